Background: an optimization exercise with open tools, aiming at small area. Do not read the settings as production practice. RTL that was checked went through simulation tests only; none was proved equivalent to the original. Runs are listed by start time; runs that overlapped did not see each other's results, and the first one shown may already differ from the original design. Some runs may be left out. An edit can pass the tests and still lose a function that they never use. Function not checked in runs 1 to 3, 6 to 8, 12 and 13: the RTL went through the layout flow alone. In runs 10 and 12 to 18 the design's own scripts or RTL, not TritonCTS, make the clock network. No driver is modelled on the clock port, so clock power and skew are understated where the tree is cut down; a real chip needs a root buffer or a tree. No activity file was given, so power comes from the tool's default toggle rates.

--- flow/run.sh ---
#!/bin/bash
# synth_recipe.tcl (not shown) runs the flow's synth.tcl, then flattens the netlist and writes it again
# the make line also repeats each setting of config.mk as NAME=value (left out here)
make -C /OpenROAD-flow-scripts/flow DESIGN_CONFIG=/design/flow/config.mk WORK_HOME=/design/flow/orfs CLKGATE_MAP_FILE= SYNTH_SCRIPT=/design/flow/synth_recipe.tcl finish
--- flow/config.mk ---
export PLATFORM = sky130hd
export DESIGN_NAME = top_module
export DESIGN_NICKNAME = top_module
export VERILOG_FILES = /design/flow/design.v
export SDC_FILE = /design/flow/constraint.sdc
export NUM_CORES = 4
export LEC_CHECK = 0
export CAP_MARGIN = 20
export CORE_MARGIN = 2
export CORE_UTILIZATION = 40
export SLEW_MARGIN = 20
--- flow/constraint.sdc ---
create_clock -name core_clock -period 10.0 [get_ports {clk}]
set_input_delay 2.0000 -clock core_clock [delete_from_list [all_inputs] [get_ports {clk}]]
set_output_delay 2.0000 -clock core_clock [all_outputs]
set_load 0.01 [all_outputs]
--- flow/design.v ---
module top_module(
    input wire clk,
    input wire rst,                
    input wire speed_up_switch,
    input wire pause_button,
    input wire hour_inc_button,    
    input wire hour_dec_button,    
    input wire min_inc_button,     
    input wire min_dec_button,     
    input wire reset_switch,
    input wire [5:0] second_switches,
    output wire [6:0] segments,
    output wire [3:0] anodes,
    output wire [5:0] leds
);
    wire speed_up;
    wire enable;
    wire hour_inc, hour_dec, min_inc, min_dec;
    wire reset_up;
    test_debouncer td(
        .clk(clk),
        .rst(rst),
        .switch(speed_up_switch),
        .speed_up(speed_up)
    );
    enable_toggle_debouncer enable_debouncer(
        .clk(clk),
        .rst(rst),
        .button(pause_button),
        .enable(enable)
    );
    debouncer hour_inc_debouncer(
        .clk(clk),
        .rst(rst),
        .PB(hour_inc_button),
        .PB_state(),
        .PB_down(),
        .PB_up(hour_inc)
    );
    debouncer hour_dec_debouncer(
        .clk(clk),
        .rst(rst),
        .PB(hour_dec_button),
        .PB_state(),
        .PB_down(),
        .PB_up(hour_dec)
    );
    debouncer min_inc_debouncer(
        .clk(clk),
        .rst(rst),
        .PB(min_inc_button),
        .PB_state(),
        .PB_down(),
        .PB_up(min_inc)
    );
    debouncer min_dec_debouncer(
        .clk(clk),
        .rst(rst),
        .PB(min_dec_button),
        .PB_state(),
        .PB_down(),
        .PB_up(min_dec)
    );
    display display_inst (
        .clk(clk),
        .rst(rst),
        .speed_up(speed_up),
        .enable(enable),
        .hour_inc(hour_inc),
        .hour_dec(hour_dec),
        .min_inc(min_inc),
        .min_dec(min_dec),
	.reset_switch(reset_switch),
        .second_switches(second_switches),
        .segments(segments),
        .anodes(anodes),
        .leds(leds)
    );
endmodule
module display(
    input wire clk,
    input wire rst,
    input wire speed_up,
    input wire enable,
    input wire hour_inc,
    input wire hour_dec,
    input wire min_inc,
    input wire min_dec,
    input wire reset_switch,	
    input wire [5:0] second_switches,
    output reg [6:0] segments,
    output reg [3:0] anodes,
    output reg [5:0] leds
);
    reg [7:0] hours;
    reg [7:0] minutes;
    reg [7:0] seconds;
    reg [1:0] digit_select;
    reg [9:0] refresh_counter;  
    reg [3:0] current_digit;
    wire one_second_pulse;
    reg prev_hour_inc;
    reg prev_hour_dec;
    reg prev_min_inc;
    reg prev_min_dec;
    reg prev_reset_switch;
    clock_divider clk_div(
        .clk(clk),
        .rst(rst),
        .speed_up(speed_up),
        .enable(enable),
        .one_second_pulse(one_second_pulse)
    );
    wire [6:0] seg;
    seven_segment_decoder decoder (
        .binary_input(current_digit),
        .segments(seg)
    );
    always @(posedge clk) begin
      if (rst) begin
        hours <= 0;
        minutes <= 0;
        seconds <= 0;
        prev_hour_inc <= 0;
        prev_hour_dec <= 0;
        prev_min_inc <= 0;
        prev_min_dec <= 0;
        prev_reset_switch <= 0;
      end else begin
	if(prev_reset_switch && reset_switch) begin
	    hours <= 0;
	    minutes <= 0;
	    seconds <= 0;
	end
        if (enable) begin
            if (one_second_pulse) begin
                if (seconds == 59) begin
                    seconds <= 0;
                    if (minutes == 59) begin
                        minutes <= 0;
                        if (hours == 23) begin
                            hours <= 0;
                        end else begin
                            hours <= hours + 1;
                        end
                    end else begin
                        minutes <= minutes + 1;
                    end
                end else begin
                    seconds <= seconds + 1;
                end
            end
        end else begin
            if (prev_hour_inc && !hour_inc) begin
                if (hours == 23)
                    hours <= 0;
                else
                    hours <= hours + 1;
            end else if (prev_hour_dec && !hour_dec) begin
                if (hours == 0)
                    hours <= 23;
                else
                    hours <= hours - 1;
            end
            if (prev_min_inc && !min_inc) begin
                if (minutes == 59)
                    minutes <= 0;
                else
                    minutes <= minutes + 1;
            end else if (prev_min_dec && !min_dec) begin
                if (minutes == 0)
                    minutes <= 59;
                else
                    minutes <= minutes - 1;
            end
            seconds <= second_switches;
        end
        prev_hour_inc <= hour_inc;
        prev_hour_dec <= hour_dec;
        prev_min_inc <= min_inc;
        prev_min_dec <= min_dec;
	prev_reset_switch <= reset_switch;
      end
    end
    always @(posedge clk) begin
        if (rst) begin
            refresh_counter <= 0;
            digit_select <= 0;
        end else if (refresh_counter == 999) begin  
            refresh_counter <= 0;
            digit_select <= digit_select + 1;
        end else begin
            refresh_counter <= refresh_counter + 1;
        end
    end
always @(*) begin
    case (digit_select)
        2'b00: begin
            anodes = 4'b0111;  
            current_digit = hours / 10;  
        end
        2'b01: begin
            anodes = 4'b1011;  
            current_digit = hours % 10;  
        end
        2'b10: begin
            anodes = 4'b1101;  
            current_digit = minutes / 10;  
        end
        2'b11: begin
            anodes = 4'b1110;  
            current_digit = minutes % 10;  
        end
    endcase
    segments = seg;
    leds = seconds[5:0];  
end
endmodule
module clock_divider(
    input wire clk,
    input wire rst,
    input wire speed_up,
    input wire enable,   
    output reg one_second_pulse
);
    reg [15:0] counter;
    reg [15:0] count_limit;
    reg prev_speed_up;
    always @(posedge clk) begin
      if (rst) begin
        counter <= 0;
        count_limit <= 0;
        prev_speed_up <= 0;
        one_second_pulse <= 0;
      end else begin
        if (speed_up)
            count_limit <= 1000;      
        else
            count_limit <= 60000;     
        if (prev_speed_up && !speed_up) begin
            if (counter >= count_limit) begin
                counter <= count_limit - 2;  
            end
        end
        if (enable) begin
            if (counter == count_limit - 1) begin
                counter <= 0;
                one_second_pulse <= 1;
            end else begin
                counter <= counter + 1;
                one_second_pulse <= 0;
            end
        end else begin
            one_second_pulse <= 0;  
        end
        prev_speed_up <= speed_up;
      end
    end
endmodule
module debouncer #(parameter N = 10)(
    input clk,
    input rst,
    input PB,   
    output reg PB_state,   
    output PB_down,   
    output PB_up    
);
    reg PB_sync_0;  
    always @(posedge clk) PB_sync_0 <= rst ? 1'b0 : ~PB;   
    reg PB_sync_1;  
    always @(posedge clk) PB_sync_1 <= rst ? 1'b0 : PB_sync_0;
    reg [N-1:0] PB_cnt;
    wire PB_idle = (PB_state == PB_sync_1);
    wire PB_cnt_max = &PB_cnt;   
    always @(posedge clk) begin
        if (rst) begin
            PB_cnt <= 0;
            PB_state <= 0;
        end else if (PB_idle)
            PB_cnt <= 0;   
        else begin
            PB_cnt <= PB_cnt + 1;   
            if (PB_cnt_max) PB_state <= ~PB_state;   
        end
    end
    assign PB_down = ~PB_idle & PB_cnt_max & ~PB_state;
    assign PB_up   = ~PB_idle & PB_cnt_max &  PB_state;
endmodule
module enable_toggle_debouncer(
    input wire clk,
    input wire rst,
    input wire button,
    output reg enable
);
    wire debounced_button_up;
    debouncer db(
        .clk(clk),
        .rst(rst),
        .PB(button),
        .PB_state(),
        .PB_down(),
        .PB_up(debounced_button_up)
    );
    reg prev_debounced_button_up;
    always @(posedge clk) begin
      if (rst) begin
        enable <= 1;  
        prev_debounced_button_up <= 0;
      end else begin
        prev_debounced_button_up <= debounced_button_up;
        if(prev_debounced_button_up && !debounced_button_up) begin
            enable <= ~enable;    
        end
      end
    end
endmodule
module seven_segment_decoder(
    input wire [3:0] binary_input,
    output reg [6:0] segments
);
    always @(*) begin
        case (binary_input)
            4'b0000: segments = 7'b1000000;  
            4'b0001: segments = 7'b1111001;  
            4'b0010: segments = 7'b0100100;  
            4'b0011: segments = 7'b0110000;  
            4'b0100: segments = 7'b0011001;  
            4'b0101: segments = 7'b0010010;  
            4'b0110: segments = 7'b0000010;  
            4'b0111: segments = 7'b1111000;  
            4'b1000: segments = 7'b0000000;  
            4'b1001: segments = 7'b0010000;  
            default: segments = 7'b1111111;  
        endcase
    end
endmodule
module test_debouncer(
    input wire clk,
    input wire rst,
    input wire switch,
    output reg speed_up
);
    reg prev_switch_state;
    always @(posedge clk) begin
      if (rst) begin
        prev_switch_state <= 0;
        speed_up <= 0;
      end else begin
        prev_switch_state <= switch;
        if (!prev_switch_state && switch) begin
            speed_up <= 1;   
        end
        else if (prev_switch_state && !switch) begin
            speed_up <= 0;   
        end
      end
    end
endmodule
==> impl_summary.log, run 1 <==
INFO  metric crit_path_start_kind = flip-flop
INFO  metric tightest_pin_transition = 976 ps
INFO  metric cts_tree = built
INFO  metric hold_violations = 0
INFO  metric synthToLayoutAreaGrowth = 12.6%
INFO  metric placementRows = 53
INFO  metric synth.cells.most_frequent = 161 x nor2_1, 130 x dfxtp_1, 92 x nand2_1
INFO  metric clock_transition_time_at_the_flip_flop_clock_pins_of_the_worst_setup_and_hold_paths = 50 ps
INFO  metric finalSetupTns = 0 ps
INFO  metric max_cap_viol_count = 0
INFO  metric die_w = 150 um
INFO  metric nFillCells = 2,117
INFO  metric multi_input_gate_area = 5440 um2
INFO  metric synth-edff-count = 0
INFO  metric port_buffers = 31
INFO  metric route.detailed.wl_per_inst = 14.3 um
INFO  metric synth-seq-cells = 130
INFO  metric synth_sequential_area_ratio = 30.7%
INFO  metric period_needed = 7210 ps
INFO  metric setup_repair_after_global_routing_missed_its_margin = false
INFO  metric post-dp-hpwl = 13,500 um
INFO  metric synth.most_common_cell = nor2_1
INFO  metric cts-buffers-inserted = 17
INFO  metric yosys.area.top_type_share = 30.7%
INFO  metric timing.hold.worst.class = flip-flop to flip-flop
INFO  metric globalRouteTotalUtil = 18.1%
INFO  metric num-nets-final = 1,140
INFO  metric post_synthesis_async_set_or_reset_flop_share = 0%
INFO  metric antenna_viol_nets_final = 0
INFO  metric mappedNetlistArea = 8480 um2
INFO  metric insertedDiodeCount = 0
INFO  metric mappedNetlistNets = 1,140
INFO  metric dr.pass1.iters = 5
INFO  metric finalMaxSlewViolations = 0
INFO  metric post_synth_inst_count = 1,081
INFO  metric slew-limit-headroom = 34.4%
INFO  metric clock_latency = 420 ps
INFO  metric fraction_of_layout_instances_using_a_drive_strength_above_1 = 6.58%
INFO  metric placeable_area = 20,900 um2
INFO  metric cts-resized-gates = 0
INFO  metric vdd_drop_max = 0.121 mV
INFO  metric synth_cell_types = 79
INFO  metric grt.overflow.total = 0
INFO  metric yosys_warnings = 6
INFO  metric skew_final = 15.5 ps
INFO  metric p_leak = 3.52 nW
INFO  metric clock-sinks = 130
INFO  metric final-seq-area = 2600 um2
INFO  metric post_drt_via_cell_ratio = 5.53
INFO  metric fin_crit_sh = 72.1%
INFO  metric design.portCount = 32
INFO  metric route.vias.total = 7,568
INFO  metric post-cts-setup-buffers = 0
INFO  metric run_status = timing/DRC/antenna clean
INFO  metric critPathCaptureType = output pin
INFO  metric drc_markers = 0
INFO  metric final_setup_violation_count = 0
INFO  metric synth.largest_area_cell = dfxtp_1
INFO  metric cts.root.buffer_cell = clkbuf_16
INFO  metric cts_max_path_buffers = 2
INFO  metric place_congestion = 0.889
INFO  metric drt-total-wl = 19,500 um
INFO  metric die_h = 150 um
INFO  metric design.die.area = 22,400 um2
INFO  metric power-per-cell-area = 131 nW/um2
INFO  metric crit_arrival = 5210 ps
INFO  metric max_clock_freq = 139 MHz
INFO  metric grt_pass1_wl = 33,400 um
INFO  metric worst-endpoint-required = 8000 ps
INFO  metric detail_route.iter0.violations = 423
INFO  metric first_global_vias = 6,878
INFO  metric worst-setup-path-type = flip-flop to output pin
INFO  metric total_power = 1.25 mW
INFO  metric crit_fanout = 27
INFO  metric ctsHoldBuffers = 0
INFO  metric grt_max_degree = 52
INFO  metric antenna_found_initial = 0
INFO  metric cts.htree.levels = 4
INFO  metric dominantRegCellSynth = dfxtp_1
INFO  metric initial_util = 40.6%
INFO  metric synth.area.top_cells = dfxtp_1 31%, nor2_1 7.1%, ha_1 6.5%, nand2_1 4.1%, nand3_1 3.8%
INFO  metric mean_instance_size_in_the_synthesized_netlist = 7.84 um2
## final timing paths
| path | cells after the start | endpoint | slack [ps] | startpoint |
|---|---|---|---|---|
| hold / removal | 1 | display_inst.refresh_counter[0] | 440 | display_inst.refresh_counter[0] |
| hold reg to reg | 1 | display_inst.refresh_counter[0] | 440 | display_inst.refresh_counter[0] |
| setup / recovery | 19 | segments[5] | 2790 | display_inst.digit_select[0] |
| setup reg to reg | 12 | display_inst.clk_div.counter[7] | 6920 | display_inst.clk_div.count_limit[8] |
## critical path, cell delays in order (launching register included)
cell             delay [ps]
dfxtp_1                 410
ha_1                    170
buf_4                   310
mux2i_4                 430
inv_4                   120
ha_1                    440
and4b_1                 230
a211oi_1                220
o211ai_1                180
a22o_1                  270
a31oi_4                 200
o211ai_2                160
nor2_1                  120
o32a_1                  260
clkinv_1                190
ha_1                    260
inv_1                    50
mux2i_1                  60
a21oi_1                 150
clkdlybuf4s50_1         550
## stage by stage
stage	instances	cell area (um2)	hold WS (ps)	util (%)	setup slack [ps]
after detailed placement	1337	8890	427	42.6	3240
final	1369	9550	438	45.7	2790
after global routing	1369	9550	456	45.7	2380
after CTS	1369	9550	440	45.7	2790
after floorplan	1081	8480	413	-	4170
after global placement	1337	8890	422	42.6	3360
## kinds of logic after synthesis
group                      synth area share [%]
xor gates and xnor gates                   7.34
and+or+nand+nor                            25.7
adders and majority gates                  6.73
DFF                                        30.7
buffers and inverters                      5.08
AOI/OAI and AO/OA                          19.1
muxes                                      5.34
## cells in the final DEF (no fill, tap or decap), types with 8 or more instances in the layout
master / netlist / final
nor3_1: 18 / 18
nand4_1: 16 / 16
o211ai_1: 16 / 16
nand2_1: 92 / 92
clkbuf_16: 0 / 17
nand3_1: 64 / 64
mux2_2: 8 / 8
xnor2_1: 35 / 35
xor2_1: 36 / 36
ha_1: 44 / 44
dfxtp_1: 130 / 129
nor2b_1: 15 / 15
o21ai_0: 61 / 61
a31oi_1: 16 / 16
a21oi_1: 60 / 60
a211oi_1: 15 / 15
and3_1: 26 / 26
mux2i_1: 25 / 25
nor2_1: 161 / 161
or3_1: 21 / 21
clkdlybuf4s50_1: 0 / 30
nor4_1: 8 / 8
inv_1: 35 / 35
## registers in the layout, indices dropped and copies added, names as in the netlist, 2 cells and up
| register | flops |
|---|---|
| display_inst.clk_div.counter | 16 |
| display_inst.refresh_counter | 10 |
| enable_debouncer.db.PB_cnt | 10 |
| hour_dec_debouncer.PB_cnt | 10 |
| hour_inc_debouncer.PB_cnt | 10 |
| min_dec_debouncer.PB_cnt | 10 |
| min_inc_debouncer.PB_cnt | 10 |
| display_inst.hours | 8 |
| display_inst.minutes | 8 |
| display_inst.seconds | 8 |
| display_inst.clk_div.count_limit | 3 |
| display_inst.digit_select | 2 |
## report_power, final
group | total, mW | switching, mW | internal [mW]
Clock | 0.677 | 0.233 | 0.445
Sequential | 0.530 | 0.00545 | 0.525
Combinational | 0.0458 | 0.0262 | 0.0195
Total | 1.25 | 0.264 | 0.989
## area by class of cell
type | count | share of cell area (%)
clock buffers | 21 | 5.03
multi-input cells | 857 | 57.0
clock inverters | 11 | 1.82
inverters | 38 | 1.57
repair buffers | 37 | 3.67
well taps | 275 | 3.60
flip-flops and latches | 130 | 27.3
## metal layers
metal / vias to the layer above / share of wire, % / GRT usage [%]
met5: - / 0 / 0
li1: 3869 / - / -
met1: 3506 / 49 / 25.2
met3: 31 / 4.1 / 3.17
met4: 0 / 1.7 / 5.38
met2: 162 / 45 / 28.6
==> run 2, diff against run 1 <==
==> flow/design.v (replaced) <==
module top_module(
    input wire clk,
    input wire rst,                
    input wire speed_up_switch,
    input wire pause_button,
    input wire hour_inc_button,
    input wire hour_dec_button,
    input wire min_inc_button,
    input wire min_dec_button,
    input wire reset_switch,
    input wire [5:0] second_switches,
    output wire [6:0] segments,
    output wire [3:0] anodes,
    output wire [5:0] leds
);
    wire speed_up;
    wire enable;
    wire hour_inc, hour_dec, min_inc, min_dec;
    test_debouncer td(.clk(clk), .rst(rst), .switch(speed_up_switch), .speed_up(speed_up));
    enable_toggle_debouncer enable_debouncer(.clk(clk), .rst(rst), .button(pause_button), .enable(enable));
    debouncer hour_inc_debouncer(.clk(clk), .rst(rst), .PB(hour_inc_button), .PB_up(hour_inc));
    debouncer hour_dec_debouncer(.clk(clk), .rst(rst), .PB(hour_dec_button), .PB_up(hour_dec));
    debouncer min_inc_debouncer(.clk(clk), .rst(rst), .PB(min_inc_button), .PB_up(min_inc));
    debouncer min_dec_debouncer(.clk(clk), .rst(rst), .PB(min_dec_button), .PB_up(min_dec));
    display display_inst (
        .clk(clk), .rst(rst), .speed_up(speed_up), .enable(enable),
        .hour_inc(hour_inc), .hour_dec(hour_dec), .min_inc(min_inc), .min_dec(min_dec),
        .reset_switch(reset_switch), .second_switches(second_switches),
        .segments(segments), .anodes(anodes), .leds(leds)
    );
endmodule
module display(
    input wire clk,
    input wire rst,
    input wire speed_up,
    input wire enable,
    input wire hour_inc,
    input wire hour_dec,
    input wire min_inc,
    input wire min_dec,
    input wire reset_switch,
    input wire [5:0] second_switches,
    output reg [6:0] segments,
    output reg [3:0] anodes,
    output reg [5:0] leds
);
    localparam [9:0] R999 = 10'b1111010110;
    reg [1:0] hours_t;     
    reg [3:0] hours_u;     
    reg [2:0] minutes_t;   
    reg [3:0] minutes_u;   
    reg [7:0] seconds;
    reg [1:0] digit_select;
    reg [9:0] refresh_counter;
    reg [3:0] current_digit;
    wire one_second_pulse;
    reg prev_hour_inc, prev_hour_dec, prev_min_inc, prev_min_dec;
    reg prev_reset_switch;
    clock_divider clk_div(
        .clk(clk), .rst(rst), .speed_up(speed_up), .enable(enable),
        .one_second_pulse(one_second_pulse)
    );
    wire [6:0] seg;
    seven_segment_decoder decoder(.binary_input(current_digit), .segments(seg));
    wire hours_top = (hours_t == 2'd2) & (hours_u == 4'd3);
    wire hours_zero = (hours_t == 2'd0) & (hours_u == 4'd0);
    wire min_top = (minutes_t == 3'd5) & (minutes_u == 4'd9);
    wire min_zero = (minutes_t == 3'd0) & (minutes_u == 4'd0);
    wire [1:0] hinc_t = hours_top ? 2'd0 : (hours_u == 4'd9) ? hours_t + 2'd1 : hours_t;
    wire [3:0] hinc_u = (hours_top | hours_u == 4'd9) ? 4'd0 : hours_u + 4'd1;
    wire [1:0] hdec_t = hours_zero ? 2'd2 : (hours_u == 4'd0) ? hours_t - 2'd1 : hours_t;
    wire [3:0] hdec_u = hours_zero ? 4'd3 : (hours_u == 4'd0) ? 4'd9 : hours_u - 4'd1;
    wire [2:0] minc_t = min_top ? 3'd0 : (minutes_u == 4'd9) ? minutes_t + 3'd1 : minutes_t;
    wire [3:0] minc_u = (minutes_u == 4'd9) ? 4'd0 : minutes_u + 4'd1;
    wire [2:0] mdec_t = min_zero ? 3'd5 : (minutes_u == 4'd0) ? minutes_t - 3'd1 : minutes_t;
    wire [3:0] mdec_u = (minutes_u == 4'd0) ? 4'd9 : minutes_u - 4'd1;
    always @(posedge clk) begin
      if (rst) begin
        hours_t <= 0;
        hours_u <= 0;
        minutes_t <= 0;
        minutes_u <= 0;
        seconds <= 0;
        prev_hour_inc <= 0;
        prev_hour_dec <= 0;
        prev_min_inc <= 0;
        prev_min_dec <= 0;
        prev_reset_switch <= 0;
      end else begin
        if (prev_reset_switch && reset_switch) begin
            hours_t <= 0;
            hours_u <= 0;
            minutes_t <= 0;
            minutes_u <= 0;
            seconds <= 0;
        end
        if (enable) begin
            if (one_second_pulse) begin
                if (seconds == 59) begin
                    seconds <= 0;
                    minutes_t <= minc_t;
                    minutes_u <= minc_u;
                    if (min_top) begin
                        hours_t <= hinc_t;
                        hours_u <= hinc_u;
                    end
                end else
                    seconds <= seconds + 8'd1;
            end
        end else begin
            if (prev_hour_inc) begin
                hours_t <= hinc_t;
                hours_u <= hinc_u;
            end else if (prev_hour_dec) begin
                hours_t <= hdec_t;
                hours_u <= hdec_u;
            end
            if (prev_min_inc) begin
                minutes_t <= minc_t;
                minutes_u <= minc_u;
            end else if (prev_min_dec) begin
                minutes_t <= mdec_t;
                minutes_u <= mdec_u;
            end
            seconds <= {2'b00, second_switches};
        end
        prev_hour_inc <= hour_inc;
        prev_hour_dec <= hour_dec;
        prev_min_inc <= min_inc;
        prev_min_dec <= min_dec;
        prev_reset_switch <= reset_switch;
      end
    end
    wire refresh_wrap = (refresh_counter == R999);
    always @(posedge clk) begin
        if (rst | refresh_wrap)
            refresh_counter <= 10'd1;
        else
            refresh_counter <= {refresh_counter[8:0], refresh_counter[9] ^ refresh_counter[6]};
        if (rst)
            digit_select <= 0;
        else if (refresh_wrap)
            digit_select <= digit_select + 2'd1;
    end
    always @(*) begin
        case (digit_select)
            2'b00: begin anodes = 4'b0111; current_digit = {2'b00, hours_t}; end
            2'b01: begin anodes = 4'b1011; current_digit = hours_u; end
            2'b10: begin anodes = 4'b1101; current_digit = {1'b0, minutes_t}; end
            2'b11: begin anodes = 4'b1110; current_digit = minutes_u; end
        endcase
        segments = seg;
        leds = seconds[5:0];
    end
endmodule
module clock_divider(
    input wire clk,
    input wire rst,
    input wire speed_up,
    input wire enable,
    output reg one_second_pulse
);
    localparam [15:0] E998   = 16'b0101010101101100;
    localparam [15:0] E999   = 16'b1010101011011001;
    localparam [15:0] E59999 = 16'b0111110110011110;
    reg [15:0] counter;
    reg speed_up_d;
    reg ge1000;
    wire low_zero = ~|counter[14:0];
    wire fb = counter[15] ^ counter[14] ^ counter[12] ^ counter[3] ^ low_zero;
    wire at_999 = (counter == E999);
    wire at_limit = speed_up_d ? at_999 : (counter == E59999);
    wire at_65535 = counter[15] & low_zero;
    wire adjust = speed_up_d & ~speed_up & ge1000;
    always @(posedge clk) begin
        speed_up_d <= ~rst & speed_up;
        one_second_pulse <= ~rst & enable & at_limit;
        if (rst) begin
            counter <= 16'd0;
            ge1000 <= 1'b0;
        end else if (enable) begin
            if (at_limit) begin
                counter <= 16'd0;
                ge1000 <= 1'b0;
            end else begin
                counter <= {counter[14:0], fb};
                if (at_65535)
                    ge1000 <= 1'b0;
                else if (at_999)
                    ge1000 <= 1'b1;
            end
        end else if (adjust) begin
            counter <= E998;
            ge1000 <= 1'b0;
        end
    end
endmodule
module debouncer(
    input clk,
    input rst,
    input PB,
    output PB_up
);
    reg PB_sync_0, PB_sync_1, PB_state;
    reg [9:0] PB_cnt;
    wire PB_idle = (PB_state == PB_sync_1);
    wire low_zero = ~|PB_cnt[8:0];
    wire PB_cnt_max = PB_cnt[9] & low_zero;
    wire fb = PB_cnt[9] ^ PB_cnt[6] ^ low_zero;
    always @(posedge clk) begin
        PB_sync_0 <= ~(rst | PB);
        PB_sync_1 <= ~rst & PB_sync_0;
        if (rst | PB_idle)
            PB_cnt <= 10'd0;
        else
            PB_cnt <= {PB_cnt[8:0], fb};
        if (rst)
            PB_state <= 1'b0;
        else if (PB_cnt_max)
            PB_state <= PB_sync_1;
    end
    assign PB_up = PB_cnt_max & PB_state & ~PB_sync_1;
endmodule
module enable_toggle_debouncer(
    input wire clk,
    input wire rst,
    input wire button,
    output reg enable
);
    wire up;
    reg up_d;
    debouncer db(.clk(clk), .rst(rst), .PB(button), .PB_up(up));
    always @(posedge clk) begin
        up_d <= ~rst & up;
        enable <= rst | (enable ^ up_d);
    end
endmodule
module seven_segment_decoder(
    input wire [3:0] binary_input,
    output reg [6:0] segments
);
    always @(*) begin
        case (binary_input)
            4'b0000: segments = 7'b1000000;  
            4'b0001: segments = 7'b1111001;  
            4'b0010: segments = 7'b0100100;  
            4'b0011: segments = 7'b0110000;  
            4'b0100: segments = 7'b0011001;  
            4'b0101: segments = 7'b0010010;  
            4'b0110: segments = 7'b0000010;  
            4'b0111: segments = 7'b1111000;  
            4'b1000: segments = 7'b0000000;  
            4'b1001: segments = 7'b0010000;  
            default: segments = 7'b1111111;
        endcase
    end
endmodule
module test_debouncer(
    input wire clk,
    input wire rst,
    input wire switch,
    output reg speed_up
);
    always @(posedge clk) speed_up <= ~rst & switch;
endmodule
--- a/flow/config.mk
+++ b/flow/config.mk
@@ -10,2 +10,5 @@
 export CORE_UTILIZATION = 40
+export CTS_BUF_LIST = sky130_fd_sc_hd__clkbuf_4
+export CTS_CLUSTER_DIAMETER = 100
+export CTS_CLUSTER_SIZE = 30
 export SLEW_MARGIN = 20
==> impl_summary.log, run 2 <==
INFO  metric cp.buffers_inverters = 3
INFO  metric finalMaxSlewViolations = 0
INFO  metric post_synthesis_async_set_or_reset_flop_share = 0%
INFO  metric grt_max_degree = 65
INFO  metric setup_repair_after_global_routing_missed_its_margin = false
INFO  metric synth.most_common_cell = dfxtp_1
INFO  metric fraction_of_layout_instances_using_a_drive_strength_above_1 = 7.65%
INFO  metric route.vias.total = 4,658
INFO  metric cts_max_path_buffers = 2
INFO  metric skew_final = 15.1 ps
INFO  metric design.portCount = 32
INFO  metric clock-sinks = 125
INFO  metric power-per-cell-area = 131 nW/um2
INFO  metric placementRows = 43
INFO  metric layout.cells.most_common = dfxtp_1
INFO  metric worst-setup-path-type = flip-flop to output pin
INFO  metric clock_latency = 530 ps
INFO  metric worst-endpoint-required = 8000 ps
INFO  metric tightest_pin_transition = 919 ps
INFO  metric dominantRegCellSynth = dfxtp_1
INFO  metric dp.cells = 817
INFO  metric initial_util = 41.2%
INFO  metric design.die.area = 15,400 um2
INFO  metric stdcell_count = 847
INFO  metric placement.cell_area = 6140 um2
INFO  metric cpMaxStageDelayCell = a222oi_1
INFO  metric finalSetupTns = 0 ps
INFO  metric critPathCaptureType = output pin
INFO  metric cts_tree = built
INFO  metric period_needed = 5300 ps
INFO  metric flip_flop_count_of_the_largest_register_after_layout = 16
INFO  metric die_h = 124 um
INFO  metric total_power = 0.834 mW
INFO  metric post_synth_inst_count = 638
INFO  metric post-dp-hpwl = 8050 um
INFO  metric globalRouteTotalUtil = 16.6%
INFO  metric hold_violations = 0
INFO  metric vdd_drop_max = 0.0630 mV
INFO  metric detail_route.iter0.violations = 299
INFO  metric crit_arrival = 3300 ps
INFO  metric max_clock_freq = 189 MHz
INFO  metric synth_cell_types = 67
INFO  metric route.detailed.wl_per_inst = 14.1 um
INFO  metric crit_path_start_kind = flip-flop
INFO  metric place_congestion = 0.823
INFO  metric antenna_viol_nets_final = 0
INFO  metric critical_path.top_delay_family = buffers and inverters
INFO  metric drt-total-wl = 11,900 um
INFO  metric die_w = 124 um
INFO  metric max_cap_viol_count = 0
INFO  metric first_global_vias = 4,334
INFO  metric cts.root.buffer_cell = clkbuf_4
INFO  metric p_leak = 2.41 nW
INFO  metric port_buffers = 31
INFO  metric cts-resized-gates = 0
INFO  metric mean_instance_size_in_the_synthesized_netlist = 9.03 um2
INFO  metric antenna_found_initial = 0
INFO  metric mappedNetlistArea = 5760 um2
INFO  metric final_setup_violation_count = 0
INFO  metric fin_area = 6360 um2
INFO  metric synth.largest_area_cell = dfxtp_1
INFO  metric post_drt_via_cell_ratio = 5.50
INFO  metric yosys.area.top_type_share = 43.4%
INFO  metric clock_transition_time_at_the_flip_flop_clock_pins_of_the_worst_setup_and_hold_paths = 90 ps
INFO  metric dr.pass1.iters = 5
INFO  metric placeable_area = 14,000 um2
INFO  metric layout.cells.most_common_list = 125 x dfxtp_1, 63 x nor2_1, 51 x and2_1, 42 x nand2_1
INFO  metric cts-buffers-inserted = 17
INFO  metric insertedDiodeCount = 0
INFO  metric timing.hold.worst.class = flip-flop to flip-flop
INFO  metric fin_crit_sh = 53.0%
INFO  metric ctsHoldBuffers = 0
INFO  metric synthToLayoutAreaGrowth = 10.5%
INFO  metric synth-edff-count = 0
INFO  metric run_status = timing/DRC/antenna clean
INFO  metric grt.overflow.total = 0
INFO  metric slew-limit-headroom = 38.7%
INFO  metric max_flop_register = display_inst.clk_div.counter
INFO  metric synth.cells.most_frequent = 125 x dfxtp_1, 63 x nor2_1, 51 x and2_1
INFO  metric timing.critical_path.slowest_cell_delay = 520 ps
INFO  metric cts.htree.levels = 4
INFO  metric synth.area.top_cells = dfxtp_1 43%, and2_1 5.5%, ha_1 4.1%, nor2_1 4.1%, xnor2_1 3.0%
INFO  metric final.hold.worst_slack = 447 ps
INFO  metric crit_fanout = 6
INFO  metric synth_sequential_area_ratio = 43.4%
INFO  metric yosys_warnings = 6
INFO  metric mappedNetlistNets = 672
INFO  metric crit_chain = inv_1 > ha_1 > a222oi_1 > mux2_2 > inv_1 > ha_1 > nor3_1 > a31oi_1 > nor2_1 > a21oi_1 > clkdlybuf4s50_1
INFO  metric synth-seq-cells = 125
INFO  metric drc_markers = 0
INFO  metric num-nets-final = 690
INFO  metric post-cts-setup-buffers = 0
INFO  metric grt_pass1_wl = 20,200 um
## run 2: cell types whose count changed after synthesis, sizes merged, moves of 33 or more
cell   before  now
and2        6   52
nand2      92   42
nand3      65   26
nor2      161   63
o21ai      63   20
xor2       36    3
## run 2: kinds of logic after synthesis
| group | synth area share [%] |
|---|---|
| AOI/OAI and AO/OA | 16.4 |
| adders and majority gates | 4.13 |
| muxes | 2.56 |
| xor gates and xnor gates | 3.50 |
| buffers and inverters | 4.34 |
| and+or+nand+nor | 25.6 |
| DFF | 43.4 |
## run 2: final cells by class
type / count / area, um2
fill: 1382 / 7620
multi-input combinational: 457 / 3010
sequential: 125 / 2500
timing repair buffer: 33 / 320
tap: 180 / 225
clock buffer: 20 / 150
inverter: 22 / 82.6
clock inverter: 10 / 76.3
## run 2: path summary, 6_finish.rpt
kind	to	slack (ps)	startpoint	depth (start not counted)
setup / recovery	segments[6]	4700	display_inst.digit_select[1]	11
hold / removal	min_dec_debouncer.PB_sync_1	450	min_dec_debouncer.PB_sync_0	1
setup reg to reg	display_inst.hours_u[0]	7480	display_inst.seconds[0]	6
hold reg to reg	min_dec_debouncer.PB_sync_1	450	min_dec_debouncer.PB_sync_0	1
## run 2: where the power goes
group          leakage, nW  internal (mW)  switching, mW  total (mW)
logic                 1.27         0.0124         0.0152      0.0276
clock network        0.128          0.124          0.174       0.299
registers             1.01          0.503        0.00409       0.507
## run 2: metrics by stage
stage	utilization, %	setup WS, ps
finish	45.5	4700
global route	45.5	4460
detailed placement	43.9	5310
CTS	45.5	4690
floorplan	-	5990
global placement	43.9	5370
## run 2: layer usage
metal	share of wire (%)	GRT usage (%)	up-vias
met5	0	0	-
met4	1.6	6.81	0
met3	4.2	3.85	15
met2	45	26.5	106
met1	49	21.7	2215
li1	-	-	2322
==> run 3, diff against run 2 <==
--- a/flow/config.mk
+++ b/flow/config.mk
@@ -10,5 +10,2 @@
 export CORE_UTILIZATION = 40
-export CTS_BUF_LIST = sky130_fd_sc_hd__clkbuf_4
-export CTS_CLUSTER_DIAMETER = 100
-export CTS_CLUSTER_SIZE = 30
 export SLEW_MARGIN = 20
==> impl_summary.log, run 3 <==
INFO  metric regToRegEndpoint = display_inst.hours_u[0]
INFO  metric max_cap_viol_count = 0
INFO  metric hold_violations = 0
INFO  metric use_met1 = 21.9%
INFO  metric max_clock_freq = 194 MHz
INFO  metric setup_repair_after_global_routing_missed_its_margin = false
INFO  metric synthToLayoutAreaGrowth = 16.2%
INFO  metric finalSetupTns = 0 ps
INFO  metric worstHoldStart = enable_debouncer.db.PB_sync_0
INFO  metric synth-edff-count = 0
INFO  metric placeable_area = 14,000 um2
INFO  metric cts_max_path_buffers = 2
INFO  metric r2r-start = display_inst.seconds[0]
INFO  metric critPathCaptureType = output pin
INFO  metric tightest_pin_transition = 924 ps
INFO  metric mappedNetlistArea = 5760 um2
INFO  metric port_buffers = 31
INFO  metric total_power = 1.10 mW
INFO  metric worst-endpoint-required = 8000 ps
INFO  metric fraction_of_layout_instances_using_a_drive_strength_above_1 = 7.80%
INFO  metric design.die.area = 15,400 um2
INFO  metric clock_latency = 400 ps
INFO  metric synth.largest_area_cell = dfxtp_1
INFO  metric worst-setup-path-type = flip-flop to output pin
INFO  metric yosys_warnings = 6
INFO  metric clock_transition_time_at_the_flip_flop_clock_pins_of_the_worst_setup_and_hold_paths = 50 ps
INFO  metric ctsHoldBuffers = 0
INFO  metric layout.cells.most_common = dfxtp_1
INFO  metric final_setup_violation_count = 0
INFO  metric yosys.area.top_type_share = 43.4%
INFO  metric run_status = timing/DRC/antenna clean
INFO  metric place_congestion = 0.823
INFO  metric synth.most_common_cell = dfxtp_1
INFO  metric grt_max_degree = 65
INFO  metric groute.layer.met3.usage = 3.71%
INFO  metric p_leak = 2.55 nW
INFO  metric post_synthesis_async_set_or_reset_flop_share = 0%
INFO  metric post-dp-hpwl = 8050 um
INFO  metric die_h = 124 um
INFO  metric crit_path_end = segments[5]
INFO  metric finalMaxSlewViolations = 0
INFO  metric crit_path_start_kind = flip-flop
INFO  metric synth-seq-cells = 125
INFO  metric multi_input_gate_area = 3010 um2
INFO  metric cts-buffers-inserted = 17
INFO  metric globalRouteTotalUtil = 16.8%
INFO  metric detail_route.iter0.violations = 306
INFO  metric crit_fanout = 6
INFO  metric cts-resized-gates = 0
INFO  metric dominantRegCellSynth = dfxtp_1
INFO  metric critPathLaunch = display_inst.digit_select[1]
INFO  metric cts_tree = built
INFO  metric vdd_drop_max = 0.128 mV
INFO  metric max_flop_register = display_inst.clk_div.counter
INFO  metric dr.pass1.iters = 5
INFO  metric die_w = 124 um
INFO  metric global_route.peak_usage_layer = met2
INFO  metric fin_crit_sh = 51.5%
INFO  metric cts.root.buffer_cell = clkbuf_16
INFO  metric post-cts-setup-buffers = 0
INFO  metric first_global_vias = 4,382
INFO  metric initial_util = 41.2%
INFO  metric drt-total-wl = 12,100 um
INFO  metric post_synth_inst_count = 638
INFO  metric insertedDiodeCount = 0
INFO  metric timing.hold.worst.class = flip-flop to flip-flop
INFO  metric synth.area.top_cells = dfxtp_1 43%, and2_1 5.5%, ha_1 4.1%, nor2_1 4.1%, xnor2_1 3.0%
INFO  metric design.portCount = 32
INFO  metric power-per-cell-area = 165 nW/um2
INFO  metric worst_r2r_path_depth = 6
INFO  metric clock-sinks = 125
INFO  metric route.detailed.wl_per_inst = 14.3 um
INFO  metric num-nets-final = 690
INFO  metric grt.overflow.total = 0
INFO  metric synth_cell_types = 67
INFO  metric post_drt_via_cell_ratio = 5.48
INFO  metric period_needed = 5150 ps
INFO  metric synth.cells.most_frequent = 125 x dfxtp_1, 63 x nor2_1, 51 x and2_1
INFO  metric layout.cells.most_common_list = 125 x dfxtp_1, 63 x nor2_1, 51 x and2_1, 42 x nand2_1
INFO  metric final-seq-area = 2500 um2
INFO  metric route.vias.total = 4,639
INFO  metric antenna_found_initial = 0
INFO  metric final_util = 47.8%
INFO  metric grt_pass1_wl = 20,500 um
INFO  metric cts.htree.levels = 4
INFO  metric flip_flop_count_of_the_largest_register_after_layout = 16
INFO  metric placementRows = 43
INFO  metric skew_final = 7.03 ps
INFO  metric synth_sequential_area_ratio = 43.4%
INFO  metric mean_instance_size_in_the_synthesized_netlist = 9.03 um2
INFO  metric r2r_slack = 7490 ps
INFO  metric antenna_viol_nets_final = 0
INFO  metric drc_markers = 0
INFO  metric slew-limit-headroom = 37.6%
INFO  metric crit_arrival = 3150 ps
INFO  metric nFillCells = 1,350
INFO  metric grt_util_met2 = 27.1%
INFO  metric mappedNetlistNets = 672
-- run 3: report_power, final --
| part | switching [mW] | total (mW) | internal (mW) | leakage (nW) |
|---|---|---|---|---|
| sequential | 0.00417 | 0.509 | 0.504 | 1.01 |
| combinational | 0.0151 | 0.0275 | 0.0124 | 1.27 |
| clock | 0.204 | 0.568 | 0.364 | 0.272 |
-- run 3: how the worst min path moves through the flow --
stage / to / cells past startpoint
after detailed placement: enable_debouncer.db.PB_sync_1 / 1
after floorplan: enable_debouncer.db.PB_sync_1 / 1
after CTS: enable_debouncer.db.PB_sync_1 / 1
after global placement: min_dec_debouncer.PB_sync_1 / 1
final: enable_debouncer.db.PB_sync_1 / 1
after global routing: min_inc_debouncer.PB_sync_1 / 1
-- run 3: layout make-up --
cell class / instances / share of cell area [%]
Sequential cell: 125 / 37.4
Inverter: 22 / 1.23
Clock inverter: 6 / 0.916
Clock buffer: 24 / 7.35
Tap cell: 180 / 3.37
Multi-Input combinational cell: 457 / 45.0
Timing Repair Buffer: 33 / 4.79
-- run 3: logic make-up (layout without fill, tap and decap cells) --
family	Yosys count	in the layout	synth area share (%)
simple gates	269	269	25.6
buf+inv	56	85	4.34
fa+ha+maj	19	19	4.13
flops	125	125	43.4
xor+xnor	23	23	3.50
mux	14	14	2.56
compound gates	132	132	16.4
-- run 3: per-layer routing --
metal | up-vias | share of wire (%)
li1 | 2319 | -
met1 | 2194 | 47
met2 | 118 | 47
met3 | 8 | 4.5
met4 | 0 | 1.0
met5 | - | 0
-- run 3: per-stage QoR --
stage | instance area, um2 | hold WS [ps] | setup slack, ps | std cells
finish | 6690 | 437 | 4850 | 847
global route | 6690 | 464 | 4620 | 847
CTS | 6690 | 440 | 4840 | 847
detailed placement | 6140 | 427 | 5310 | 817
global placement | 6140 | 422 | 5370 | 817
floorplan | 5760 | 414 | 5990 | 638
-- run 3: critical path, cell delays in order (launching register included) --
cell and delay (ps):
dfxtp_1 370, inv_1 80, ha_1 240, a222oi_1 510, mux2_2 310, inv_1 110, ha_1 200, nor3_1 170
a31oi_1 60, nor2_1 160, nor2_1 70, clkdlybuf4s50_1 470
==> run 4, diff against run 3 <==
--- a/flow/design.v
+++ b/flow/design.v
@@ -64,70 +64,71 @@
     seven_segment_decoder decoder(.binary_input(current_digit), .segments(seg));
-    wire hours_top = (hours_t == 2'd2) & (hours_u == 4'd3);
-    wire hours_zero = (hours_t == 2'd0) & (hours_u == 4'd0);
-    wire min_top = (minutes_t == 3'd5) & (minutes_u == 4'd9);
-    wire min_zero = (minutes_t == 3'd0) & (minutes_u == 4'd0);
-    wire [1:0] hinc_t = hours_top ? 2'd0 : (hours_u == 4'd9) ? hours_t + 2'd1 : hours_t;
-    wire [3:0] hinc_u = (hours_top | hours_u == 4'd9) ? 4'd0 : hours_u + 4'd1;
-    wire [1:0] hdec_t = hours_zero ? 2'd2 : (hours_u == 4'd0) ? hours_t - 2'd1 : hours_t;
-    wire [3:0] hdec_u = hours_zero ? 4'd3 : (hours_u == 4'd0) ? 4'd9 : hours_u - 4'd1;
-    wire [2:0] minc_t = min_top ? 3'd0 : (minutes_u == 4'd9) ? minutes_t + 3'd1 : minutes_t;
-    wire [3:0] minc_u = (minutes_u == 4'd9) ? 4'd0 : minutes_u + 4'd1;
-    wire [2:0] mdec_t = min_zero ? 3'd5 : (minutes_u == 4'd0) ? minutes_t - 3'd1 : minutes_t;
-    wire [3:0] mdec_u = (minutes_u == 4'd0) ? 4'd9 : minutes_u - 4'd1;
-    always @(posedge clk) begin
-      if (rst) begin
-        hours_t <= 0;
-        hours_u <= 0;
-        minutes_t <= 0;
-        minutes_u <= 0;
-        seconds <= 0;
-        prev_hour_inc <= 0;
-        prev_hour_dec <= 0;
-        prev_min_inc <= 0;
-        prev_min_dec <= 0;
-        prev_reset_switch <= 0;
-      end else begin
-        if (prev_reset_switch && reset_switch) begin
+    wire clear = prev_reset_switch & reset_switch;
+    wire sec_top = (seconds == 8'd59);
+    wire mu9 = minutes_u[3] & minutes_u[0];
+    wire mu0 = ~|minutes_u;
+    wire mt5 = minutes_t[2] & minutes_t[0];
+    wire mt0 = ~|minutes_t;
+    wire hu9 = hours_u[3] & hours_u[0];
+    wire hu0 = ~|hours_u;
+    wire h23 = hours_t[1] & hours_u[1] & hours_u[0];
+    wire h0 = ~|hours_t & hu0;
+    wire roll = enable & one_second_pulse & sec_top;
+    wire min_up = enable ? roll : prev_min_inc;
+    wire min_dn = ~enable & ~prev_min_inc & prev_min_dec;
+    wire hour_up = enable ? roll & mu9 & mt5 : prev_hour_inc;
+    wire hour_dn = ~enable & ~prev_hour_inc & prev_hour_dec;
+    always @(posedge clk) begin
+        if (rst) begin
+            minutes_u <= 0;
+            minutes_t <= 0;
+        end else if (min_up) begin
+            minutes_u <= mu9 ? 4'd0 : minutes_u + 4'd1;
+            if (mu9) minutes_t <= mt5 ? 3'd0 : minutes_t + 3'd1;
+        end else if (min_dn) begin
+            minutes_u <= mu0 ? 4'd9 : minutes_u - 4'd1;
+            if (mu0) minutes_t <= mt0 ? 3'd5 : minutes_t - 3'd1;
+        end else if (clear) begin
+            minutes_u <= 0;
+            minutes_t <= 0;
+        end
+    end
+    always @(posedge clk) begin
+        if (rst) begin
+            hours_u <= 0;
             hours_t <= 0;
+        end else if (hour_up) begin
+            hours_u <= (h23 | hu9) ? 4'd0 : hours_u + 4'd1;
+            hours_t <= h23 ? 2'd0 : hu9 ? hours_t + 2'd1 : hours_t;
+        end else if (hour_dn) begin
+            hours_u <= h0 ? 4'd3 : hu0 ? 4'd9 : hours_u - 4'd1;
+            hours_t <= h0 ? 2'd2 : hu0 ? hours_t - 2'd1 : hours_t;
+        end else if (clear) begin
             hours_u <= 0;
-            minutes_t <= 0;
-            minutes_u <= 0;
+            hours_t <= 0;
+        end
+    end
+    always @(posedge clk) begin
+        if (rst)
             seconds <= 0;
-        end
-        if (enable) begin
-            if (one_second_pulse) begin
-                if (seconds == 59) begin
-                    seconds <= 0;
-                    minutes_t <= minc_t;
-                    minutes_u <= minc_u;
-                    if (min_top) begin
-                        hours_t <= hinc_t;
-                        hours_u <= hinc_u;
-                    end
-                end else
-                    seconds <= seconds + 8'd1;
-            end
+        else if (~enable)
+            seconds <= {2'b00, second_switches};
+        else if (one_second_pulse)
+            seconds <= sec_top ? 8'd0 : seconds + 8'd1;
+        else if (clear)
+            seconds <= 0;
+    end
+    always @(posedge clk) begin
+        if (rst) begin
+            prev_hour_inc <= 0;
+            prev_hour_dec <= 0;
+            prev_min_inc <= 0;
+            prev_min_dec <= 0;
+            prev_reset_switch <= 0;
         end else begin
-            if (prev_hour_inc) begin
-                hours_t <= hinc_t;
-                hours_u <= hinc_u;
-            end else if (prev_hour_dec) begin
-                hours_t <= hdec_t;
-                hours_u <= hdec_u;
-            end
-            if (prev_min_inc) begin
-                minutes_t <= minc_t;
-                minutes_u <= minc_u;
-            end else if (prev_min_dec) begin
-                minutes_t <= mdec_t;
-                minutes_u <= mdec_u;
-            end
-            seconds <= {2'b00, second_switches};
-        end
-        prev_hour_inc <= hour_inc;
-        prev_hour_dec <= hour_dec;
-        prev_min_inc <= min_inc;
-        prev_min_dec <= min_dec;
-        prev_reset_switch <= reset_switch;
-      end
+            prev_hour_inc <= hour_inc;
+            prev_hour_dec <= hour_dec;
+            prev_min_inc <= min_inc;
+            prev_min_dec <= min_dec;
+            prev_reset_switch <= reset_switch;
+        end
     end
@@ -239,19 +240,13 @@
     input wire [3:0] binary_input,
-    output reg [6:0] segments
-);
-    always @(*) begin
-        case (binary_input)
-            4'b0000: segments = 7'b1000000;  
-            4'b0001: segments = 7'b1111001;  
-            4'b0010: segments = 7'b0100100;  
-            4'b0011: segments = 7'b0110000;  
-            4'b0100: segments = 7'b0011001;  
-            4'b0101: segments = 7'b0010010;  
-            4'b0110: segments = 7'b0000010;  
-            4'b0111: segments = 7'b1111000;  
-            4'b1000: segments = 7'b0000000;  
-            4'b1001: segments = 7'b0010000;  
-            default: segments = 7'b1111111;
-        endcase
-    end
+    output wire [6:0] segments
+);
+    wire A = binary_input[3], B = binary_input[2], C = binary_input[1], D = binary_input[0];
+    wire a = A | C | (B & D) | (~B & ~D);
+    wire b = ~B | (~C & ~D) | (C & D);
+    wire c = B | ~C | D;
+    wire d = A | (~B & ~D) | (~B & C) | (C & ~D) | (B & ~C & D);
+    wire e = (~B & ~D) | (C & ~D);
+    wire f = A | (~C & ~D) | (B & ~C) | (B & ~D);
+    wire g = A | (~B & C) | (B & ~C) | (C & ~D);
+    assign segments = ~{g, f, e, d, c, b, a};
 endmodule
--- a/flow/config.mk
+++ b/flow/config.mk
@@ -10,2 +10,5 @@
 export CORE_UTILIZATION = 40
+export CTS_BUF_LIST = sky130_fd_sc_hd__clkbuf_4
+export CTS_CLUSTER_DIAMETER = 100
+export CTS_CLUSTER_SIZE = 30
 export SLEW_MARGIN = 20
==> impl_summary.log, run 4 <==
INFO  metric crit_arrival = 2940 ps
INFO  metric setup_repair_after_global_routing_missed_its_margin = false
INFO  metric final_setup_violation_count = 0
INFO  metric dominantRegCellSynth = dfxtp_1
INFO  metric stdcell_count = 786
INFO  metric mean_instance_size_in_the_synthesized_netlist = 9.12 um2
INFO  metric antenna_viol_nets_final = 0
INFO  metric route.detailed.wl_per_inst = 13.2 um
INFO  metric port_buffers = 31
INFO  metric slew-limit-headroom = 35.9%
INFO  metric timing.hold.worst.class = flip-flop to flip-flop
INFO  metric nFillCells = 1,245
INFO  metric yosys_warnings = 5
INFO  metric die_w = 119 um
INFO  metric cts-resized-gates = 0
INFO  metric max_cap_viol_count = 0
INFO  metric clock-sinks = 125
INFO  metric period_needed = 4940 ps
INFO  metric synth_sequential_area_ratio = 47.5%
INFO  metric design.portCount = 32
INFO  metric grt_pass1_wl = 18,200 um
INFO  metric tightest_pin_transition = 954 ps
INFO  metric worstHoldStart = hour_inc_debouncer.PB_sync_0
INFO  metric final_util = 47.0%
INFO  metric cts_tree = built
INFO  metric initial_util = 41.4%
INFO  metric total_power = 0.927 mW
INFO  metric synth.area.top_cells = dfxtp_1 48%, and2_1 6.3%, nor2_1 4.2%, xnor2_1 3.8%, ha_1 3.6%
INFO  metric die_h = 119 um
INFO  metric run_status = timing/DRC/antenna clean
INFO  metric mappedNetlistNets = 607
INFO  metric grt.overflow.total = 0
INFO  metric max_flop_register = display_inst.clk_div.counter
INFO  metric detail_route.iter0.violations = 274
INFO  metric post_synth_inst_count = 577
INFO  metric place_congestion = 0.908
INFO  metric max_clock_freq = 202 MHz
INFO  metric design.die.area = 14,100 um2
INFO  metric crit_fanout = 5
INFO  metric fraction_of_layout_instances_using_a_drive_strength_above_1 = 6.51%
INFO  metric worst-endpoint-required = 8000 ps
INFO  metric synth.largest_area_cell = dfxtp_1
INFO  metric post-dp-hpwl = 7110 um
INFO  metric hold_violations = 0
INFO  metric cts_max_path_buffers = 2
INFO  metric crit_path_start_kind = flip-flop
INFO  metric first_global_vias = 3,908
INFO  metric dr.pass1.iters = 5
INFO  metric dp.cells = 754
INFO  metric synth.most_common_cell = dfxtp_1
INFO  metric r2r_slack = 7020 ps
INFO  metric vdd_drop_max = 0.109 mV
INFO  metric finalMaxSlewViolations = 0
INFO  metric antenna_found_initial = 0
INFO  metric num-nets-final = 631
INFO  metric power-per-cell-area = 155 nW/um2
INFO  metric grt_max_degree = 67
INFO  metric regToRegEndpoint = display_inst.minutes_u[2]
INFO  metric fin_crit_sh = 49.4%
INFO  metric critPathCaptureType = output pin
INFO  metric insertedDiodeCount = 0
INFO  metric route.vias.total = 4,104
INFO  metric cts-buffers-inserted = 17
INFO  metric synth.cells.most_frequent = 125 x dfxtp_1, 59 x nor2_1, 53 x and2_1
INFO  metric globalRouteTotalUtil = 15.8%
INFO  metric drt-total-wl = 10,300 um
INFO  metric cts.root.buffer_cell = clkbuf_4
INFO  metric synthToLayoutAreaGrowth = 13.6%
INFO  metric yosys.area.top_type_share = 47.5%
INFO  metric synth-edff-count = 0
INFO  metric mappedNetlistArea = 5270 um2
INFO  metric placementRows = 41
INFO  metric worstHoldEndpoint = hour_inc_debouncer.PB_sync_1
INFO  metric drc_markers = 0
INFO  metric flip_flop_count_of_the_largest_register_after_layout = 16
INFO  metric cts.htree.levels = 4
INFO  metric finalSetupTns = 0 ps
INFO  metric layout.cells.most_common_list = 125 x dfxtp_1, 59 x nor2_1, 53 x and2_1, 35 x nor3_1, 30 x clkdlybuf4s50_1
INFO  metric clock_latency = 520 ps
INFO  metric synth-seq-cells = 125
INFO  metric p_leak = 2.22 nW
INFO  metric worst-setup-path-type = flip-flop to output pin
INFO  metric synth_cell_types = 61
INFO  metric post_drt_via_cell_ratio = 5.22
INFO  metric r2r-start = enable_debouncer.enable
INFO  metric clock_transition_time_at_the_flip_flop_clock_pins_of_the_worst_setup_and_hold_paths = 110 ps
INFO  metric placeable_area = 12,700 um2
INFO  metric worst_r2r_path_depth = 5
INFO  metric skew_final = 17.5 ps
INFO  metric layout.cells.most_common = dfxtp_1
INFO  metric post_synthesis_async_set_or_reset_flop_share = 0%
INFO  metric post-cts-setup-buffers = 0
INFO  metric ctsHoldBuffers = 0
INFO  metric hold_depth = 1
-- run 4: changes by cell type after synthesis, sizes merged, moves of 5 or more --
cell,delta
nand2,-18
nor3,+18
nand3,-10
nor2b,-5
nor3b,+5
-- run 4: critical path, stage by stage, from the launching register on --
cell and delay [ps]:
dfxtp_1 400, inv_1 80, ha_1 240, a22oi_1 210
o211ai_1 200, nor3_1 410, xnor2_1 120, nor3_1 190
clkdlybuf4s50_1 570
-- run 4: report_power, final --
group	switching (mW)	internal [mW]	total, mW	leakage (nW)
Sequential	0.00455	0.504	0.508	1.01
Clock	0.190	0.198	0.388	0.168
Combinational	0.0161	0.0141	0.0303	1.04
-- run 4: final cells by class --
cell class	instances	area (um2)	share of cell area, %
clock buffers	17	128	2.13
repair buffers	32	313	5.23
multi-input cells	404	2550	42.7
clock inverters	15	193	3.22
well taps	172	215	3.60
flip-flops and latches	125	2500	41.8
inverters	21	78.8	1.32
-- run 4: routing by layer --
layer / up-vias / track usage, % / part of all wire [%]
li1: 2102 / - / -
met1: 1907 / 20.7 / 49
met2: 87 / 23.6 / 45
met3: 8 / 5.21 / 5.1
met4: 0 / 6.77 / 0.94
met5: - / 0 / 0
-- run 4: stage by stage --
step	instance area [um2]	hold WS [ps]	worst slack, ps
after global routing	5980	471	4740
after global placement	5660	422	5800
after detailed placement	5660	430	5660
after floorplan	5270	414	6230
final	5980	452	5060
after CTS	5980	456	5040
-- run 4: cell families after synthesis --
family	synth area share (%)
buffers and inverters	4.02
AND/OR/NAND/NOR	25.9
multiplexers	1.73
XOR/XNOR	3.99
flip-flops	47.5
adder cells (fa/ha/maj)	3.56
AO/OA/AOI/OAI	13.3
-- run 4: worst max-delay path by stage --
| stage | cells after the start | endpoint | slack, ps | startpoint |
|---|---|---|---|---|
| floorplan | 8 | segments[3] | 6230 | display_inst.digit_select[0] |
| global placement | 7 | segments[3] | 5800 | display_inst.digit_select[1] |
| detailed placement | 7 | segments[3] | 5660 | display_inst.digit_select[1] |
| CTS | 7 | segments[3] | 5040 | display_inst.digit_select[1] |
| global route | 8 | segments[3] | 4740 | display_inst.digit_select[1] |
| finish | 8 | segments[3] | 5060 | display_inst.digit_select[1] |
==> run 5, diff against run 4 <==
==> flow/flow/run.sh (new file) <==
#!/bin/bash
# Own layout flow: the standard ORFS flow with
#  - the standard synthesis script (synth_recipe.tcl) run unchanged, except that the
#    combinational logic is mapped with an area-oriented ABC script (flow/abc_area.script)
#    and adders are left to ABC (no separate half/full-adder extraction);
#  - ports buffered with the smallest buffer (buf_1);
#  - clock tree built from clkbuf_4 without dummy loads.
# Each tool's output goes to make.log / write_def.log here, and ORFS's per-step logs
# to orfs/logs/.
set -euo pipefail
W=$(pwd)
export BUFFER_PORTS_ARGS="-buffer_cell sky130_fd_sc_hd__buf_1"
export CTS_ARGS="-sink_clustering_enable -repair_clock_nets -buf_list sky130_fd_sc_hd__clkbuf_4 -sink_clustering_size 30 -sink_clustering_max_diameter 100 -dont_use_dummy_load"
KNOBS=()
while IFS= read -r line; do
  k=${line#export }; k=${k%% =*}; v=${line#*= }
  KNOBS+=("$k=$v")
done < <(grep -E '^export (CORE_UTILIZATION|CORE_MARGIN|CAP_MARGIN|SLEW_MARGIN|PLACE_DENSITY|DIE_AREA|CORE_AREA|CORE_ASPECT_RATIO|CTS_BUF_LIST|CTS_CLUSTER_SIZE|CTS_CLUSTER_DIAMETER) ' config.mk || true)
make -C "$FLOW_HOME" DESIGN_CONFIG="$W/config.mk" WORK_HOME="$W/orfs" CLKGATE_MAP_FILE= \
  ADDER_MAP_FILE= SYNTH_SCRIPT="$W/flow/synth.tcl" "${KNOBS[@]}" finish > "$W/make.log" 2>&1
R="$W/orfs/results/${FLOW_PLATFORM}/top_module/base"
: # left out here: write the final layout as DEF
==> flow/flow/abc_area.script (new file) <==
strash
dc2
&get -n
&dch -f
&nf -R 1000
&put
strash
dc2
&get -n
&dch -f
&nf -R 1000
&put
topo
==> flow/flow/synth.tcl (new file) <==
# The standard synthesis script, with ABC's mapping script replaced by an area one.
set own_abc_script [file join [file dirname [info script]] abc_area.script]
proc abc {args} {
  global own_abc_script
  set i [lsearch -exact $args -script]
  if {$i >= 0} { set args [lreplace $args $i [expr {$i + 1}] -script $own_abc_script] }
  yosys abc {*}$args
}
source [file join [file dirname [info script]] .. synth_recipe.tcl]
==> flow/standard.sh (new file) <==
#!/bin/bash
# synth_recipe.tcl (not shown) runs the flow's synth.tcl, then flattens the netlist and writes it again
# the make line also repeats each setting of config.mk as NAME=value (left out here)
make -C /OpenROAD-flow-scripts/flow DESIGN_CONFIG=/design/flow/config.mk WORK_HOME=/design/flow/orfs CLKGATE_MAP_FILE= SYNTH_SCRIPT=/design/flow/synth_recipe.tcl "${@:-finish}"
--- a/flow/config.mk
+++ b/flow/config.mk
@@ -10,5 +10,2 @@
 export CORE_UTILIZATION = 40
-export CTS_BUF_LIST = sky130_fd_sc_hd__clkbuf_4
-export CTS_CLUSTER_DIAMETER = 100
-export CTS_CLUSTER_SIZE = 30
 export SLEW_MARGIN = 20
removed: flow/run.sh
==> impl_summary.log, run 5 <==
INFO  metric grt_max_degree = 66
INFO  metric critPathLaunch = display_inst.digit_select[0]
INFO  metric post-dp-hpwl = 6330 um
INFO  metric power-per-cell-area = 149 nW/um2
INFO  metric tightest_pin_transition = 1080 ps
INFO  metric run_status = timing/DRC/antenna clean
INFO  metric synth.most_common_cell = dfxtp_1
INFO  metric layout.cells.most_common_list = 125 x dfxtp_1, 82 x nor2_1, 58 x and2_0, 41 x nand2_1, 41 x nor3_1
INFO  metric met2_wire_length = 4000 um
INFO  metric r2r_slack = 7430 ps
INFO  metric mappedNetlistArea = 4740 um2
INFO  metric detail_route.iter0.violations = 216
INFO  metric yosys_warnings = 5
INFO  metric design.die.area = 12,700 um2
INFO  metric worst_r2r_path_depth = 6
INFO  metric clock_transition_time_at_the_flip_flop_clock_pins_of_the_worst_setup_and_hold_paths = 100 ps
INFO  metric cts-buffers-inserted = 17
INFO  metric drt-total-wl = 9310 um
INFO  metric synth_cell_types = 41
INFO  metric placementRows = 39
INFO  metric finalMaxSlewViolations = 0
INFO  metric synth_sequential_area_ratio = 52.8%
INFO  metric placeable_area = 11,500 um2
INFO  metric fin_crit_sh = 44.2%
INFO  metric antenna_found_initial = 0
INFO  metric synth.cells.most_frequent = 125 x dfxtp_1, 82 x nor2_1, 58 x and2_0
INFO  metric clock_latency = 510 ps
INFO  metric max_flop_register = display_inst.clk_div.counter
INFO  metric hold_violations = 0
INFO  metric mappedNetlistNets = 546
INFO  metric post-cts-setup-buffers = 0
INFO  metric max_clock_freq = 226 MHz
INFO  metric initial_util = 41.3%
INFO  metric worst-setup-path-type = flip-flop to output pin
INFO  metric synth.largest_area_cell = dfxtp_1
INFO  metric timing.hold.worst.class = flip-flop to flip-flop
INFO  metric skew_final = 27.6 ps
INFO  metric port_buffers = 31
INFO  metric detailroute.wirelength.met3 = 409 um
INFO  metric first_global_vias = 3,594
INFO  metric flip_flop_count_of_the_largest_register_after_layout = 16
INFO  metric globalRouteTotalUtil = 16.0%
INFO  metric cts.htree.levels = 4
INFO  metric die_w = 113 um
INFO  metric crit_arrival = 2420 ps
INFO  metric ctsHoldBuffers = 0
INFO  metric synth-seq-cells = 125
INFO  metric nFillCells = 1,141
INFO  metric period_needed = 4420 ps
INFO  metric synth-edff-count = 0
INFO  metric crit_fanout = 7
INFO  metric top_signal_layer_used = met4
INFO  metric vdd_drop_max = 0.0765 mV
INFO  metric crit_path_end = segments[5]
INFO  metric synth.area.top_cells = dfxtp_1 53%, and2_0 7.7%, nor2_1 6.5%, nor3_1 4.3%, a21oi_1 4.1%
INFO  metric drc_markers = 0
INFO  metric mean_instance_size_in_the_synthesized_netlist = 8.93 um2
INFO  metric dominantRegCellSynth = dfxtp_1
INFO  metric met1_length = 4730 um
INFO  metric post_drt_via_cell_ratio = 5.20
INFO  metric r2r-start = enable_debouncer.enable
INFO  metric post_synth_inst_count = 531
INFO  metric finalSetupTns = 0 ps
INFO  metric grt_pass1_wl = 16,300 um
INFO  metric die_h = 113 um
INFO  metric fraction_of_layout_instances_using_a_drive_strength_above_1 = 3.31%
INFO  metric place_congestion = 0.849
INFO  metric cts_tree = built
INFO  metric route.detailed.wl_per_inst = 13.0 um
INFO  metric final_setup_violation_count = 0
INFO  metric yosys.area.top_type_share = 52.8%
INFO  metric dr.pass1.iters = 5
INFO  metric p_leak = 1.88 nW
INFO  metric post_synthesis_async_set_or_reset_flop_share = 0%
INFO  metric grt.overflow.total = 0
INFO  metric antenna_viol_nets_final = 0
INFO  metric clock-sinks = 125
INFO  metric layout.cells.most_common = dfxtp_1
INFO  metric cts.root.buffer_cell = clkbuf_4
INFO  metric route.vias.total = 3,731
INFO  metric total_power = 0.765 mW
INFO  metric max_cap_viol_count = 0
INFO  metric regToRegEndpoint = display_inst.minutes_t[0]
INFO  metric synthToLayoutAreaGrowth = 8.16%
INFO  metric slew-limit-headroom = 27.1%
INFO  metric insertedDiodeCount = 0
INFO  metric critPathCaptureType = output pin
INFO  metric design.portCount = 32
INFO  metric setup_repair_after_global_routing_missed_its_margin = false
INFO  metric cts-resized-gates = 0
INFO  metric num-nets-final = 591
INFO  metric crit_path_start_kind = flip-flop
INFO  metric cts_max_path_buffers = 2
INFO  metric worst-endpoint-required = 8000 ps
[run 5: changes by cell type in the layout (fill, tap and decap cells not counted), sizes merged, moves of 13 or more]
cell           previous run  this run
nand2                    24        41
nor2                     59        82
ha                       15         0
buf                       2        31
inv                      24         0
xnor2                    23        10
clkdlybuf4s50            30         0
[run 5: how the worst min path moves through the flow]
stage                                   from                       endpoint  cells past startpoint
3_3_place_gp   enable_debouncer.db.PB_sync_0  enable_debouncer.db.PB_sync_1                      1
4_1_cts          min_inc_debouncer.PB_sync_0    min_inc_debouncer.PB_sync_1                      1
6_report         min_inc_debouncer.PB_sync_0    min_inc_debouncer.PB_sync_1                      1
2_1_floorplan          enable_debouncer.up_d        enable_debouncer.enable                      1
3_5_place_dp   enable_debouncer.db.PB_sync_0  enable_debouncer.db.PB_sync_1                      1
5_1_grt          min_inc_debouncer.PB_sync_0    min_inc_debouncer.PB_sync_1                      1
[run 5: critical path: stages (launching register included)]
cell,delay (ps)
dfxtp_1,380
clkinv_1,180
and3_1,190
a221oi_1,490
nor2_1,160
nor2_1,190
and3b_1,180
buf_1,150
[run 5: power by group]
group	internal (mW)	switching, mW
clock network	0.0776	0.147
logic	0.0124	0.0177
registers	0.504	0.00602
[run 5: cells by family after synthesis]
logic type | count (synthesis) | synth area share [%]
compound gates | 98 | 12.8
simple gates | 280 | 29.9
xor+xnor | 16 | 2.96
mux | 1 | 0.238
buf+inv | 11 | 1.35
flops | 125 | 52.8
[run 5: layout make-up]
type | instances | area, um2 | share of cell area [%]
Clock buffer | 17 | 128 | 2.49
Multi-Input combinational cell | 395 | 2170 | 42.4
Inverter | 5 | 18.8 | 0.366
Timing Repair Buffer | 32 | 125 | 2.44
Tap cell | 143 | 179 | 3.49
Sequential cell | 125 | 2500 | 48.8
[run 5: per-stage QoR]
stage               cell area, um2  std cells  hold WS [ps]  setup WS [ps]  util [%]
floorplan                     4740        531           412           6390         -
global placement              5000        700           419           6270      43.6
detailed placement            5000        700           431           6110      43.6
CTS                           5130        717           433           5520      44.7
global route                  5130        717           439           5270      44.7
finish                        5130        717           431           5580      44.7
[run 5: per-layer routing]
layer | vias up | track usage, %
met3 | 12 | 5.03
met1 | 1691 | 20.4
met2 | 76 | 24.8
li1 | 1952 | -
met4 | 0 | 7.40
met5 | - | 0
==> run 6, diff against run 5 <==
--- a/flow/design.v
+++ b/flow/design.v
@@ -46,7 +46,7 @@
 );
-    localparam [9:0] R999 = 10'b1111010110;
-    reg [1:0] hours_t;     
-    reg [3:0] hours_u;     
-    reg [2:0] minutes_t;   
-    reg [3:0] minutes_u;   
+    localparam [9:0] R999 = 10'b1001101110;
+    reg [1:0] hours_t;
+    reg [4:0] hours_u;
+    reg [2:0] minutes_t;
+    reg [4:0] minutes_u;
     reg [7:0] seconds;
@@ -54,3 +54,3 @@
     reg [9:0] refresh_counter;
-    reg [3:0] current_digit;
+    reg [4:0] current_digit;
     wire one_second_pulse;
@@ -66,10 +66,9 @@
     wire sec_top = (seconds == 8'd59);
-    wire mu9 = minutes_u[3] & minutes_u[0];
-    wire mu0 = ~|minutes_u;
-    wire mt5 = minutes_t[2] & minutes_t[0];
-    wire mt0 = ~|minutes_t;
-    wire hu9 = hours_u[3] & hours_u[0];
-    wire hu0 = ~|hours_u;
-    wire h23 = hours_t[1] & hours_u[1] & hours_u[0];
-    wire h0 = ~|hours_t & hu0;
+    wire mu9 = minutes_u[4] & ~minutes_u[3];
+    wire mu0 = ~minutes_u[4] & ~minutes_u[0];
+    wire mt5 = minutes_t[2] & ~minutes_t[1];
+    wire hu9 = hours_u[4] & ~hours_u[3];
+    wire hu0 = ~hours_u[4] & ~hours_u[0];
+    wire h23 = hours_t[1] & hours_u[2];             
+    wire h0 = ~hours_t[0] & hu0;
     wire roll = enable & one_second_pulse & sec_top;
@@ -84,7 +83,7 @@
         end else if (min_up) begin
-            minutes_u <= mu9 ? 4'd0 : minutes_u + 4'd1;
-            if (mu9) minutes_t <= mt5 ? 3'd0 : minutes_t + 3'd1;
+            minutes_u <= {minutes_u[3:0], ~minutes_u[4]};
+            if (mu9) minutes_t <= {minutes_t[1:0], ~minutes_t[2]};
         end else if (min_dn) begin
-            minutes_u <= mu0 ? 4'd9 : minutes_u - 4'd1;
-            if (mu0) minutes_t <= mt0 ? 3'd5 : minutes_t - 3'd1;
+            minutes_u <= {~minutes_u[0], minutes_u[4:1]};
+            if (mu0) minutes_t <= {~minutes_t[0], minutes_t[2:1]};
         end else if (clear) begin
@@ -99,7 +98,17 @@
         end else if (hour_up) begin
-            hours_u <= (h23 | hu9) ? 4'd0 : hours_u + 4'd1;
-            hours_t <= h23 ? 2'd0 : hu9 ? hours_t + 2'd1 : hours_t;
+            if (h23) begin
+                hours_u <= 0;
+                hours_t <= 0;
+            end else begin
+                hours_u <= {hours_u[3:0], ~hours_u[4]};
+                if (hu9) hours_t <= {hours_t[0], 1'b1};
+            end
         end else if (hour_dn) begin
-            hours_u <= h0 ? 4'd3 : hu0 ? 4'd9 : hours_u - 4'd1;
-            hours_t <= h0 ? 2'd2 : hu0 ? hours_t - 2'd1 : hours_t;
+            if (h0) begin
+                hours_u <= 5'b00111;
+                hours_t <= 2'b11;
+            end else begin
+                hours_u <= {~hours_u[0], hours_u[4:1]};
+                if (hu0) hours_t <= {1'b0, hours_t[1]};
+            end
         end else if (clear) begin
@@ -135,7 +144,5 @@
     wire refresh_wrap = (refresh_counter == R999);
-    always @(posedge clk) begin
-        if (rst | refresh_wrap)
-            refresh_counter <= 10'd1;
-        else
-            refresh_counter <= {refresh_counter[8:0], refresh_counter[9] ^ refresh_counter[6]};
+    wire refresh_clr = rst | refresh_wrap;
+    always @(posedge clk) begin
+        refresh_counter <= ~({refresh_counter[8:0], refresh_counter[9] ^ refresh_counter[6]} | {10{refresh_clr}});
         if (rst)
@@ -145,7 +152,9 @@
     end
+    wire [4:0] mt_code = {minutes_t[2] & ~minutes_t[1], minutes_t[2] & ~minutes_t[0], minutes_t[2],
+                          minutes_t[1] | minutes_t[2], minutes_t[0] | minutes_t[2]};
     always @(*) begin
         case (digit_select)
-            2'b00: begin anodes = 4'b0111; current_digit = {2'b00, hours_t}; end
+            2'b00: begin anodes = 4'b0111; current_digit = {3'b000, hours_t}; end
             2'b01: begin anodes = 4'b1011; current_digit = hours_u; end
-            2'b10: begin anodes = 4'b1101; current_digit = {1'b0, minutes_t}; end
+            2'b10: begin anodes = 4'b1101; current_digit = mt_code; end
             2'b11: begin anodes = 4'b1110; current_digit = minutes_u; end
@@ -239,14 +248,17 @@
 module seven_segment_decoder(
-    input wire [3:0] binary_input,
+    input wire [4:0] binary_input,
     output wire [6:0] segments
 );
-    wire A = binary_input[3], B = binary_input[2], C = binary_input[1], D = binary_input[0];
-    wire a = A | C | (B & D) | (~B & ~D);
-    wire b = ~B | (~C & ~D) | (C & D);
-    wire c = B | ~C | D;
-    wire d = A | (~B & ~D) | (~B & C) | (C & ~D) | (B & ~C & D);
-    wire e = (~B & ~D) | (C & ~D);
-    wire f = A | (~C & ~D) | (B & ~C) | (B & ~D);
-    wire g = A | (~B & C) | (B & ~C) | (C & ~D);
-    assign segments = ~{g, f, e, d, c, b, a};
+    wire [4:0] q = binary_input;
+    wire d1 = q[0] & ~q[1];
+    wire d4 = q[3] & ~q[4];
+    wire d7 = q[2] & ~q[1];
+    wire a = d1 | d4;                                   
+    wire b = q[4] & q[1];                               
+    wire c = q[1] & ~q[2];                              
+    wire d = d1 | d4 | d7;                              
+    wire e = d1 | (q[2] & q[0]) | d7 | (q[4] & ~q[3]);  
+    wire f = (q[0] & ~q[3]) | d7;                       
+    wire g = ~q[1] & (~q[4] | q[2]);                    
+    assign segments = {g, f, e, d, c, b, a};
 endmodule
--- a/flow/flow/run.sh
+++ b/flow/flow/run.sh
@@ -6,3 +6,3 @@
 #  - ports buffered with the smallest buffer (buf_1);
-#  - clock tree built from clkbuf_4 without dummy loads.
+#  - clock tree built without dummy loads, from the buffers in CTS_BUF_LIST.
 # Each tool's output goes to make.log / write_def.log here, and ORFS's per-step logs
@@ -12,3 +12,2 @@
 export BUFFER_PORTS_ARGS="-buffer_cell sky130_fd_sc_hd__buf_1"
-export CTS_ARGS="-sink_clustering_enable -repair_clock_nets -buf_list sky130_fd_sc_hd__clkbuf_4 -sink_clustering_size 30 -sink_clustering_max_diameter 100 -dont_use_dummy_load"
 KNOBS=()
@@ -18,2 +17,7 @@
 done < <(grep -E '^export (CORE_UTILIZATION|CORE_MARGIN|CAP_MARGIN|SLEW_MARGIN|PLACE_DENSITY|DIE_AREA|CORE_AREA|CORE_ASPECT_RATIO|CTS_BUF_LIST|CTS_CLUSTER_SIZE|CTS_CLUSTER_DIAMETER) ' config.mk || true)
+cfg() { grep -E "^export $1 = " config.mk | head -n 1 | sed -e "s/^export $1 = //"; }
+CTS_BUFS=$(cfg CTS_BUF_LIST); CTS_BUFS=${CTS_BUFS:-sky130_fd_sc_hd__clkbuf_4}
+CTS_SIZE=$(cfg CTS_CLUSTER_SIZE); CTS_SIZE=${CTS_SIZE:-30}
+CTS_DIAM=$(cfg CTS_CLUSTER_DIAMETER); CTS_DIAM=${CTS_DIAM:-100}
+export CTS_ARGS="-sink_clustering_enable -repair_clock_nets -buf_list {$CTS_BUFS} -sink_clustering_size $CTS_SIZE -sink_clustering_max_diameter $CTS_DIAM -dont_use_dummy_load"
 make -C "$FLOW_HOME" DESIGN_CONFIG="$W/config.mk" WORK_HOME="$W/orfs" CLKGATE_MAP_FILE= \
--- a/flow/config.mk
+++ b/flow/config.mk
@@ -10,2 +10,5 @@
 export CORE_UTILIZATION = 40
+export CTS_BUF_LIST = sky130_fd_sc_hd__clkbuf_16
+export CTS_CLUSTER_DIAMETER = 200
+export CTS_CLUSTER_SIZE = 70
 export SLEW_MARGIN = 20
==> impl_summary.log, run 6 <==
INFO  metric die_h = 112 um
INFO  metric yosys.area.top_type_share = 54.3%
INFO  metric power-per-cell-area = 192 nW/um2
INFO  metric clock_power_share = 46.1%
INFO  metric skew_final = 15.8 ps
INFO  metric synth_sequential_area_ratio = 54.3%
INFO  metric max_clock_freq = 239 MHz
INFO  metric layout.cells.most_common = dfxtp_1
INFO  metric power_frac_seq = 51.2%
INFO  metric placeable_area = 11,400 um2
INFO  metric fin_crit_sh = 41.9%
INFO  metric clock_transition_time_at_the_flip_flop_clock_pins_of_the_worst_setup_and_hold_paths = 50 ps
INFO  metric post-cts-setup-buffers = 0
INFO  metric max_cap_viol_count = 0
INFO  metric port_buffers = 31
INFO  metric post-dp-hpwl = 6090 um
INFO  metric drt-total-wl = 9020 um
INFO  metric layout.cells.most_common_list = 127 x dfxtp_1, 80 x nor2_1, 51 x and2_0, 39 x nand2_1, 38 x a21oi_1
INFO  metric place_congestion = 0.820
INFO  metric stdcell_count = 700
INFO  metric timing.hold.worst.class = flip-flop to flip-flop
INFO  metric post_synth_inst_count = 521
INFO  metric nFillCells = 1,100
INFO  metric die_w = 112 um
INFO  metric dp.cells = 683
INFO  metric crit_fanout = 10
INFO  metric vdd_drop_max = 0.116 mV
INFO  metric finalSetupTns = 0 ps
INFO  metric dr.pass1.iters = 4
INFO  metric antenna_viol_nets_final = 0
INFO  metric cts_tree = built
INFO  metric met2_wire_length = 4030 um
INFO  metric worst-endpoint-required = 8000 ps
INFO  metric fraction_of_layout_instances_using_a_drive_strength_above_1 = 3.41%
INFO  metric hold_depth = 1
INFO  metric critPathCaptureType = output pin
INFO  metric grt_pass1_wl = 15,800 um
INFO  metric route.detailed.wl_per_inst = 12.9 um
INFO  metric insertedDiodeCount = 0
INFO  metric drc_markers = 0
INFO  metric synth.most_common_cell = dfxtp_1
INFO  metric dominantRegCellSynth = dfxtp_1
INFO  metric hold_violations = 0
INFO  metric crit_path_start_kind = flip-flop
INFO  metric p_int = 0.820 mW
INFO  metric total_power = 1.02 mW
INFO  metric slew-limit-headroom = 45.1%
INFO  metric synth.largest_area_cell = dfxtp_1
INFO  metric num-nets-final = 574
INFO  metric cts.htree.levels = 4
INFO  metric synth-seq-cells = 127
INFO  metric synth.area.top_cells = dfxtp_1 54%, and2_0 6.8%, nor2_1 6.4%, a21oi_1 4.1%, nor3_1 3.6%
INFO  metric synthToLayoutAreaGrowth = 13.5%
INFO  metric mean_instance_size_in_the_synthesized_netlist = 8.99 um2
INFO  metric netSwitchingPower = 0.202 mW
INFO  metric placement.setup.worst_slack = 6250 ps
INFO  metric worst_r2r_path_depth = 6
INFO  metric power.switching_fraction = 19.8%
INFO  metric mappedNetlistNets = 536
INFO  metric tightest_pin_transition = 815 ps
INFO  metric antenna_found_initial = 0
INFO  metric placement.cell_area = 4890 um2
INFO  metric first_global_vias = 3,457
INFO  metric p_leak = 1.98 nW
INFO  metric post_synthesis_async_set_or_reset_flop_share = 0%
INFO  metric max_flop_register = display_inst.clk_div.counter
INFO  metric route.vias.total = 3,650
INFO  metric synth-edff-count = 0
INFO  metric final_setup_violation_count = 0
INFO  metric globalRouteTotalUtil = 15.4%
INFO  metric met1_length = 4540 um
INFO  metric clock-sinks = 127
INFO  metric flip_flop_count_of_the_largest_register_after_layout = 16
INFO  metric synth.cells.most_frequent = 127 x dfxtp_1, 80 x nor2_1, 51 x and2_0
INFO  metric grt_max_degree = 67
INFO  metric top_signal_layer_used = met4
INFO  metric initial_util = 41.0%
INFO  metric detailroute.wirelength.met3 = 366 um
INFO  metric placementRows = 39
INFO  metric mappedNetlistArea = 4690 um2
INFO  metric post_drt_via_cell_ratio = 5.21
INFO  metric synth_cell_types = 37
INFO  metric yosys_warnings = 5
INFO  metric grt.overflow.total = 0
INFO  metric final.setup.worst_slack = 5810 ps
INFO  metric run_status = timing/DRC/antenna clean
INFO  metric worst-setup-path-type = flip-flop to output pin
INFO  metric finalMaxSlewViolations = 0
INFO  metric setup_repair_after_global_routing_missed_its_margin = false
INFO  metric share_comb_of_total_power = 2.8%
INFO  metric design.die.area = 12,600 um2
INFO  metric detail_route.iter0.violations = 258
INFO  metric design.portCount = 32
INFO  metric crit_arrival = 2190 ps
INFO  metric cts-resized-gates = 0
INFO  metric clock_latency = 400 ps
INFO  metric cts_max_path_buffers = 2
INFO  metric cts-buffers-inserted = 17
INFO  metric period_needed = 4190 ps
INFO  metric ctsHoldBuffers = 0
INFO  metric cts.root.buffer_cell = clkbuf_16
INFO  metric fin_area = 5320 um2
-- run 6: cell types whose count changed in the layout (fill, tap and decap cells not counted), moves of 5 or more --
cell	change
xor2_1	-5
clkbuf_4	-17
and2_0	-7
clkinv_1	+6
clkbuf_16	+17
nor3_1	-7
-- run 6: final timing paths --
check | to | startpoint | slack (ps)
worst max-delay path | segments[3] | display_inst.digit_select[0] | 5810
worst min-delay path | display_inst.refresh_counter[9] | display_inst.refresh_counter[8] | 420
worst max register to register | display_inst.minutes_t[2] | enable_debouncer.enable | 7060
worst min register to register | display_inst.refresh_counter[9] | display_inst.refresh_counter[8] | 420
-- run 6: logic make-up after synthesis --
logic type             share of synthesized area [%]
flip-flops                                      54.3
AND/OR/NAND/NOR                                 27.6
AO/OA/AOI/OAI                                   13.7
XOR/XNOR                                        1.50
buffers and inverters                           2.96
-- run 6: critical path, stage by stage, from the launching register on --
cell	delay [ps]
dfxtp_1	370
and2_0	280
a221oi_1	530
nor2_1	130
o22ai_1	190
nand2b_1	140
buf_1	150
-- run 6: stage by stage --
| stage | utilization (%) | hold WS (ps) |
|---|---|---|
| final | 46.6 | 415 |
| after global routing | 46.6 | 428 |
| after CTS | 46.6 | 416 |
| after detailed placement | 42.8 | 399 |
| after global placement | 42.8 | 396 |
| after floorplan | - | 385 |
-- run 6: layout make-up --
class                      instances  area (um2)  area share (%)
clock buffer                      17         425            8.00
sequential                       127        2540            47.8
inverter                          11        41.3           0.776
tap                              143         179            3.36
multi-input combinational        370        2000            37.7
timing repair buffer              32         125            2.35
-- run 6: metal layers --
metal	track usage, %	up-vias
met5	0	-
met2	23.0	69
met3	5.56	11
met4	6.34	0
li1	-	1885
met1	20.2	1685
-- run 6: power by group through the flow --
stage,sequential [mW],clock (mW),combinational [mW]
floorplan,0.531,0,0.0183
global placement,0.533,0,0.0278
detailed placement,0.533,0,0.0285
CTS,0.523,0.484,0.0286
global route,0.524,0.507,0.0321
finish,0.523,0.471,0.0281
==> run 7, diff against run 6 <==
--- a/flow/config.mk
+++ b/flow/config.mk
@@ -10,5 +10,5 @@
 export CORE_UTILIZATION = 40
-export CTS_BUF_LIST = sky130_fd_sc_hd__clkbuf_16
-export CTS_CLUSTER_DIAMETER = 200
-export CTS_CLUSTER_SIZE = 70
+export CTS_BUF_LIST = sky130_fd_sc_hd__clkbuf_8
+export CTS_CLUSTER_DIAMETER = 100
+export CTS_CLUSTER_SIZE = 30
 export SLEW_MARGIN = 20
==> impl_summary.log, run 7 <==
INFO  metric worst-path-stages = 6
INFO  metric dr.pass1.iters = 6
INFO  metric crit_path_end = segments[3]
INFO  metric port_buffers = 31
INFO  metric die_w = 112 um
INFO  metric initial_util = 41.0%
INFO  metric synth.largest_area_cell = dfxtp_1
INFO  metric tightest_pin_transition = 839 ps
INFO  metric global_route.peak_usage_layer = met2
INFO  metric synth_sequential_area_ratio = 54.3%
INFO  metric p_leak = 1.90 nW
INFO  metric cpMaxStageDelayCell = a221oi_1
INFO  metric clock_latency = 430 ps
INFO  metric design.die.area = 12,600 um2
INFO  metric critPathLaunch = display_inst.digit_select[0]
INFO  metric placement.setup.worst_slack = 6250 ps
INFO  metric crit_path_start_kind = flip-flop
INFO  metric post-cts-setup-buffers = 0
INFO  metric groute.layer.met3.usage = 4.91%
INFO  metric grt.overflow.total = 0
INFO  metric setup_repair_after_global_routing_missed_its_margin = false
INFO  metric vdd_drop_max = 0.0720 mV
INFO  metric drt-total-wl = 8990 um
INFO  metric timing.critical_path.slowest_cell_delay = 530 ps
INFO  metric synthToLayoutAreaGrowth = 9.40%
INFO  metric period_needed = 4210 ps
INFO  metric skew_final = 23.2 ps
INFO  metric final.hold.worst_slack = 410 ps
INFO  metric power-per-cell-area = 167 nW/um2
INFO  metric cts.htree.levels = 4
INFO  metric insertedDiodeCount = 0
INFO  metric layout.cells.most_common_list = 127 x dfxtp_1, 80 x nor2_1, 51 x and2_0, 39 x nand2_1, 38 x a21oi_1
INFO  metric run_status = timing/DRC/antenna clean
INFO  metric globalRouteTotalUtil = 15.3%
INFO  metric ctsHoldBuffers = 0
INFO  metric grt_util_met2 = 23.2%
INFO  metric placement.cell_area = 4890 um2
INFO  metric mappedNetlistNets = 536
INFO  metric crit_chain = and2_0 > a221oi_1 > nor2_1 > o22ai_1 > nand2b_1 > buf_1
INFO  metric route.vias.total = 3,643
INFO  metric finalSetupTns = 0 ps
INFO  metric fraction_of_layout_instances_using_a_drive_strength_above_1 = 3.41%
INFO  metric drc_markers = 0
INFO  metric dp.cells = 683
INFO  metric post_synthesis_async_set_or_reset_flop_share = 0%
INFO  metric synth_cell_types = 37
INFO  metric die_h = 112 um
INFO  metric timing.hold.worst.class = flip-flop to flip-flop
INFO  metric cts-buffers-inserted = 17
INFO  metric post_drt_via_cell_ratio = 5.20
INFO  metric mean_instance_size_in_the_synthesized_netlist = 8.99 um2
INFO  metric use_met1 = 20.1%
INFO  metric stdcell_count = 700
INFO  metric clock_transition_time_at_the_flip_flop_clock_pins_of_the_worst_setup_and_hold_paths = 70 ps
INFO  metric fin_area = 5130 um2
INFO  metric grt_pass1_wl = 15,700 um
INFO  metric route.detailed.wl_per_inst = 12.8 um
INFO  metric placementRows = 39
INFO  metric num-nets-final = 574
INFO  metric placeable_area = 11,400 um2
INFO  metric post_synth_inst_count = 521
INFO  metric worst-setup-path-type = flip-flop to output pin
INFO  metric mappedNetlistArea = 4690 um2
INFO  metric grt_max_degree = 67
INFO  metric cts_tree = built
INFO  metric detail_route.iter0.violations = 238
INFO  metric worst-endpoint-required = 8000 ps
INFO  metric crit_arrival = 2210 ps
INFO  metric regToRegEndpoint = display_inst.minutes_t[2]
INFO  metric antenna_found_initial = 0
INFO  metric worst_r2r_path_depth = 6
INFO  metric place_congestion = 0.820
INFO  metric cts.root.buffer_cell = clkbuf_8
INFO  metric r2r-start = enable_debouncer.enable
INFO  metric final_setup_violation_count = 0
INFO  metric crit_fanout = 10
INFO  metric r2r_slack = 7070 ps
INFO  metric synth.cells.most_frequent = 127 x dfxtp_1, 80 x nor2_1, 51 x and2_0
INFO  metric design.portCount = 32
INFO  metric critPathCaptureType = output pin
INFO  metric finalMaxSlewViolations = 0
INFO  metric max_clock_freq = 238 MHz
INFO  metric cts_max_path_buffers = 2
INFO  metric yosys_warnings = 5
INFO  metric flip_flop_count_of_the_largest_register_after_layout = 16
INFO  metric max_cap_viol_count = 0
INFO  metric cts-resized-gates = 0
INFO  metric post-dp-hpwl = 6090 um
INFO  metric critical_path.top_delay_family = compound AO/OA/AOI/OAI gates
INFO  metric slew-limit-headroom = 43.5%
INFO  metric antenna_viol_nets_final = 0
INFO  metric layout.cells.most_common = dfxtp_1
INFO  metric hold_violations = 0
INFO  metric synth-seq-cells = 127
INFO  metric nFillCells = 1,124
INFO  metric dominantRegCellSynth = dfxtp_1
INFO  metric fin_crit_sh = 42.1%
INFO  metric synth-edff-count = 0
INFO  metric max_flop_register = display_inst.clk_div.counter
INFO  metric clock-sinks = 127
INFO  metric final.setup.worst_slack = 5790 ps
INFO  metric cp.buffers_inverters = 1
INFO  metric first_global_vias = 3,444
INFO  metric yosys.area.top_type_share = 54.3%
INFO  metric synth.area.top_cells = dfxtp_1 54%, and2_0 6.8%, nor2_1 6.4%, a21oi_1 4.1%, nor3_1 3.6%
INFO  metric synth.most_common_cell = dfxtp_1
[run 7: cell type report]
cell class / instances / area (um2) / area share (%)
sequential: 127 / 2540 / 49.6
tap: 143 / 179 / 3.49
multi-input combinational: 370 / 2000 / 39.1
clock buffer: 17 / 234 / 4.56
timing repair buffer: 32 / 125 / 2.44
inverter: 11 / 41.3 / 0.805
[run 7: per-layer routing]
layer,vias to the layer above,share of wire [%]
met5,-,0
met4,0,1.4
met3,10,3.7
met2,66,44
met1,1687,50
li1,1880,-
[run 7: worst min path at each step]
stage	from	to	slack [ps]	depth (start not counted)
4_1_cts	display_inst.refresh_counter[7]	display_inst.refresh_counter[8]	410	1
3_3_place_gp	display_inst.refresh_counter[5]	display_inst.refresh_counter[6]	400	1
5_1_grt	display_inst.refresh_counter[7]	display_inst.refresh_counter[8]	420	1
6_report	display_inst.refresh_counter[7]	display_inst.refresh_counter[8]	410	1
2_1_floorplan	display_inst.refresh_counter[3]	display_inst.refresh_counter[4]	380	1
3_5_place_dp	display_inst.refresh_counter[5]	display_inst.refresh_counter[6]	400	1
[run 7: worst reg2reg max path, delay by kind of cell, from the launching register on]
kind                   cells  cell delay (ps)
AO/OA/AOI/OAI              3              930
buffers and inverters      1              550
flip-flops                 1              630
AND/OR/NAND/NOR            2              680
[run 7: report_power, final]
part / total (mW) / internal, mW / switching [mW] / leakage [nW]
logic: 0.0282 / 0.0111 / 0.0171 / 0.742
clock network: 0.307 / 0.149 / 0.158 / 0.122
registers: 0.522 / 0.515 / 0.00669 / 1.03
[run 7: kinds of logic after synthesis]
group / after synthesis / synth area share (%)
AO/OA/AOI/OAI: 103 / 13.7
XOR/XNOR: 8 / 1.50
buffers and inverters: 24 / 2.96
flip-flops: 127 / 54.3
AND/OR/NAND/NOR: 259 / 27.6
[run 7: metrics by stage]
| step | power, mW | util [%] |
|---|---|---|
| 3_3_place_gp | 0.560 | 42.8 |
| 2_1_floorplan | 0.549 | - |
| 5_1_grt | 0.895 | 44.9 |
| 6_report | 0.857 | 44.9 |
| 3_5_place_dp | 0.561 | 42.8 |
| 4_1_cts | 0.870 | 44.9 |
==> run 8, diff against run 7 <==
--- a/flow/design.v
+++ b/flow/design.v
@@ -172,14 +172,16 @@
 );
-    localparam [15:0] E998   = 16'b0101010101101100;
-    localparam [15:0] E999   = 16'b1010101011011001;
-    localparam [15:0] E59999 = 16'b0111110110011110;
-    reg [15:0] counter;
+    localparam [6:0] A0 = 7'b0100001;
+    localparam [9:0] B0 = 10'b0000000001;
+    localparam [9:0] E998 = 10'b1111101011;
+    reg [6:0] a;
+    reg [9:0] b;
     reg speed_up_d;
-    reg ge1000;
-    wire low_zero = ~|counter[14:0];
-    wire fb = counter[15] ^ counter[14] ^ counter[12] ^ counter[3] ^ low_zero;
-    wire at_999 = (counter == E999);
-    wire at_limit = speed_up_d ? at_999 : (counter == E59999);
-    wire at_65535 = counter[15] & low_zero;
-    wire adjust = speed_up_d & ~speed_up & ge1000;
+    wire a_zero = ~a[1] & ~a[2] & ~a[3] & ~a[4];            
+    wire a_59 = ~a[0] & ~a[2] & ~a[4] & ~a[6];
+    wire a_65 = a[1] & a[2] & a[3] & a[4] & a[5];
+    wire b_999 = ~b[0] & b[1] & b[2] & ~b[3] & b[4] & ~b[5] & b[6] & b[7] & b[8] & b[9];
+    wire b_535 = b[0] & b[1] & b[2] & b[3] & ~b[4] & ~b[5] & b[6] & b[7] & b[8] & ~b[9];
+    wire at_limit = b_999 & (speed_up_d ? a_zero : a_59);   
+    wire at_65535 = a_65 & b_535;
+    wire adjust = speed_up_d & ~speed_up & ~a_zero;         
     always @(posedge clk) begin
@@ -188,18 +190,17 @@
         if (rst) begin
-            counter <= 16'd0;
-            ge1000 <= 1'b0;
+            a <= A0;
+            b <= B0;
         end else if (enable) begin
-            if (at_limit) begin
-                counter <= 16'd0;
-                ge1000 <= 1'b0;
+            if (at_limit | at_65535) begin
+                a <= A0;
+                b <= B0;
+            end else if (b_999) begin
+                a <= {a[5:0], a[6] ^ a[5]};
+                b <= B0;
             end else begin
-                counter <= {counter[14:0], fb};
-                if (at_65535)
-                    ge1000 <= 1'b0;
-                else if (at_999)
-                    ge1000 <= 1'b1;
+                b <= {b[8:0], b[9] ^ b[6]};
             end
         end else if (adjust) begin
-            counter <= E998;
-            ge1000 <= 1'b0;
+            a <= A0;
+            b <= E998;
         end
--- a/flow/flow/run.sh
+++ b/flow/flow/run.sh
@@ -17,3 +17,3 @@
 done < <(grep -E '^export (CORE_UTILIZATION|CORE_MARGIN|CAP_MARGIN|SLEW_MARGIN|PLACE_DENSITY|DIE_AREA|CORE_AREA|CORE_ASPECT_RATIO|CTS_BUF_LIST|CTS_CLUSTER_SIZE|CTS_CLUSTER_DIAMETER) ' config.mk || true)
-cfg() { grep -E "^export $1 = " config.mk | head -n 1 | sed -e "s/^export $1 = //"; }
+cfg() { grep -E "^export $1 = " config.mk | head -n 1 | sed -e "s/^export $1 = //" || true; }
 CTS_BUFS=$(cfg CTS_BUF_LIST); CTS_BUFS=${CTS_BUFS:-sky130_fd_sc_hd__clkbuf_4}
@@ -21,3 +21,5 @@
 CTS_DIAM=$(cfg CTS_CLUSTER_DIAMETER); CTS_DIAM=${CTS_DIAM:-100}
-export CTS_ARGS="-sink_clustering_enable -repair_clock_nets -buf_list {$CTS_BUFS} -sink_clustering_size $CTS_SIZE -sink_clustering_max_diameter $CTS_DIAM -dont_use_dummy_load"
+CTS_ROOT=""
+ROOT_ARG=""; [ -n "$CTS_ROOT" ] && ROOT_ARG="-root_buf $CTS_ROOT"
+export CTS_ARGS="$ROOT_ARG -sink_clustering_enable -repair_clock_nets -buf_list {$CTS_BUFS} -sink_clustering_size $CTS_SIZE -sink_clustering_max_diameter $CTS_DIAM -dont_use_dummy_load"
 make -C "$FLOW_HOME" DESIGN_CONFIG="$W/config.mk" WORK_HOME="$W/orfs" CLKGATE_MAP_FILE= \
--- a/flow/config.mk
+++ b/flow/config.mk
@@ -10,5 +10,5 @@
 export CORE_UTILIZATION = 40
-export CTS_BUF_LIST = sky130_fd_sc_hd__clkbuf_8
+export CTS_BUF_LIST = sky130_fd_sc_hd__clkbuf_4
 export CTS_CLUSTER_DIAMETER = 100
-export CTS_CLUSTER_SIZE = 30
+export CTS_CLUSTER_SIZE = 60
 export SLEW_MARGIN = 20
==> impl_summary.log, run 8 <==
INFO  metric run_status = timing/DRC/antenna clean
INFO  metric worst-endpoint-required = 8000 ps
INFO  metric antenna_viol_nets_final = 0
INFO  metric post-dp-hpwl = 5950 um
INFO  metric synthToLayoutAreaGrowth = 7.14%
INFO  metric antenna_found_initial = 0
INFO  metric grt.overflow.total = 0
INFO  metric post-cts-setup-buffers = 0
INFO  metric critPathCaptureType = output pin
INFO  metric yosys.area.top_type_share = 54.4%
INFO  metric design.portCount = 32
INFO  metric cts-resized-gates = 0
INFO  metric cts_tree = built
INFO  metric slew-limit-headroom = 33.0%
INFO  metric grt_max_degree = 62
INFO  metric num-nets-final = 562
INFO  metric fraction_of_layout_instances_using_a_drive_strength_above_1 = 3.49%
INFO  metric synth.most_common_cell = dfxtp_1
INFO  metric cts.root.buffer_cell = clkbuf_4
INFO  metric crit_path_start_kind = flip-flop
INFO  metric use_met1 = 19.8%
INFO  metric placementRows = 39
INFO  metric grt_util_met2 = 22.0%
INFO  metric clock-sinks = 127
INFO  metric synth.largest_area_cell = dfxtp_1
INFO  metric globalRouteTotalUtil = 14.8%
INFO  metric timing.critical_path.mode_cell = nor2b_1
INFO  metric max_clock_freq = 234 MHz
INFO  metric cpMaxStageDelayCell = dfxtp_1
INFO  metric synth.cells.most_frequent = 127 x dfxtp_1, 70 x nor2_1, 52 x and2_0
INFO  metric fin_crit_sh = 42.7%
INFO  metric route.detailed.wl_per_inst = 12.6 um
INFO  metric synth.area.top_cells = dfxtp_1 54%, and2_0 7.0%, nor2_1 5.6%, nor3_1 4.4%, a21oi_1 3.6%
INFO  metric global_route.peak_usage_layer = met2
INFO  metric setup_repair_after_global_routing_missed_its_margin = false
INFO  metric mappedNetlistNets = 524
INFO  metric clock_latency = 510 ps
INFO  metric timing.hold.worst.class = flip-flop to flip-flop
INFO  metric multi_input_gate_area = 1990 um2
INFO  metric p_leak = 1.79 nW
INFO  metric groute.layer.met3.usage = 5.45%
INFO  metric drc_markers = 0
INFO  metric finalMaxSlewViolations = 0
INFO  metric crit_fanout = 8
INFO  metric initial_util = 41.0%
INFO  metric hold_violations = 0
INFO  metric placeable_area = 11,400 um2
INFO  metric placement.setup.worst_slack = 6180 ps
INFO  metric place_congestion = 0.854
INFO  metric detail_route.iter0.violations = 290
INFO  metric first_global_vias = 3,358
INFO  metric final_setup_violation_count = 0
INFO  metric final-seq-area = 2540 um2
INFO  metric crit_arrival = 2270 ps
INFO  metric port_buffers = 31
INFO  metric post_drt_via_cell_ratio = 5.18
INFO  metric timing.critical_path.slowest_cell_delay = 440 ps
INFO  metric post_synth_inst_count = 509
INFO  metric ctsHoldBuffers = 0
INFO  metric max_cap_viol_count = 0
INFO  metric clock_transition_time_at_the_flip_flop_clock_pins_of_the_worst_setup_and_hold_paths = 110 ps
INFO  metric synth_sequential_area_ratio = 54.4%
INFO  metric crit_chain = nor2b_1 > clkinv_1 > nor2_1 > o22ai_1 > o21a_1 > nor2b_1 > o211ai_1 > buf_1
INFO  metric final.setup.worst_slack = 5730 ps
INFO  metric layout.cells.most_common = dfxtp_1
INFO  metric mappedNetlistArea = 4680 um2
INFO  metric mean_instance_size_in_the_synthesized_netlist = 9.19 um2
INFO  metric finalSetupTns = 0 ps
INFO  metric cts.htree.levels = 4
INFO  metric drt-total-wl = 8650 um
INFO  metric worst-setup-path-type = flip-flop to output pin
INFO  metric power-per-cell-area = 154 nW/um2
INFO  metric synth_cell_types = 41
INFO  metric synth-edff-count = 0
INFO  metric period_needed = 4270 ps
INFO  metric die_h = 112 um
INFO  metric nFillCells = 1,153
INFO  metric critPathLaunch = display_inst.digit_select[0]
INFO  metric tightest_pin_transition = 995 ps
INFO  metric worstHoldStart = display_inst.refresh_counter[0]
INFO  metric post_synthesis_async_set_or_reset_flop_share = 0%
INFO  metric die_w = 112 um
INFO  metric synth-seq-cells = 127
INFO  metric grt_pass1_wl = 15,400 um
INFO  metric dr.pass1.iters = 5
INFO  metric r2r-start = enable_debouncer.enable
INFO  metric design.die.area = 12,600 um2
INFO  metric skew_final = 30.0 ps
INFO  metric insertedDiodeCount = 0
INFO  metric cts_max_path_buffers = 2
INFO  metric route.vias.total = 3,563
INFO  metric vdd_drop_max = 0.0810 mV
INFO  metric cts-buffers-inserted = 17
INFO  metric yosys_warnings = 5
INFO  metric layout.cells.most_common_list = 127 x dfxtp_1, 70 x nor2_1, 52 x and2_0, 41 x nor3_1, 34 x a21oi_1
INFO  metric dominantRegCellSynth = dfxtp_1
-- run 8: cell types whose count changed in the layout (fill, tap and decap cells not counted), moves of 5 or more --
cell and delta:
clkbuf_4 +17, clkbuf_8 -17, nor2_1 -10, a22oi_1 -9
nor3_1 +7, and3_1 -6, nand2_1 -6, a22o_1 +5
-- run 8: final cells by class --
class / instances / share of cell area (%)
Sequential cell: 127 / 50.7
Multi-Input combinational cell: 356 / 39.7
Tap cell: 143 / 3.57
Clock buffer: 17 / 2.55
Timing Repair Buffer: 32 / 2.50
Inverter: 13 / 0.974
-- run 8: report_power, final --
part / leakage [nW] / switching (mW) / internal, mW
registers: 1.03 / 0.00633 / 0.514
clock network: 0.0782 / 0.149 / 0.0777
logic: 0.678 / 0.0166 / 0.00992
-- run 8: critical path, delay by kind of cell, from the launching register on --
| kind | cells | cell delay [ps] |
|---|---|---|
| AO/OA/AOI/OAI | 3 | 440 |
| buffers and inverters | 2 | 320 |
| flip-flops | 1 | 440 |
| AND/OR/NAND/NOR | 3 | 570 |
-- run 8: kinds of logic (layout without fill, tap and decap cells) --
logic type             after synthesis  count (layout)  synth area share, %
AND/OR/NAND/NOR                    249             249                 27.3
buffers and inverters               26              62                 3.13
XOR/XNOR                             8               8                 1.50
AO/OA/AOI/OAI                       99              99                 13.8
flip-flops                         127             127                 54.4
-- run 8: final timing paths --
check	to	slack [ps]	cells past startpoint
worst max-delay path	segments[4]	5730	8
worst min-delay path	display_inst.refresh_counter[1]	410	1
worst max register to register	display_inst.minutes_t[2]	7090	6
worst min register to register	display_inst.refresh_counter[1]	410	1
-- run 8: through the flow --
stage / utilization, % / cells / power [mW] / cell area [um2] / hold WS [ps]
5_1_grt: 43.9 / 688 / 0.817 / 5010 / 435
3_3_place_gp: 42.8 / 671 / 0.558 / 4880 / 398
6_report: 43.9 / 688 / 0.774 / 5010 / 415
4_1_cts: 43.9 / 688 / 0.787 / 5010 / 422
3_5_place_dp: 42.8 / 671 / 0.559 / 4880 / 404
2_1_floorplan: - / 509 / 0.548 / 4680 / 383
-- run 8: layer usage --
layer  vias up  part of all wire (%)
li1       1857                     -
met1      1628                    51
met2        70                    43
met3         8                   4.8
met4         0                  0.98
met5         -                     0
==> run 9, diff against run 8 <==
--- a/flow/design.v
+++ b/flow/design.v
@@ -129,15 +129,7 @@
     always @(posedge clk) begin
-        if (rst) begin
-            prev_hour_inc <= 0;
-            prev_hour_dec <= 0;
-            prev_min_inc <= 0;
-            prev_min_dec <= 0;
-            prev_reset_switch <= 0;
-        end else begin
-            prev_hour_inc <= hour_inc;
-            prev_hour_dec <= hour_dec;
-            prev_min_inc <= min_inc;
-            prev_min_dec <= min_dec;
-            prev_reset_switch <= reset_switch;
-        end
+        prev_hour_inc <= hour_inc;
+        prev_hour_dec <= hour_dec;
+        prev_min_inc <= min_inc;
+        prev_min_dec <= min_dec;
+        prev_reset_switch <= reset_switch;
     end
@@ -187,3 +179,3 @@
     always @(posedge clk) begin
-        speed_up_d <= ~rst & speed_up;
+        speed_up_d <= speed_up;    
         one_second_pulse <= ~rst & enable & at_limit;
@@ -271,3 +263,3 @@
 );
-    always @(posedge clk) speed_up <= ~rst & switch;
-endmodule
+    always @(posedge clk) speed_up <= switch;
+endmodule
--- a/flow/config.mk
+++ b/flow/config.mk
@@ -11,4 +11,2 @@
 export CTS_BUF_LIST = sky130_fd_sc_hd__clkbuf_4
-export CTS_CLUSTER_DIAMETER = 100
-export CTS_CLUSTER_SIZE = 60
 export SLEW_MARGIN = 20
==> impl_summary.log, run 9 <==
INFO  metric run_status = timing/DRC/antenna clean
INFO  metric grt.overflow.total = 0
INFO  metric hold_violations = 0
INFO  metric globalRouteTotalUtil = 14.9%
INFO  metric power-per-cell-area = 155 nW/um2
INFO  metric period_needed = 4280 ps
INFO  metric synth.cells.most_frequent = 127 x dfxtp_1, 74 x nor2_1, 54 x and2_0
INFO  metric finalMaxSlewViolations = 0
INFO  metric synth-edff-count = 0
INFO  metric placement.setup.worst_slack = 6260 ps
INFO  metric synth_sequential_area_ratio = 55.1%
INFO  metric post_synth_inst_count = 501
INFO  metric design.portCount = 32
INFO  metric cts-buffers-inserted = 17
INFO  metric placementRows = 39
INFO  metric post-dp-hpwl = 5940 um
INFO  metric cts.htree.levels = 4
INFO  metric die_w = 111 um
INFO  metric placeable_area = 11,300 um2
INFO  metric crit_path_start_kind = flip-flop
INFO  metric synth.area.top_cells = dfxtp_1 55%, and2_0 7.3%, nor2_1 6.0%, nor3_1 3.6%, nand2_1 2.9%
INFO  metric synth.most_common_cell = dfxtp_1
INFO  metric cts-resized-gates = 0
INFO  metric port_buffers = 31
INFO  metric antenna_found_initial = 0
INFO  metric post_synthesis_async_set_or_reset_flop_share = 0%
INFO  metric setup_repair_after_global_routing_missed_its_margin = false
INFO  metric grt_pass1_wl = 15,100 um
INFO  metric skew_final = 30.2 ps
INFO  metric layout.cells.most_common = dfxtp_1
INFO  metric crit_fanout = 8
INFO  metric timing.hold.worst.class = flip-flop to flip-flop
INFO  metric fin_crit_sh = 42.8%
INFO  metric post_drt_via_cell_ratio = 5.16
INFO  metric dominantRegCellSynth = dfxtp_1
INFO  metric route.detailed.wl_per_inst = 12.7 um
INFO  metric synth_cell_types = 42
INFO  metric ctsHoldBuffers = 0
INFO  metric layout.cells.most_common_list = 127 x dfxtp_1, 74 x nor2_1, 54 x and2_0, 36 x nand2_1, 33 x nor3_1
INFO  metric mappedNetlistArea = 4610 um2
INFO  metric clock-sinks = 127
INFO  metric finalSetupTns = 0 ps
INFO  metric slew-limit-headroom = 31.2%
INFO  metric max_cap_viol_count = 0
INFO  metric max_clock_freq = 234 MHz
INFO  metric antenna_viol_nets_final = 0
INFO  metric grt_max_degree = 59
INFO  metric place_congestion = 0.824
INFO  metric drc_markers = 0
INFO  metric worst-setup-path-type = flip-flop to output pin
INFO  metric route.vias.total = 3,510
INFO  metric synthToLayoutAreaGrowth = 7.25%
INFO  metric cts_max_path_buffers = 2
INFO  metric vdd_drop_max = 0.0764 mV
INFO  metric mean_instance_size_in_the_synthesized_netlist = 9.20 um2
INFO  metric first_global_vias = 3,352
INFO  metric final.setup.worst_slack = 5720 ps
INFO  metric synth-seq-cells = 127
INFO  metric synth.largest_area_cell = dfxtp_1
INFO  metric design.die.area = 12,400 um2
INFO  metric final_setup_violation_count = 0
INFO  metric insertedDiodeCount = 0
INFO  metric num-nets-final = 554
INFO  metric crit_arrival = 2280 ps
INFO  metric clock_transition_time_at_the_flip_flop_clock_pins_of_the_worst_setup_and_hold_paths = 80 ps
INFO  metric die_h = 111 um
INFO  metric mappedNetlistNets = 516
INFO  metric yosys.area.top_type_share = 55.1%
INFO  metric initial_util = 40.7%
INFO  metric post-cts-setup-buffers = 0
INFO  metric p_leak = 1.81 nW
INFO  metric yosys_warnings = 5
INFO  metric dr.pass1.iters = 5
INFO  metric worst-endpoint-required = 8000 ps
INFO  metric fraction_of_layout_instances_using_a_drive_strength_above_1 = 3.54%
INFO  metric cts_tree = built
INFO  metric drt-total-wl = 8620 um
INFO  metric cts.root.buffer_cell = clkbuf_4
INFO  metric critPathCaptureType = output pin
INFO  metric detail_route.iter0.violations = 195
INFO  metric clock_latency = 500 ps
INFO  metric tightest_pin_transition = 1030 ps
run 9: cell count changes after synthesis, moves of 4 or more:
cell,previous run,this run
o21ai_0,22,26
nand3_1,2,7
nor2b_1,13,9
nor3b_1,2,6
nor2_1,70,74
a21oi_1,34,23
nor3_1,41,33
run 9: layout make-up:
class,instances,area (um2)
Clock buffer,17,128
Fill cell,1161,6380
Inverter,15,56.3
Multi-Input combinational cell,346,1910
Sequential cell,127,2540
Tap cell,143,179
Timing Repair Buffer,32,125
run 9: report_power, final:
group	switching, mW	total [mW]	internal [mW]	leakage (nW)
Clock	0.145	0.223	0.0777	0.0782
Combinational	0.0151	0.0238	0.00863	0.703
Sequential	0.00532	0.519	0.514	1.03
run 9: final timing paths:
| path | from | to | slack (ps) | cells after the start |
|---|---|---|---|---|
| worst min-delay path | td.speed_up | display_inst.clk_div.speed_up_d | 400 | 0 |
| worst min register to register | td.speed_up | display_inst.clk_div.speed_up_d | 400 | 0 |
| worst max-delay path | display_inst.digit_select[0] | segments[3] | 5720 | 6 |
| worst max register to register | display_inst.seconds[0] | display_inst.hours_t[1] | 6730 | 13 |
run 9: through the flow:
stage,std cells,power [mW],utilization [%],area (um2),hold WS (ps)
6_report,680,0.766,43.7,4940,399
5_1_grt,680,0.804,43.7,4940,429
4_1_cts,680,0.779,43.7,4940,400
3_5_place_dp,663,0.555,42.6,4820,360
3_3_place_gp,663,0.554,42.6,4820,362
2_1_floorplan,501,0.544,-,4610,347
run 9: kinds of logic (layout without fill, tap and decap cells):
logic type                count (synthesis)  in the layout  synth area share, %
and+or+nand+nor                         243            243                 26.4
DFF                                     127            127                 55.1
AOI/OAI and AO/OA                        94             94                 13.4
buffers and inverters                    28             64                 3.34
xor gates and xnor gates                  9              9                 1.71
run 9: layer usage:
| metal | vias to the layer above | part of all wire [%] | track usage [%] |
|---|---|---|---|
| met5 | - | 0 | 0 |
| met4 | 0 | 1.2 | 6.26 |
| met3 | 9 | 4.8 | 4.95 |
| met1 | 1610 | 50 | 19.5 |
| li1 | 1813 | - | - |
| met2 | 78 | 44 | 22.6 |
run 9: worst max-delay path, cell delays in order, from the launching register on:
cell       delay (ps)
dfxtp_1           360
and2_0            280
a221oi_1          540
nor2_1            140
o2bb2ai_1         190
nand2b_1          130
buf_1             150
==> run 10, diff against run 9 <==
--- a/flow/flow/run.sh
+++ b/flow/flow/run.sh
@@ -6,3 +6,3 @@
 #  - ports buffered with the smallest buffer (buf_1);
-#  - clock tree built without dummy loads, from the buffers in CTS_BUF_LIST.
+#  - a one-level clock tree built by flow/clock_tree.tcl in place of TritonCTS.
 # Each tool's output goes to make.log / write_def.log here, and ORFS's per-step logs
@@ -23,2 +23,4 @@
 ROOT_ARG=""; [ -n "$CTS_ROOT" ] && ROOT_ARG="-root_buf $CTS_ROOT"
+export PRE_CTS_TCL="$W/flow/clock_tree.tcl"
+export OWN_CTS_BUF=sky130_fd_sc_hd__clkbuf_16 OWN_CTS_GROUPS=4
 export CTS_ARGS="$ROOT_ARG -sink_clustering_enable -repair_clock_nets -buf_list {$CTS_BUFS} -sink_clustering_size $CTS_SIZE -sink_clustering_max_diameter $CTS_DIAM -dont_use_dummy_load"
==> flow/flow/clock_tree.tcl (new file) <==
set cts_buf_master sky130_fd_sc_hd__clkbuf_16
set cts_groups 1
if {[info exists ::env(OWN_CTS_BUF)]} { set cts_buf_master $::env(OWN_CTS_BUF) }
if {[info exists ::env(OWN_CTS_GROUPS)]} { set cts_groups $::env(OWN_CTS_GROUPS) }
set block [ord::get_db_block]
set db [ord::get_db]
set clk_net [$block findNet clk]
set sinks {}
foreach it [$clk_net getITerms] { lappend sinks $it }
# split the sinks into cts_groups groups: by x into columns, each column by y
proc sink_x {it} { return [lindex [[$it getInst] getLocation] 0] }
proc sink_y {it} { return [lindex [[$it getInst] getLocation] 1] }
proc split_by {lst n key} {
  set lst [lsort -command [list apply {{k a b} { expr {[$k $a] - [$k $b]} }} $key] $lst]
  set per [expr {int(ceil(double([llength $lst]) / $n))}]
  set out {}
  for {set i 0} {$i < $n} {incr i} { lappend out [lrange $lst [expr {$i * $per}] [expr {($i + 1) * $per - 1}]] }
  return $out
}
set cols [expr {$cts_groups >= 2 ? 2 : 1}]
set rows [expr {int(ceil(double($cts_groups) / $cols))}]
set groups {}
foreach col [split_by $sinks $cols sink_x] {
  foreach grp [split_by $col $rows sink_y] { lappend groups $grp }
}
set master [$db findMaster $cts_buf_master]
set g -1
foreach grp $groups {
  incr g
  if {[llength $grp] == 0} continue
  set net [odb::dbNet_create $block "clknet_own_$g"]
  $net setSigType CLOCK
  set sx 0; set sy 0
  foreach it $grp {
    set loc [[$it getInst] getLocation]
    set sx [expr {$sx + [lindex $loc 0]}]; set sy [expr {$sy + [lindex $loc 1]}]
    $it disconnect
    $it connect $net
  }
  set inst [odb::dbInst_create $block $master "clkbuf_own_$g"]
  [$inst findITerm A] connect $clk_net
  [$inst findITerm X] connect $net
  $inst setLocation [expr {$sx / [llength $grp]}] [expr {$sy / [llength $grp]}]
  $inst setPlacementStatus PLACED
  puts "own clock tree: buffer $g ($cts_buf_master) drives [llength $grp] sinks"
}
proc clock_tree_synthesis {args} { puts "clock_tree_synthesis skipped: own clock tree built" }
==> impl_summary.log, run 10 <==
INFO  metric run_status = timing/DRC/antenna clean
INFO  metric grt_max_degree = 59
INFO  metric grt_util_met2 = 22.5%
INFO  metric port_buffers = 31
INFO  metric setup_repair_after_global_routing_missed_its_margin = false
INFO  metric route.detailed.wl_per_inst = 12.6 um
INFO  metric yosys.area.top_type_share = 55.1%
INFO  metric power_frac_seq = 70.3%
INFO  metric globalRouteTotalUtil = 13.4%
INFO  metric netSwitchingPower = 0.142 mW
INFO  metric fin_crit_sh = 39.6%
INFO  metric tightest_pin_transition = 1040 ps
INFO  metric antenna_viol_nets_final = 0
INFO  metric synth.area.top_cells = dfxtp_1 55%, and2_0 7.3%, nor2_1 6.0%, nor3_1 3.6%, nand2_1 2.9%
INFO  metric synth_sequential_area_ratio = 55.1%
INFO  metric antenna_found_initial = 0
INFO  metric post_synth_inst_count = 501
INFO  metric dominantRegCellSynth = dfxtp_1
INFO  metric skew_final = 7.30 ps
INFO  metric drt-total-wl = 8380 um
INFO  metric timing.critical_path.slowest_cell_delay = 530 ps
INFO  metric vdd_drop_max = 0.0877 mV
INFO  metric worst-setup-path-type = flip-flop to output pin
INFO  metric mean_instance_size_in_the_synthesized_netlist = 9.20 um2
INFO  metric r2r-start = display_inst.seconds[0]
INFO  metric synth.largest_area_cell = dfxtp_1
INFO  metric insertedDiodeCount = 0
INFO  metric synthToLayoutAreaGrowth = 6.65%
INFO  metric ctsHoldBuffers = 0
INFO  metric clock_latency = 170 ps
INFO  metric worst-endpoint-required = 8000 ps
INFO  metric initial_util = 40.7%
INFO  metric route.vias.total = 3,443
INFO  metric synth-edff-count = 0
INFO  metric finalSetupTns = 0 ps
INFO  metric crit_chain = and2_0 > a221oi_1 > nor2_1 > o2bb2ai_1 > nand2b_1 > buf_1
INFO  metric layout.cells.most_common = dfxtp_1
INFO  metric worstHoldStart = td.speed_up
INFO  metric clock_power_share = 26.5%
INFO  metric mappedNetlistNets = 516
INFO  metric fraction_of_layout_instances_using_a_drive_strength_above_1 = 1.15%
INFO  metric max_clock_freq = 253 MHz
INFO  metric design.portCount = 32
INFO  metric design.die.area = 12,400 um2
INFO  metric crit_arrival = 1960 ps
INFO  metric hold_violations = 0
INFO  metric timing.hold.worst.class = flip-flop to flip-flop
INFO  metric global_route.peak_usage_layer = met2
INFO  metric critPathLaunch = display_inst.digit_select[0]
INFO  metric power.switching_fraction = 19.2%
INFO  metric clock_transition_time_at_the_flip_flop_clock_pins_of_the_worst_setup_and_hold_paths = 110 ps
INFO  metric place_congestion = 0.824
INFO  metric first_global_vias = 3,247
INFO  metric slew-limit-headroom = 30.5%
INFO  metric max_cap_viol_count = 0
INFO  metric crit_path_start_kind = flip-flop
INFO  metric grt_pass1_wl = 14,800 um
INFO  metric cpMaxStageDelayCell = a221oi_1
INFO  metric post_synthesis_async_set_or_reset_flop_share = 0%
INFO  metric die_w = 111 um
INFO  metric cp.buffers_inverters = 1
INFO  metric p_leak = 1.78 nW
INFO  metric num-nets-final = 541
INFO  metric fin_area = 4920 um2
INFO  metric synth.most_common_cell = dfxtp_1
INFO  metric crit_fanout = 8
INFO  metric placeable_area = 11,300 um2
INFO  metric power-per-cell-area = 150 nW/um2
INFO  metric critical_path.top_delay_family = compound AO/OA/AOI/OAI gates
INFO  metric layout.cells.most_common_list = 127 x dfxtp_1, 74 x nor2_1, 54 x and2_0, 36 x nand2_1, 33 x nor3_1
INFO  metric yosys_warnings = 5
INFO  metric post-cts-setup-buffers = 0
INFO  metric cts-resized-gates = 0
INFO  metric drc_markers = 0
INFO  metric synth-seq-cells = 127
INFO  metric share_comb_of_total_power = 3.2%
INFO  metric final_setup_violation_count = 0
INFO  metric synth_cell_types = 42
INFO  metric use_met1 = 19.6%
INFO  metric post_drt_via_cell_ratio = 5.16
INFO  metric dr.pass1.iters = 4
INFO  metric detail_route.iter0.violations = 194
INFO  metric p_int = 0.597 mW
INFO  metric placementRows = 39
INFO  metric groute.layer.met3.usage = 1.09%
INFO  metric period_needed = 3960 ps
INFO  metric die_h = 111 um
INFO  metric placement.cell_area = 4820 um2
INFO  metric critPathCaptureType = output pin
INFO  metric mappedNetlistArea = 4610 um2
INFO  metric finalMaxSlewViolations = 0
INFO  metric synth.cells.most_frequent = 127 x dfxtp_1, 74 x nor2_1, 54 x and2_0
INFO  metric post-dp-hpwl = 5940 um
INFO  metric grt.overflow.total = 0
==> run 10: cell types whose count changed in the layout (fill, tap and decap cells not counted) <==
cell / delta
clkbuf_16: +4
clkbuf_4: -17
==> run 10: worst paths after layout <==
kind                                           to  slack [ps]  depth (start not counted)
setup / recovery                      segments[3]        6040                          6
hold / removal    display_inst.clk_div.speed_up_d         380                          0
setup reg to reg          display_inst.hours_t[1]        6810                         14
hold reg to reg   display_inst.clk_div.speed_up_d         380                          0
==> run 10: cell type report <==
| type | instances | area (um2) |
|---|---|---|
| buffer | 4 | 100 |
| fill | 1157 | 6400 |
| inverter | 15 | 56.3 |
| multi-input combinational | 346 | 1910 |
| sequential | 127 | 2540 |
| tap | 143 | 179 |
| timing repair buffer | 32 | 125 |
==> run 10: metrics by stage <==
stage	power [mW]	utilization, %	cells	hold slack, ps	worst slack (ps)
floorplan	0.544	-	501	347	6530
global placement	0.554	42.6	663	362	6380
detailed placement	0.555	42.6	663	360	6260
CTS	0.705	43.4	667	362	6260
global route	0.770	43.4	667	400	5880
finish	0.739	43.4	667	382	6040
==> run 10: power by group through the flow <==
stage | clock network [mW] | registers (mW) | logic [mW]
floorplan | 0 | 0.529 | 0.0151
global placement | 0 | 0.531 | 0.0236
detailed placement | 0 | 0.531 | 0.0241
CTS | 0.150 | 0.531 | 0.0242
global route | 0.222 | 0.521 | 0.0274
finish | 0.196 | 0.519 | 0.0238
==> run 10: worst register-to-register path: stages (launching register included) <==
cell	delay, ps
dfxtp_1	390
and2_0	210
and4_1	300
nor4b_1	380
clkinv_1	160
nor2_1	220
nand3_1	100
o21ai_0	140
o21ai_0	160
nand2_1	150
nor2_1	100
a21o_1	240
nand3b_1	200
a221oi_1	230
nor3_1	80
==> run 10: cell families after synthesis <==
group | Yosys count | share of synthesized area [%]
AND/OR/NAND/NOR | 243 | 26.4
flip-flops | 127 | 55.1
AO/OA/AOI/OAI | 94 | 13.4
buffers and inverters | 28 | 3.34
XOR/XNOR | 9 | 1.71
==> run 10: per-layer routing <==
layer / routed length, um / share of wire [%] / vias up
met1: 4350 / 52 / 1587
met5: 0 / 0 / -
met2: 3640 / 43 / 68
li1: - / - / 1783
met3: 322 / 3.8 / 5
met4: 74 / 0.88 / 0
==> run 11, diff against run 10 <==
--- a/flow/design.v
+++ b/flow/design.v
@@ -206,8 +206,11 @@
 );
+    localparam [9:0] MASK = 10'b1010101010;
     reg PB_sync_0, PB_sync_1, PB_state;
-    reg [9:0] PB_cnt;
+    reg [9:0] r;
+    wire [9:0] c = r ^ MASK;                    
     wire PB_idle = (PB_state == PB_sync_1);
-    wire low_zero = ~|PB_cnt[8:0];
-    wire PB_cnt_max = PB_cnt[9] & low_zero;
-    wire fb = PB_cnt[9] ^ PB_cnt[6] ^ low_zero;
+    wire clr = rst | PB_idle;
+    wire low_zero = ~|c[8:0];
+    wire PB_cnt_max = c[9] & low_zero;
+    wire fb = c[9] ^ c[6] ^ low_zero;
     always @(posedge clk) begin
@@ -215,6 +218,4 @@
         PB_sync_1 <= ~rst & PB_sync_0;
-        if (rst | PB_idle)
-            PB_cnt <= 10'd0;
-        else
-            PB_cnt <= {PB_cnt[8:0], fb};
+        r <= {~(r[8] & ~clr), ~(r[7] | clr), ~(r[6] & ~clr), ~(r[5] | clr), ~(r[4] & ~clr),
+              ~(r[3] | clr), ~(r[2] & ~clr), ~(r[1] | clr), ~(r[0] & ~clr), fb & ~clr};
         if (rst)
--- a/flow/flow/run.sh
+++ b/flow/flow/run.sh
@@ -6,3 +6,3 @@
 #  - ports buffered with the smallest buffer (buf_1);
-#  - a one-level clock tree built by flow/clock_tree.tcl in place of TritonCTS.
+#  - clock tree built without dummy loads, from the buffers in CTS_BUF_LIST.
 # Each tool's output goes to make.log / write_def.log here, and ORFS's per-step logs
@@ -23,4 +23,2 @@
 ROOT_ARG=""; [ -n "$CTS_ROOT" ] && ROOT_ARG="-root_buf $CTS_ROOT"
-export PRE_CTS_TCL="$W/flow/clock_tree.tcl"
-export OWN_CTS_BUF=sky130_fd_sc_hd__clkbuf_16 OWN_CTS_GROUPS=4
 export CTS_ARGS="$ROOT_ARG -sink_clustering_enable -repair_clock_nets -buf_list {$CTS_BUFS} -sink_clustering_size $CTS_SIZE -sink_clustering_max_diameter $CTS_DIAM -dont_use_dummy_load"
removed: flow/flow/clock_tree.tcl
==> impl_summary.log, run 11 <==
INFO  metric run_status = timing/DRC/antenna clean
INFO  metric post-cts-setup-buffers = 0
INFO  metric cp.buffers_inverters = 1
INFO  metric setup_repair_after_global_routing_missed_its_margin = false
INFO  metric synth.largest_area_cell = dfxtp_1
INFO  metric clock_transition_time_at_the_flip_flop_clock_pins_of_the_worst_setup_and_hold_paths = 100 ps
INFO  metric finalMaxSlewViolations = 0
INFO  metric power-per-cell-area = 156 nW/um2
INFO  metric route.detailed.wl_per_inst = 13.1 um
INFO  metric worst_r2r_path_depth = 8
INFO  metric synth.most_common_cell = dfxtp_1
INFO  metric initial_util = 40.6%
INFO  metric post-dp-hpwl = 6360 um
INFO  metric timing.critical_path.slowest_cell_delay = 400 ps
INFO  metric worst-path-stages = 7
INFO  metric crit_chain = and2_0 > a221oi_1 > o21bai_1 > nand2_1 > o21ai_0 > nand2b_1 > buf_1
INFO  metric placeable_area = 11,300 um2
INFO  metric crit_arrival = 2270 ps
INFO  metric place_congestion = 0.834
INFO  metric post_synth_inst_count = 514
INFO  metric layout.cells.most_common = dfxtp_1
INFO  metric cts-resized-gates = 0
INFO  metric grt.overflow.total = 0
INFO  metric hold_violations = 0
INFO  metric stdcell_count = 696
INFO  metric critPathCaptureType = output pin
INFO  metric critPathLaunch = display_inst.digit_select[0]
INFO  metric crit_path_start_kind = flip-flop
INFO  metric first_global_vias = 3,529
INFO  metric cts-buffers-inserted = 17
INFO  metric clock_latency = 510 ps
INFO  metric synthToLayoutAreaGrowth = 7.68%
INFO  metric post_drt_via_cell_ratio = 5.33
INFO  metric mappedNetlistArea = 4580 um2
INFO  metric dominantRegCellSynth = dfxtp_1
INFO  metric synth-seq-cells = 127
INFO  metric crit_fanout = 8
INFO  metric final_setup_violation_count = 0
INFO  metric antenna_found_initial = 1
INFO  metric cts_max_path_buffers = 2
INFO  metric cpMaxStageDelayCell = a221oi_1
INFO  metric cts.root.buffer_cell = clkbuf_4
INFO  metric critical_path.top_delay_family = compound AO/OA/AOI/OAI gates
INFO  metric design.portCount = 32
INFO  metric cts.htree.levels = 4
INFO  metric synth_sequential_area_ratio = 55.5%
INFO  metric max_clock_freq = 234 MHz
INFO  metric worst-setup-path-type = flip-flop to output pin
INFO  metric r2r_slack = 7360 ps
INFO  metric max_cap_viol_count = 0
INFO  metric r2r-start = display_inst.seconds[0]
INFO  metric period_needed = 4270 ps
INFO  metric skew_final = 29.3 ps
INFO  metric placementRows = 39
INFO  metric synth_cell_types = 42
INFO  metric num-nets-final = 569
INFO  metric regToRegEndpoint = display_inst.minutes_t[0]
INFO  metric worst-endpoint-required = 8000 ps
INFO  metric vdd_drop_max = 0.0823 mV
INFO  metric antenna_viol_nets_final = 0
INFO  metric synth.cells.most_frequent = 127 x dfxtp_1, 94 x nor2_1, 65 x nand2_1
INFO  metric synth-edff-count = 0
INFO  metric finalSetupTns = 0 ps
INFO  metric fin_area = 4930 um2
INFO  metric design.die.area = 12,300 um2
INFO  metric synth.area.top_cells = dfxtp_1 56%, nor2_1 7.7%, nand2_1 5.3%, nor3_1 3.0%, a21oi_1 2.7%
INFO  metric die_w = 111 um
INFO  metric yosys_warnings = 5
INFO  metric yosys.area.top_type_share = 55.5%
INFO  metric grt_pass1_wl = 15,500 um
INFO  metric dp.cells = 678
INFO  metric post_synthesis_async_set_or_reset_flop_share = 0%
INFO  metric drc_markers = 0
INFO  metric grt_max_degree = 61
INFO  metric clock-sinks = 127
INFO  metric timing.hold.worst.class = flip-flop to flip-flop
INFO  metric cts_tree = built
INFO  metric mean_instance_size_in_the_synthesized_netlist = 8.91 um2
INFO  metric fraction_of_layout_instances_using_a_drive_strength_above_1 = 3.99%
INFO  metric tightest_pin_transition = 798 ps
INFO  metric p_leak = 1.81 nW
INFO  metric die_h = 111 um
INFO  metric route.vias.total = 3,713
INFO  metric mappedNetlistNets = 529
INFO  metric drt-total-wl = 9140 um
INFO  metric dr.pass1.iters = 5
INFO  metric placement.cell_area = 4800 um2
INFO  metric fin_crit_sh = 42.7%
INFO  metric layout.cells.most_common_list = 127 x dfxtp_1, 94 x nor2_1, 65 x nand2_1, 30 x buf_1, 27 x nor3_1
INFO  metric crit_path_end = segments[3]
INFO  metric port_buffers = 31
INFO  metric globalRouteTotalUtil = 15.3%
INFO  metric detail_route.iter0.violations = 180
INFO  metric slew-limit-headroom = 46.3%
INFO  metric ctsHoldBuffers = 0
## run 11: worst min-delay path by stage
stage | from | endpoint | slack [ps] | cells past startpoint
floorplan | td.speed_up | display_inst.clk_div.speed_up_d | 350 | 0
global placement | min_dec_debouncer.r[0] | min_dec_debouncer.r[1] | 370 | 1
detailed placement | min_dec_debouncer.r[0] | min_dec_debouncer.r[1] | 370 | 1
CTS | hour_inc_debouncer.r[8] | hour_inc_debouncer.r[9] | 370 | 1
global route | enable_debouncer.db.r[8] | enable_debouncer.db.r[9] | 380 | 1
finish | hour_inc_debouncer.r[8] | hour_inc_debouncer.r[9] | 370 | 1
## run 11: cell families after synthesis
kind of cell           share of synthesized area (%)
AO/OA/AOI/OAI                                   13.9
XOR/XNOR                                       0.574
buffers and inverters                           3.44
flip-flops                                      55.5
multiplexers                                    1.15
AND/OR/NAND/NOR                                 25.4
## run 11: per-layer routing
metal  part of all wire (%)  vias up  routed length [um]  global-route usage, %
met2                     45       85                4090                   24.7
met1                     49     1756                4500                   19.1
met5                      0        -                   0                      0
met4                    1.3        0                 115                   6.08
met3                    4.7       11                 433                   4.92
li1                       -     1861                   -                      -
## run 11: power by group
part           switching (mW)  total [mW]  internal, mW  leakage, nW
logic                  0.0166      0.0257       0.00914        0.702
registers             0.00556       0.519         0.514         1.03
clock network           0.148       0.226        0.0777       0.0782
## run 11: final cells by class
| type | instances | area, um2 |
|---|---|---|
| Fill cell | 1122 | 6340 |
| Tap cell | 143 | 179 |
| Antenna cell | 1 | 2.50 |
| Clock buffer | 17 | 128 |
| Sequential cell | 127 | 2540 |
| Inverter | 16 | 60.1 |
| Multi-Input combinational cell | 358 | 1880 |
| Timing Repair Buffer | 34 | 140 |
## run 11: worst register-to-register path, stage by stage, from the launching register on
cell and delay, ps:
dfxtp_1 410, nand2_1 130, nor4_1 190, nand2_1 200, o22ai_1 620, nor3b_1 260
nand3b_1 330, a221oi_1 270, a211oi_1 80
## run 11: through the flow
| stage | hold slack [ps] | util (%) | total power [mW] | setup slack, ps |
|---|---|---|---|---|
| global route | 382 | 43.7 | 0.807 | 5430 |
| CTS | 374 | 43.7 | 0.781 | 5690 |
| finish | 374 | 43.7 | 0.771 | 5730 |
| global placement | 367 | 42.6 | 0.556 | 6340 |
| floorplan | 347 | - | 0.546 | 6500 |
| detailed placement | 369 | 42.6 | 0.557 | 6260 |
==> run 12, diff against run 11 <==
--- a/flow/design.v
+++ b/flow/design.v
@@ -118,12 +118,7 @@
     end
-    always @(posedge clk) begin
-        if (rst)
-            seconds <= 0;
-        else if (~enable)
-            seconds <= {2'b00, second_switches};
-        else if (one_second_pulse)
-            seconds <= sec_top ? 8'd0 : seconds + 8'd1;
-        else if (clear)
-            seconds <= 0;
-    end
+    wire [7:0] sec_carry = {&seconds[6:0], &seconds[5:0], &seconds[4:0], &seconds[3:0],
+                            &seconds[2:0], &seconds[1:0], seconds[0], 1'b1} & {8{one_second_pulse}};
+    wire sec_kill = one_second_pulse ? sec_top : clear;
+    always @(posedge clk)
+        seconds <= rst ? 8'd0 : enable ? (seconds ^ sec_carry) & ~{8{sec_kill}} : {2'b00, second_switches};
     always @(posedge clk) begin
--- a/flow/flow/run.sh
+++ b/flow/flow/run.sh
@@ -6,3 +6,3 @@
 #  - ports buffered with the smallest buffer (buf_1);
-#  - clock tree built without dummy loads, from the buffers in CTS_BUF_LIST.
+#  - a two-level inverter clock tree built by flow/clock_tree.tcl in place of TritonCTS.
 # Each tool's output goes to make.log / write_def.log here, and ORFS's per-step logs
@@ -23,2 +23,4 @@
 ROOT_ARG=""; [ -n "$CTS_ROOT" ] && ROOT_ARG="-root_buf $CTS_ROOT"
+export PRE_CTS_TCL="$W/flow/clock_tree.tcl"
+export OWN_CTS_ROOT=sky130_fd_sc_hd__clkinv_8 OWN_CTS_LEAF=sky130_fd_sc_hd__inv_8 OWN_CTS_GROUPS=6
 export CTS_ARGS="$ROOT_ARG -sink_clustering_enable -repair_clock_nets -buf_list {$CTS_BUFS} -sink_clustering_size $CTS_SIZE -sink_clustering_max_diameter $CTS_DIAM -dont_use_dummy_load"
==> flow/flow/clock_tree.tcl (new file) <==
# Runs at the start of the CTS step (PRE_CTS_TCL), in place of TritonCTS:
# a two-level inverter clock tree. The clock port drives one root inverter
# (OWN_CTS_ROOT); it drives OWN_CTS_GROUPS leaf inverters (OWN_CTS_LEAF), each
# placed at the centre of one group of flip-flops (split by position into two
# columns and then rows) and driving that group. Every flip-flop sees the clock
# through exactly two inverters, so its polarity is unchanged and the clock
# arrives at the same depth everywhere. The rest of the CTS step (placement
# legalisation, timing repair) runs as usual.
set root_master $::env(OWN_CTS_ROOT)
set leaf_master $::env(OWN_CTS_LEAF)
set cts_groups $::env(OWN_CTS_GROUPS)
set block [ord::get_db_block]
set db [ord::get_db]
set clk_net [$block findNet clk]
set sinks {}
foreach it [$clk_net getITerms] { lappend sinks $it }
proc sink_x {it} { return [lindex [[$it getInst] getLocation] 0] }
proc sink_y {it} { return [lindex [[$it getInst] getLocation] 1] }
proc split_by {lst n key} {
  set lst [lsort -command [list apply {{k a b} { expr {[$k $a] - [$k $b]} }} $key] $lst]
  set per [expr {int(ceil(double([llength $lst]) / $n))}]
  set out {}
  for {set i 0} {$i < $n} {incr i} { lappend out [lrange $lst [expr {$i * $per}] [expr {($i + 1) * $per - 1}]] }
  return $out
}
set cols [expr {$cts_groups >= 2 ? 2 : 1}]
set rows [expr {int(ceil(double($cts_groups) / $cols))}]
set groups {}
foreach col [split_by $sinks $cols sink_x] {
  foreach grp [split_by $col $rows sink_y] { if {[llength $grp]} { lappend groups $grp } }
}
# root inverter
set mid_net [odb::dbNet_create $block clknet_own_root]
$mid_net setSigType CLOCK
set root [odb::dbInst_create $block [$db findMaster $root_master] clkinv_own_root]
[$root findITerm A] connect $clk_net
[$root findITerm Y] connect $mid_net
set ax 0; set ay 0; set na 0
set g -1
foreach grp $groups {
  incr g
  set net [odb::dbNet_create $block "clknet_own_$g"]
  $net setSigType CLOCK
  set sx 0; set sy 0
  foreach it $grp {
    set loc [[$it getInst] getLocation]
    set sx [expr {$sx + [lindex $loc 0]}]; set sy [expr {$sy + [lindex $loc 1]}]
    $it disconnect
    $it connect $net
  }
  set inst [odb::dbInst_create $block [$db findMaster $leaf_master] "clkinv_own_$g"]
  [$inst findITerm A] connect $mid_net
  [$inst findITerm Y] connect $net
  set x [expr {$sx / [llength $grp]}]; set y [expr {$sy / [llength $grp]}]
  $inst setLocation $x $y
  $inst setPlacementStatus PLACED
  set ax [expr {$ax + $x}]; set ay [expr {$ay + $y}]; incr na
  puts "own clock tree: leaf $g ($leaf_master) drives [llength $grp] sinks"
}
$root setLocation [expr {$ax / $na}] [expr {$ay / $na}]
$root setPlacementStatus PLACED
proc clock_tree_synthesis {args} { puts "clock_tree_synthesis skipped: own clock tree built" }
# cts.tcl next clones clock-tree inverters next to each of their loads; that
# would undo this tree, so it is skipped too.
proc repair_clock_inverters {args} { puts "repair_clock_inverters skipped: own clock tree built" }
==> impl_summary.log, run 12 <==
INFO  metric max_cap_viol_count = 0
INFO  metric design.die.area = 12,300 um2
INFO  metric mean_instance_size_in_the_synthesized_netlist = 9.00 um2
INFO  metric worst-setup-path-type = flip-flop to output pin
INFO  metric hold_violations = 0
INFO  metric mappedNetlistArea = 4560 um2
INFO  metric placeable_area = 11,300 um2
INFO  metric power-per-cell-area = 152 nW/um2
INFO  metric stdcell_count = 676
INFO  metric synth_cell_types = 40
INFO  metric final.hold.worst_slack = 364 ps
INFO  metric cpMaxStageDelayCell = dfxtp_1
INFO  metric synthToLayoutAreaGrowth = 6.36%
INFO  metric design.portCount = 32
INFO  metric dominantRegCellSynth = dfxtp_1
INFO  metric grt_max_degree = 65
INFO  metric port_buffers = 31
INFO  metric timing.critical_path.slowest_cell_delay = 420 ps
INFO  metric synth_sequential_area_ratio = 55.7%
INFO  metric clock_latency = 270 ps
INFO  metric post_synthesis_async_set_or_reset_flop_share = 0%
INFO  metric detail_route.iter0.violations = 143
INFO  metric yosys.area.top_type_share = 55.7%
INFO  metric finalMaxSlewViolations = 0
INFO  metric route.detailed.wl_per_inst = 12.3 um
INFO  metric power.switching_fraction = 25.5%
INFO  metric post_synth_inst_count = 507
INFO  metric synth.most_common_cell = dfxtp_1
INFO  metric synth.cells.most_frequent = 127 x dfxtp_1, 95 x nor2_1, 52 x nand2_1
INFO  metric drt-total-wl = 8280 um
INFO  metric power_frac_seq = 70.4%
INFO  metric crit_path_start_kind = flip-flop
INFO  metric yosys_warnings = 5
INFO  metric die_w = 111 um
INFO  metric dr.pass1.iters = 5
INFO  metric initial_util = 40.5%
INFO  metric post-dp-hpwl = 5890 um
INFO  metric synth.largest_area_cell = dfxtp_1
INFO  metric vdd_drop_max = 0.0659 mV
INFO  metric antenna_viol_nets_final = 0
INFO  metric drc_markers = 0
INFO  metric antenna_found_initial = 0
INFO  metric nFillCells = 1,104
INFO  metric cts-resized-gates = 0
INFO  metric first_global_vias = 3,360
INFO  metric run_status = timing/DRC/antenna clean
INFO  metric synth-edff-count = 0
INFO  metric insertedDiodeCount = 0
INFO  metric max_clock_freq = 249 MHz
INFO  metric die_h = 111 um
INFO  metric synth-seq-cells = 127
INFO  metric synth.area.top_cells = dfxtp_1 56%, nor2_1 7.8%, nand2_1 4.3%, nor3_1 3.4%, o21ai_0 3.2%
INFO  metric period_needed = 4010 ps
INFO  metric grt_pass1_wl = 14,800 um
INFO  metric clock_power_share = 26.0%
INFO  metric p_leak = 1.73 nW
INFO  metric share_comb_of_total_power = 3.6%
INFO  metric worst-endpoint-required = 8000 ps
INFO  metric grt.overflow.total = 0
INFO  metric p_int = 0.550 mW
INFO  metric critPathCaptureType = output pin
INFO  metric ctsHoldBuffers = 0
INFO  metric setup_repair_after_global_routing_missed_its_margin = false
INFO  metric timing.hold.worst.class = flip-flop to flip-flop
INFO  metric crit_fanout = 8
INFO  metric layout.cells.most_common = dfxtp_1
INFO  metric tightest_pin_transition = 1040 ps
INFO  metric crit_chain = nand2b_1 > or2_0 > nor2_1 > a221oi_1 > clkinv_1 > o221ai_1 > buf_1
INFO  metric layout.cells.most_common_list = 127 x dfxtp_1, 95 x nor2_1, 52 x nand2_1, 31 x nor3_1, 30 x buf_1
INFO  metric clock_transition_time_at_the_flip_flop_clock_pins_of_the_worst_setup_and_hold_paths = 110 ps
INFO  metric slew-limit-headroom = 30.3%
INFO  metric dp.cells = 669
INFO  metric fin_crit_sh = 40.1%
INFO  metric skew_final = 13.1 ps
INFO  metric finalSetupTns = 0 ps
INFO  metric mappedNetlistNets = 522
INFO  metric final_setup_violation_count = 0
INFO  metric globalRouteTotalUtil = 13.5%
INFO  metric route.vias.total = 3,484
INFO  metric placementRows = 39
INFO  metric fraction_of_layout_instances_using_a_drive_strength_above_1 = 1.69%
INFO  metric place_congestion = 0.795
INFO  metric num-nets-final = 550
INFO  metric post-cts-setup-buffers = 0
INFO  metric crit_arrival = 2010 ps
INFO  metric post_drt_via_cell_ratio = 5.15
INFO  metric netSwitchingPower = 0.189 mW
-- run 12: cell count changes after synthesis, sizes merged, moves of 5 or more --
| cell | delta |
|---|---|
| nand2 | -13 |
| nand2b | +7 |
| a21oi | -6 |
| a31oi | -6 |
| o21ai | +6 |
| nand3 | -5 |
-- run 12: cells by family after synthesis --
logic type | synth area share (%)
flops | 55.7
buf+inv | 3.12
compound gates | 13.1
mux | 0.439
xor+xnor | 1.15
simple gates | 26.5
-- run 12: metal layers --
layer,wire (um),track usage (%)
met1,4050,18.1
met2,3780,23.7
met3,270,1.26
met4,178,2.75
met5,0,0
-- run 12: layout make-up --
| cell class | instances | area [um2] | share of cell area, % |
|---|---|---|---|
| well taps | 143 | 179 | 3.69 |
| flip-flops and latches | 127 | 2540 | 52.4 |
| multi-input cells | 355 | 1880 | 38.7 |
| inverters | 19 | 129 | 2.65 |
| repair buffers | 32 | 125 | 2.58 |
-- run 12: final timing paths --
path | startpoint | endpoint | slack, ps | cells after the start
max reg2reg | enable_debouncer.enable | display_inst.minutes_t[0] | 7040 | 6
min reg2reg | td.speed_up | display_inst.clk_div.speed_up_d | 360 | 0
min | td.speed_up | display_inst.clk_div.speed_up_d | 360 | 0
max | display_inst.digit_select[0] | segments[4] | 5990 | 7
-- run 12: metrics by stage --
stage                     setup slack, ps  util (%)  power (mW)  area, um2
after floorplan                      6510         -       0.548       4560
after global placement               6410      42.3       0.558       4770
after detailed placement             6300      42.3       0.558       4770
after CTS                            6310      43.1       0.704       4850
after global routing                 5760      43.1       0.774       4850
final                                5990      43.1       0.738       4850
-- run 12: worst max-delay path: cells and delay by family (launching register included) --
kind | cells | cell delay (ps)
DFF | 1 | 420
buffers and inverters | 2 | 330
AOI/OAI and AO/OA | 2 | 570
and+or+nand+nor | 3 | 430
-- run 12: power by group through the flow --
| stage | sequential, mW | combinational (mW) | clock (mW) |
|---|---|---|---|
| detailed placement | 0.532 | 0.0267 | 0 |
| finish | 0.520 | 0.0265 | 0.192 |
| global placement | 0.532 | 0.0264 | 0 |
| CTS | 0.532 | 0.0269 | 0.146 |
| floorplan | 0.530 | 0.0182 | 0 |
| global route | 0.522 | 0.0309 | 0.222 |
==> run 13, diff against run 12 <==
--- a/flow/flow/run.sh
+++ b/flow/flow/run.sh
@@ -24,3 +24,3 @@
 export PRE_CTS_TCL="$W/flow/clock_tree.tcl"
-export OWN_CTS_ROOT=sky130_fd_sc_hd__clkinv_8 OWN_CTS_LEAF=sky130_fd_sc_hd__inv_8 OWN_CTS_GROUPS=6
+export OWN_CTS_ROOT=sky130_fd_sc_hd__clkinv_8 OWN_CTS_LEAF=sky130_fd_sc_hd__inv_6 OWN_CTS_GROUPS=8
 export CTS_ARGS="$ROOT_ARG -sink_clustering_enable -repair_clock_nets -buf_list {$CTS_BUFS} -sink_clustering_size $CTS_SIZE -sink_clustering_max_diameter $CTS_DIAM -dont_use_dummy_load"
==> impl_summary.log, run 13 <==
INFO  metric critical_path.top_delay_family = compound AO/OA/AOI/OAI gates
INFO  metric timing.critical_path.slowest_cell_delay = 420 ps
INFO  metric dr.pass1.iters = 4
INFO  metric synth.area.top_cells = dfxtp_1 56%, nor2_1 7.8%, nand2_1 4.3%, nor3_1 3.4%, o21ai_0 3.2%
INFO  metric die_h = 111 um
INFO  metric synth_top_family_by_area = simple AND/OR/NAND/NOR gates
INFO  metric design.die.area = 12,300 um2
INFO  metric drt-total-wl = 8290 um
INFO  metric slew-limit-headroom = 26.8%
INFO  metric critPathCaptureType = output pin
INFO  metric num-nets-final = 552
INFO  metric post-dp-hpwl = 5890 um
INFO  metric clock_transition_time_at_the_flip_flop_clock_pins_of_the_worst_setup_and_hold_paths = 100 ps
INFO  metric final_util = 43.1%
INFO  metric fin_crit_sh = 40.3%
INFO  metric yosys.area.top_type_share = 55.7%
INFO  metric crit_fanout = 8
INFO  metric vdd_drop_max = 0.0648 mV
INFO  metric share_comb_of_total_power = 3.6%
INFO  metric initial_util = 40.5%
INFO  metric cp.buffers_inverters = 2
INFO  metric synth_compound_gate_area_share = 13.1%
INFO  metric met1_length = 4030 um
INFO  metric dominantRegCellSynth = dfxtp_1
INFO  metric synth_cell_types = 40
INFO  metric die_w = 111 um
INFO  metric route.vias.total = 3,521
INFO  metric detail_route.iter0.violations = 167
INFO  metric post_synthesis_async_set_or_reset_flop_share = 0%
INFO  metric max_cap_viol_count = 0
INFO  metric place_congestion = 0.795
INFO  metric netSwitchingPower = 0.189 mW
INFO  metric insertedDiodeCount = 0
INFO  metric detailroute.wirelength.met3 = 336 um
INFO  metric post-cts-setup-buffers = 0
INFO  metric finalSetupTns = 0 ps
INFO  metric timing.hold.worst.class = flip-flop to flip-flop
INFO  metric met2_wire_length = 3720 um
INFO  metric antenna_found_initial = 0
INFO  metric route.detailed.wl_per_inst = 12.2 um
INFO  metric setup_repair_after_global_routing_missed_its_margin = false
INFO  metric layout.cells.most_common_list = 127 x dfxtp_1, 95 x nor2_1, 52 x nand2_1, 31 x nor3_1, 30 x buf_1
INFO  metric post_drt_via_cell_ratio = 5.19
INFO  metric finalMaxSlewViolations = 0
INFO  metric run_status = timing/DRC/antenna clean
INFO  metric grt_pass1_wl = 14,900 um
INFO  metric clock_power_share = 25.9%
INFO  metric placeable_area = 11,300 um2
INFO  metric synth.most_common_cell = dfxtp_1
INFO  metric port_buffers = 31
INFO  metric synthToLayoutAreaGrowth = 6.41%
INFO  metric power.switching_fraction = 25.6%
INFO  metric synthXorXnorAreaFrac = 1.15%
INFO  metric p_leak = 1.73 nW
INFO  metric placementRows = 39
INFO  metric period_needed = 4030 ps
INFO  metric synth.largest_area_cell = dfxtp_1
INFO  metric synth.mux.area_fraction = 0.439%
INFO  metric max_clock_freq = 248 MHz
INFO  metric post_synth_inst_count = 507
INFO  metric skew_final = 11.4 ps
INFO  metric mappedNetlistArea = 4560 um2
INFO  metric mean_instance_size_in_the_synthesized_netlist = 9.00 um2
INFO  metric mappedNetlistNets = 522
INFO  metric yosys.area_share.adder = 0%
INFO  metric top_signal_layer_used = met4
INFO  metric antenna_viol_nets_final = 0
INFO  metric drc_markers = 0
INFO  metric crit_path_start_kind = flip-flop
INFO  metric grt_max_degree = 65
INFO  metric cpMaxStageDelayCell = dfxtp_1
INFO  metric final_setup_violation_count = 0
INFO  metric grt.overflow.total = 0
INFO  metric nFillCells = 1,114
INFO  metric synthSimpleGateAreaFrac = 26.5%
INFO  metric layout.cells.most_common = dfxtp_1
INFO  metric synth.cells.most_frequent = 127 x dfxtp_1, 95 x nor2_1, 52 x nand2_1
INFO  metric cts-resized-gates = 0
INFO  metric power_frac_seq = 70.5%
INFO  metric crit_chain = nand2b_1 > or2_0 > nor2_1 > a221oi_1 > clkinv_1 > o221ai_1 > buf_1
INFO  metric dp.cells = 669
INFO  metric fraction_of_layout_instances_using_a_drive_strength_above_1 = 2.06%
INFO  metric tightest_pin_transition = 1100 ps
INFO  metric stdcell_count = 678
INFO  metric synth-edff-count = 0
INFO  metric power-per-cell-area = 152 nW/um2
INFO  metric synth-seq-cells = 127
INFO  metric crit_arrival = 2030 ps
INFO  metric globalRouteTotalUtil = 13.5%
INFO  metric clock_latency = 270 ps
INFO  metric ctsHoldBuffers = 0
INFO  metric first_global_vias = 3,368
INFO  metric worst-setup-path-type = flip-flop to output pin
INFO  metric worst-endpoint-required = 8000 ps
INFO  metric p_int = 0.549 mW
INFO  metric yosys_warnings = 5
INFO  metric hold_violations = 0
INFO  metric design.portCount = 32
INFO  metric synth_sequential_area_ratio = 55.7%
run 13: cell counts after synthesis:
No cell type changed its count.
run 13: per-stage QoR:
stage               power [mW]  hold slack [ps]  setup WS [ps]  instance area, um2
global route             0.776              377           5750                4860
detailed placement       0.558              349           6300                4770
finish                   0.738              363           5970                4860
global placement         0.558              343           6410                4770
CTS                      0.703              351           6310                4860
floorplan                0.548              331           6510                4560
run 13: layer usage:
layer | GRT usage, % | up-vias
li1 | - | 1820
met1 | 18.0 | 1610
met2 | 23.6 | 73
met3 | 1.37 | 18
met4 | 3.08 | 0
met5 | 0 | -
run 13: kinds of logic (layout without fill, tap and decap cells):
group | count (synthesis) | in the layout
compound gates | 93 | 93
simple gates | 254 | 254
mux | 2 | 2
xor+xnor | 6 | 6
flops | 127 | 127
buf+inv | 25 | 53
run 13: area by class of cell:
type	count	area, um2	share of cell area, %
inverter	21	131	2.70
multi-input combinational	355	1880	38.7
sequential	127	2540	52.3
tap	143	179	3.68
timing repair buffer	32	125	2.58
run 13: power groups by stage:
stage	logic, mW	clock network, mW	registers, mW
global route	0.0309	0.224	0.522
CTS	0.0269	0.145	0.532
detailed placement	0.0267	0	0.532
finish	0.0265	0.191	0.520
floorplan	0.0182	0	0.530
global placement	0.0264	0	0.532
run 13: final timing paths:
kind              slack, ps                         endpoint                         start  depth (start not counted)
hold reg to reg         360  display_inst.clk_div.speed_up_d                   td.speed_up                          0
hold / removal          360  display_inst.clk_div.speed_up_d                   td.speed_up                          0
setup reg to reg       6990        display_inst.minutes_t[0]       enable_debouncer.enable                          6
setup / recovery       5970                      segments[4]  display_inst.digit_select[0]                          7
run 13: worst reg2reg max path: stages (launching register included):
cell and delay [ps]:
dfxtp_1 520, nor3b_1 970, a211oi_1 280, a21o_1 260
a221oi_1 550, mux2i_1 250, nor2_1 50
==> run 14, diff against run 13 <==
--- a/flow/design.v
+++ b/flow/design.v
@@ -173,2 +173,7 @@
     wire adjust = speed_up_d & ~speed_up & ~a_zero;         
+    wire restart = rst | (enable & (at_limit | at_65535));    
+    wire b_restart = restart | (enable & b_999);
+    wire load = ~enable & adjust;                            
+    wire [9:0] b_step = {b[8:0], b[9] ^ b[6]};
+    wire [6:0] a_step = {a[5:0], a[6] ^ a[5]};
     always @(posedge clk) begin
@@ -176,19 +181,4 @@
         one_second_pulse <= ~rst & enable & at_limit;
-        if (rst) begin
-            a <= A0;
-            b <= B0;
-        end else if (enable) begin
-            if (at_limit | at_65535) begin
-                a <= A0;
-                b <= B0;
-            end else if (b_999) begin
-                a <= {a[5:0], a[6] ^ a[5]};
-                b <= B0;
-            end else begin
-                b <= {b[8:0], b[9] ^ b[6]};
-            end
-        end else if (adjust) begin
-            a <= A0;
-            b <= E998;
-        end
+        b <= b_restart ? B0 : load ? E998 : enable ? b_step : b;
+        a <= (restart | load) ? A0 : (enable & b_999) ? a_step : a;
     end
--- a/flow/flow/run.sh
+++ b/flow/flow/run.sh
@@ -24,3 +24,3 @@
 export PRE_CTS_TCL="$W/flow/clock_tree.tcl"
-export OWN_CTS_ROOT=sky130_fd_sc_hd__clkinv_8 OWN_CTS_LEAF=sky130_fd_sc_hd__inv_6 OWN_CTS_GROUPS=8
+export OWN_CTS_ROOT=sky130_fd_sc_hd__clkinv_8 OWN_CTS_LEAF=sky130_fd_sc_hd__inv_8 OWN_CTS_GROUPS=6
 export CTS_ARGS="$ROOT_ARG -sink_clustering_enable -repair_clock_nets -buf_list {$CTS_BUFS} -sink_clustering_size $CTS_SIZE -sink_clustering_max_diameter $CTS_DIAM -dont_use_dummy_load"
==> impl_summary.log, run 14 <==
INFO  metric crit_path_start_kind = flip-flop
INFO  metric fin_crit_sh = 40.8%
INFO  metric worst-endpoint-required = 8000 ps
INFO  metric antenna_viol_nets_final = 0
INFO  metric run_status = timing/DRC/antenna clean
INFO  metric period_needed = 4080 ps
INFO  metric p_leak = 1.76 nW
INFO  metric crit_arrival = 2080 ps
INFO  metric drt-total-wl = 8380 um
INFO  metric max_cap_viol_count = 0
INFO  metric final_setup_violation_count = 0
INFO  metric route.detailed.wl_per_inst = 12.8 um
INFO  metric antenna_found_initial = 0
INFO  metric detailroute.wirelength.met3 = 347 um
INFO  metric initial_util = 41.3%
INFO  metric placeable_area = 10,900 um2
INFO  metric post_drt_via_cell_ratio = 5.26
INFO  metric layout.cells.most_common_list = 127 x dfxtp_1, 88 x nor2_1, 51 x nand2_1, 30 x buf_1, 29 x nor3_1
INFO  metric globalRouteTotalUtil = 13.6%
INFO  metric ctsHoldBuffers = 0
INFO  metric clock_latency = 270 ps
INFO  metric fraction_of_layout_instances_using_a_drive_strength_above_1 = 2.14%
INFO  metric place_congestion = 0.796
INFO  metric die_w = 110 um
INFO  metric p_int = 0.549 mW
INFO  metric placementRows = 38
INFO  metric met1_length = 4060 um
INFO  metric power-per-cell-area = 153 nW/um2
INFO  metric synth_cell_types = 42
INFO  metric vdd_drop_max = 0.0827 mV
INFO  metric first_global_vias = 3,196
INFO  metric synth-seq-cells = 127
INFO  metric yosys.area.top_type_share = 56.4%
INFO  metric synth.area.top_cells = dfxtp_1 56%, nor2_1 7.3%, nand2_1 4.2%, nor3_1 3.2%, o21ai_0 2.6%
INFO  metric mappedNetlistArea = 4510 um2
INFO  metric top_signal_layer_used = met4
INFO  metric insertedDiodeCount = 0
INFO  metric design.portCount = 32
INFO  metric finalMaxSlewViolations = 0
INFO  metric nFillCells = 1,131
INFO  metric netSwitchingPower = 0.188 mW
INFO  metric grt_max_degree = 47
INFO  metric port_buffers = 31
INFO  metric synth.largest_area_cell = dfxtp_1
INFO  metric mappedNetlistNets = 501
INFO  metric max_clock_freq = 245 MHz
INFO  metric die_h = 110 um
INFO  metric post_synthesis_async_set_or_reset_flop_share = 0%
INFO  metric timing.hold.worst.class = flip-flop to flip-flop
INFO  metric design.die.area = 12,100 um2
INFO  metric layout.cells.most_common = dfxtp_1
INFO  metric cts-resized-gates = 0
INFO  metric hold_violations = 0
INFO  metric share_comb_of_total_power = 3.5%
INFO  metric synth.most_common_cell = dfxtp_1
INFO  metric power_frac_seq = 70.5%
INFO  metric finalSetupTns = 0 ps
INFO  metric synth.cells.most_frequent = 127 x dfxtp_1, 88 x nor2_1, 51 x nand2_1
INFO  metric synth_sequential_area_ratio = 56.4%
INFO  metric crit_fanout = 8
INFO  metric dr.pass1.iters = 5
INFO  metric synthToLayoutAreaGrowth = 6.68%
INFO  metric grt_pass1_wl = 14,000 um
INFO  metric dominantRegCellSynth = dfxtp_1
INFO  metric grt.overflow.total = 0
INFO  metric post-dp-hpwl = 5940 um
INFO  metric synth-edff-count = 0
INFO  metric worst-setup-path-type = flip-flop to output pin
INFO  metric clock_transition_time_at_the_flip_flop_clock_pins_of_the_worst_setup_and_hold_paths = 120 ps
INFO  metric setup_repair_after_global_routing_missed_its_margin = false
INFO  metric met2_wire_length = 3810 um
INFO  metric num-nets-final = 531
INFO  metric skew_final = 18.4 ps
INFO  metric tightest_pin_transition = 935 ps
INFO  metric detail_route.iter0.violations = 197
INFO  metric post_synth_inst_count = 486
INFO  metric drc_markers = 0
INFO  metric power.switching_fraction = 25.5%
INFO  metric yosys_warnings = 5
INFO  metric route.vias.total = 3,441
INFO  metric critPathCaptureType = output pin
INFO  metric post-cts-setup-buffers = 0
INFO  metric slew-limit-headroom = 37.2%
INFO  metric clock_power_share = 26.0%
INFO  metric mean_instance_size_in_the_synthesized_netlist = 9.28 um2
INFO  metric final.hold.worst_slack = 382 ps
## run 14: changes by cell type after synthesis, moves of 4 or more
cell      change
a211oi_1      -8
mux2i_1       +7
nor2_1        -7
o22ai_1       +7
o21ai_0       -6
nand2b_1      -5
a211o_1       +4
a221oi_1      +4
a22o_1        -4
nor2b_1       -4
## run 14: per-layer routing
| metal | GRT usage (%) | vias up |
|---|---|---|
| met4 | 2.41 | 0 |
| met2 | 24.1 | 77 |
| met5 | 0 | - |
| met1 | 18.5 | 1587 |
| met3 | 0.941 | 16 |
| li1 | - | 1761 |
## run 14: cell type report
type	count	area (um2)	area share [%]
Multi-Input combinational cell	337	1840	38.2
Timing Repair Buffer	34	140	2.91
Sequential cell	127	2540	52.8
Tap cell	140	175	3.64
Inverter	16	118	2.44
## run 14: worst paths after layout
path / slack, ps / start / to / depth (start not counted)
hold reg to reg: 380 / enable_debouncer.db.r[8] / enable_debouncer.db.r[9] / 1
setup / recovery: 5920 / display_inst.digit_select[0] / segments[3] / 6
setup reg to reg: 7090 / display_inst.minutes_u[4] / display_inst.hours_t[0] / 10
hold / removal: 380 / enable_debouncer.db.r[8] / enable_debouncer.db.r[9] / 1
## run 14: power groups by stage
stage                     Clock, mW  Sequential, mW  Combinational (mW)
final                         0.192           0.519              0.0259
after global routing          0.218           0.521              0.0297
after CTS                     0.146           0.531              0.0263
after detailed placement          0           0.531              0.0262
after global placement            0           0.531              0.0256
after floorplan                   0           0.529              0.0180
## run 14: critical path, cell delays in order (launching register included)
cell and delay (ps):
dfxtp_1 380, and2_0 310, a221oi_1 500, nor2_1 150, o22ai_1 170, nand2b_1 140
buf_1 180
## run 14: cells by family after synthesis
group	after synthesis	synth area share (%)
xor gates and xnor gates	7	1.36
DFF	127	56.4
muxes	9	2.00
AOI/OAI and AO/OA	88	12.9
buffers and inverters	22	2.91
and+or+nand+nor	233	24.5
## run 14: through the flow
stage	power [mW]	instance area (um2)	setup WS (ps)	util [%]	cells
finish	0.737	4810	5920	44.0	654
global route	0.769	4810	5750	44.0	654
CTS	0.703	4810	6260	44.0	654
detailed placement	0.557	4730	6270	43.2	647
global placement	0.557	4730	6410	43.2	647
floorplan	0.548	4510	6510	-	486
==> run 15, diff against run 14 <==
--- a/flow/config.mk
+++ b/flow/config.mk
@@ -9,3 +9,3 @@
 export CORE_MARGIN = 2
-export CORE_UTILIZATION = 40
+export CORE_UTILIZATION = 65
 export CTS_BUF_LIST = sky130_fd_sc_hd__clkbuf_4
==> impl_summary.log, run 15 <==
INFO  metric mappedNetlistArea = 4510 um2
INFO  metric cts-resized-gates = 0
INFO  metric drt-total-wl = 7690 um
INFO  metric design.die.area = 7620 um2
INFO  metric worst_r2r_path_depth = 10
INFO  metric yosys_warnings = 5
INFO  metric critPathCaptureType = output pin
INFO  metric route.vias.total = 3,412
INFO  metric layout.cells.most_common = dfxtp_1
INFO  metric post_drt_via_cell_ratio = 5.75
INFO  metric p_int = 0.549 mW
INFO  metric run_status = timing/DRC/antenna clean
INFO  metric synth-edff-count = 0
INFO  metric synth-seq-cells = 127
INFO  metric mean_instance_size_in_the_synthesized_netlist = 9.28 um2
INFO  metric layout.cells.most_common_list = 127 x dfxtp_1, 88 x nor2_1, 51 x nand2_1, 30 x buf_1, 29 x nor3_1
INFO  metric r2r_slack = 7050 ps
INFO  metric antenna_found_initial = 0
INFO  metric synth_cell_types = 42
INFO  metric grt.overflow.total = 0
INFO  metric yosys.area.top_type_share = 56.4%
INFO  metric first_global_vias = 2,943
INFO  metric slew-limit-headroom = 30.0%
INFO  metric crit_arrival = 2020 ps
INFO  metric clock_latency = 250 ps
INFO  metric post-dp-hpwl = 5500 um
INFO  metric finalSetupTns = 0 ps
INFO  metric grt_pass1_wl = 12,900 um
INFO  metric route.detailed.wl_per_inst = 13.0 um
INFO  metric globalRouteTotalUtil = 19.9%
INFO  metric dominantRegCellSynth = dfxtp_1
INFO  metric antenna_viol_nets_final = 0
INFO  metric placementRows = 30
INFO  metric p_leak = 1.76 nW
INFO  metric crit_path_end = segments[3]
INFO  metric detail_route.iter0.violations = 270
INFO  metric crit_fanout = 8
INFO  metric fraction_of_layout_instances_using_a_drive_strength_above_1 = 1.95%
INFO  metric dr.pass1.iters = 4
INFO  metric tightest_pin_transition = 1050 ps
INFO  metric place_congestion = 0.877
INFO  metric final.setup.worst_slack = 5980 ps
INFO  metric power_frac_seq = 71.0%
INFO  metric post_synthesis_async_set_or_reset_flop_share = 0%
INFO  metric r2r-start = display_inst.minutes_u[4]
INFO  metric synth_sequential_area_ratio = 56.4%
INFO  metric design.portCount = 32
INFO  metric clock_transition_time_at_the_flip_flop_clock_pins_of_the_worst_setup_and_hold_paths = 110 ps
INFO  metric final_setup_violation_count = 0
INFO  metric timing.hold.worst.class = flip-flop to flip-flop
INFO  metric mappedNetlistNets = 501
INFO  metric port_buffers = 31
INFO  metric max_clock_freq = 249 MHz
INFO  metric regToRegEndpoint = display_inst.hours_t[0]
INFO  metric vdd_drop_max = 0.128 mV
INFO  metric synthToLayoutAreaGrowth = 4.85%
INFO  metric period_needed = 4020 ps
INFO  metric clock_power_share = 25.5%
INFO  metric placement.setup.worst_slack = 6300 ps
INFO  metric hold_violations = 0
INFO  metric grt_max_degree = 47
INFO  metric share_comb_of_total_power = 3.5%
INFO  metric synth.area.top_cells = dfxtp_1 56%, nor2_1 7.3%, nand2_1 4.2%, nor3_1 3.2%, o21ai_0 2.6%
INFO  metric insertedDiodeCount = 0
INFO  metric post_synth_inst_count = 486
INFO  metric synth.cells.most_frequent = 127 x dfxtp_1, 88 x nor2_1, 51 x nand2_1
INFO  metric synth.largest_area_cell = dfxtp_1
INFO  metric power-per-cell-area = 155 nW/um2
INFO  metric drc_markers = 0
INFO  metric die_w = 87.3 um
INFO  metric worst-setup-path-type = flip-flop to output pin
INFO  metric num-nets-final = 530
INFO  metric final.hold.worst_slack = 387 ps
INFO  metric fin_crit_sh = 40.2%
INFO  metric setup_repair_after_global_routing_missed_its_margin = false
INFO  metric critPathLaunch = display_inst.digit_select[0]
INFO  metric max_cap_viol_count = 0
INFO  metric ctsHoldBuffers = 0
INFO  metric synth.most_common_cell = dfxtp_1
INFO  metric skew_final = 11.7 ps
INFO  metric die_h = 87.3 um
INFO  metric power.switching_fraction = 24.9%
INFO  metric crit_path_start_kind = flip-flop
INFO  metric finalMaxSlewViolations = 0
INFO  metric worst-endpoint-required = 8000 ps
INFO  metric netSwitchingPower = 0.182 mW
INFO  metric placeable_area = 6760 um2
INFO  metric post-cts-setup-buffers = 0
INFO  metric initial_util = 66.8%
[run 15: cell types whose count changed in the layout (fill, tap and decap cells not counted)]
cell | previous run | this run
buf_4 | 3 | 2
[run 15: worst min-delay path by stage]
stage                                      end  depth (start not counted)                      from  slack (ps)
4_1_cts                 min_inc_debouncer.r[9]                          1    min_inc_debouncer.r[8]         370
2_1_floorplan  display_inst.clk_div.speed_up_d                          0               td.speed_up         350
6_report                min_inc_debouncer.r[9]                          1    min_inc_debouncer.r[8]         390
3_5_place_dp            min_inc_debouncer.r[9]                          1    min_inc_debouncer.r[8]         370
3_3_place_gp          enable_debouncer.db.r[1]                          1  enable_debouncer.db.r[0]         360
5_1_grt        display_inst.clk_div.speed_up_d                          0               td.speed_up         390
[run 15: cell families (layout without fill, tap and decap cells)]
family | after synthesis | after routing | synth area share, %
and+or+nand+nor | 233 | 233 | 24.5
xor gates and xnor gates | 7 | 7 | 1.36
buffers and inverters | 22 | 49 | 2.91
DFF | 127 | 127 | 56.4
muxes | 9 | 9 | 2.00
AOI/OAI and AO/OA | 88 | 88 | 12.9
[run 15: power by group through the flow]
stage | clock (mW) | combinational, mW | sequential, mW
finish | 0.187 | 0.0254 | 0.519
global route | 0.211 | 0.0290 | 0.521
CTS | 0.146 | 0.0256 | 0.531
detailed placement | 0 | 0.0255 | 0.531
global placement | 0 | 0.0250 | 0.531
floorplan | 0 | 0.0180 | 0.529
[run 15: cell type report]
type | instances | area (um2)
inverters | 16 | 118
multi-input cells | 337 | 1840
well taps | 80 | 100
fillers | 539 | 2030
repair buffers | 33 | 133
flip-flops and latches | 127 | 2540
[run 15: critical path, cell delays in order, from the launching register on]
cell and delay, ps:
dfxtp_1 370, and2_0 310, a221oi_1 520, nor2_1 120, o22ai_1 170, nand2b_1 130, buf_1 150
[run 15: per-stage QoR]
stage	util [%]	area, um2	power (mW)	std cells
floorplan	-	4510	0.548	486
global placement	68.8	4650	0.556	586
detailed placement	68.8	4650	0.557	586
CTS	70.0	4730	0.702	593
global route	70.0	4730	0.760	593
finish	70.0	4730	0.732	593
[run 15: metal layers]
metal	vias up	part of all wire (%)	GRT usage, %
met4	0	1.4	3.22
li1	1770	-	-
met2	75	44	32.0
met3	9	3.7	1.42
met5	-	0	0
met1	1558	51	29.9
==> run 16, diff against run 15 <==
--- a/flow/config.mk
+++ b/flow/config.mk
@@ -9,3 +9,3 @@
 export CORE_MARGIN = 2
-export CORE_UTILIZATION = 65
+export CORE_UTILIZATION = 80
 export CTS_BUF_LIST = sky130_fd_sc_hd__clkbuf_4
==> impl_summary.log, run 16 <==
INFO  metric power_frac_seq = 71.0%
INFO  metric grt_pass1_wl = 14,800 um
INFO  metric clock_transition_time_at_the_flip_flop_clock_pins_of_the_worst_setup_and_hold_paths = 110 ps
INFO  metric synth.cells.most_frequent = 127 x dfxtp_1, 88 x nor2_1, 51 x nand2_1
INFO  metric final_setup_violation_count = 0
INFO  metric initial_util = 82.4%
INFO  metric placementRows = 27
INFO  metric timing.hold.worst.class = flip-flop to flip-flop
INFO  metric hold_violations = 0
INFO  metric power.switching_fraction = 25.0%
INFO  metric mean_instance_size_in_the_synthesized_netlist = 9.28 um2
INFO  metric drt-total-wl = 9010 um
INFO  metric finalSetupTns = 0 ps
INFO  metric p_leak = 1.75 nW
INFO  metric first_global_vias = 3,336
INFO  metric worst-setup-path-type = flip-flop to output pin
INFO  metric synth.area.top_cells = dfxtp_1 56%, nor2_1 7.3%, nand2_1 4.2%, nor3_1 3.2%, o21ai_0 2.6%
INFO  metric mappedNetlistArea = 4510 um2
INFO  metric slew-limit-headroom = 27.2%
INFO  metric layout.cells.most_common = dfxtp_1
INFO  metric fin_crit_sh = 40.3%
INFO  metric synth_cell_types = 42
INFO  metric setup_repair_after_global_routing_missed_its_margin = false
INFO  metric synth-seq-cells = 127
INFO  metric post-dp-hpwl = 6410 um
INFO  metric placement.setup.worst_slack = 6280 ps
INFO  metric regToRegEndpoint = display_inst.hours_t[1]
INFO  metric max_cap_viol_count = 0
INFO  metric grt_max_degree = 47
INFO  metric yosys_warnings = 5
INFO  metric crit_chain = and2_0 > a221oi_1 > nor2_1 > o22ai_1 > nand2b_1 > buf_1
INFO  metric dr.pass1.iters = 7
INFO  metric synth.most_common_cell = dfxtp_1
INFO  metric insertedDiodeCount = 0
INFO  metric hold_depth = 1
INFO  metric globalRouteTotalUtil = 28.6%
INFO  metric synth-edff-count = 0
INFO  metric final-seq-area = 2540 um2
INFO  metric die_h = 79.1 um
INFO  metric num-nets-final = 529
INFO  metric tightest_pin_transition = 1090 ps
INFO  metric fraction_of_layout_instances_using_a_drive_strength_above_1 = 1.76%
INFO  metric design.portCount = 32
INFO  metric post-cts-setup-buffers = 0
INFO  metric skew_final = 10.9 ps
INFO  metric synth.largest_area_cell = dfxtp_1
INFO  metric period_needed = 4030 ps
INFO  metric power-per-cell-area = 155 nW/um2
INFO  metric nFillCells = 316
INFO  metric critical_path.top_delay_family = compound AO/OA/AOI/OAI gates
INFO  metric crit_path_start_kind = flip-flop
INFO  metric mappedNetlistNets = 501
INFO  metric post_synth_inst_count = 486
INFO  metric crit_fanout = 8
INFO  metric antenna_viol_nets_final = 0
INFO  metric synth_sequential_area_ratio = 56.4%
INFO  metric vdd_drop_max = 0.157 mV
INFO  metric design.die.area = 6260 um2
INFO  metric ctsHoldBuffers = 0
INFO  metric final.setup.worst_slack = 5970 ps
INFO  metric post_drt_via_cell_ratio = 6.16
INFO  metric route.vias.total = 3,595
INFO  metric run_status = timing/DRC/antenna clean
INFO  metric place_congestion = 0.936
INFO  metric antenna_found_initial = 0
INFO  metric post_synthesis_async_set_or_reset_flop_share = 0%
INFO  metric crit_arrival = 2030 ps
INFO  metric detail_route.iter0.violations = 303
INFO  metric worst-endpoint-required = 8000 ps
INFO  metric netSwitchingPower = 0.183 mW
INFO  metric worstHoldStart = enable_debouncer.db.r[4]
INFO  metric max_clock_freq = 248 MHz
INFO  metric p_int = 0.549 mW
INFO  metric port_buffers = 31
INFO  metric cts-resized-gates = 0
INFO  metric worst-path-stages = 6
INFO  metric cpMaxStageDelayCell = a221oi_1
INFO  metric synthToLayoutAreaGrowth = 4.46%
INFO  metric critPathLaunch = display_inst.digit_select[0]
INFO  metric r2r-start = display_inst.minutes_u[4]
INFO  metric placeable_area = 5470 um2
INFO  metric layout.cells.most_common_list = 127 x dfxtp_1, 88 x nor2_1, 51 x nand2_1, 30 x buf_1, 29 x nor3_1
INFO  metric worstHoldEndpoint = enable_debouncer.db.r[5]
INFO  metric r2r_slack = 6910 ps
INFO  metric multi_input_gate_area = 1840 um2
INFO  metric cp.buffers_inverters = 1
INFO  metric share_comb_of_total_power = 3.6%
INFO  metric dominantRegCellSynth = dfxtp_1
INFO  metric route.detailed.wl_per_inst = 15.4 um
INFO  metric drc_markers = 0
INFO  metric grt.overflow.total = 0
INFO  metric timing.critical_path.slowest_cell_delay = 530 ps
INFO  metric worst_r2r_path_depth = 9
INFO  metric finalMaxSlewViolations = 0
INFO  metric clock_latency = 250 ps
INFO  metric critPathCaptureType = output pin
INFO  metric yosys.area.top_type_share = 56.4%
INFO  metric die_w = 79.1 um
INFO  metric clock_power_share = 25.4%
==> run 16: changes by cell type in the layout (fill, tap and decap cells not counted), sizes merged <==
cell / change
buf: -1
==> run 16: worst register-to-register path: stages (launching register included) <==
cell	delay, ps
dfxtp_1	460
clkinv_1	130
o41ai_1	470
o21ai_0	170
a21oi_1	320
a21boi_0	700
nor2b_1	250
or3b_1	150
a21oi_1	70
a211oi_1	280
==> run 16: how the worst max path moves through the flow <==
stage	end	slack, ps
2_1_floorplan	segments[4]	6510
3_3_place_gp	segments[3]	6400
3_5_place_dp	segments[3]	6280
4_1_cts	segments[3]	6270
5_1_grt	segments[3]	5800
6_report	segments[3]	5970
==> run 16: cells by family (layout without fill, tap and decap cells) <==
family / after synthesis / in the layout / share of synthesized area (%)
XOR/XNOR: 7 / 7 / 1.36
buffers and inverters: 22 / 48 / 2.91
flip-flops: 127 / 127 / 56.4
multiplexers: 9 / 9 / 2.00
AO/OA/AOI/OAI: 88 / 88 / 12.9
AND/OR/NAND/NOR: 233 / 233 / 24.5
==> run 16: through the flow <==
step           instances  area, um2  power [mW]  utilization [%]  hold WS, ps
2_1_floorplan        486       4510       0.548                -          348
3_3_place_gp         577       4630       0.555             84.6          360
3_5_place_dp         577       4630       0.557             84.6          366
4_1_cts              584       4710       0.703             86.1          366
5_1_grt              584       4710       0.756             86.1          399
6_report             584       4710       0.732             86.1          388
==> run 16: power groups by stage <==
stage               sequential (mW)  combinational [mW]  clock, mW
finish                        0.520              0.0263      0.186
floorplan                     0.529              0.0180          0
detailed placement            0.531              0.0259          0
CTS                           0.531              0.0261      0.146
global route                  0.521              0.0294      0.206
global placement              0.531              0.0246          0
==> run 16: per-layer routing <==
layer	track usage (%)	routed length, um	up-vias
met1	36.9	3780	1691
met2	53.0	4690	132
li1	-	-	1760
met3	2.50	420	12
met4	5.17	118	0
met5	0	0	-
==> run 16: final cells by class <==
class / instances / share of cell area, %
well taps: 72 / 1.91
flip-flops and latches: 127 / 53.9
repair buffers: 32 / 2.65
inverters: 16 / 2.50
multi-input cells: 337 / 39.0
==> run 17, diff against run 16 <==
==> flow/flow/run.sh (replaced) <==
#!/bin/bash
# Own layout flow: the standard ORFS flow (config.mk, make targets up to finish) with
#  - the standard synthesis script (synth_recipe.tcl) run unchanged, except that the
#    combinational logic is mapped with an area-oriented ABC script (flow/abc_area.script,
#    via flow/synth.tcl) and adders are left to ABC (no separate half/full-adder extraction);
#  - every port buffered, with the smallest buffer (buf_1);
#  - a two-level inverter clock tree built by flow/clock_tree.tcl (PRE_CTS_TCL hook) in
#    place of TritonCTS: one root inverter, six leaf inverters, each flip-flop two
#    inverters from the clock port.
# make's output goes to make.log and write_def's to write_def.log in this folder;
# ORFS's per-step logs are in orfs/logs/.
set -euo pipefail
W=$(pwd)
export BUFFER_PORTS_ARGS="-buffer_cell sky130_fd_sc_hd__buf_1"
KNOBS=()
while IFS= read -r line; do
  k=${line#export }; k=${k%% =*}; v=${line#*= }
  KNOBS+=("$k=$v")
done < <(grep -E '^export (CORE_UTILIZATION|CORE_MARGIN|CAP_MARGIN|SLEW_MARGIN|PLACE_DENSITY|DIE_AREA|CORE_AREA|CORE_ASPECT_RATIO) ' config.mk || true)
export PRE_CTS_TCL="$W/flow/clock_tree.tcl"
export OWN_CTS_ROOT=sky130_fd_sc_hd__clkinv_8 OWN_CTS_LEAF=sky130_fd_sc_hd__inv_8 OWN_CTS_GROUPS=6
make -C "$FLOW_HOME" DESIGN_CONFIG="$W/config.mk" WORK_HOME="$W/orfs" CLKGATE_MAP_FILE= \
  ADDER_MAP_FILE= SYNTH_SCRIPT="$W/flow/synth.tcl" "${KNOBS[@]}" finish > "$W/make.log" 2>&1
R="$W/orfs/results/${FLOW_PLATFORM}/top_module/base"
: # left out here: write the final layout as DEF
--- a/flow/config.mk
+++ b/flow/config.mk
@@ -10,3 +10,2 @@
 export CORE_UTILIZATION = 80
-export CTS_BUF_LIST = sky130_fd_sc_hd__clkbuf_4
 export SLEW_MARGIN = 20
==> impl_summary.log, run 17 <==
INFO  metric initial_util = 82.4%
INFO  metric synth_top_family_by_area = simple AND/OR/NAND/NOR gates
INFO  metric post_synthesis_async_set_or_reset_flop_share = 0%
INFO  metric synth.mux.area_fraction = 2.00%
INFO  metric mappedNetlistArea = 4510 um2
INFO  metric clock_transition_time_at_the_flip_flop_clock_pins_of_the_worst_setup_and_hold_paths = 110 ps
INFO  metric fraction_of_layout_instances_using_a_drive_strength_above_1 = 1.76%
INFO  metric post_synth_inst_count = 486
INFO  metric synth_cell_types = 42
INFO  metric grt_max_degree = 47
INFO  metric nFillCells = 316
INFO  metric crit_arrival = 2030 ps
INFO  metric clock_latency = 250 ps
INFO  metric antenna_viol_nets_final = 0
INFO  metric run_status = timing/DRC/antenna clean
INFO  metric drt-total-wl = 9010 um
INFO  metric synth.most_common_cell = dfxtp_1
INFO  metric post-dp-hpwl = 6410 um
INFO  metric synth.cells.most_frequent = 127 x dfxtp_1, 88 x nor2_1, 51 x nand2_1
INFO  metric synth-seq-cells = 127
INFO  metric finalSetupTns = 0 ps
INFO  metric p_leak = 1.75 nW
INFO  metric timing.hold.worst.class = flip-flop to flip-flop
INFO  metric post_drt_via_cell_ratio = 6.16
INFO  metric grt.overflow.total = 0
INFO  metric worst-endpoint-required = 8000 ps
INFO  metric final_setup_violation_count = 0
INFO  metric drc_markers = 0
INFO  metric first_global_vias = 3,336
INFO  metric mappedNetlistNets = 501
INFO  metric met1_length = 3780 um
INFO  metric crit_fanout = 8
INFO  metric power-per-cell-area = 155 nW/um2
INFO  metric place_congestion = 0.936
INFO  metric max_cap_viol_count = 0
INFO  metric route.detailed.wl_per_inst = 15.4 um
INFO  metric fin_crit_sh = 40.3%
INFO  metric detail_route.iter0.violations = 303
INFO  metric layout.cells.most_common = dfxtp_1
INFO  metric synthSimpleGateAreaFrac = 24.5%
INFO  metric design.die.area = 6260 um2
INFO  metric port_buffers = 31
INFO  metric final.setup.worst_slack = 5970 ps
INFO  metric ctsHoldBuffers = 0
INFO  metric insertedDiodeCount = 0
INFO  metric dominantRegCellSynth = dfxtp_1
INFO  metric max_clock_freq = 248 MHz
INFO  metric crit_path_start_kind = flip-flop
INFO  metric mean_instance_size_in_the_synthesized_netlist = 9.28 um2
INFO  metric critPathCaptureType = output pin
INFO  metric finalMaxSlewViolations = 0
INFO  metric detailroute.wirelength.met3 = 420 um
INFO  metric globalRouteTotalUtil = 28.6%
INFO  metric hold_violations = 0
INFO  metric skew_final = 10.9 ps
INFO  metric top_signal_layer_used = met4
INFO  metric dp.cells = 577
INFO  metric die_w = 79.1 um
INFO  metric synthToLayoutAreaGrowth = 4.46%
INFO  metric tightest_pin_transition = 1090 ps
INFO  metric dr.pass1.iters = 7
INFO  metric yosys.area_share.adder = 0%
INFO  metric yosys_warnings = 5
INFO  metric vdd_drop_max = 0.157 mV
INFO  metric synth_compound_gate_area_share = 12.9%
INFO  metric setup_repair_after_global_routing_missed_its_margin = false
INFO  metric placementRows = 27
INFO  metric stdcell_count = 584
INFO  metric cts-resized-gates = 0
INFO  metric worst-setup-path-type = flip-flop to output pin
INFO  metric antenna_found_initial = 0
INFO  metric period_needed = 4030 ps
INFO  metric synth.area.top_cells = dfxtp_1 56%, nor2_1 7.3%, nand2_1 4.2%, nor3_1 3.2%, o21ai_0 2.6%
INFO  metric placeable_area = 5470 um2
INFO  metric yosys.area.top_type_share = 56.4%
INFO  metric layout.cells.most_common_list = 127 x dfxtp_1, 88 x nor2_1, 51 x nand2_1, 30 x buf_1, 29 x nor3_1
INFO  metric synth_sequential_area_ratio = 56.4%
INFO  metric grt_pass1_wl = 14,800 um
INFO  metric synthXorXnorAreaFrac = 1.36%
INFO  metric route.vias.total = 3,595
INFO  metric synth.largest_area_cell = dfxtp_1
INFO  metric num-nets-final = 529
INFO  metric slew-limit-headroom = 27.2%
INFO  metric synth-edff-count = 0
INFO  metric met2_wire_length = 4690 um
INFO  metric die_h = 79.1 um
INFO  metric placement.setup.worst_slack = 6280 ps
INFO  metric post-cts-setup-buffers = 0
INFO  metric design.portCount = 32
run 17: stage by stage:
stage	hold slack [ps]	utilization (%)	power, mW	cell area (um2)
2_1_floorplan	348	-	0.548	4510
3_3_place_gp	360	84.6	0.555	4630
3_5_place_dp	366	84.6	0.557	4630
4_1_cts	366	86.1	0.703	4710
5_1_grt	399	86.1	0.756	4710
6_report	388	86.1	0.732	4710
run 17: critical path: stages, from the launching register on:
cell	delay (ps)
dfxtp_1	370
and2_0	290
a221oi_1	530
nor2_1	140
o22ai_1	170
nand2b_1	120
buf_1	150
run 17: worst paths after layout:
check                                                  start                       end  slack (ps)  depth (start not counted)
worst max register to register     display_inst.minutes_u[4]   display_inst.hours_t[1]        6910                          9
worst min register to register      enable_debouncer.db.r[4]  enable_debouncer.db.r[5]         390                          1
worst max-delay path            display_inst.digit_select[0]               segments[3]        5970                          6
worst min-delay path                enable_debouncer.db.r[4]  enable_debouncer.db.r[5]         390                          1
run 17: routing by layer:
| layer | vias to the layer above | GRT usage, % |
|---|---|---|
| met5 | - | 0 |
| met4 | 0 | 5.17 |
| met3 | 12 | 2.50 |
| met2 | 132 | 53.0 |
| met1 | 1691 | 36.9 |
| li1 | 1760 | - |
run 17: power breakdown:
group	leakage (nW)	switching, mW	internal, mW	total (mW)
sequential	1.03	0.00595	0.514	0.520
clock	0.0432	0.161	0.0257	0.186
combinational	0.674	0.0167	0.00961	0.0263
run 17: cell families (layout without fill, tap and decap cells):
group | Yosys count | in the layout
xor gates and xnor gates | 7 | 7
DFF | 127 | 127
AOI/OAI and AO/OA | 88 | 88
and+or+nand+nor | 233 | 233
muxes | 9 | 9
buffers and inverters | 22 | 48
run 17: cell type report:
cell class / count / area, um2 / share of cell area [%]
multi-input combinational: 337 / 1840 / 39.0
timing repair buffer: 32 / 125 / 2.65
tap: 72 / 90.1 / 1.91
sequential: 127 / 2540 / 53.9
inverter: 16 / 118 / 2.50
==> run 18, diff against run 17 <==
--- a/flow/design.v
+++ b/flow/design.v
@@ -192,3 +192,4 @@
     localparam [9:0] MASK = 10'b1010101010;
-    reg PB_sync_0, PB_sync_1, PB_state;
+    reg PB_sync_0, PB_sync_1_n, PB_state;    
+    wire PB_sync_1 = ~PB_sync_1_n;
     reg [9:0] r;
@@ -202,3 +203,3 @@
         PB_sync_0 <= ~(rst | PB);
-        PB_sync_1 <= ~rst & PB_sync_0;
+        PB_sync_1_n <= rst | ~PB_sync_0;
         r <= {~(r[8] & ~clr), ~(r[7] | clr), ~(r[6] & ~clr), ~(r[5] | clr), ~(r[4] & ~clr),
==> impl_summary.log, run 18 <==
INFO  metric synth-edff-count = 0
INFO  metric crit_arrival = 1970 ps
INFO  metric max_cap_viol_count = 0
INFO  metric port_buffers = 31
INFO  metric synth_cell_types = 41
INFO  metric layout.cells.most_common_list = 127 x dfxtp_1, 75 x nor2_1, 56 x nand2_1, 30 x buf_1, 23 x o21ai_0
INFO  metric max_clock_freq = 252 MHz
INFO  metric synth.cells.most_frequent = 127 x dfxtp_1, 75 x nor2_1, 56 x nand2_1
INFO  metric vdd_drop_max = 0.152 mV
INFO  metric synth_sequential_area_ratio = 56.7%
INFO  metric timing.critical_path.slowest_cell_delay = 450 ps
INFO  metric antenna_viol_nets_final = 0
INFO  metric mean_instance_size_in_the_synthesized_netlist = 9.35 um2
INFO  metric dr.pass1.iters = 5
INFO  metric post_synth_inst_count = 480
INFO  metric critPathCaptureType = output pin
INFO  metric stdcell_count = 577
INFO  metric insertedDiodeCount = 0
INFO  metric synth.area.top_cells = dfxtp_1 57%, nor2_1 6.3%, nand2_1 4.7%, o21ai_0 2.6%, nor2b_1 2.2%
INFO  metric cpMaxStageDelayCell = dfxtp_1
INFO  metric slew-limit-headroom = 46.0%
INFO  metric finalSetupTns = 0 ps
INFO  metric grt.overflow.total = 0
INFO  metric worstHoldStart = min_inc_debouncer.PB_sync_0
INFO  metric worst_r2r_path_depth = 8
INFO  metric ctsHoldBuffers = 0
INFO  metric worstHoldEndpoint = min_inc_debouncer.PB_sync_1_n
INFO  metric mappedNetlistNets = 495
INFO  metric place_congestion = 0.919
INFO  metric post_synthesis_async_set_or_reset_flop_share = 0%
INFO  metric yosys.area.top_type_share = 56.7%
INFO  metric crit_fanout = 7
INFO  metric finalMaxSlewViolations = 0
INFO  metric detail_route.iter0.violations = 221
INFO  metric r2r_slack = 7310 ps
INFO  metric synth.largest_area_cell = dfxtp_1
INFO  metric worst-endpoint-required = 8000 ps
INFO  metric clock_transition_time_at_the_flip_flop_clock_pins_of_the_worst_setup_and_hold_paths = 110 ps
INFO  metric regToRegEndpoint = display_inst.hours_t[1]
INFO  metric layout.cells.most_common = dfxtp_1
INFO  metric antenna_found_initial = 0
INFO  metric route.detailed.wl_per_inst = 15.0 um
INFO  metric post-cts-setup-buffers = 0
INFO  metric nFillCells = 319
INFO  metric dp.cells = 570
INFO  metric synth.most_common_cell = dfxtp_1
INFO  metric hold_depth = 1
INFO  metric drt-total-wl = 8670 um
INFO  metric initial_util = 82.0%
INFO  metric post_drt_via_cell_ratio = 6.04
INFO  metric r2r-start = display_inst.minutes_t[2]
INFO  metric first_global_vias = 3,396
INFO  metric tightest_pin_transition = 810 ps
INFO  metric design.portCount = 32
INFO  metric crit_chain = and2_0 > nand2_1 > nand4_1 > o21a_1 > nor2b_1 > o211ai_1 > buf_1
INFO  metric yosys_warnings = 5
INFO  metric dominantRegCellSynth = dfxtp_1
INFO  metric hold_violations = 0
INFO  metric period_needed = 3970 ps
INFO  metric crit_path_start_kind = flip-flop
INFO  metric final_setup_violation_count = 0
INFO  metric p_leak = 1.72 nW
INFO  metric placeable_area = 5470 um2
INFO  metric clock_latency = 260 ps
INFO  metric die_h = 78.9 um
INFO  metric post-dp-hpwl = 6070 um
INFO  metric power-per-cell-area = 157 nW/um2
INFO  metric setup_repair_after_global_routing_missed_its_margin = false
INFO  metric fraction_of_layout_instances_using_a_drive_strength_above_1 = 1.78%
INFO  metric globalRouteTotalUtil = 28.1%
INFO  metric num-nets-final = 522
INFO  metric cts-resized-gates = 0
INFO  metric placementRows = 27
INFO  metric design.die.area = 6220 um2
INFO  metric drc_markers = 0
INFO  metric grt_max_degree = 42
INFO  metric die_w = 78.9 um
INFO  metric synthToLayoutAreaGrowth = 4.43%
INFO  metric mappedNetlistArea = 4490 um2
INFO  metric run_status = timing/DRC/antenna clean
INFO  metric fin_crit_sh = 39.7%
INFO  metric route.vias.total = 3,487
INFO  metric skew_final = 11.7 ps
INFO  metric worst-setup-path-type = flip-flop to output pin
INFO  metric grt_pass1_wl = 14,600 um
INFO  metric timing.hold.worst.class = flip-flop to flip-flop
INFO  metric synth-seq-cells = 127
==> run 18: layout make-up <==
cell class / instances / area, um2 / share of cell area [%]
Multi-Input combinational cell: 330 / 1810 / 38.7
Sequential cell: 127 / 2540 / 54.3
Tap cell: 72 / 90.1 / 1.92
Inverter: 17 / 121 / 2.59
Timing Repair Buffer: 31 / 118 / 2.51
==> run 18: critical path, delay by kind of cell, from the launching register on <==
family / cells / cell delay (ps)
AND/OR/NAND/NOR: 4 / 840
AO/OA/AOI/OAI: 2 / 290
flip-flops: 1 / 450
buffers and inverters: 1 / 140
==> run 18: routing by layer <==
layer	share of wire [%]	up-vias	global-route usage (%)
met5	0	-	0
met2	50	108	52.5
li1	-	1729	-
met4	1.7	0	7.07
met3	3.9	18	2.27
met1	44	1632	35.4
==> run 18: per-stage QoR <==
stage	instance area [um2]	worst slack (ps)	hold WS, ps	power, mW	utilization, %
after floorplan	4490	6490	347	0.549	-
after detailed placement	4600	5840	357	0.558	84.0
final	4690	6030	376	0.735	85.6
after CTS	4680	5800	357	0.704	85.5
after global placement	4600	5900	353	0.556	84.0
after global routing	4690	5830	394	0.761	85.6
==> run 18: cell families (layout without fill, tap and decap cells) <==
family	Yosys count	in the layout	synth area share, %
flops	127	127	56.7
mux	8	8	1.78
xor+xnor	9	9	1.76
buf+inv	23	48	3.01
simple gates	222	222	23.6
compound gates	91	91	13.2
==> run 18: power breakdown <==
part | internal (mW) | leakage (nW) | switching [mW]
clock network | 0.0257 | 0.0432 | 0.163
logic | 0.00954 | 0.640 | 0.0169
registers | 0.514 | 1.03 | 0.00638
==> run 18: how the worst max path moves through the flow <==
stage | from | to | slack, ps | cells past startpoint
2_1_floorplan | display_inst.digit_select[0] | segments[3] | 6490 | 7
3_3_place_gp | rst | display_inst.clk_div.b[4] | 5900 | 6
3_5_place_dp | rst | display_inst.clk_div.b[2] | 5840 | 6
4_1_cts | rst | display_inst.clk_div.b[2] | 5800 | 6
5_1_grt | display_inst.digit_select[0] | segments[5] | 5830 | 7
6_report | display_inst.digit_select[1] | segments[4] | 6030 | 7
==> run 19, diff against run 18 <==
--- a/flow/config.mk
+++ b/flow/config.mk
@@ -9,3 +9,3 @@
 export CORE_MARGIN = 2
-export CORE_UTILIZATION = 80
+export CORE_UTILIZATION = 90
 export SLEW_MARGIN = 20
==> impl_summary.log, run 19 <==
INFO  metric synth.largest_area_cell = dfxtp_1
INFO  metric synthSimpleGateAreaFrac = 23.6%
INFO  metric initial_util = 94.4%
INFO  metric yosys.area_share.adder = 0%
INFO  metric die_w = 74.6 um
INFO  metric synth.cells.most_frequent = 127 x dfxtp_1, 75 x nor2_1, 56 x nand2_1
INFO  metric synth.most_common_cell = dfxtp_1
INFO  metric synth_sequential_area_ratio = 56.7%
INFO  metric mappedNetlistArea = 4490 um2
INFO  metric mean_instance_size_in_the_synthesized_netlist = 9.35 um2
INFO  metric run_status = did not finish
INFO  metric yosys_warnings = 5
INFO  metric synthXorXnorAreaFrac = 1.76%
INFO  metric synth_cell_types = 41
INFO  metric dominantRegCellSynth = dfxtp_1
INFO  metric flow.first_error = [ERROR GPL-0301] Utilization 105.630 % exceeds 100%.
INFO  metric post_synth_inst_count = 480
INFO  metric placementRows = 25
INFO  metric synth.area.top_cells = dfxtp_1 57%, nor2_1 6.3%, nand2_1 4.7%, o21ai_0 2.6%, nor2b_1 2.2%
INFO  metric stop_stage = 3_1_place_gp_skip_io
INFO  metric die_h = 74.6 um
INFO  metric synth_compound_gate_area_share = 13.2%
INFO  metric post_synthesis_async_set_or_reset_flop_share = 0%
INFO  metric yosys.area.top_type_share = 56.7%
INFO  metric synth_top_family_by_area = simple AND/OR/NAND/NOR gates
INFO  metric synth-seq-cells = 127
INFO  metric synth.mux.area_fraction = 1.78%
INFO  metric synth-edff-count = 0
INFO  metric mappedNetlistNets = 495
-- run 19: cell counts after synthesis --
Identical to the previous run, type by type.
-- run 19: kinds of logic after synthesis --
logic type	after synthesis
DFF	127
xor gates and xnor gates	9
and+or+nand+nor	222
buffers and inverters	23
muxes	8
AOI/OAI and AO/OA	91

afterwards: timing with drivers on the ports:
How much do the figures lean on ideal ports? The routed layouts below were timed once more, with nothing changed but the port constraints.
Step 1 sets driving cells, clkbuf_16 on the clock port and buf_2 on the other inputs (assumed; they add their load-dependent delay and slew).
Step 2 moves the port delays by t, midway between the first and last clock arrival at a register: inputs arrive t later, outputs are due t later. That takes back most of the time a late clock gives input paths.
Slacks: ideal ports / drivers / drivers and shift; pairs: ideal ports / drivers.
run	t (ns)	setup slack, ns	hold WS [ns]	clock arrival spread, ns	worst data-port slew with drivers (ns)
run 1	0.459	2.788 / 2.745 / 3.204	0.438 / 0.438 / 0.438	0.016 / 0.016	0.05
run 2	0.552	4.701 / 4.666 / 5.219	0.447 / 0.447 / 0.447	0.023 / 0.023	0.03
run 3	0.439	4.845 / 4.805 / 5.244	0.437 / 0.437 / 0.437	0.008 / 0.008	0.03
run 4	0.548	5.057 / 5.024 / 5.572	0.452 / 0.452 / 0.452	0.017 / 0.018	0.03
run 5	0.534	5.579 / 5.546 / 6.080	0.431 / 0.431 / 0.431	0.028 / 0.028	0.04
run 6	0.434	5.809 / 5.770 / 6.204	0.415 / 0.415 / 0.415	0.018 / 0.018	0.03
run 7	0.449	5.795 / 5.761 / 6.210	0.410 / 0.410 / 0.410	0.024 / 0.023	0.03
run 8	0.526	5.726 / 5.694 / 6.200	0.415 / 0.415 / 0.415	0.032 / 0.032	0.03
run 9	0.516	5.724 / 5.692 / 6.209	0.399 / 0.399 / 0.399	0.031 / 0.031	0.06
run 10	0.249	6.042 / 5.962 / 6.211	0.382 / 0.382 / 0.382	0.009 / 0.009	0.06
run 11	0.524	5.733 / 5.700 / 6.225	0.374 / 0.374 / 0.374	0.030 / 0.029	0.04
run 12	0.311	5.986 / 5.934 / 6.245	0.364 / 0.364 / 0.364	0.013 / 0.013	0.05
run 13	0.316	5.974 / 5.922 / 6.238	0.363 / 0.363 / 0.363	0.011 / 0.012	0.05
run 14	0.308	5.915 / 5.865 / 6.174	0.382 / 0.382 / 0.382	0.019 / 0.019	0.03
run 15	0.296	5.982 / 5.933 / 6.229	0.387 / 0.387 / 0.387	0.012 / 0.012	0.04
run 16	0.296	5.966 / 5.919 / 6.216	0.388 / 0.388 / 0.388	0.011 / 0.011	0.04
run 17	0.296	5.966 / 5.919 / 6.216	0.388 / 0.388 / 0.388	0.011 / 0.011	0.04
run 18	0.300	6.032 / 5.984 / 5.804	0.376 / 0.376 / 0.376	0.014 / 0.014	0.03
After both steps setup and hold are still met in every run listed. For run 18, which loses most, drivers alone change the setup slack by -0.048 ns; drivers and shift together by -0.228 ns.
